Context: an optimization exercise on an open-source flow, tuned for small area. The choices shown serve that exercise and are no tape-out recipe. Where RTL was checked, it was by simulation tests only, not by an equivalence proof against the original. Runs are listed by start time; runs that overlapped did not see each other's results, and the first one shown may already differ from the original design. The series may have gaps, and a smaller design here may also do less where the tests do not look. The RTL of run 1 was laid out without a check of its function. In runs 8 to 13 the design's own scripts or RTL, not TritonCTS, make the clock network. The clock input has no modelled driver; a real chip could not lean on it and would need a root buffer or a full tree.

<file path="flow/design.v">
module debouncer (SIGNAL_I, CLK_I, RST_I, SIGNAL_O);
    parameter integer DEBNC_CLOCKS = 1 << 16;
    parameter integer PORT_WIDTH   = 4;
    input  [PORT_WIDTH-1:0] SIGNAL_I;
    input                   CLK_I;
    input                   RST_I;   
    output [PORT_WIDTH-1:0] SIGNAL_O;
    reg [31:0] sig_cntrs_ary [0:PORT_WIDTH-1];
    reg [PORT_WIDTH-1:0] sig_out_reg;
    integer idx;
    always @(posedge CLK_I) begin
        if (RST_I)
            sig_out_reg <= {PORT_WIDTH{1'b0}};
        else
        for (idx = 0; idx < PORT_WIDTH; idx = idx + 1) begin
            if (sig_cntrs_ary[idx] == (DEBNC_CLOCKS-1))
                sig_out_reg[idx] <= ~sig_out_reg[idx];
        end
    end
    always @(posedge CLK_I) begin
        for (idx = 0; idx < PORT_WIDTH; idx = idx + 1) begin
            if (RST_I) begin
                sig_cntrs_ary[idx] <= 32'd0;
            end else if (sig_out_reg[idx] ^ SIGNAL_I[idx]) begin
                if (sig_cntrs_ary[idx] == (DEBNC_CLOCKS-1))
                    sig_cntrs_ary[idx] <= 32'd0;
                else
                    sig_cntrs_ary[idx] <= sig_cntrs_ary[idx] + 32'd1;
            end else begin
                sig_cntrs_ary[idx] <= 32'd0;
            end
        end
    end
    assign SIGNAL_O = sig_out_reg;
endmodule
module UART_TX_CTRL (SEND, DATA, CLK, RST, READY, UART_TX);
    input        SEND;
    input  [7:0] DATA;
    input        CLK;
    input        RST;    
    output       READY;
    output       UART_TX;
    parameter [6:0]  BIT_TMR_MAX    = 7'd86;      
    parameter integer BIT_INDEX_MAX = 10;
    reg [1:0]  txState;           
    reg [6:0]  bitTmr;
    wire       bitDone;
    reg [3:0]  bitIndex;
    reg [9:0]  txData;
    reg        txBit;
    parameter RDY      = 2'd0;
    parameter LOAD_BIT = 2'd1;
    parameter SEND_BIT = 2'd2;
    assign bitDone = (bitTmr == BIT_TMR_MAX);
    assign UART_TX = txBit;
    assign READY   = (txState == RDY);
    always @(posedge CLK) begin
        if (RST) txState <= RDY;
        else
        case (txState)
            RDY: begin
                if (SEND) txState <= LOAD_BIT;
                else      txState <= RDY;
            end
            LOAD_BIT: txState <= SEND_BIT;
            SEND_BIT: begin
                if (bitDone) begin
                    if (bitIndex == BIT_INDEX_MAX) txState <= RDY;
                    else                           txState <= LOAD_BIT;
                end
            end
            default: txState <= RDY;
        endcase
    end
    always @(posedge CLK) begin
        if (RST)                  bitTmr <= 7'd0;
        else if (txState == RDY)  bitTmr <= 7'd0;
        else if (bitDone)         bitTmr <= 7'd0;
        else                      bitTmr <= bitTmr + 7'd1;
    end
    always @(posedge CLK) begin
        if (RST)                  bitIndex <= 4'd0;
        else if (txState == RDY)  bitIndex <= 4'd0;
        else if (txState == LOAD_BIT) bitIndex <= bitIndex + 4'd1;
    end
    always @(posedge CLK) begin
        if (RST)       txData <= 10'b11_1111_1111;
        else if (SEND) txData <= {1'b1, DATA, 1'b0};  
    end
    always @(posedge CLK) begin
        if (RST)                  txBit <= 1'b1;
        else if (txState == RDY)  txBit <= 1'b1;             
        else if (txState == LOAD_BIT) txBit <= txData[bitIndex];
    end
endmodule
module RGB_controller (GCLK, RST, RGB_LED_1_O, RGB_LED_2_O);
    input        GCLK;
    input        RST;           
    output [2:0] RGB_LED_1_O;   
    output [2:0] RGB_LED_2_O;
    parameter [7:0]  WINDOW        = 8'hFF;
    parameter [10:0] DELTACOUNTMAX = 11'd2000;    
    parameter [8:0]  VALCOUNTMAX   = 9'b101_111_111;
    reg [7:0]  windowcount;
    reg [10:0] deltacount;
    reg [8:0]  valcount;
    wire [7:0] incVal;
    wire [7:0] decVal;
    reg [7:0] redVal,   greenVal,   blueVal;
    reg [7:0] redVal2,  greenVal2,  blueVal2;
    reg [2:0] rgbLedReg1;
    reg [2:0] rgbLedReg2;
    assign incVal = {1'b0, valcount[6:0]};
    assign decVal = {1'b0,
                     ~valcount[6], ~valcount[5], ~valcount[4],
                     ~valcount[3], ~valcount[2], ~valcount[1], ~valcount[0]};
    always @(posedge GCLK) begin
        if (RST)                  windowcount <= 8'd0;
        else if (windowcount < WINDOW) windowcount <= windowcount + 8'd1;
        else                      windowcount <= 8'd0;
    end
    always @(posedge GCLK) begin
        if (RST)                        deltacount <= 11'd0;
        else if (deltacount < DELTACOUNTMAX) deltacount <= deltacount + 11'd1;
        else                            deltacount <= 11'd0;
    end
    always @(posedge GCLK) begin
        if (RST) valcount <= 9'd0;
        else if (deltacount == 11'd0) begin
            if (valcount < VALCOUNTMAX) valcount <= valcount + 9'd1;
            else                        valcount <= 9'd0;
        end
    end
    always @(*) begin
        case (valcount[8:7])
            2'b00: begin
                redVal   = incVal; greenVal = decVal; blueVal  = 8'd0;
                redVal2  = incVal; greenVal2= decVal; blueVal2 = 8'd0;
            end
            2'b01: begin
                redVal   = decVal; greenVal = 8'd0;   blueVal  = incVal;
                redVal2  = decVal; greenVal2= 8'd0;   blueVal2 = incVal;
            end
            default: begin
                redVal   = 8'd0;   greenVal = incVal; blueVal  = decVal;
                redVal2  = 8'd0;   greenVal2= incVal; blueVal2 = decVal;
            end
        endcase
    end
    always @(posedge GCLK) begin
        if (RST) begin
            rgbLedReg1 <= 3'b000;
            rgbLedReg2 <= 3'b000;
        end else begin
        rgbLedReg1[2] <= (redVal   > windowcount);
        rgbLedReg1[1] <= (greenVal > windowcount);
        rgbLedReg1[0] <= (blueVal  > windowcount);
        rgbLedReg2[2] <= (redVal2   > windowcount);
        rgbLedReg2[1] <= (greenVal2 > windowcount);
        rgbLedReg2[0] <= (blueVal2  > windowcount);
        end
    end
    assign RGB_LED_1_O = rgbLedReg1;
    assign RGB_LED_2_O = rgbLedReg2;
endmodule
module GPIO_demo (
    SW, BTN, CLK, RST, LED, UART_TXD,
    RGB0_Red, RGB0_Green, RGB0_Blue,
    RGB1_Red, RGB1_Green, RGB1_Blue,
    RGB2_Red, RGB2_Green, RGB2_Blue,
    RGB3_Red, RGB3_Green, RGB3_Blue
);
    input  [3:0] SW;
    input  [3:0] BTN;
    input        CLK;
    input        RST;    
    output [3:0] LED;
    output       UART_TXD;
    output       RGB0_Red, RGB0_Green, RGB0_Blue;
    output       RGB1_Red, RGB1_Green, RGB1_Blue;
    output       RGB2_Red, RGB2_Green, RGB2_Blue;
    output       RGB3_Red, RGB3_Green, RGB3_Blue;
    parameter integer MAX_STR_LEN     = 31;
    parameter integer WELCOME_STR_LEN = 31;
    parameter integer BTN_STR_LEN     = 24;
    parameter integer RESET_CNTR_MAX  = 2000;    
    parameter [2:0] RST_REG     = 3'd0;
    parameter [2:0] LD_INIT_STR = 3'd1;
    parameter [2:0] SEND_CHAR   = 3'd2;
    parameter [2:0] RDY_LOW     = 3'd3;
    parameter [2:0] WAIT_RDY    = 3'd4;
    parameter [2:0] WAIT_BTN    = 3'd5;
    parameter [2:0] LD_BTN_STR  = 3'd6;
    wire [3:0] btnDeBnc;
    reg  [3:0] btnReg;
    wire       btnDetect;
    reg  [2:0] uartState;
    wire       uartRdy;
    reg        uartSend;
    reg  [7:0] uartData;
    wire       uartTX;
    reg        sel_btn_str;
    reg  [5:0] strIndex;
    reg  [5:0] strEnd;
    reg [10:0] reset_cntr;
    assign LED = SW;
    debouncer
    #(
        .DEBNC_CLOCKS (1 << 10),
        .PORT_WIDTH   (4)
    )
    Inst_btn_debounce (
        .SIGNAL_I (BTN),
        .CLK_I    (CLK),
        .RST_I    (RST),
        .SIGNAL_O (btnDeBnc)
    );
    always @(posedge CLK) begin
        if (RST) btnReg <= 4'b0000;
        else     btnReg <= btnDeBnc;
    end
    assign btnDetect =
        ((~btnReg[0] & btnDeBnc[0]) |
         (~btnReg[1] & btnDeBnc[1]) |
         (~btnReg[2] & btnDeBnc[2]) |
         (~btnReg[3] & btnDeBnc[3]));
    always @(posedge CLK) begin
        if (RST)
            reset_cntr <= 11'd0;
        else if ((reset_cntr == RESET_CNTR_MAX) || (uartState != RST_REG))
            reset_cntr <= 11'd0;
        else
            reset_cntr <= reset_cntr + 11'd1;
    end
    always @(posedge CLK) begin
        if (RST) uartState <= RST_REG;
        else
        case (uartState)
            RST_REG: begin
                if (reset_cntr == RESET_CNTR_MAX) uartState <= LD_INIT_STR;
            end
            LD_INIT_STR: uartState <= SEND_CHAR;
            SEND_CHAR  : uartState <= RDY_LOW;
            RDY_LOW    : uartState <= WAIT_RDY;
            WAIT_RDY: begin
                if (uartRdy) begin
                    if (strEnd == strIndex) uartState <= WAIT_BTN;
                    else                    uartState <= SEND_CHAR;
                end
            end
            WAIT_BTN: begin
                if (btnDetect) uartState <= LD_BTN_STR;
            end
            LD_BTN_STR: uartState <= SEND_CHAR;
            default: uartState <= RST_REG;
        endcase
    end
    always @(posedge CLK) begin
        if (RST) begin
            sel_btn_str <= 1'b0;
            strEnd      <= 6'd0;
        end else if (uartState == LD_INIT_STR) begin
            sel_btn_str <= 1'b0;                        
            strEnd      <= WELCOME_STR_LEN[5:0];
        end else if (uartState == LD_BTN_STR) begin
            sel_btn_str <= 1'b1;                        
            strEnd      <= BTN_STR_LEN[5:0];
        end
    end
    always @(posedge CLK) begin
        if (RST)
            strIndex <= 6'd0;
        else if ((uartState == LD_INIT_STR) || (uartState == LD_BTN_STR))
            strIndex <= 6'd0;
        else if (uartState == SEND_CHAR)
            strIndex <= strIndex + 6'd1;
    end
    function [7:0] welcome_byte;
        input [5:0] idx;
        begin
            case (idx)
                6'd0 : welcome_byte = 8'h0A;
                6'd1 : welcome_byte = 8'h0D;
                6'd2 : welcome_byte = 8'h41;
                6'd3 : welcome_byte = 8'h52;
                6'd4 : welcome_byte = 8'h54;
                6'd5 : welcome_byte = 8'h59;
                6'd6 : welcome_byte = 8'h20;
                6'd7 : welcome_byte = 8'h47;
                6'd8 : welcome_byte = 8'h50;
                6'd9 : welcome_byte = 8'h49;
                6'd10: welcome_byte = 8'h4F;
                6'd11: welcome_byte = 8'h2F;
                6'd12: welcome_byte = 8'h55;
                6'd13: welcome_byte = 8'h41;
                6'd14: welcome_byte = 8'h52;
                6'd15: welcome_byte = 8'h54;
                6'd16: welcome_byte = 8'h20;
                6'd17: welcome_byte = 8'h44;
                6'd18: welcome_byte = 8'h45;
                6'd19: welcome_byte = 8'h4D;
                6'd20: welcome_byte = 8'h4F;
                6'd21: welcome_byte = 8'h21;
                6'd22: welcome_byte = 8'h20;
                6'd23: welcome_byte = 8'h20;
                6'd24: welcome_byte = 8'h20;
                6'd25: welcome_byte = 8'h20;
                6'd26: welcome_byte = 8'h20;
                6'd27: welcome_byte = 8'h20;
                6'd28: welcome_byte = 8'h0A;
                6'd29: welcome_byte = 8'h0A;
                6'd30: welcome_byte = 8'h0D;
                default: welcome_byte = 8'h00;
            endcase
        end
    endfunction
    function [7:0] btn_byte;
        input [5:0] idx;
        begin
            case (idx)
                6'd0 : btn_byte = 8'h42;
                6'd1 : btn_byte = 8'h75;
                6'd2 : btn_byte = 8'h74;
                6'd3 : btn_byte = 8'h74;
                6'd4 : btn_byte = 8'h6F;
                6'd5 : btn_byte = 8'h6E;
                6'd6 : btn_byte = 8'h20;
                6'd7 : btn_byte = 8'h70;
                6'd8 : btn_byte = 8'h72;
                6'd9 : btn_byte = 8'h65;
                6'd10: btn_byte = 8'h73;
                6'd11: btn_byte = 8'h73;
                6'd12: btn_byte = 8'h20;
                6'd13: btn_byte = 8'h64;
                6'd14: btn_byte = 8'h65;
                6'd15: btn_byte = 8'h74;
                6'd16: btn_byte = 8'h65;
                6'd17: btn_byte = 8'h63;
                6'd18: btn_byte = 8'h74;
                6'd19: btn_byte = 8'h65;
                6'd20: btn_byte = 8'h64;
                6'd21: btn_byte = 8'h21;
                6'd22: btn_byte = 8'h0A;
                6'd23: btn_byte = 8'h0D;
                default: btn_byte = 8'h00;
            endcase
        end
    endfunction
    always @(posedge CLK) begin
        if (RST) begin
            uartSend <= 1'b0;
            uartData <= 8'h00;
        end else if (uartState == SEND_CHAR) begin
            uartSend <= 1'b1;
            if (sel_btn_str) uartData <= btn_byte(strIndex);
            else             uartData <= welcome_byte(strIndex);
        end else begin
            uartSend <= 1'b0;
        end
    end
    UART_TX_CTRL u_uart_tx_ctrl (
        .SEND    (uartSend),
        .DATA    (uartData),
        .CLK     (CLK),
        .RST     (RST),
        .READY   (uartRdy),
        .UART_TX (uartTX)
    );
    assign UART_TXD = uartTX;
    RGB_controller RGB_Core1 (
        .GCLK        (CLK),
        .RST         (RST),
        .RGB_LED_1_O ({RGB0_Red, RGB0_Blue, RGB0_Green}),
        .RGB_LED_2_O ({RGB2_Red, RGB2_Blue, RGB2_Green})
    );
    RGB_controller RGB_Core2 (
        .GCLK        (CLK),
        .RST         (RST),
        .RGB_LED_1_O ({RGB1_Red, RGB1_Blue, RGB1_Green}),
        .RGB_LED_2_O ({RGB3_Red, RGB3_Blue, RGB3_Green})
    );
endmodule
</file>
<file path="flow/constraint.sdc">
create_clock -name core_clock -period 10.0 [get_ports {CLK}]
set_input_delay 2.0000 -clock core_clock [delete_from_list [all_inputs] [get_ports {CLK}]]
set_output_delay 2.0000 -clock core_clock [all_outputs]
set_load 0.01 [all_outputs]
</file>
<file path="flow/run.sh">
#!/bin/bash
# synth_recipe.tcl (not shown) runs the flow's synth.tcl, then flattens the netlist and writes it again
# the make line also repeats each setting of config.mk as NAME=value (left out here)
make -C /OpenROAD-flow-scripts/flow DESIGN_CONFIG=/design/flow/config.mk WORK_HOME=/design/flow/orfs CLKGATE_MAP_FILE= SYNTH_SCRIPT=/design/flow/synth_recipe.tcl finish
</file>
<file path="flow/config.mk">
export PLATFORM = sky130hd
export DESIGN_NAME = GPIO_demo
export DESIGN_NICKNAME = GPIO_demo
export VERILOG_FILES = /design/flow/design.v
export SDC_FILE = /design/flow/constraint.sdc
export NUM_CORES = 4
export LEC_CHECK = 0
export CAP_MARGIN = 20
export CORE_MARGIN = 2
export CORE_UTILIZATION = 40
export SLEW_MARGIN = 20
</file>
==> results of run 1 <==
==> worst max-delay path, delay by kind of cell <==
kind | cells | cell delay (ns)
AOI/OAI and AO/OA | 2 | 0.47
adders and majority gates | 1 | 0.41
buffers and inverters | 3 | 0.68
and+or+nand+nor | 2 | 0.84
==> Yosys cell counts, types with 12 or more instances <==
library cell and n:
mux2_2 12, ha_1 71, and4_1 14, nand2b_1 12, clkbuf_1 55, nand3_1 84
xor2_1 98, xnor2_1 92, inv_1 48, nor2_1 287, nor4_1 26, nor3_1 36
dfxtp_1 265, nand4_1 50, o21ai_0 46, or3_1 14, a21oi_1 56, nand2_1 92
and2_1 16, nor2b_1 18, and3_1 47, mux2i_1 15
==> worst max path at each step <==
stage / cells past startpoint / to
5_1_grt: 8 / register
6_report: 8 / register
3_5_place_dp: 8 / register
3_3_place_gp: 8 / register
4_1_cts: 8 / register
2_1_floorplan: 1 / LED[0]
==> final cells by class <==
class	count	area (µm²)
Multi-Input combinational cell	1191	7560
Sequential cell	265	5310
Tap cell	448	561
Clock inverter	7	63.8
Clock buffer	47	886
Fill cell	3323	18500
Inverter	51	191
Timing Repair Buffer	19	183
==> through the flow <==
| stage | area (µm²) | std cells | worst slack [ns] |
|---|---|---|---|
| 5_1_grt | 14700 | 2028 | 5.70 |
| 3_3_place_gp | 13800 | 1974 | 5.52 |
| 3_5_place_dp | 13800 | 1974 | 5.41 |
| 2_1_floorplan | 13400 | 1588 | 5.88 |
| 4_1_cts | 14700 | 2028 | 5.99 |
| 6_report | 14700 | 2028 | 5.95 |
==> logic make-up after synthesis <==
| family | Yosys count | share of synthesized area |
|---|---|---|
| AOI/OAI and AO/OA | 178 | 0.0853 |
| adders and majority gates | 71 | 0.0662 |
| muxes | 29 | 0.0241 |
| and+or+nand+nor | 723 | 0.263 |
| DFF | 265 | 0.395 |
| xor gates and xnor gates | 190 | 0.124 |
| buffers and inverters | 132 | 0.0416 |
==> metal layers <==
metal / GRT usage / vias up
met1: 0.200 / 4687
li1: - / 5384
met5: 0 / -
met2: 0.232 / 125
met4: 0.0339 / 0
met3: 0.0235 / 37
==> results.yml, run 1 <==
timing:
  fmax_mhz: 247
  worst_pin_slew_ns: 0.847
  finalSetupTns_ns: 0
  report.final.slew_viol_count: 0
  slew_headroom: 0.435
  finalHoldViolCount: 0
  skew_ns: 0.0202
  min_period_ns: 4.05
  timing.final.crit_share: 0.405
  setup_violations: 0
  rsz0062_at_grt: "false"
  hold_slack_ns: 0.446
place:
  place_congestion: 0.860
  hpwl_mm: 17.1
  portBuffers: 18
logic_synthesis:
  synthTopCellsByArea: "dfxtp_1, nor2_1, ha_1, xor2_1, xnor2_1"
  syn_nets: 1669
  synth_cell_type_count: 75
  syn_area_per_cell_um2: 8.45
  synth.top_cell.area_share: 0.395
  yosysWarnings: 5
  ys_async_sr_fraction: 0
  ys_seq_area_frac: 0.395
  synth_top_cell_by_area: "dfxtp_1"
  synth_cells: 1588
  ys_ff_latch: 265
  netlist_area_um2: 13400
  synth_edf_count: 0
  synth_ff_type: "dfxtp_1"
setup_path:
  slowest_delay_ns: 0.78
  cp-startpoint: "RST"
  slowest_stage: "nor3_1"
  critPathLaunchType: "input pin"
  cp_data_arrival_time_ns: 4.45
  cp_cell_sequence: "buf_2 > buf_4 > nor3_1 > inv_1 > ha_1 > nor2_1 > a2111oi_1 > a31oi_1"
  crit_path_end_kind: "register"
  worstPathRequired_ns: 10.40
  timing.rr.start: "uartState[2]$_SDFFE_PP0P_"
  r2r_cells: 8
  reg2reg_slack_ns: 6.82
  critical_path_class: "in -> reg"
  worstPathMaxFanout: 73
detailed_routing:
  highest_layer: "met4"
  wl_met2_mm: 11.1
  drc: 0
  num_vias: 10200
  drt-met1-wl_mm: 12.7
  wl_met3_um: 890
  dr.first_iter.drc_count: 457
  ant_nets: 0
  firstDrtPassIters: 5
  wl_per_cell_um: 12.4
  viasPerCell: 5.05
  routed_wl_mm: 25.2
floorplan:
  initial_core_util: 0.403
  die_x_um: 187
  die_y_um: 187
  core-area_um2: 33300
  pin_count: 27
  die_area_um2: 35000
  rows: 67
layout:
  largest_register: "Inst_btn_debounce.sig_cntrs_ary"
  final_cell_mix: "nor2_1, dfxtp_1, xor2_1"
  area_growth_pct: 9.92
  largest_reg_flops: 128
  nets: 1639
  final_common_cell: "nor2_1"
  final_util: 0.443
  drive_gt1_frac: 0.0525
  num_antenna_cells: 0
clock_network:
  clock_sinks: 265
  hold_buffers: 0
  clk_latency_ns: 0.55
  cts_setup_buffers: 0
  cts_buffers: 30
  cts_tree: "built"
  cts_max_path_buffers: 3
  cts_root_buffer: "clkbuf_16"
  htree_levels: 1
  cts_resized: 0
  clkTransAtPathRegs_ns: 0.06
global_route:
  grt_max_degree: 74
  grt_use_total: 0.143
  gr-total-overflow: 0
  grt_antenna_before_repair: 0
  grt_pass1_wl_mm: 44.5
  grt_pass1_vias: 9568
hold_path:
  worstHoldPathCells: 1
  hp-start: "Inst_btn_debounce.sig_cntrs_ary[3][0]$_SDFF_PP0_"
  min_path_type: "reg -> reg"
  hold_end: "Inst_btn_debounce.sig_cntrs_ary[3][0]$_SDFF_PP0_"
status:
  status: "complete, no violations"
job:
  cap_violations: 0
Power of run 1 is not shown: the default activity estimate is doubtful for this run.
==> run 2, diff against run 1 <==
==> flow/design.v (replaced) <==
module debouncer (SIGNAL_I, CLK_I, RST_I, PRESS_O);
    input  [3:0] SIGNAL_I;
    input        CLK_I;
    input        RST_I;      
    output       PRESS_O;    
    parameter [9:0] CNT_MAX = 10'b10_0000_0000;
    reg [9:0] cnt0, cnt1, cnt2, cnt3;
    reg [3:0] sig_out_reg;
    wire [3:0] at_max;
    assign at_max[0] = (cnt0 == CNT_MAX);
    assign at_max[1] = (cnt1 == CNT_MAX);
    assign at_max[2] = (cnt2 == CNT_MAX);
    assign at_max[3] = (cnt3 == CNT_MAX);
    wire [3:0] clr = {4{RST_I}} | ~(SIGNAL_I ^ sig_out_reg) | at_max;
    function [9:0] nxt;
        input [9:0] c;
        begin
            nxt = {c[8:0], ~(c[9] ^ c[6]) ^ (&c[8:0])};
        end
    endfunction
    always @(posedge CLK_I) begin
        cnt0 <= clr[0] ? 10'd0 : nxt(cnt0);
        cnt1 <= clr[1] ? 10'd0 : nxt(cnt1);
        cnt2 <= clr[2] ? 10'd0 : nxt(cnt2);
        cnt3 <= clr[3] ? 10'd0 : nxt(cnt3);
    end
    always @(posedge CLK_I) begin
        if (RST_I) sig_out_reg <= 4'b0000;
        else       sig_out_reg <= sig_out_reg ^ at_max;
    end
    assign PRESS_O = |(at_max & ~sig_out_reg);
endmodule
module UART_TX_CTRL (CLK, RST, E_WRAP, PRESS, UART_TX);
    input  CLK;
    input  RST;       
    input  E_WRAP;    
    input  PRESS;     
    output UART_TX;
    parameter [3:0] S_RST0  = 4'd9;     
    parameter [3:0] S_RST1  = 4'd10;    
    parameter [3:0] S_WAIT  = 4'd11;    
    parameter [3:0] S_IDLE  = 4'd14;    
    parameter [3:0] S_STOP  = 4'd8;
    parameter [6:0] T_0  = 7'b0000000;
    parameter [6:0] T_82 = 7'b0010100;
    parameter [6:0] T_84 = 7'b1010010;
    parameter [6:0] T_85 = 7'b0100100;
    parameter [6:0] T_86 = 7'b1001000;
    reg [3:0] slot;
    reg [6:0] tmr;
    reg [5:0] chr;     
    wire tmr_end = (tmr == T_86);
    wire active  = (slot[3:2] != 2'b10) && (slot != S_WAIT);   
    wire last    = chr[5] ? (chr[4:0] == 5'd23) : (chr[4:0] == 5'd30);
    always @(posedge CLK) begin
        if (RST) slot <= S_RST0;
        else case (slot)
            S_RST0: if (E_WRAP) slot <= S_RST1;
            S_RST1: if (E_WRAP) slot <= S_IDLE;
            S_WAIT: if (PRESS)  slot <= S_IDLE;
            S_STOP: if (tmr_end) slot <= last ? (PRESS ? S_IDLE : S_WAIT) : S_IDLE;
            default: if (tmr_end) slot <= slot + 4'd1;
        endcase
    end
    always @(posedge CLK) begin
        if ((slot == S_RST1) && E_WRAP)          tmr <= T_85;
        else if ((slot == S_WAIT) ||
                 ((slot == S_STOP) && tmr_end && last)) tmr <= T_82;
        else if ((slot == S_STOP) && tmr_end)    tmr <= T_84;
        else if (tmr_end)                        tmr <= T_0;
        else                                     tmr <= {tmr[5:0], ~(tmr[6] ^ tmr[5])};
    end
    always @(posedge CLK) begin
        if ((slot == S_RST1) && E_WRAP)          chr <= 6'd0;
        else if ((slot == S_WAIT) ||
                 ((slot == S_STOP) && tmr_end && last)) chr <= 6'd32;
        else if ((slot == S_STOP) && tmr_end)    chr <= chr + 6'd1;
    end
    function [7:0] rom_byte;
        input [5:0] idx;
        begin
            case (idx)
                6'd0 : rom_byte = 8'h0A;
                6'd1 : rom_byte = 8'h0D;
                6'd2 : rom_byte = 8'h41;
                6'd3 : rom_byte = 8'h52;
                6'd4 : rom_byte = 8'h54;
                6'd5 : rom_byte = 8'h59;
                6'd6 : rom_byte = 8'h20;
                6'd7 : rom_byte = 8'h47;
                6'd8 : rom_byte = 8'h50;
                6'd9 : rom_byte = 8'h49;
                6'd10: rom_byte = 8'h4F;
                6'd11: rom_byte = 8'h2F;
                6'd12: rom_byte = 8'h55;
                6'd13: rom_byte = 8'h41;
                6'd14: rom_byte = 8'h52;
                6'd15: rom_byte = 8'h54;
                6'd16: rom_byte = 8'h20;
                6'd17: rom_byte = 8'h44;
                6'd18: rom_byte = 8'h45;
                6'd19: rom_byte = 8'h4D;
                6'd20: rom_byte = 8'h4F;
                6'd21: rom_byte = 8'h21;
                6'd22: rom_byte = 8'h20;
                6'd23: rom_byte = 8'h20;
                6'd24: rom_byte = 8'h20;
                6'd25: rom_byte = 8'h20;
                6'd26: rom_byte = 8'h20;
                6'd27: rom_byte = 8'h20;
                6'd28: rom_byte = 8'h0A;
                6'd29: rom_byte = 8'h0A;
                6'd30: rom_byte = 8'h0D;
                6'd32: rom_byte = 8'h42;
                6'd33: rom_byte = 8'h75;
                6'd34: rom_byte = 8'h74;
                6'd35: rom_byte = 8'h74;
                6'd36: rom_byte = 8'h6F;
                6'd37: rom_byte = 8'h6E;
                6'd38: rom_byte = 8'h20;
                6'd39: rom_byte = 8'h70;
                6'd40: rom_byte = 8'h72;
                6'd41: rom_byte = 8'h65;
                6'd42: rom_byte = 8'h73;
                6'd43: rom_byte = 8'h73;
                6'd44: rom_byte = 8'h20;
                6'd45: rom_byte = 8'h64;
                6'd46: rom_byte = 8'h65;
                6'd47: rom_byte = 8'h74;
                6'd48: rom_byte = 8'h65;
                6'd49: rom_byte = 8'h63;
                6'd50: rom_byte = 8'h74;
                6'd51: rom_byte = 8'h65;
                6'd52: rom_byte = 8'h64;
                6'd53: rom_byte = 8'h21;
                6'd54: rom_byte = 8'h0A;
                6'd55: rom_byte = 8'h0D;
                default: rom_byte = 8'h00;
            endcase
        end
    endfunction
    wire [7:0] cur_byte = rom_byte(chr);
    assign UART_TX = slot[3] ? ~(slot[2] & slot[1] & slot[0]) : cur_byte[slot[2:0]];
endmodule
module RGB_controller (GCLK, RST, E_WRAP, RED_O, GREEN_O, BLUE_O);
    input  GCLK;
    input  RST;         
    output E_WRAP;
    output RED_O, GREEN_O, BLUE_O;
    parameter [10:0] E_START = 11'b101_1101_0011;    
    parameter [10:0] E_LAST  = 11'b011_1010_0111;    
    parameter [8:0]  VALCOUNTMAX = 9'd383;
    reg [7:0]  wcnt;
    reg [10:0] ecnt;
    reg [8:0]  vcnt;
    assign E_WRAP = (ecnt == E_LAST);
    always @(posedge GCLK) begin
        if (RST) wcnt <= 8'hFF;
        else     wcnt <= wcnt + 8'd1;
    end
    always @(posedge GCLK) begin
        if (RST)         ecnt <= E_START;
        else if (E_WRAP) ecnt <= 11'd0;
        else             ecnt <= {ecnt[9:0], ~(ecnt[10] ^ ecnt[8])};
    end
    always @(posedge GCLK) begin
        if (RST) vcnt <= 9'd0;
        else if (E_WRAP) begin
            if (vcnt == VALCOUNTMAX) vcnt <= 9'd0;
            else                     vcnt <= vcnt + 9'd1;
        end
    end
    wire inc_on = ~wcnt[7] & (vcnt[6:0] > wcnt[6:0]);
    wire dec_on = ~wcnt[7] & (~vcnt[6:0] > wcnt[6:0]);
    reg red, green, blue;
    always @(*) begin
        case (vcnt[8:7])
            2'b00:   begin red = inc_on; green = dec_on; blue = 1'b0;   end
            2'b01:   begin red = dec_on; green = 1'b0;   blue = inc_on; end
            default: begin red = 1'b0;   green = inc_on; blue = dec_on; end
        endcase
    end
    assign RED_O   = red;
    assign GREEN_O = green;
    assign BLUE_O  = blue;
endmodule
module GPIO_demo (
    SW, BTN, CLK, RST, LED, UART_TXD,
    RGB0_Red, RGB0_Green, RGB0_Blue,
    RGB1_Red, RGB1_Green, RGB1_Blue,
    RGB2_Red, RGB2_Green, RGB2_Blue,
    RGB3_Red, RGB3_Green, RGB3_Blue
);
    input  [3:0] SW;
    input  [3:0] BTN;
    input        CLK;
    input        RST;    
    output [3:0] LED;
    output       UART_TXD;
    output       RGB0_Red, RGB0_Green, RGB0_Blue;
    output       RGB1_Red, RGB1_Green, RGB1_Blue;
    output       RGB2_Red, RGB2_Green, RGB2_Blue;
    output       RGB3_Red, RGB3_Green, RGB3_Blue;
    assign LED = SW;
    wire press;      
    debouncer Inst_btn_debounce (
        .SIGNAL_I (BTN),
        .CLK_I    (CLK),
        .RST_I    (RST),
        .PRESS_O  (press)
    );
    wire pwm_red, pwm_green, pwm_blue;
    wire e_wrap;     
    RGB_controller RGB_Core (
        .GCLK    (CLK),
        .RST     (RST),
        .E_WRAP  (e_wrap),
        .RED_O   (pwm_red),
        .GREEN_O (pwm_green),
        .BLUE_O  (pwm_blue)
    );
    assign RGB0_Red = pwm_red;  assign RGB0_Blue = pwm_green;  assign RGB0_Green = pwm_blue;
    assign RGB1_Red = pwm_red;  assign RGB1_Blue = pwm_green;  assign RGB1_Green = pwm_blue;
    assign RGB2_Red = pwm_red;  assign RGB2_Blue = pwm_green;  assign RGB2_Green = pwm_blue;
    assign RGB3_Red = pwm_red;  assign RGB3_Blue = pwm_green;  assign RGB3_Green = pwm_blue;
    UART_TX_CTRL u_uart_tx_ctrl (
        .CLK     (CLK),
        .RST     (RST),
        .E_WRAP  (e_wrap),
        .PRESS   (press),
        .UART_TX (UART_TXD)
    );
endmodule
==> run 2 against run 1 <==
Compared with the run above: still clean on timing, DRC and antenna; first-iteration DRC count shrank 55%; clock skew fell by 0.0094 ns; register-to-register slack gained 0.87 ns; synthesized cell count decreased by 67%; sequential cell count shrank 176; maximum frequency fell by 23%; via count shrank 65%; critical path depth stayed put; critical path type is now reg -> out.
==> results.yml, run 2 <==
detailed_routing:
  firstDrtPassIters: 5
  routed_wl_mm: 8.91
  num_vias: 3561
  drc: 0
  viasPerCell: 5.28
  wl_per_cell_um: 13.2
  ant_nets: 0
  dr.first_iter.drc_count: 204
timing:
  min_period_ns: 5.28
  fmax_mhz: 189
  slew_headroom: 0.366
  report.final.slew_viol_count: 0
  skew_ns: 0.0108
  rsz0062_at_grt: "false"
  setup_violations: 0
  finalHoldViolCount: 0
  timing.final.crit_share: 0.528
  worst_pin_slew_ns: 0.950
  finalSetupTns_ns: 0
setup_path:
  crit_path_end_kind: "primary output"
  reg2reg_slack_ns: 7.69
  slowest_stage: "dfxtp_1"
  worstReg2RegEnd: "u_uart_tx_ctrl.slot[1]$_SDFFE_PP0P_"
  critical_path_class: "reg -> out"
  cp_cell_sequence: "inv_1 > ha_1 > o21ai_0 > or3b_2 > a221oi_1 > o41ai_1 > a31oi_1 > clkdlybuf4s50_1"
  critPathLaunchType: "register"
  timing.rr.start: "Inst_btn_debounce.cnt1[7]$_SDFF_PP0_"
  worstPathRequired_ns: 8.00
  worstSetupEndpoint: "UART_TXD"
  cp_data_arrival_time_ns: 3.28
  cp-startpoint: "u_uart_tx_ctrl.chr[1]$_SDFFE_PP0P_"
  worstPathMaxFanout: 15
  slowest_delay_ns: 0.64
  r2r_cells: 8
logic_synthesis:
  ys_ff_latch: 89
  synthTopCellsByCount: "dfxtp_1, nand2_1, and2_1"
  synth_cell_type_count: 69
  yosysWarnings: 3
  synth_cells: 531
  syn_area_per_cell_um2: 8.77
  netlist_area_um2: 4660
  ys_seq_area_frac: 0.382
  synthTopCellsByArea: "dfxtp_1, ha_1, and2_1, nand2_1, xnor2_1"
  synth_top_cell_by_area: "dfxtp_1"
  yosysMostFrequentCell: "dfxtp_1"
  synth_ff_type: "dfxtp_1"
  synth_edf_count: 0
  synth.top_cell.area_share: 0.382
  ys_async_sr_fraction: 0
  syn_nets: 574
clock_network:
  htree_levels: 3
  clock_sinks: 89
  cts_buffers: 9
  hold_buffers: 0
  clk_latency_ns: 0.33
  cts_max_path_buffers: 2
  cts_resized: 0
  cts_root_buffer: "clkbuf_16"
  cts_tree: "built"
  clkTransAtPathRegs_ns: 0.07
  cts_setup_buffers: 0
floorplan:
  rows: 39
  die_area_um2: 12500
  die_y_um: 112
  core-area_um2: 11400
  initial_core_util: 0.410
  pin_count: 27
  die_x_um: 112
layout:
  final_common_cell: "dfxtp_1"
  drive_gt1_frac: 0.0695
  final_cell_mix: "dfxtp_1, nand2_1, and2_1"
  largest_reg_flops: 11
  largest_register: "RGB_Core.ecnt"
  fill_cells: 1101
  area_growth_pct: 10.5
  nets: 570
  num_antenna_cells: 0
global_route:
  grt_antenna_before_repair: 0
  gr-total-overflow: 0
  grt_use_total: 0.147
  grt_max_degree: 39
  grt_pass1_vias: 3377
  grt_pass1_wl_mm: 15.5
place:
  place_congestion: 0.918
  portBuffers: 18
  hpwl_mm: 6.35
status:
  status: "complete, no violations"
job:
  cap_violations: 0
hold_path:
  min_path_type: "reg -> reg"
[run 2: cell count changes in the layout (fill, tap and decap cells not counted), moves of 36 or more]
| cell | previous run | this run |
|---|---|---|
| nor2_1 | 287 | 33 |
| dfxtp_1 | 265 | 89 |
| xor2_1 | 98 | 11 |
| xnor2_1 | 92 | 18 |
| nand3_1 | 84 | 11 |
| nand2_1 | 92 | 45 |
| and3_1 | 47 | 4 |
| ha_1 | 71 | 33 |
| a21oi_1 | 56 | 20 |
| nand4_1 | 50 | 14 |
[run 2: layout make-up]
type | count | area, µm² | share of cell area
clock buffers | 9 | 225 | 0.0438
flip-flops and latches | 89 | 1780 | 0.346
well taps | 143 | 179 | 0.0348
clock inverters | 7 | 100 | 0.0194
inverters | 32 | 120 | 0.0233
repair buffers | 19 | 188 | 0.0365
multi-input cells | 376 | 2550 | 0.496
[run 2: worst max-delay path, delay by kind of cell, from the launching register on]
family                     cells  cell delay, ns
AOI/OAI and AO/OA              4            0.76
adders and majority gates      1            0.34
buffers and inverters          2            0.75
DFF                            1            0.64
and+or+nand+nor                1            0.46
[run 2: logic make-up after synthesis]
| group | synth area share |
|---|---|
| DFF | 0.382 |
| AOI/OAI and AO/OA | 0.126 |
| and+or+nand+nor | 0.266 |
| buffers and inverters | 0.0693 |
| adders and majority gates | 0.0886 |
| muxes | 0.0132 |
| xor gates and xnor gates | 0.0545 |
[run 2: worst min-delay path by stage]
stage / endpoint / cells past startpoint / slack (ns) / start
5_1_grt: RGB_Core.ecnt[8]$_SDFF_PP1_ / 2 / 0.46 / RGB_Core.ecnt[7]$_SDFF_PP1_
6_report: RGB_Core.ecnt[10]$_SDFF_PP1_ / 2 / 0.44 / RGB_Core.ecnt[9]$_SDFF_PP0_
3_5_place_dp: RGB_Core.wcnt[0]$_SDFF_PP1_ / 1 / 0.43 / RGB_Core.wcnt[0]$_SDFF_PP1_
3_3_place_gp: RGB_Core.wcnt[0]$_SDFF_PP1_ / 1 / 0.43 / RGB_Core.wcnt[0]$_SDFF_PP1_
2_1_floorplan: RGB_Core.wcnt[0]$_SDFF_PP1_ / 1 / 0.41 / RGB_Core.wcnt[0]$_SDFF_PP1_
4_1_cts: RGB_Core.ecnt[10]$_SDFF_PP1_ / 2 / 0.45 / RGB_Core.ecnt[9]$_SDFF_PP0_
[run 2: through the flow]
step	worst slack (ns)	std cells	instance area [µm²]	hold WS, ns	util
after CTS	4.74	675	5150	0.447	0.453
final	4.72	675	5150	0.441	0.453
after floorplan	5.70	531	4660	0.406	-
after global routing	4.45	675	5150	0.461	0.453
after global placement	5.19	659	4820	0.428	0.424
after detailed placement	5.10	659	4820	0.434	0.424
[run 2: layer usage]
layer  part of all wire  wire (µm)  vias up  global-route usage
li1                   -          -     1823                   -
met1               0.50       4430     1630               0.204
met2               0.44       3960       96               0.226
met3              0.046        410       12              0.0250
met4              0.013        114        0              0.0658
met5                  0          0        -                   0
Power of run 2 is not shown: the default activity estimate is doubtful for this run.
==> run 3, diff against run 2 <==
==> flow/design.v (replaced) <==
module debouncer (SIGNAL_I, CLK_I, RST_I, PRESS_O);
    input  [3:0] SIGNAL_I;
    input        CLK_I;
    input        RST_I;      
    output       PRESS_O;    
    parameter [9:0] CNT_POL = 10'b10_1010_1010;
    reg [9:0] cnt_q0, cnt_q1, cnt_q2, cnt_q3;    
    reg [3:0] sig_out_reg;
    wire [9:0] cnt0 = cnt_q0 ^ CNT_POL;
    wire [9:0] cnt1 = cnt_q1 ^ CNT_POL;
    wire [9:0] cnt2 = cnt_q2 ^ CNT_POL;
    wire [9:0] cnt3 = cnt_q3 ^ CNT_POL;
    wire [3:0] low_zero = {~|cnt3[8:0], ~|cnt2[8:0], ~|cnt1[8:0], ~|cnt0[8:0]};
    wire [3:0] at_max   = {cnt3[9], cnt2[9], cnt1[9], cnt0[9]} & low_zero;
    wire [3:0] clr = {4{RST_I}} | ~(SIGNAL_I ^ sig_out_reg) | at_max;
    function [9:0] nxt;
        input [9:0] c;
        input       z;
        begin
            nxt = {c[8:0], c[9] ^ c[6] ^ z};
        end
    endfunction
    always @(posedge CLK_I) begin
        cnt_q0 <= (clr[0] ? 10'd0 : nxt(cnt0, low_zero[0])) ^ CNT_POL;
        cnt_q1 <= (clr[1] ? 10'd0 : nxt(cnt1, low_zero[1])) ^ CNT_POL;
        cnt_q2 <= (clr[2] ? 10'd0 : nxt(cnt2, low_zero[2])) ^ CNT_POL;
        cnt_q3 <= (clr[3] ? 10'd0 : nxt(cnt3, low_zero[3])) ^ CNT_POL;
    end
    always @(posedge CLK_I) begin
        if (RST_I) sig_out_reg <= 4'b0000;
        else       sig_out_reg <= sig_out_reg ^ at_max;
    end
    assign PRESS_O = |(at_max & ~sig_out_reg);
endmodule
module UART_TX_CTRL (CLK, RST, E_WRAP, V_LSB, PRESS, UART_TX);
    input  CLK;
    input  RST;       
    input  E_WRAP;    
    input  V_LSB;     
    input  PRESS;     
    output UART_TX;
    parameter [3:0] S_GUARD = 4'd9;
    parameter [3:0] S_WAIT  = 4'd10;
    parameter [3:0] S_PRESS = 4'd11;
    parameter [3:0] S_SEND  = 4'd13;
    parameter [3:0] S_IDLE  = 4'd14;
    parameter [3:0] S_STOP  = 4'd8;
    parameter [6:0] T_FIRST = 7'd7;     
    parameter [6:0] T_LOAD  = 7'd5;     
    parameter [6:0] T_LAST  = 7'd10;    
    parameter [5:0] C_WELCOME = 6'd33;
    parameter [5:0] C_BUTTON  = 6'd8;
    reg [3:0] slot;
    reg [6:0] tmr;
    reg [5:0] chr;
    wire tmr_end = (tmr == T_LAST);
    wire timed   = (slot < 4'd9) || (slot > 4'd13);    
    wire last    = &chr[4:0];
    always @(posedge CLK) begin
        if (RST) slot <= S_GUARD;
        else case (slot)
            S_GUARD: if (E_WRAP && V_LSB) slot <= S_IDLE;
            S_WAIT:  if (PRESS) slot <= S_PRESS;
            S_STOP:  if (tmr_end) slot <= last ? (PRESS ? S_PRESS : S_WAIT) : S_SEND;
            4'd11, 4'd12, S_SEND: slot <= slot + 4'd1;
            default: if (tmr_end) slot <= slot + 4'd1;
        endcase
    end
    always @(posedge CLK) begin
        if (!timed)       tmr <= T_LOAD;
        else if (tmr_end) tmr <= T_FIRST;
        else              tmr <= {tmr[5:0], tmr[6] ^ tmr[5]};
    end
    always @(posedge CLK) begin
        if (slot == S_GUARD)              chr <= C_WELCOME;
        else if (slot == S_PRESS)         chr <= C_BUTTON;
        else if ((slot == S_STOP) && tmr_end) chr <= chr + 6'd1;
    end
    function [7:0] rom_byte;
        input [5:0] idx;
        begin
            case (idx)
                6'd8 : rom_byte = 8'h42;
                6'd9 : rom_byte = 8'h75;
                6'd10: rom_byte = 8'h74;
                6'd11: rom_byte = 8'h74;
                6'd12: rom_byte = 8'h6F;
                6'd13: rom_byte = 8'h6E;
                6'd14: rom_byte = 8'h20;
                6'd15: rom_byte = 8'h70;
                6'd16: rom_byte = 8'h72;
                6'd17: rom_byte = 8'h65;
                6'd18: rom_byte = 8'h73;
                6'd19: rom_byte = 8'h73;
                6'd20: rom_byte = 8'h20;
                6'd21: rom_byte = 8'h64;
                6'd22: rom_byte = 8'h65;
                6'd23: rom_byte = 8'h74;
                6'd24: rom_byte = 8'h65;
                6'd25: rom_byte = 8'h63;
                6'd26: rom_byte = 8'h74;
                6'd27: rom_byte = 8'h65;
                6'd28: rom_byte = 8'h64;
                6'd29: rom_byte = 8'h21;
                6'd30: rom_byte = 8'h0A;
                6'd31: rom_byte = 8'h0D;
                6'd33: rom_byte = 8'h0A;
                6'd34: rom_byte = 8'h0D;
                6'd35: rom_byte = 8'h41;
                6'd36: rom_byte = 8'h52;
                6'd37: rom_byte = 8'h54;
                6'd38: rom_byte = 8'h59;
                6'd39: rom_byte = 8'h20;
                6'd40: rom_byte = 8'h47;
                6'd41: rom_byte = 8'h50;
                6'd42: rom_byte = 8'h49;
                6'd43: rom_byte = 8'h4F;
                6'd44: rom_byte = 8'h2F;
                6'd45: rom_byte = 8'h55;
                6'd46: rom_byte = 8'h41;
                6'd47: rom_byte = 8'h52;
                6'd48: rom_byte = 8'h54;
                6'd49: rom_byte = 8'h20;
                6'd50: rom_byte = 8'h44;
                6'd51: rom_byte = 8'h45;
                6'd52: rom_byte = 8'h4D;
                6'd53: rom_byte = 8'h4F;
                6'd54: rom_byte = 8'h21;
                6'd55: rom_byte = 8'h20;
                6'd56: rom_byte = 8'h20;
                6'd57: rom_byte = 8'h20;
                6'd58: rom_byte = 8'h20;
                6'd59: rom_byte = 8'h20;
                6'd60: rom_byte = 8'h20;
                6'd61: rom_byte = 8'h0A;
                6'd62: rom_byte = 8'h0A;
                6'd63: rom_byte = 8'h0D;
                default: rom_byte = 8'h00;
            endcase
        end
    endfunction
    wire [7:0] cur_byte = rom_byte(chr);
    assign UART_TX = slot[3] ? ~(slot[2] & slot[1] & slot[0]) : cur_byte[slot[2:0]];
endmodule
module RGB_controller (GCLK, RST, E_WRAP, V_LSB, RED_O, GREEN_O, BLUE_O);
    input  GCLK;
    input  RST;         
    output E_WRAP;
    output V_LSB;
    output RED_O, GREEN_O, BLUE_O;
    parameter [10:0] E_FIRST = 11'd235;    
    parameter [10:0] E_START = 11'd227;    
    parameter [10:0] E_LAST  = 11'd454;    
    parameter [10:0] E_POL   = 11'b010_1010_1010;
    parameter [8:0]  VALCOUNTMAX = 9'd383;
    reg [7:0]  wcnt;
    reg [10:0] ecnt_q;
    reg [8:0]  vcnt;
    wire [10:0] ecnt = ecnt_q ^ E_POL;
    assign E_WRAP = (ecnt == E_LAST);
    assign V_LSB  = vcnt[0];
    always @(posedge GCLK) begin
        if (RST) wcnt <= 8'hFF;
        else     wcnt <= wcnt + 8'd1;
    end
    always @(posedge GCLK) begin
        if (RST)         ecnt_q <= E_START ^ E_POL;
        else if (E_WRAP) ecnt_q <= E_FIRST ^ E_POL;
        else             ecnt_q <= {ecnt[9:0], ecnt[10] ^ ecnt[8]} ^ E_POL;
    end
    always @(posedge GCLK) begin
        if (RST || (E_WRAP && (vcnt == VALCOUNTMAX))) vcnt <= 9'd0;
        else                                          vcnt <= vcnt + {8'd0, E_WRAP};
    end
    wire inc_on = ~wcnt[7] & (vcnt[6:0] > wcnt[6:0]);
    wire dec_on = ~wcnt[7] & (~vcnt[6:0] > wcnt[6:0]);
    reg red, green, blue;
    always @(*) begin
        case (vcnt[8:7])
            2'b00:   begin red = inc_on; green = dec_on; blue = 1'b0;   end
            2'b01:   begin red = dec_on; green = 1'b0;   blue = inc_on; end
            default: begin red = 1'b0;   green = inc_on; blue = dec_on; end
        endcase
    end
    assign RED_O   = red;
    assign GREEN_O = green;
    assign BLUE_O  = blue;
endmodule
module GPIO_demo (
    SW, BTN, CLK, RST, LED, UART_TXD,
    RGB0_Red, RGB0_Green, RGB0_Blue,
    RGB1_Red, RGB1_Green, RGB1_Blue,
    RGB2_Red, RGB2_Green, RGB2_Blue,
    RGB3_Red, RGB3_Green, RGB3_Blue
);
    input  [3:0] SW;
    input  [3:0] BTN;
    input        CLK;
    input        RST;    
    output [3:0] LED;
    output       UART_TXD;
    output       RGB0_Red, RGB0_Green, RGB0_Blue;
    output       RGB1_Red, RGB1_Green, RGB1_Blue;
    output       RGB2_Red, RGB2_Green, RGB2_Blue;
    output       RGB3_Red, RGB3_Green, RGB3_Blue;
    assign LED = SW;
    wire press;      
    debouncer Inst_btn_debounce (
        .SIGNAL_I (BTN),
        .CLK_I    (CLK),
        .RST_I    (RST),
        .PRESS_O  (press)
    );
    wire pwm_red, pwm_green, pwm_blue;
    wire e_wrap;     
    wire v_lsb;      
    RGB_controller RGB_Core (
        .GCLK    (CLK),
        .RST     (RST),
        .E_WRAP  (e_wrap),
        .V_LSB   (v_lsb),
        .RED_O   (pwm_red),
        .GREEN_O (pwm_green),
        .BLUE_O  (pwm_blue)
    );
    assign RGB0_Red = pwm_red;  assign RGB0_Blue = pwm_green;  assign RGB0_Green = pwm_blue;
    assign RGB1_Red = pwm_red;  assign RGB1_Blue = pwm_green;  assign RGB1_Green = pwm_blue;
    assign RGB2_Red = pwm_red;  assign RGB2_Blue = pwm_green;  assign RGB2_Green = pwm_blue;
    assign RGB3_Red = pwm_red;  assign RGB3_Blue = pwm_green;  assign RGB3_Green = pwm_blue;
    UART_TX_CTRL u_uart_tx_ctrl (
        .CLK     (CLK),
        .RST     (RST),
        .E_WRAP  (e_wrap),
        .V_LSB   (v_lsb),
        .PRESS   (press),
        .UART_TX (UART_TXD)
    );
endmodule
==> run 3 against run 2 <==
Compared with the run above: final cell count decreased by 2.5%; die area decreased by 2.0%; register-to-register slack got worse by 0.13 ns; sequential cell count unchanged; sequential share of layout area increased by 1.0 points; via count decreased by 4.6%; critical endpoint unchanged; largest cell class unchanged; highest routed layer unchanged.
==> results.yml, run 3 <==
detailed_routing:
  wl_per_cell_um: 13.0
  num_vias: 3397
  ant_nets: 0
  viasPerCell: 5.16
  drc: 0
  firstDrtPassIters: 4
  routed_wl_mm: 8.53
  dr.first_iter.drc_count: 159
layout:
  final_cell_mix: "dfxtp_1, nor2_1, nand2_1"
  multi_input_area_um2: 2430
  final_common_cell: "dfxtp_1"
  fill_cells: 1036
  largest_reg_flops: 11
  register_area_um2: 1780
  num_antenna_cells: 0
  area_growth_pct: 9.82
  drive_gt1_frac: 0.0734
  largest_register: "RGB_Core.ecnt_q"
  nets: 557
place:
  place_congestion: 0.900
  hpwl_mm: 6.19
  portBuffers: 18
logic_synthesis:
  ys_seq_area_frac: 0.391
  ys_async_sr_fraction: 0
  ys_ff_latch: 89
  synth_cell_type_count: 69
  syn_area_per_cell_um2: 8.79
  netlist_area_um2: 4560
  syn_nets: 563
  synth_top_cell_by_area: "dfxtp_1"
  yosysWarnings: 3
  synth_cells: 519
  yosysMostFrequentCell: "dfxtp_1"
  synthTopCellsByCount: "dfxtp_1, nor2_1, nand2_1"
  synth_edf_count: 0
  synthTopCellsByArea: "dfxtp_1, ha_1, nor2_1, nand2_1, xnor2_1"
  synth.top_cell.area_share: 0.391
  synth_ff_type: "dfxtp_1"
setup_path:
  cp_data_arrival_time_ns: 3.12
  critical_path_class: "reg -> out"
  worstPathRequired_ns: 8.00
  crit_buf_inv: 2
  critPathLaunchType: "register"
  cp_top_family: "simple AND/OR/NAND/NOR gates"
  worstPathMaxFanout: 11
  crit_path_end_kind: "primary output"
  slowest_stage: "dfxtp_1"
  slowest_delay_ns: 0.57
  cp_cell_sequence: "inv_1 > ha_1 > nor2b_1 > nor3_2 > a221o_1 > a21oi_1 > or3_1 > a31oi_1 > clkdlybuf4s50_1"
clock_network:
  cts_max_path_buffers: 2
  cts_buffers: 9
  cts_setup_buffers: 0
  clk_latency_ns: 0.34
  cts_resized: 0
  hold_buffers: 0
  cts_tree: "built"
  htree_levels: 3
  clock_sinks: 89
  clkTransAtPathRegs_ns: 0.07
  cts_root_buffer: "clkbuf_16"
timing:
  report.final.slew_viol_count: 0
  rsz0062_at_grt: "false"
  finalHoldViolCount: 0
  fmax_mhz: 195
  finalSetupTns_ns: 0
  timing.final.crit_share: 0.512
  setup_violations: 0
  worst_pin_slew_ns: 0.778
  min_period_ns: 5.12
  skew_ns: 0.00836
  slew_headroom: 0.481
floorplan:
  core-area_um2: 11000
  die_y_um: 111
  pin_count: 27
  initial_core_util: 0.415
  die_x_um: 111
  die_area_um2: 12300
  rows: 38
global_route:
  grt_pass1_wl_mm: 14.9
  grt_max_degree: 36
  gr-total-overflow: 0
  grt_use_total: 0.143
  grt_pass1_vias: 3239
  grt_antenna_before_repair: 0
status:
  status: "complete, no violations"
job:
  cap_violations: 0
hold_path:
  min_path_type: "reg -> reg"
[run 3: cell types whose count changed in the layout (fill, tap and decap cells not counted), sizes merged, moves of 7 or more]
cell | before | now
xnor2 | 18 | 25
nand3 | 11 | 22
nor2 | 35 | 62
nand4 | 14 | 5
and2 | 41 | 7
o21ai | 21 | 14
nand2 | 45 | 60
[run 3: through the flow]
stage               hold slack [ns]  area [µm²]  setup WS (ns)   util  cells
floorplan                     0.353        4560           5.88      -    519
global placement              0.362        4690           5.11  0.427    642
detailed placement            0.368        4690           5.04  0.427    642
CTS                           0.384        5010           4.68  0.456    658
global route                  0.394        5010           4.62  0.456    658
finish                        0.382        5010           4.88  0.456    658
[run 3: final timing paths]
path	cells after the start	from	slack, ns	endpoint
worst max-delay path	9	u_uart_tx_ctrl.chr[0]$_SDFFE_PP1P_	4.88	UART_TXD
worst min-delay path	1	Inst_btn_debounce.cnt_q1[2]$_SDFF_PP0_	0.38	Inst_btn_debounce.cnt_q1[3]$_DFF_P_
worst max register to register	10	Inst_btn_debounce.cnt_q3[2]$_SDFF_PP0_	7.56	u_uart_tx_ctrl.slot[0]$_SDFFE_PP1P_
worst min register to register	1	Inst_btn_debounce.cnt_q1[2]$_SDFF_PP0_	0.38	Inst_btn_debounce.cnt_q1[3]$_DFF_P_
[run 3: final cells by class]
class	count	share of cell area
Multi-Input combinational cell	363	0.485
Sequential cell	89	0.356
Clock buffer	9	0.0450
Timing Repair Buffer	18	0.0360
Tap cell	140	0.0350
Inverter	32	0.0245
Clock inverter	7	0.0185
[run 3: kinds of logic after synthesis]
kind of cell,after synthesis,share of synthesized area
flip-flops,89,0.391
XOR/XNOR,32,0.0614
AND/OR/NAND/NOR,211,0.230
adder cells (fa/ha/maj),34,0.0933
AO/OA/AOI/OAI,76,0.120
multiplexers,10,0.0280
buffers and inverters,67,0.0768
[run 3: worst register-to-register path, cell delays in order (launching register included)]
cell and delay, ns:
dfxtp_1 0.31, or4b_1 0.51, nor3_1 0.17, nand4_1 0.16, nor2_2 0.15, ha_1 0.16, nor4_1 0.07, nand3_1 0.10
o221a_2 0.26, o21ai_1 0.08, a221o_1 0.34
[run 3: per-layer routing]
metal  global-route usage  vias up  part of all wire
met4               0.0450        0             0.013
met3               0.0306        9             0.031
met1                0.200     1585              0.51
met2                0.222       51              0.44
met5                    0        -                 0
li1                     -     1752                 -
Power of run 3 is not shown: the default activity estimate is doubtful for this run.
==> run 4, diff against run 3 <==
==> flow/flow/run.sh (new file) <==
#!/bin/bash
# Layout flow: the standard synthesis, then a stronger ABC re-mapping of the
# combinational logic (registers are kept as they are), then the standard ORFS
# flow from floorplan to finish with smaller port buffers and a leaner clock tree.
# Each tool's full output goes to a log file in the work folder.
set -euo pipefail
WORK=$(pwd)
RES=$WORK/orfs/results/$FLOW_PLATFORM/GPIO_demo/base

bash standard.sh synth > $WORK/log_1_standard_synth.txt 2>&1

cp $RES/1_2_yosys.v $RES/1_2_yosys_standard.v
REOPT_IN=$RES/1_2_yosys_standard.v REOPT_OUT=$RES/1_2_yosys.v \
  REOPT_SCRIPT=$WORK/flow/deep.script \
  yosys -c $WORK/flow/reopt.tcl > $WORK/log_2_reopt.txt 2>&1

export BUFFER_PORTS_ARGS="-buffer_cell sky130_fd_sc_hd__buf_1"
if [[ -f $WORK/flow/cts_args.txt ]]; then
  export CTS_ARGS="$(cat $WORK/flow/cts_args.txt)"
fi
bash standard.sh finish > $WORK/log_3_standard_finish.txt 2>&1
==> flow/flow/cts_args.txt (new file) <==
-sink_clustering_enable -repair_clock_nets -dont_use_dummy_load -buf_list sky130_fd_sc_hd__clkbuf_8 -sink_clustering_size 30 -sink_clustering_max_diameter 100
==> flow/flow/deep.script (new file) <==
strash
&get -n
&deepsyn -T 60
&put
dch -f
amap
==> flow/flow/reopt.tcl (new file) <==
# Re-map the combinational logic of the standard synthesis netlist with a
# stronger ABC script. Flip-flop cells stay as they are (same names, same cells).
yosys -import
set lib $::env(FLOW_HOME)/platforms/$::env(FLOW_PLATFORM)/lib/sky130_fd_sc_hd__tt_025C_1v80.lib
set top $::env(FLOW_TOP)

read_liberty -ignore_miss_func $lib
blackbox sky130_fd_sc_hd__df* sky130_fd_sc_hd__edf* sky130_fd_sc_hd__sdf* sky130_fd_sc_hd__dl*
read_verilog $::env(REOPT_IN)
hierarchy -top $top
flatten
opt -purge
tee -o $::env(REOPT_OUT).before_stat.txt stat
abc -script $::env(REOPT_SCRIPT) -liberty $lib \
  -dont_use sky130_fd_sc_hd__lpflow_* -dont_use sky130_fd_sc_hd__probe* \
  -dont_use sky130_fd_sc_hd__clkdly* -dont_use sky130_fd_sc_hd__dlygate* \
  -dont_use sky130_fd_sc_hd__dlymetal* -dont_use sky130_fd_sc_hd__clkbuf* \
  -dont_use sky130_fd_sc_hd__clkinv*
read_liberty -lib -overwrite $lib
hierarchy -top $top
opt_clean -purge
hilomap -singleton -hicell sky130_fd_sc_hd__conb_1 HI -locell sky130_fd_sc_hd__conb_1 LO
insbuf -buf sky130_fd_sc_hd__buf_4 A X
splitnets
opt_clean -purge
check -assert -mapped
tee -o $::env(REOPT_OUT).stat.txt stat -liberty $lib
write_verilog -noattr -nohex -nodec $::env(REOPT_OUT)
==> flow/standard.sh (new file) <==
#!/bin/bash
# synth_recipe.tcl (not shown) runs the flow's synth.tcl, then flattens the netlist and writes it again
# the make line also repeats each setting of config.mk as NAME=value (left out here)
make -C /OpenROAD-flow-scripts/flow DESIGN_CONFIG=/design/flow/config.mk WORK_HOME=/design/flow/orfs CLKGATE_MAP_FILE= SYNTH_SCRIPT=/design/flow/synth_recipe.tcl "${@:-finish}"
removed: flow/run.sh
==> run 4 against run 3 <==
Compared with the run above: still clean; maximum frequency up 0.32%; non-clock buffer count increased by 1; clock skew rose by 0.017 ns; first-iteration DRC count decreased by 26%; clock-buffer cell count stayed put; highest routed layer unchanged; final cell count down 14%; critical path type unchanged; synthesized cell count down 15%; sequential cell count unchanged; via count shrank 12%; utilization shrank 1.7 points; worst setup slack better by 0.016 ns.
==> results.yml, run 4 <==
layout:
  largest_reg_flops: 11
  finish.instance_area_um2: 3810
  final_common_cell: "nor2_1"
  nets: 469
  final_cell_mix: "nor2_1, dfxtp_1, inv_1"
  area_growth_pct: 6.62
  fill_cells: 904
  drive_gt1_frac: 0.0219
  largest_register: "RGB_Core.ecnt_q"
  num_antenna_cells: 0
floorplan:
  initial_core_util: 0.412
  core-area_um2: 8680
  die_y_um: 98.5
  die_area_um2: 9710
  die_x_um: 98.5
  rows: 34
  pin_count: 27
clock_network:
  cts_buffers: 9
  cts_tree: "built"
  clk_latency_ns: 0.34
  cts_root_buffer: "clkbuf_8"
  cts_max_path_buffers: 2
  clkTransAtPathRegs_ns: 0.09
  hold_buffers: 0
  htree_levels: 3
  cts_resized: 0
  cts_setup_buffers: 0
  clock_sinks: 89
global_route:
  grt_use_total: 0.160
  grt_pass1_vias: 2979
  grt_max_degree: 24
  grt_pass1_wl_mm: 12.8
  grt_antenna_before_repair: 0
  gr-total-overflow: 0
logic_synthesis:
  synth_cells: 442
  netlist_area_um2: 3570
  yosysWarnings: 3
  syn_area_per_cell_um2: 8.09
  syn_nets: 452
setup_path:
  cp-startpoint: "u_uart_tx_ctrl.chr[0]$_SDFFE_PP1P_"
  slowest_delay_ns: 0.35
  worstSetupEndpoint: "UART_TXD"
  cp_cell_sequence: "inv_1 > nor2_1 > inv_1 > nor2_1 > a221oi_1 > nor2_1 > o21ai_0 > o311ai_0 > nor3_1 > or2_0 > a31oi_1 > nor2_1 > a311oi_1 > a31oi_1 > nor2_1 > a21oi_1 > buf_1"
  worstPathRequired_ns: 8.00
  crit_top_cell: "nor2_1"
  reg2reg_slack_ns: 7.66
  slowest_stage: "dfxtp_1"
  cp.depth: 17
  critPathLaunchType: "register"
  crit_path_end_kind: "primary output"
  critical_path_class: "reg -> out"
  timing.rr.start: "u_uart_tx_ctrl.tmr[5]$_SDFF_PP0_"
  r2r_cells: 11
  cp_data_arrival_time_ns: 3.10
  crit_buf_inv: 3
  worstReg2RegEnd: "u_uart_tx_ctrl.slot[2]$_SDFFE_PP0P_"
  worstPathMaxFanout: 10
  cp_top_family: "compound AO/OA/AOI/OAI gates"
place:
  place_congestion: 0.871
  place_ws_ns: 5.27
  hpwl_mm: 5.28
  portBuffers: 18
  placed_area_um2: 3690
status:
  status: "complete, no violations"
detailed_routing:
  wl_per_cell_um: 12.7
  routed_wl_mm: 7.16
  viasPerCell: 5.26
  dr.first_iter.drc_count: 117
  firstDrtPassIters: 4
  ant_nets: 0
  drc: 0
  num_vias: 2974
hold_path:
  min_path_type: "reg -> reg"
timing:
  finalSetupTns_ns: 0
  report.final.slew_viol_count: 0
  fin_ws_ns: 4.90
  timing.final.crit_share: 0.510
  min_period_ns: 5.10
  slew_headroom: 0.529
  setup_violations: 0
  fmax_mhz: 196
  rsz0062_at_grt: "false"
  skew_ns: 0.0253
  worst_pin_slew_ns: 0.700
  finalHoldViolCount: 0
job:
  cap_violations: 0
-- run 4: cell count changes in the layout (fill, tap and decap cells not counted), moves of 18 or more --
cell             before  now
xnor2_1              25    0
ha_1                 34    0
nor2_1               61   97
nand2_1              60   37
buf_1                 0   18
clkdlybuf4s50_1      18    0
-- run 4: area by class of cell --
type | count | area (µm²) | share of cell area
flip-flops and latches | 89 | 1780 | 0.467
multi-input cells | 298 | 1540 | 0.403
inverters | 42 | 158 | 0.0414
well taps | 108 | 135 | 0.0355
clock buffers | 9 | 124 | 0.0325
repair buffers | 19 | 75.1 | 0.0197
-- run 4: worst min-delay path by stage --
| stage | startpoint | slack, ns | cells past startpoint | end |
|---|---|---|---|---|
| floorplan | Inst_btn_debounce.cnt_q1[4]$_SDFF_PP0_ | 0.35 | 1 | Inst_btn_debounce.cnt_q1[5]$_DFF_P_ |
| global placement | Inst_btn_debounce.cnt_q2[4]$_SDFF_PP0_ | 0.36 | 1 | Inst_btn_debounce.cnt_q2[5]$_DFF_P_ |
| detailed placement | Inst_btn_debounce.cnt_q1[8]$_SDFF_PP0_ | 0.37 | 1 | Inst_btn_debounce.cnt_q1[9]$_DFF_P_ |
| CTS | Inst_btn_debounce.cnt_q0[2]$_SDFF_PP0_ | 0.38 | 1 | Inst_btn_debounce.cnt_q0[3]$_DFF_P_ |
| global route | Inst_btn_debounce.cnt_q0[2]$_SDFF_PP0_ | 0.41 | 1 | Inst_btn_debounce.cnt_q0[3]$_DFF_P_ |
| finish | Inst_btn_debounce.cnt_q0[2]$_SDFF_PP0_ | 0.38 | 1 | Inst_btn_debounce.cnt_q0[3]$_DFF_P_ |
-- run 4: metal layers --
metal  track usage  vias up  wire, µm
met1         0.194     1311      3320
met3        0.0461       30       352
li1              -     1554         -
met2         0.262       79      3220
met5             0        -         0
met4        0.0769        0       270
-- run 4: worst register-to-register path: stages, from the launching register on --
cell and delay, ns:
dfxtp_1 0.31, nor2_1 0.13, nand3_1 0.08, nor4_1 0.54, nand4_1 0.25, nor2_1 0.20, nand2_1 0.13, nand2_1 0.17
o21ai_0 0.10, o21a_1 0.14, o21a_1 0.10, nor3_1 0.12
-- run 4: per-stage QoR --
stage	hold slack, ns	utilization	cells
5_1_grt	0.406	0.439	565
3_3_place_gp	0.364	0.425	556
6_report	0.381	0.439	565
2_1_floorplan	0.353	-	442
4_1_cts	0.384	0.439	565
3_5_place_dp	0.367	0.425	556
Power of run 4 is not shown: the default activity estimate is doubtful for this run.
==> run 5, diff against run 4 <==
==> flow/flow/cts_args.txt (replaced) <==
-sink_clustering_enable -repair_clock_nets -dont_use_dummy_load -buf_list sky130_fd_sc_hd__clkbuf_8
--- a/flow/config.mk
+++ b/flow/config.mk
@@ -8,4 +8,5 @@
 export CAP_MARGIN = 20
 export CORE_MARGIN = 2
-export CORE_UTILIZATION = 40
+export CORE_UTILIZATION = 65
+export PLACE_DENSITY = 0.8
 export SLEW_MARGIN = 20
==> run 5 against run 4 <==
Compared with the run above: still clean on timing, DRC and antenna; sequential share of layout area about the same; clock-buffer cell count unchanged; first-iteration DRC count up 120%; design area about the same; synthesized cell count up 2.0%; via count up 5.6%; wire length up 6.4%; worst setup slack worse by 0.0033 ns; maximum frequency about the same; critical path depth down 3; synthesized area up 1.3%; sequential cell count unchanged; critical endpoint unchanged.
==> results.yml, run 5 <==
status:
  status: "complete, no violations"
layout:
  final_common_cell: "nor2_1"
  final_cell_mix: "nor2_1, dfxtp_1, inv_1"
  area_growth_pct: 5.29
  num_antenna_cells: 0
  nets: 478
  instances_no_fill: 538
  largest_reg_flops: 11
  largest_register: "RGB_Core.ecnt_q"
  drive_gt1_frac: 0.0215
  final_util: 0.701
place:
  place_congestion: 0.961
  hpwl_mm: 5.63
  dp_cells: 529
  portBuffers: 18
setup_path:
  cp_data_arrival_time_ns: 3.10
  worstPathRequired_ns: 8.00
  critPathLaunchType: "register"
  critical_path_class: "reg -> out"
  crit_path_end_kind: "primary output"
  worstPathMaxFanout: 8
global_route:
  grt_pass1_wl_mm: 12.5
  grt_antenna_before_repair: 0
  gr-total-overflow: 0
  grt_use_total: 0.256
  grt_pass1_vias: 2913
  grt_max_degree: 25
detailed_routing:
  wl_per_cell_um: 14.2
  dr.first_iter.drc_count: 258
  routed_wl_mm: 7.62
  firstDrtPassIters: 5
  num_vias: 3140
  ant_nets: 0
  drc: 0
  viasPerCell: 5.84
clock_network:
  clkTransAtPathRegs_ns: 0.07
  cts_resized: 0
  cts_setup_buffers: 0
  cts_tree: "built"
  cts_max_path_buffers: 2
  htree_levels: 3
  hold_buffers: 0
  clk_latency_ns: 0.36
  cts_root_buffer: "clkbuf_8"
  cts_buffers: 9
  clock_sinks: 89
floorplan:
  pin_count: 27
  core-area_um2: 5440
  initial_core_util: 0.666
  die_area_um2: 6190
  die_x_um: 78.7
  rows: 27
  die_y_um: 78.7
logic_synthesis:
  yosysWarnings: 3
  netlist_area_um2: 3620
  synth_cells: 451
  syn_area_per_cell_um2: 8.03
  syn_nets: 461
timing:
  skew_ns: 0.0251
  finalHoldViolCount: 0
  slew_headroom: 0.435
  report.final.slew_viol_count: 0
  min_period_ns: 5.10
  finalSetupTns_ns: 0
  worst_pin_slew_ns: 0.839
  fmax_mhz: 196
  timing.final.crit_share: 0.510
  setup_violations: 0
  rsz0062_at_grt: "false"
job:
  cap_violations: 0
hold_path:
  min_path_type: "reg -> reg"
-- run 5: final timing paths --
path	start	slack [ns]	to	depth (start not counted)
worst min-delay path	Inst_btn_debounce.cnt_q2[4]$_SDFF_PP0_	0.38	Inst_btn_debounce.cnt_q2[5]$_DFF_P_	1
worst min register to register	Inst_btn_debounce.cnt_q2[4]$_SDFF_PP0_	0.38	Inst_btn_debounce.cnt_q2[5]$_DFF_P_	1
worst max-delay path	u_uart_tx_ctrl.chr[3]$_SDFFE_PP0P_	4.90	UART_TXD	14
worst max register to register	RGB_Core.ecnt_q[8]$_SDFF_PP0_	7.17	RGB_Core.vcnt[8]$_SDFF_PP0_	8
-- run 5: metal layers --
layer | GRT usage | vias up | wire length, µm
met5 | 0 | - | 0
met4 | 0.104 | 0 | 167
met1 | 0.303 | 1451 | 3330
li1 | - | 1570 | -
met3 | 0.0598 | 20 | 345
met2 | 0.448 | 99 | 3780
-- run 5: layout make-up --
| class | count | area, µm² |
|---|---|---|
| flip-flops and latches | 89 | 1780 |
| fillers | 410 | 1630 |
| multi-input cells | 305 | 1580 |
| inverters | 44 | 165 |
| clock buffers | 9 | 124 |
| well taps | 72 | 90.1 |
| repair buffers | 19 | 75.1 |
-- run 5: worst max-delay path: stages, from the launching register on --
cell and delay (ns):
dfxtp_1 0.36, inv_1 0.22, nor2_1 0.13, nor2_1 0.11
nor2_1 0.04, a21oi_1 0.20, nor2_1 0.06, o311ai_0 0.56
a21oi_1 0.15, or4_1 0.41, o21a_1 0.11, o32a_1 0.15
nor2_1 0.08, a21oi_1 0.04, buf_1 0.14
-- run 5: per-stage QoR --
stage / setup slack [ns] / area [µm²] / hold slack [ns]
6_report: 4.90 / 3810 / 0.385
5_1_grt: 4.60 / 3810 / 0.398
4_1_cts: 4.92 / 3810 / 0.384
3_5_place_dp: 5.30 / 3690 / 0.377
3_3_place_gp: 5.25 / 3690 / 0.370
2_1_floorplan: 5.74 / 3620 / 0.358
Power of run 5 is not shown: the default activity estimate is doubtful for this run.
==> run 6, diff against run 5 <==
==> flow/flow/run.sh (replaced) <==
#!/bin/bash
# Layout flow: the standard synthesis, then a stronger ABC re-mapping of the
# combinational logic (registers are kept as they are: same names, same cells),
# then the standard ORFS flow from floorplan to finish, with smaller port buffers
# and clock tree settings from flow/cts_args.txt.
# Each tool's full output goes to a log file of its own in the work folder.
set -euo pipefail
WORK=$(pwd)
RES=$WORK/orfs/results/$FLOW_PLATFORM/GPIO_demo/base
SEEDS="${REOPT_SEEDS:-1 2 3 4}"
DEEP_T="${REOPT_T:-240}"

bash standard.sh synth > $WORK/log_1_standard_synth.txt 2>&1

cp $RES/1_2_yosys.v $RES/1_2_yosys_standard.v
# several ABC runs with different seeds in parallel; keep the smallest result
for s in $SEEDS; do
  sed -e "s/@T@/$DEEP_T/" -e "s/@S@/$s/" $WORK/flow/deep.script.in > $WORK/deep_$s.script
  REOPT_IN=$RES/1_2_yosys_standard.v REOPT_OUT=$WORK/reopt_$s.v \
    REOPT_SCRIPT=$WORK/deep_$s.script \
    yosys -c $WORK/flow/reopt.tcl > $WORK/log_2_reopt_seed$s.txt 2>&1 &
done
wait
best=""; best_area=""
for s in $SEEDS; do
  [[ -f $WORK/reopt_$s.v.stat.txt ]] || continue
  a=$(awk '/Chip area/ {print $NF}' $WORK/reopt_$s.v.stat.txt)
  echo "seed $s area $a" >> $WORK/log_2_reopt_choice.txt
  if [[ -z "$best" ]] || awk -v a=$a -v b=$best_area 'BEGIN {exit !(a < b)}'; then best=$s; best_area=$a; fi
done
echo "chosen seed $best area $best_area" >> $WORK/log_2_reopt_choice.txt
cp $WORK/reopt_$best.v $RES/1_2_yosys.v

export BUFFER_PORTS_ARGS="-buffer_cell sky130_fd_sc_hd__buf_1"
if [[ -f $WORK/flow/cts_args.txt ]]; then
  export CTS_ARGS="$(cat $WORK/flow/cts_args.txt)"
fi
bash standard.sh finish > $WORK/log_3_standard_finish.txt 2>&1
==> flow/flow/deep.script.in (new file) <==
strash
&get -n
&deepsyn -T @T@ -S @S@
&put
dch -f
amap
removed: flow/flow/deep.script
==> run 6 against run 5 <==
Compared with the run above: still clean on timing, DRC and antenna; via count is 4.3% lower; utilization is 1.8 points higher; sequential cell count stayed put; synthesized area is 1.9% lower; clock skew hardly changed; sequential share of layout area is 0.89 points higher; final cell count is 3.5% lower; non-clock buffer count stayed put; largest cell class unchanged.
==> results.yml, run 6 <==
timing:
  worst_pin_slew_ns: 0.876
  min_period_ns: 4.57
  report.final.slew_viol_count: 0
  skew_ns: 0.0246
  timing.final.crit_share: 0.457
  rsz0062_at_grt: "false"
  finalHoldViolCount: 0
  fmax_mhz: 219
  slew_headroom: 0.410
  setup_violations: 0
  finalSetupTns_ns: 0
layout:
  num_antenna_cells: 0
  largest_reg_flops: 11
  finish.instance_area_um2: 3740
  final_common_cell: "nor2_1"
  largest_register: "RGB_Core.ecnt_q"
  final_cell_mix: "nor2_1, dfxtp_1, inv_1"
  register_area_um2: 1780
  multi_input_area_um2: 1510
  drive_gt1_frac: 0.0223
  nets: 461
  fill_cells: 398
  area_growth_pct: 5.32
detailed_routing:
  routed_wl_mm: 7.12
  num_vias: 3006
  wl_per_cell_um: 13.7
  firstDrtPassIters: 5
  drc: 0
  dr.first_iter.drc_count: 182
  viasPerCell: 5.79
  ant_nets: 0
place:
  portBuffers: 18
  hpwl_mm: 5.14
  placed_area_um2: 3620
  place_congestion: 0.968
global_route:
  gr-total-overflow: 0
  grt_use_total: 0.248
  grt_max_degree: 23
  grt_pass1_wl_mm: 12.1
  grt_antenna_before_repair: 0
  grt_pass1_vias: 2797
floorplan:
  die_y_um: 77.9
  die_x_um: 77.9
  pin_count: 27
  core-area_um2: 5200
  initial_core_util: 0.683
  rows: 26
  die_area_um2: 6070
hold_path:
  min_path_type: "reg -> reg"
  hp-start: "Inst_btn_debounce.cnt_q0[8]$_SDFF_PP0_"
clock_network:
  clock_sinks: 89
  cts_root_buffer: "clkbuf_8"
  cts_buffers: 9
  cts_tree: "built"
  cts_setup_buffers: 0
  clk_latency_ns: 0.35
  cts_resized: 0
  cts_max_path_buffers: 2
  htree_levels: 3
  hold_buffers: 0
  clkTransAtPathRegs_ns: 0.08
setup_path:
  cp-startpoint: "u_uart_tx_ctrl.chr[1]$_SDFFE_PP0P_"
  timing.rr.start: "RGB_Core.ecnt_q[6]$_SDFF_PP1_"
  worstPathRequired_ns: 8.00
  worstPathMaxFanout: 10
  crit_path_end_kind: "primary output"
  critPathLaunchType: "register"
  critical_path_class: "reg -> out"
  cp_data_arrival_time_ns: 2.57
status:
  status: "complete, no violations"
logic_synthesis:
  syn_area_per_cell_um2: 8.19
  syn_nets: 444
  yosysWarnings: 3
  netlist_area_um2: 3550
  synth_cells: 434
job:
  cap_violations: 0
## run 6: per-layer routing
| metal | vias up | wire, µm | track usage |
|---|---|---|---|
| li1 | 1528 | - | - |
| met1 | 1393 | 3280 | 0.308 |
| met2 | 75 | 3430 | 0.418 |
| met3 | 10 | 308 | 0.0616 |
| met4 | 0 | 90 | 0.0895 |
| met5 | - | 0 | 0 |
## run 6: final timing paths
check / slack [ns] / endpoint / depth (start not counted)
worst max-delay path: 5.43 / UART_TXD / 10
worst min-delay path: 0.38 / Inst_btn_debounce.cnt_q0[9]$_DFF_P_ / 1
worst max register to register: 7.15 / RGB_Core.vcnt[8]$_SDFF_PP0_ / 8
worst min register to register: 0.38 / Inst_btn_debounce.cnt_q0[9]$_DFF_P_ / 1
## run 6: metrics by stage
stage / std cells / setup WS, ns / hold WS [ns] / util
2_1_floorplan: 434 / 5.88 / 0.358 / -
3_3_place_gp: 510 / 5.84 / 0.369 / 0.695
3_5_place_dp: 510 / 5.84 / 0.373 / 0.695
4_1_cts: 519 / 5.46 / 0.383 / 0.719
5_1_grt: 519 / 5.16 / 0.399 / 0.719
6_report: 519 / 5.43 / 0.381 / 0.719
## run 6: critical path, stage by stage, from the launching register on
cell and delay [ns]:
dfxtp_1 0.48, inv_1 0.22, a22oi_1 0.26, nand2_1 0.11, a221oi_1 0.40, o21ai_0 0.19
a31oi_1 0.20, nor2_1 0.06, nor2_1 0.09, o32ai_1 0.08, buf_1 0.15
## run 6: layout make-up
type	instances	share of cell area
Multi-Input combinational cell	288	0.403
Timing Repair Buffer	19	0.0201
Inverter	44	0.0441
Tap cell	70	0.0234
Clock buffer	9	0.0331
Sequential cell	89	0.476
Power of run 6 is not shown: the default activity estimate is doubtful for this run.
==> run 7, diff against run 6 <==
--- a/flow/design.v
+++ b/flow/design.v
@@ -13,5 +13,5 @@
     wire [3:0] low_zero = {~|cnt3[8:0], ~|cnt2[8:0], ~|cnt1[8:0], ~|cnt0[8:0]};
     wire [3:0] at_max   = {cnt3[9], cnt2[9], cnt1[9], cnt0[9]} & low_zero;
-    wire [3:0] clr = {4{RST_I}} | ~(SIGNAL_I ^ sig_out_reg) | at_max;
+    wire [3:0] clr = {4{RST_I}} | ~(SIGNAL_I ^ sig_out_reg);
     function [9:0] nxt;
         input [9:0] c;
@@ -46,9 +46,8 @@
     parameter [3:0] S_IDLE  = 4'd14;
     parameter [3:0] S_STOP  = 4'd8;
-    parameter [6:0] T_FIRST = 7'd7;     
-    parameter [6:0] T_LOAD  = 7'd5;     
-    parameter [6:0] T_LAST  = 7'd10;    
+    parameter [6:0] T_LOAD  = 7'd53;    
+    parameter [6:0] T_LAST  = 7'd107;   
     parameter [5:0] C_WELCOME = 6'd33;
-    parameter [5:0] C_BUTTON  = 6'd8;
+    parameter [5:0] C_BUTTON  = 6'd7;     
     reg [3:0] slot;
     reg [6:0] tmr;
@@ -68,12 +67,11 @@
     end
     always @(posedge CLK) begin
-        if (!timed)       tmr <= T_LOAD;
-        else if (tmr_end) tmr <= T_FIRST;
-        else              tmr <= {tmr[5:0], tmr[6] ^ tmr[5]};
+        if (!timed) tmr <= T_LOAD;
+        else        tmr <= {tmr[5:0], tmr[6] ^ tmr[5] ^ tmr_end};
     end
     always @(posedge CLK) begin
-        if (slot == S_GUARD)              chr <= C_WELCOME;
-        else if (slot == S_PRESS)         chr <= C_BUTTON;
-        else if ((slot == S_STOP) && tmr_end) chr <= chr + 6'd1;
+        if (slot == S_GUARD)      chr <= C_WELCOME;
+        else if (slot == S_PRESS) chr <= C_BUTTON;
+        else if (slot == S_SEND)  chr <= chr + 6'd1;
     end
     function [7:0] rom_byte;
@@ -149,7 +147,6 @@
     output V_LSB;
     output RED_O, GREEN_O, BLUE_O;
-    parameter [10:0] E_FIRST = 11'd235;    
-    parameter [10:0] E_START = 11'd227;    
-    parameter [10:0] E_LAST  = 11'd454;    
+    parameter [10:0] E_START = 11'd614;     
+    parameter [10:0] E_LAST  = 11'd1228;    
     parameter [10:0] E_POL   = 11'b010_1010_1010;
     parameter [8:0]  VALCOUNTMAX = 9'd383;
@@ -165,7 +162,6 @@
     end
     always @(posedge GCLK) begin
-        if (RST)         ecnt_q <= E_START ^ E_POL;
-        else if (E_WRAP) ecnt_q <= E_FIRST ^ E_POL;
-        else             ecnt_q <= {ecnt[9:0], ecnt[10] ^ ecnt[8]} ^ E_POL;
+        if (RST) ecnt_q <= E_START ^ E_POL;
+        else     ecnt_q <= {ecnt[9:0], ecnt[10] ^ ecnt[8] ^ E_WRAP} ^ E_POL;
     end
     always @(posedge GCLK) begin
==> run 7 against run 6 <==
Compared with the run above: synthesized area down 0.67%; clock-buffer cell count stayed put; global-route usage down 1.0 points; worst hold slack better by 0.011 ns; via count decreased by 4.2%; still clean on timing, DRC and antenna; first-iteration DRC count up 40%.
==> results.yml, run 7 <==
setup_path:
  worstReg2RegEnd: "RGB_Core.vcnt[1]$_SDFF_PP0_"
  worstPathMaxFanout: 10
  timing.rr.start: "RGB_Core.ecnt_q[8]$_SDFF_PP0_"
  reg2reg_slack_ns: 6.85
  critPathLaunchType: "register"
  worstPathRequired_ns: 8.00
  cp_data_arrival_time_ns: 2.97
  r2r_cells: 13
  critical_path_class: "reg -> out"
  crit_path_end_kind: "primary output"
timing:
  skew_ns: 0.0189
  slew_headroom: 0.389
  finalSetupTns_ns: 0
  finalHoldViolCount: 0
  setup_violations: 0
  report.final.slew_viol_count: 0
  worst_pin_slew_ns: 0.907
  min_period_ns: 4.97
  fmax_mhz: 201
  rsz0062_at_grt: "false"
  timing.final.crit_share: 0.497
detailed_routing:
  wl_per_cell_um: 13.3
  num_vias: 2881
  routed_wl_mm: 6.72
  firstDrtPassIters: 4
  dr.first_iter.drc_count: 254
  viasPerCell: 5.68
  drc: 0
  ant_nets: 0
hold_path:
  worstHoldPathCells: 1
  hp-start: "Inst_btn_debounce.cnt_q2[2]$_SDFF_PP0_"
  hold_end: "Inst_btn_debounce.cnt_q2[3]$_DFF_P_"
  min_path_type: "reg -> reg"
global_route:
  grt_pass1_wl_mm: 11.7
  grt_use_total: 0.238
  grt_antenna_before_repair: 0
  gr-total-overflow: 0
  grt_pass1_vias: 2691
  grt_max_degree: 19
clock_network:
  htree_levels: 3
  cts_setup_buffers: 0
  cts_root_buffer: "clkbuf_8"
  cts_resized: 0
  clk_latency_ns: 0.34
  cts_buffers: 9
  cts_tree: "built"
  hold_buffers: 0
  clkTransAtPathRegs_ns: 0.06
  cts_max_path_buffers: 2
  clock_sinks: 89
logic_synthesis:
  syn_nets: 432
  netlist_area_um2: 3530
  yosysWarnings: 3
  syn_area_per_cell_um2: 8.36
  synth_cells: 422
layout:
  largest_register: "RGB_Core.ecnt_q"
  final_cell_mix: "nor2_1, dfxtp_1, inv_1"
  nets: 449
  final_common_cell: "nor2_1"
  fill_cells: 380
  num_antenna_cells: 0
  drive_gt1_frac: 0.0229
  largest_reg_flops: 11
  area_growth_pct: 5.35
  multi_input_area_um2: 1510
  register_area_um2: 1780
floorplan:
  initial_core_util: 0.682
  die_x_um: 77.7
  die_y_um: 77.7
  rows: 26
  core-area_um2: 5170
  die_area_um2: 6040
  pin_count: 27
place:
  place_congestion: 0.958
  hpwl_mm: 4.92
  portBuffers: 18
job:
  cap_violations: 0
status:
  status: "complete, no violations"
run 7: cell count changes in the layout (fill, tap and decap cells not counted), moves of 3 or more:
cell,change
nand4_1,-6
a221oi_1,-5
or4b_1,+3
or2_0,+6
nor3b_1,+3
nand2_1,-8
nor4_1,-6
a222oi_1,+3
o21ai_0,-4
nand2b_1,+6
inv_1,-7
nor2_1,+4
run 7: final cells by class:
class | instances | area share
repair buffers | 19 | 0.0202
inverters | 37 | 0.0373
multi-input cells | 283 | 0.406
flip-flops and latches | 89 | 0.479
well taps | 70 | 0.0236
clock buffers | 9 | 0.0333
run 7: stage by stage:
step	util	cell area [µm²]	setup slack (ns)	instances	hold slack [ns]
2_1_floorplan	-	3530	5.73	422	0.362
3_3_place_gp	0.695	3590	5.45	498	0.374
3_5_place_dp	0.695	3590	5.43	498	0.377
4_1_cts	0.719	3720	5.08	507	0.396
5_1_grt	0.719	3720	4.79	507	0.403
6_report	0.719	3720	5.03	507	0.392
run 7: worst max-delay path: stages (launching register included):
cell,delay (ns)
dfxtp_1,0.41
inv_1,0.19
o221a_1,0.32
a221oi_1,0.28
nor2_1,0.08
a21oi_1,0.15
o21ai_0,0.09
o311a_1,0.12
or4_1,0.39
a222oi_1,0.22
nor2_1,0.07
a21oi_1,0.15
buf_1,0.17
run 7: how the worst max path moves through the flow:
stage                                                   from  endpoint  slack, ns
after floorplan           u_uart_tx_ctrl.chr[0]$_SDFFE_PP1P_  UART_TXD       5.73
after global placement    u_uart_tx_ctrl.chr[0]$_SDFFE_PP1P_  UART_TXD       5.45
after detailed placement  u_uart_tx_ctrl.chr[0]$_SDFFE_PP1P_  UART_TXD       5.43
after CTS                 u_uart_tx_ctrl.chr[0]$_SDFFE_PP1P_  UART_TXD       5.08
after global routing      u_uart_tx_ctrl.chr[0]$_SDFFE_PP1P_  UART_TXD       4.79
final                     u_uart_tx_ctrl.chr[0]$_SDFFE_PP1P_  UART_TXD       5.03
run 7: routing by layer:
layer	routed length [µm]	GRT usage
met3	357	0.0465
met2	3110	0.393
met5	0	0
met4	59	0.0875
met1	3200	0.308
Power of run 7 is not shown: the default activity estimate is doubtful for this run.
==> run 8, diff against run 7 <==
--- a/flow/flow/run.sh
+++ b/flow/flow/run.sh
@@ -3,11 +3,11 @@
 # combinational logic (registers are kept as they are: same names, same cells),
 # then the standard ORFS flow from floorplan to finish, with smaller port buffers
-# and clock tree settings from flow/cts_args.txt.
+# and clock tree settings from flow/cts_args.txt or flow/manual_cts.tcl.
 # Each tool's full output goes to a log file of its own in the work folder.
 set -euo pipefail
 WORK=$(pwd)
 RES=$WORK/orfs/results/$FLOW_PLATFORM/GPIO_demo/base
-SEEDS="${REOPT_SEEDS:-1 2 3 4}"
-DEEP_T="${REOPT_T:-240}"
+SEEDS="${REOPT_SEEDS:-1 2}"
+DEEP_T="${REOPT_T:-60}"
 
 bash standard.sh synth > $WORK/log_1_standard_synth.txt 2>&1
@@ -36,3 +36,9 @@
   export CTS_ARGS="$(cat $WORK/flow/cts_args.txt)"
 fi
+# flow/manual_cts.tcl, if present, replaces TritonCTS with a fixed buffer grid
+# (settings in flow/manual_cts.env)
+if [[ -f $WORK/flow/manual_cts.tcl ]]; then
+  export PRE_CTS_TCL=$WORK/flow/manual_cts.tcl
+  set -a; source $WORK/flow/manual_cts.env; set +a
+fi
 bash standard.sh finish > $WORK/log_3_standard_finish.txt 2>&1
==> flow/flow/manual_cts.env (new file) <==
MANUAL_CTS_GX=3
MANUAL_CTS_GY=3
MANUAL_CTS_CELL=sky130_fd_sc_hd__clkbuf_4
MANUAL_CTS_ROOT=sky130_fd_sc_hd__clkbuf_4
==> flow/flow/manual_cts.tcl (new file) <==
# Clock buffering in place of TritonCTS: the clock port drives a few clock
# buffers (MANUAL_CTS_CELL), each driving the clock pins of the flip-flops in
# one cell of a GX x GY grid over the flip-flops (equal counts per strip).
proc clock_tree_synthesis {args} {
  set gx [expr {[info exists ::env(MANUAL_CTS_GX)] ? $::env(MANUAL_CTS_GX) : 2}]
  set gy [expr {[info exists ::env(MANUAL_CTS_GY)] ? $::env(MANUAL_CTS_GY) : 2}]
  set cell [expr {[info exists ::env(MANUAL_CTS_CELL)] ? $::env(MANUAL_CTS_CELL) : "sky130_fd_sc_hd__clkbuf_8"}]
  set block [ord::get_db_block]
  set db [ord::get_db]
  set master [$db findMaster $cell]
  set clknet [[$block findBTerm CLK] getNet]
  set sinks {}
  foreach it [$clknet getITerms] {
    set bb [[$it getInst] getBBox]
    lappend sinks [list [expr {([$bb xMin] + [$bb xMax]) / 2}] [expr {([$bb yMin] + [$bb yMax]) / 2}] $it]
  }
  set sinks [lsort -integer -index 0 $sinks]
  set drv $clknet
  if {$gx * $gy > 4} {
    set rcell [expr {[info exists ::env(MANUAL_CTS_ROOT)] ? $::env(MANUAL_CTS_ROOT) : $cell}]
    set root [odb::dbInst_create $block [$db findMaster $rcell] "clkbuf_manual_root"]
    set drv [odb::dbNet_create $block "clknet_manual_root"]
    $drv setSigType CLOCK
    [$root findITerm A] connect $clknet
    [$root findITerm X] connect $drv
    set sx 0; set sy 0
    foreach s $sinks { set sx [expr {$sx + [lindex $s 0]}]; set sy [expr {$sy + [lindex $s 1]}] }
    $root setLocation [expr {$sx / [llength $sinks]}] [expr {$sy / [llength $sinks]}]
    $root setPlacementStatus PLACED
  }
  set n [llength $sinks]
  puts "manual CTS: $n sinks, ${gx}x${gy} x $cell"
  set g 0
  for {set i 0} {$i < $gx} {incr i} {
    set strip [lsort -integer -index 1 [lrange $sinks [expr {$i * $n / $gx}] [expr {($i + 1) * $n / $gx - 1}]]]
    set m [llength $strip]
    for {set j 0} {$j < $gy} {incr j} {
      set grp [lrange $strip [expr {$j * $m / $gy}] [expr {($j + 1) * $m / $gy - 1}]]
      set buf [odb::dbInst_create $block $master "clkbuf_manual_$g"]
      set net [odb::dbNet_create $block "clknet_manual_$g"]
      $net setSigType CLOCK
      set sx 0; set sy 0
      foreach s $grp {
        set it [lindex $s 2]
        $it disconnect
        $it connect $net
        set sx [expr {$sx + [lindex $s 0]}]; set sy [expr {$sy + [lindex $s 1]}]
      }
      [$buf findITerm A] connect $drv
      [$buf findITerm X] connect $net
      set k [llength $grp]
      $buf setLocation [expr {$sx / $k}] [expr {$sy / $k}]
      $buf setPlacementStatus PLACED
      incr g
    }
  }
  set_propagated_clock [all_clocks]
}
removed: flow/flow/cts_args.txt
==> run 8 against run 7 <==
Compared with the run above: register-to-register slack better by 0.02 ns; worst hold slack worse by 0.0031 ns; die area is 0.50% higher; global-route usage is 0.35 points higher; critical path depth is 2 higher; wire length is 8.9% higher; sequential cell count stayed put; critical path type unchanged; critical endpoint unchanged.
==> results.yml, run 8 <==
layout:
  drive_gt1_frac: 0.0223
  final_common_cell: "nor2_1"
  fill_cells: 412
  area_growth_pct: 3.74
  largest_register: "RGB_Core.ecnt_q"
  multi_input_area_um2: 1520
  largest_reg_flops: 11
  final_cell_mix: "nor2_1, dfxtp_1, nand2_1"
  register_area_um2: 1780
  num_antenna_cells: 0
  nets: 461
detailed_routing:
  ant_nets: 0
  drc: 0
  viasPerCell: 5.85
  firstDrtPassIters: 5
  wl_per_cell_um: 14.1
  num_vias: 3038
  routed_wl_mm: 7.31
  dr.first_iter.drc_count: 383
place:
  place_congestion: 0.904
  hpwl_mm: 5.46
  portBuffers: 18
logic_synthesis:
  syn_area_per_cell_um2: 8.18
  netlist_area_um2: 3550
  synth_cells: 434
  yosysWarnings: 3
  syn_nets: 444
global_route:
  grt_pass1_wl_mm: 12.3
  grt_use_total: 0.241
  grt_max_degree: 19
  grt_pass1_vias: 2776
  gr-total-overflow: 0
  grt_antenna_before_repair: 0
setup_path:
  reg2reg_slack_ns: 6.87
  cp_data_arrival_time_ns: 2.90
  crit_path_end_kind: "primary output"
  timing.rr.start: "RGB_Core.ecnt_q[8]$_SDFF_PP0_"
  worstReg2RegEnd: "RGB_Core.vcnt[1]$_SDFF_PP0_"
  critPathLaunchType: "register"
  r2r_cells: 13
  worstPathMaxFanout: 9
  critical_path_class: "reg -> out"
  cp-startpoint: "u_uart_tx_ctrl.chr[2]$_SDFFE_PP0P_"
  worstPathRequired_ns: 8.00
  worstSetupEndpoint: "UART_TXD"
floorplan:
  die_y_um: 77.9
  die_area_um2: 6070
  rows: 26
  pin_count: 27
  die_x_um: 77.9
  core-area_um2: 5170
  initial_core_util: 0.686
timing:
  worst_pin_slew_ns: 0.866
  rsz0062_at_grt: "false"
  skew_ns: 0.0141
  min_period_ns: 4.90
  fmax_mhz: 204
  setup_violations: 0
  timing.final.crit_share: 0.490
  finalHoldViolCount: 0
  slew_headroom: 0.419
  report.final.slew_viol_count: 0
  finalSetupTns_ns: 0
clock_network:
  cts_resized: 0
  cts_setup_buffers: 0
  clk_latency_ns: 0.43
  clkTransAtPathRegs_ns: 0.10
  hold_buffers: 0
status:
  status: "complete, no violations"
hold_path:
  min_path_type: "reg -> reg"
job:
  cap_violations: 0
-- run 8: critical path, stage by stage, from the launching register on --
cell and delay [ns]:
dfxtp_1 0.43, inv_1 0.18, nor2_1 0.31, inv_1 0.15, o21ai_0 0.15, a21boi_0 0.28
nand3_1 0.11, o211ai_1 0.09, a222oi_1 0.09, a31oi_1 0.15, nor2_1 0.05, nor3_1 0.14
nor2_1 0.06, a21oi_1 0.11, buf_1 0.16
-- run 8: routing by layer --
layer / global-route usage / vias to the layer above / routed length (µm)
li1: - / 1515 / -
met2: 0.432 / 110 / 3500
met5: 0 / - / 0
met4: 0.0571 / 0 / 181
met3: 0.0209 / 19 / 384
met1: 0.314 / 1394 / 3250
-- run 8: worst min-delay path by stage --
stage	start	to	slack (ns)	cells after the start
finish	Inst_btn_debounce.cnt_q2[2]$_SDFF_PP0_	Inst_btn_debounce.cnt_q2[3]$_DFF_P_	0.39	1
global route	Inst_btn_debounce.cnt_q2[2]$_SDFF_PP0_	Inst_btn_debounce.cnt_q2[3]$_DFF_P_	0.41	1
CTS	Inst_btn_debounce.cnt_q2[2]$_SDFF_PP0_	Inst_btn_debounce.cnt_q2[3]$_DFF_P_	0.39	1
detailed placement	RGB_Core.ecnt_q[1]$_SDFF_PP0_	RGB_Core.ecnt_q[2]$_SDFF_PP1_	0.37	1
global placement	Inst_btn_debounce.cnt_q2[2]$_SDFF_PP0_	Inst_btn_debounce.cnt_q2[3]$_DFF_P_	0.36	1
floorplan	Inst_btn_debounce.cnt_q1[2]$_SDFF_PP0_	Inst_btn_debounce.cnt_q1[3]$_DFF_P_	0.35	1
-- run 8: cell type report --
| class | count | share of cell area |
|---|---|---|
| Multi-Input combinational cell | 293 | 0.414 |
| Inverter | 39 | 0.0398 |
| Buffer | 10 | 0.0204 |
| Sequential cell | 89 | 0.484 |
| Tap cell | 70 | 0.0238 |
| Timing Repair Buffer | 18 | 0.0184 |
-- run 8: per-stage QoR --
step / hold WS [ns] / cells / utilization / cell area, µm² / setup WS, ns
2_1_floorplan: 0.353 / 434 / - / 3550 / 5.88
3_3_place_gp: 0.363 / 509 / 0.697 / 3610 / 5.68
3_5_place_dp: 0.372 / 509 / 0.697 / 3610 / 5.63
4_1_cts: 0.392 / 519 / 0.712 / 3680 / 5.14
5_1_grt: 0.406 / 519 / 0.712 / 3680 / 4.77
6_report: 0.389 / 519 / 0.712 / 3680 / 5.10
Power of run 8 is not shown: the default activity estimate is doubtful for this run.
==> run 9, diff against run 8 <==
--- a/flow/flow/run.sh
+++ b/flow/flow/run.sh
@@ -8,6 +8,6 @@
 WORK=$(pwd)
 RES=$WORK/orfs/results/$FLOW_PLATFORM/GPIO_demo/base
-SEEDS="${REOPT_SEEDS:-1 2}"
-DEEP_T="${REOPT_T:-60}"
+SEEDS="${REOPT_SEEDS:-1 2 3 4}"
+DEEP_T="${REOPT_T:-240}"
 
 bash standard.sh synth > $WORK/log_1_standard_synth.txt 2>&1
==> run 9 against run 8 <==
Compared with the run above: register-to-register slack lost 0.05 ns; synthesized cell count is 2.8% lower; design area down 0.31%; final cell count down 2.1%; worst hold slack improved by 0.0053 ns; synthesized area down 0.53%; via count shrank 4.0%; still clean on timing, DRC and antenna; worst setup slack worse by 0.21 ns; critical path type unchanged.
==> results.yml, run 9 <==
hold_path:
  hold_end: "RGB_Core.ecnt_q[6]$_SDFF_PP1_"
  hp-start: "RGB_Core.ecnt_q[5]$_SDFF_PP0_"
  worstHoldPathCells: 1
  min_path_type: "reg -> reg"
setup_path:
  r2r_cells: 13
  critPathLaunchType: "register"
  timing.rr.start: "RGB_Core.ecnt_q[8]$_SDFF_PP0_"
  cp-startpoint: "u_uart_tx_ctrl.chr[0]$_SDFFE_PP1P_"
  reg2reg_slack_ns: 6.82
  critical_path_class: "reg -> out"
  crit_path_end_kind: "primary output"
  worstPathRequired_ns: 8.00
  worstReg2RegEnd: "RGB_Core.vcnt[1]$_SDFF_PP0_"
  worstPathMaxFanout: 10
  cp_data_arrival_time_ns: 3.10
timing:
  finalSetupTns_ns: 0
  fmax_mhz: 196
  timing.final.crit_share: 0.510
  hold_slack_ns: 0.394
  finalHoldViolCount: 0
  worst_pin_slew_ns: 0.960
  report.final.slew_viol_count: 0
  min_period_ns: 5.10
  rsz0062_at_grt: "false"
  setup_violations: 0
  slew_headroom: 0.353
  skew_ns: 0.0212
layout:
  register_area_um2: 1780
  area_growth_pct: 3.97
  largest_reg_flops: 11
  num_antenna_cells: 0
  fill_cells: 384
  finish.instance_area_um2: 3670
  largest_register: "RGB_Core.ecnt_q"
  drive_gt1_frac: 0.0251
  final_cell_mix: "nor2_1, dfxtp_1, inv_1"
  multi_input_area_um2: 1510
  nets: 450
  final_common_cell: "nor2_1"
place:
  place_congestion: 0.958
  placed_area_um2: 3590
  hpwl_mm: 4.92
  portBuffers: 18
global_route:
  grt_max_degree: 19
  grt_pass1_wl_mm: 11.8
  grt_use_total: 0.227
  gr-total-overflow: 0
  grt_pass1_vias: 2723
  grt_antenna_before_repair: 0
job:
  cap_violations: 0
detailed_routing:
  ant_nets: 0
  firstDrtPassIters: 5
  dr.first_iter.drc_count: 239
  num_vias: 2916
  routed_wl_mm: 6.78
  wl_per_cell_um: 13.3
  drc: 0
  viasPerCell: 5.74
logic_synthesis:
  syn_area_per_cell_um2: 8.36
  yosysWarnings: 3
  netlist_area_um2: 3530
  synth_cells: 422
  syn_nets: 432
floorplan:
  die_y_um: 77.7
  core-area_um2: 5170
  die_x_um: 77.7
  die_area_um2: 6040
  initial_core_util: 0.682
  rows: 26
  pin_count: 27
status:
  status: "complete, no violations"
clock_network:
  clk_latency_ns: 0.42
  cts_resized: 0
  hold_buffers: 0
  cts_setup_buffers: 0
  clkTransAtPathRegs_ns: 0.12
## run 9: cell types whose count changed in the layout (fill, tap and decap cells not counted), moves of 3 or more
cell,before,now
a21oi_1,13,16
nand2_1,41,26
nand2b_1,7,17
nor2_1,105,96
nor3_1,14,17
o22ai_1,7,10
## run 9: worst max-delay path by stage
stage                    end
finish              UART_TXD
detailed placement  UART_TXD
global placement    UART_TXD
global route        UART_TXD
floorplan           UART_TXD
CTS                 UART_TXD
## run 9: stage by stage
stage / util / worst slack (ns) / instances
2_1_floorplan: - / 5.73 / 422
3_3_place_gp: 0.695 / 5.45 / 498
3_5_place_dp: 0.695 / 5.43 / 498
4_1_cts: 0.709 / 4.95 / 508
5_1_grt: 0.709 / 4.63 / 508
6_report: 0.709 / 4.90 / 508
## run 9: layer usage
layer / up-vias / share of wire / GRT usage
met1: 1334 / 0.47 / 0.306
met2: 83 / 0.46 / 0.400
li1: 1484 / - / -
met5: - / 0 / 0
met4: 0 / 0.018 / 0.0411
met3: 15 / 0.052 / 0.0209
## run 9: critical path: stages, from the launching register on
cell and delay [ns]:
dfxtp_1 0.44, inv_1 0.18, o221a_1 0.32, a221oi_1 0.29, nor2_1 0.08, a21oi_1 0.16, o21ai_0 0.10, o311a_1 0.12
or4_1 0.39, a222oi_1 0.22, nor2_1 0.07, a21oi_1 0.15, buf_1 0.17
## run 9: area by class of cell
| type | instances | share of cell area |
|---|---|---|
| well taps | 70 | 0.0239 |
| multi-input cells | 283 | 0.412 |
| plain buffers | 10 | 0.0205 |
| repair buffers | 19 | 0.0205 |
| inverters | 37 | 0.0378 |
| flip-flops and latches | 89 | 0.486 |
Power of run 9 is not shown: the default activity estimate is doubtful for this run.
==> run 10, diff against run 9 <==
--- a/flow/design.v
+++ b/flow/design.v
@@ -150,5 +150,4 @@
     parameter [10:0] E_LAST  = 11'd1228;    
     parameter [10:0] E_POL   = 11'b010_1010_1010;
-    parameter [8:0]  VALCOUNTMAX = 9'd383;
     reg [7:0]  wcnt;
     reg [10:0] ecnt_q;
@@ -165,7 +164,11 @@
         else     ecnt_q <= {ecnt[9:0], ecnt[10] ^ ecnt[8] ^ E_WRAP} ^ E_POL;
     end
+    wire v_carry = E_WRAP & (&vcnt[6:0]);
     always @(posedge GCLK) begin
-        if (RST || (E_WRAP && (vcnt == VALCOUNTMAX))) vcnt <= 9'd0;
-        else                                          vcnt <= vcnt + {8'd0, E_WRAP};
+        if (RST) vcnt <= 9'd0;
+        else begin
+            vcnt[6:0] <= vcnt[6:0] + {6'd0, E_WRAP};
+            if (v_carry) vcnt[8:7] <= {vcnt[7], ~vcnt[8] & ~vcnt[7]};
+        end
     end
     wire inc_on = ~wcnt[7] & (vcnt[6:0] > wcnt[6:0]);
==> flow/flow/manual_cts.env (replaced) <==
MANUAL_CTS_GX=3
MANUAL_CTS_GY=3
MANUAL_CTS_CELL=sky130_fd_sc_hd__clkbuf_4
MANUAL_CTS_ROOT=sky130_fd_sc_hd__clkbuf_8
MANUAL_CTS_SLEW_PS=105
MANUAL_CTS_UPSIZE=sky130_fd_sc_hd__clkbuf_8
--- a/flow/flow/manual_cts.tcl
+++ b/flow/flow/manual_cts.tcl
@@ -1,5 +1,6 @@
 # Clock buffering in place of TritonCTS: the clock port drives a few clock
 # buffers (MANUAL_CTS_CELL), each driving the clock pins of the flip-flops in
-# one cell of a GX x GY grid over the flip-flops (equal counts per strip).
+# one group of nearby flip-flops: GX x GY groups, first a grid with equal
+# counts per strip, then refined by k-means on the clock pin positions.
 proc clock_tree_synthesis {args} {
   set gx [expr {[info exists ::env(MANUAL_CTS_GX)] ? $::env(MANUAL_CTS_GX) : 2}]
@@ -31,28 +32,79 @@
   set n [llength $sinks]
   puts "manual CTS: $n sinks, ${gx}x${gy} x $cell"
-  set g 0
+  # initial groups: a GX x GY grid with equal counts per strip
+  set groups {}
   for {set i 0} {$i < $gx} {incr i} {
     set strip [lsort -integer -index 1 [lrange $sinks [expr {$i * $n / $gx}] [expr {($i + 1) * $n / $gx - 1}]]]
     set m [llength $strip]
     for {set j 0} {$j < $gy} {incr j} {
-      set grp [lrange $strip [expr {$j * $m / $gy}] [expr {($j + 1) * $m / $gy - 1}]]
-      set buf [odb::dbInst_create $block $master "clkbuf_manual_$g"]
-      set net [odb::dbNet_create $block "clknet_manual_$g"]
-      $net setSigType CLOCK
-      set sx 0; set sy 0
-      foreach s $grp {
-        set it [lindex $s 2]
-        $it disconnect
-        $it connect $net
-        set sx [expr {$sx + [lindex $s 0]}]; set sy [expr {$sy + [lindex $s 1]}]
-      }
-      [$buf findITerm A] connect $drv
-      [$buf findITerm X] connect $net
-      set k [llength $grp]
-      $buf setLocation [expr {$sx / $k}] [expr {$sy / $k}]
-      $buf setPlacementStatus PLACED
-      incr g
+      lappend groups [lrange $strip [expr {$j * $m / $gy}] [expr {($j + 1) * $m / $gy - 1}]]
     }
   }
+  # refine with a few rounds of k-means on the pin positions
+  set iters [expr {[info exists ::env(MANUAL_CTS_KMEANS)] ? $::env(MANUAL_CTS_KMEANS) : 10}]
+  for {set it 0} {$it < $iters} {incr it} {
+    set cents {}
+    foreach grp $groups {
+      if {[llength $grp] == 0} continue
+      set sx 0; set sy 0
+      foreach s $grp { set sx [expr {$sx + [lindex $s 0]}]; set sy [expr {$sy + [lindex $s 1]}] }
+      lappend cents [list [expr {$sx / [llength $grp]}] [expr {$sy / [llength $grp]}]]
+    }
+    set groups {}
+    foreach c $cents { lappend groups {} }
+    foreach s $sinks {
+      set best 0; set bd -1
+      for {set k 0} {$k < [llength $cents]} {incr k} {
+        set c [lindex $cents $k]
+        set d [expr {abs([lindex $s 0] - [lindex $c 0]) + abs([lindex $s 1] - [lindex $c 1])}]
+        if {$bd < 0 || $d < $bd} { set bd $d; set best $k }
+      }
+      lset groups $best [concat [lindex $groups $best] [list $s]]
+    }
+  }
+  set g 0
+  foreach grp $groups {
+    if {[llength $grp] == 0} continue
+    set buf [odb::dbInst_create $block $master "clkbuf_manual_$g"]
+    set net [odb::dbNet_create $block "clknet_manual_$g"]
+    $net setSigType CLOCK
+    set sx 0; set sy 0
+    foreach s $grp {
+      set it [lindex $s 2]
+      $it disconnect
+      $it connect $net
+      set sx [expr {$sx + [lindex $s 0]}]; set sy [expr {$sy + [lindex $s 1]}]
+    }
+    [$buf findITerm A] connect $drv
+    [$buf findITerm X] connect $net
+    set k [llength $grp]
+    $buf setLocation [expr {$sx / $k}] [expr {$sy / $k}]
+    $buf setPlacementStatus PLACED
+    incr g
+  }
   set_propagated_clock [all_clocks]
+  # leaf buffers whose estimated worst clock-pin slew is over the limit are
+  # upsized, repeatedly, along MANUAL_CTS_UPSIZE (a list of cells)
+  set limit [expr {[info exists ::env(MANUAL_CTS_SLEW_PS)] ? $::env(MANUAL_CTS_SLEW_PS) : 100}]
+  set sizes [expr {[info exists ::env(MANUAL_CTS_UPSIZE)] ? $::env(MANUAL_CTS_UPSIZE) : "sky130_fd_sc_hd__clkbuf_8 sky130_fd_sc_hd__clkbuf_16"}]
+  foreach next $sizes {
+    estimate_parasitics -placement
+    for {set i 0} {$i < $g} {incr i} {
+      set inst [$block findInst "clkbuf_manual_$i"]
+      set worst 0
+      foreach it [[[$inst findITerm X] getNet] getITerms] {
+        if {[$it isInputSignal] || [$it getIoType] eq "INPUT"} {
+          set pin [get_pins [[$it getInst] getName]/[[$it getMTerm] getName]]
+          set sl [expr {[get_property $pin slew_max] * 1000.0}]
+          if {$sl > $worst} { set worst $sl }
+        }
+      }
+      puts "manual CTS: clkbuf_manual_$i [[$inst getMaster] getName] worst clock-pin slew $worst ps (estimate)"
+      if {$worst > $limit} {
+        $inst swapMaster [$db findMaster $next]
+        puts "manual CTS: clkbuf_manual_$i -> $next"
+      }
+    }
+  }
+  estimate_parasitics -placement
 }
==> run 10 against run 9 <==
Compared with the run above: utilization increased by 0.36 points; register-to-register slack improved by 0.86 ns; via count decreased by 0.99%; largest cell class unchanged; highest routed layer unchanged.
==> results.yml, run 10 <==
layout:
  finish.instance_area_um2: 3690
  nets: 463
  fill_cells: 394
  largest_reg_flops: 11
  final_cell_mix: "dfxtp_1, nor2_1, nand2_1"
  drive_gt1_frac: 0.0244
  num_antenna_cells: 0
  final_util: 0.713
  area_growth_pct: 4.69
  largest_register: "RGB_Core.ecnt_q"
logic_synthesis:
  syn_area_per_cell_um2: 8.10
  syn_nets: 445
  yosysWarnings: 3
  netlist_area_um2: 3520
  synth_cells: 435
floorplan:
  core-area_um2: 5170
  die_x_um: 77.6
  die_y_um: 77.6
  rows: 26
  pin_count: 27
  die_area_um2: 6030
  initial_core_util: 0.681
timing:
  slew_headroom: 0.522
  timing.final.crit_share: 0.489
  fmax_mhz: 205
  finalSetupTns_ns: 0
  report.final.slew_viol_count: 0
  setup_violations: 0
  skew_ns: 0.0165
  min_period_ns: 4.89
  finalHoldViolCount: 0
  worst_pin_slew_ns: 0.713
  rsz0062_at_grt: "false"
setup_path:
  worstPathRequired_ns: 8.00
  cp_data_arrival_time_ns: 2.89
  crit_path_end_kind: "primary output"
  critical_path_class: "reg -> out"
  r2r_cells: 6
  reg2reg_slack_ns: 7.68
  worstReg2RegEnd: "RGB_Core.vcnt[7]$_SDFFE_PP0P_"
  timing.rr.start: "RGB_Core.ecnt_q[7]$_SDFF_PP1_"
  worstPathMaxFanout: 9
  critPathLaunchType: "register"
place:
  portBuffers: 18
  hpwl_mm: 5.14
  placed_area_um2: 3590
  place_congestion: 0.935
global_route:
  grt_pass1_vias: 2724
  grt_use_total: 0.232
  grt_antenna_before_repair: 0
  grt_max_degree: 26
  grt_pass1_wl_mm: 12.0
  gr-total-overflow: 0
clock_network:
  cts_setup_buffers: 0
  clk_latency_ns: 0.36
  hold_buffers: 0
  cts_resized: 0
  clkTransAtPathRegs_ns: 0.08
detailed_routing:
  drc: 0
  firstDrtPassIters: 4
  ant_nets: 0
  wl_per_cell_um: 13.3
  routed_wl_mm: 6.92
  dr.first_iter.drc_count: 114
  viasPerCell: 5.54
  num_vias: 2887
hold_path:
  hp-start: "Inst_btn_debounce.cnt_q0[2]$_SDFF_PP0_"
  worstHoldPathCells: 1
  min_path_type: "reg -> reg"
  hold_end: "Inst_btn_debounce.cnt_q0[3]$_DFF_P_"
job:
  cap_violations: 0
status:
  status: "complete, no violations"
[run 10: routing by layer]
metal / GRT usage / share of wire
met4: 0.0571 / 0.014
met1: 0.315 / 0.45
met5: 0 / 0
met3: 0.0279 / 0.047
met2: 0.394 / 0.48
[run 10: through the flow]
stage	cells	hold slack (ns)	worst slack (ns)
after floorplan	435	0.358	5.86
after global placement	511	0.363	5.48
after detailed placement	511	0.367	5.50
after CTS	521	0.388	5.12
after global routing	521	0.399	4.84
final	521	0.387	5.11
[run 10: worst max-delay path by stage]
stage	cells past startpoint	from	end	slack [ns]
after floorplan	13	u_uart_tx_ctrl.chr[1]$_SDFFE_PP0P_	UART_TXD	5.86
after global placement	14	u_uart_tx_ctrl.chr[1]$_SDFFE_PP0P_	UART_TXD	5.48
after detailed placement	14	u_uart_tx_ctrl.chr[5]$_SDFFE_PP1P_	UART_TXD	5.50
after CTS	14	u_uart_tx_ctrl.chr[5]$_SDFFE_PP1P_	UART_TXD	5.12
after global routing	14	u_uart_tx_ctrl.chr[5]$_SDFFE_PP1P_	UART_TXD	4.84
final	14	u_uart_tx_ctrl.chr[5]$_SDFFE_PP1P_	UART_TXD	5.11
[run 10: cell type report]
type / count / area [µm²] / area share
flip-flops and latches: 89 / 1780 / 0.483
multi-input cells: 289 / 1480 / 0.401
repair buffers: 19 / 75.1 / 0.0204
plain buffers: 10 / 100 / 0.0271
inverters: 44 / 165 / 0.0448
well taps: 70 / 87.6 / 0.0237
[run 10: worst max-delay path: stages, from the launching register on]
cell	delay, ns
dfxtp_1	0.50
inv_1	0.15
nor2_1	0.18
or3_1	0.15
a31oi_1	0.09
nor3_1	0.20
a21oi_1	0.12
nor3_1	0.17
o21ai_0	0.10
nor4b_1	0.16
o32a_1	0.29
nor2_1	0.10
nor3b_1	0.05
nor2_1	0.11
buf_1	0.16
Power of run 10 is not shown: the default activity estimate is doubtful for this run.
==> run 11, diff against run 10 <==
--- a/flow/design.v
+++ b/flow/design.v
@@ -73,5 +73,5 @@
         if (slot == S_GUARD)      chr <= C_WELCOME;
         else if (slot == S_PRESS) chr <= C_BUTTON;
-        else if (slot == S_SEND)  chr <= chr + 6'd1;
+        else if (slot == S_SEND)  chr[4:0] <= chr[4:0] + 5'd1;    
     end
     function [7:0] rom_byte;
--- a/flow/flow/run.sh
+++ b/flow/flow/run.sh
@@ -8,5 +8,5 @@
 WORK=$(pwd)
 RES=$WORK/orfs/results/$FLOW_PLATFORM/GPIO_demo/base
-SEEDS="${REOPT_SEEDS:-1 2 3 4}"
+SEEDS="${REOPT_SEEDS:-1 2 3 4 5 6}"
 DEEP_T="${REOPT_T:-240}"
 
==> run 11 against run 10 <==
Compared with the run above: still clean on timing, DRC and antenna; utilization fell by 0.22 points; final cell count fell by 0.58%; via count rose by 3.7%; first-iteration DRC count up 110%; register-to-register slack improved by 0.15 ns; synthesized area down 0.14%; sequential share of layout area increased by 0.15 points; wire length down 5.1%; die area is 0.14% lower; maximum frequency shrank 4.5%; clock skew rose by 0.017 ns; critical endpoint unchanged; largest cell class unchanged.
==> results.yml, run 11 <==
detailed_routing:
  wl_per_cell_um: 12.7
  dr.first_iter.drc_count: 237
  num_vias: 2993
  viasPerCell: 5.78
  ant_nets: 0
  drc: 0
  routed_wl_mm: 6.57
  firstDrtPassIters: 6
timing:
  finalHoldViolCount: 0
  worst_pin_slew_ns: 0.667
  skew_ns: 0.0335
  slew_headroom: 0.553
  min_period_ns: 5.11
  finalSetupTns_ns: 0
  setup_violations: 0
  report.final.slew_viol_count: 0
  rsz0062_at_grt: "false"
  fmax_mhz: 196
  timing.final.crit_share: 0.511
setup_path:
  slowest_stage: "dfxtp_1"
  critical_path_class: "reg -> out"
  cp-startpoint: "u_uart_tx_ctrl.chr[2]$_SDFFE_PP0P_"
  cp_top_family: "compound AO/OA/AOI/OAI gates"
  cp_cell_sequence: "inv_1 > nor2_1 > nand2_1 > o21ai_0 > nand2_1 > o221ai_1 > nor4_1 > o32ai_1 > o211ai_1 > o21bai_1 > a222oi_1 > o21bai_1 > buf_1"
  cp_data_arrival_time_ns: 3.11
  timing.rr.start: "RGB_Core.ecnt_q[0]$_SDFF_PP0_"
  r2r_cells: 6
  worstReg2RegEnd: "RGB_Core.vcnt[8]$_SDFFE_PP0P_"
  slowest_delay_ns: 0.41
  worstSetupEndpoint: "UART_TXD"
  worstPathRequired_ns: 8.00
  worstPathMaxFanout: 10
  crit_buf_inv: 2
  reg2reg_slack_ns: 7.83
  cp.depth: 13
  critPathLaunchType: "register"
  crit_path_end_kind: "primary output"
place:
  portBuffers: 18
  place_congestion: 1.09
  hpwl_mm: 4.74
logic_synthesis:
  syn_area_per_cell_um2: 8.14
  syn_nets: 442
  synth_cells: 432
  netlist_area_um2: 3520
  yosysWarnings: 3
clock_network:
  cts_setup_buffers: 0
  clk_latency_ns: 0.37
  clkTransAtPathRegs_ns: 0.11
  hold_buffers: 0
  cts_resized: 0
layout:
  final_common_cell: "nor2_1"
  largest_register: "RGB_Core.ecnt_q"
  final_cell_mix: "nor2_1, dfxtp_1, inv_1"
  area_growth_pct: 4.52
  register_area_um2: 1780
  fill_cells: 425
  nets: 460
  multi_input_area_um2: 1480
  largest_reg_flops: 11
  drive_gt1_frac: 0.0246
  num_antenna_cells: 0
hold_path:
  min_path_type: "reg -> reg"
global_route:
  gr-total-overflow: 0
  grt_pass1_wl_mm: 11.6
  grt_use_total: 0.223
  grt_pass1_vias: 2733
  grt_antenna_before_repair: 0
  grt_max_degree: 24
floorplan:
  core-area_um2: 5170
  die_x_um: 77.6
  initial_core_util: 0.680
  rows: 26
  die_y_um: 77.6
  pin_count: 27
  die_area_um2: 6020
status:
  status: "complete, no violations"
job:
  cap_violations: 0
## run 11: worst min path at each step
stage | startpoint | endpoint | slack, ns | cells past startpoint
final | Inst_btn_debounce.cnt_q2[6]$_SDFF_PP0_ | Inst_btn_debounce.cnt_q2[7]$_DFF_P_ | 0.37 | 1
after global routing | RGB_Core.ecnt_q[5]$_SDFF_PP0_ | RGB_Core.ecnt_q[6]$_SDFF_PP1_ | 0.38 | 1
after CTS | RGB_Core.ecnt_q[5]$_SDFF_PP0_ | RGB_Core.ecnt_q[6]$_SDFF_PP1_ | 0.36 | 1
after detailed placement | Inst_btn_debounce.cnt_q0[4]$_SDFF_PP0_ | Inst_btn_debounce.cnt_q0[5]$_DFF_P_ | 0.37 | 1
after global placement | Inst_btn_debounce.cnt_q0[4]$_SDFF_PP0_ | Inst_btn_debounce.cnt_q0[5]$_DFF_P_ | 0.36 | 1
after floorplan | Inst_btn_debounce.cnt_q0[2]$_SDFF_PP0_ | Inst_btn_debounce.cnt_q0[3]$_DFF_P_ | 0.35 | 1
## run 11: metrics by stage
stage | worst slack [ns] | std cells | instance area [µm²] | util | hold slack, ns
final | 4.89 | 518 | 3680 | 0.711 | 0.365
after global routing | 4.67 | 518 | 3680 | 0.711 | 0.377
after CTS | 5.00 | 518 | 3680 | 0.711 | 0.365
after detailed placement | 5.40 | 508 | 3580 | 0.693 | 0.367
after global placement | 5.58 | 508 | 3580 | 0.693 | 0.361
after floorplan | 5.85 | 432 | 3520 | - | 0.353
## run 11: cell type report
class                      instances  area share
multi-input combinational        287       0.402
timing repair buffer              19      0.0204
tap                               70      0.0238
inverter                          43      0.0439
sequential                        89       0.485
buffer                            10      0.0255
## run 11: per-layer routing
layer / track usage / vias up / share of wire / wire length [µm]
li1: - / 1513 / - / -
met1: 0.299 / 1345 / 0.46 / 3000
met2: 0.385 / 100 / 0.46 / 3000
met3: 0.0198 / 35 / 0.053 / 350
met4: 0.0607 / 0 / 0.035 / 229
met5: 0 / - / 0 / 0
Power of run 11 is not shown: the default activity estimate is doubtful for this run.
==> run 12, diff against run 11 <==
--- a/flow/flow/run.sh
+++ b/flow/flow/run.sh
@@ -8,6 +8,6 @@
 WORK=$(pwd)
 RES=$WORK/orfs/results/$FLOW_PLATFORM/GPIO_demo/base
-SEEDS="${REOPT_SEEDS:-1 2 3 4 5 6}"
-DEEP_T="${REOPT_T:-240}"
+SEEDS="${REOPT_SEEDS:-1 2 3 4 5 6 7 8}"
+DEEP_T="${REOPT_T:-150}"
 
 bash standard.sh synth > $WORK/log_1_standard_synth.txt 2>&1
==> flow/flow/manual_cts.env (replaced) <==
MANUAL_CTS_GRIDS="3x3 4x2 2x4 3x4 4x3"
MANUAL_CTS_CELL=sky130_fd_sc_hd__clkbuf_4
MANUAL_CTS_ROOT=sky130_fd_sc_hd__clkbuf_4
MANUAL_CTS_SLEW_PS=100
MANUAL_CTS_UPSIZE="sky130_fd_sc_hd__clkbuf_8 sky130_fd_sc_hd__clkbuf_16"
==> flow/flow/manual_cts.tcl (replaced) <==

proc mcts_env {name default} {
  if {[info exists ::env($name)] && $::env($name) ne ""} { return $::env($name) }
  return $default
}

proc mcts_area {cell} {
  return [get_property [lindex [get_lib_cells */$cell] 0] area]
}

# build one tree; returns {area insts nets}
proc mcts_build {gx gy} {
  set cell [mcts_env MANUAL_CTS_CELL sky130_fd_sc_hd__clkbuf_4]
  set rcell [mcts_env MANUAL_CTS_ROOT $cell]
  set limit [mcts_env MANUAL_CTS_SLEW_PS 100]
  set sizes [mcts_env MANUAL_CTS_UPSIZE "sky130_fd_sc_hd__clkbuf_8 sky130_fd_sc_hd__clkbuf_16"]
  set iters [mcts_env MANUAL_CTS_KMEANS 10]
  set block [ord::get_db_block]
  set db [ord::get_db]
  set master [$db findMaster $cell]
  set clknet [[$block findBTerm CLK] getNet]
  set insts {}; set nets {}
  set sinks {}
  foreach it [$clknet getITerms] {
    set bb [[$it getInst] getBBox]
    lappend sinks [list [expr {([$bb xMin] + [$bb xMax]) / 2}] [expr {([$bb yMin] + [$bb yMax]) / 2}] $it]
  }
  set sinks [lsort -integer -index 0 $sinks]
  set n [llength $sinks]
  set drv $clknet
  if {$gx * $gy > 4} {
    set root [odb::dbInst_create $block [$db findMaster $rcell] "clkbuf_manual_root"]
    set drv [odb::dbNet_create $block "clknet_manual_root"]
    $drv setSigType CLOCK
    lappend insts $root; lappend nets $drv
    [$root findITerm A] connect $clknet
    [$root findITerm X] connect $drv
    set sx 0; set sy 0
    foreach s $sinks { set sx [expr {$sx + [lindex $s 0]}]; set sy [expr {$sy + [lindex $s 1]}] }
    $root setLocation [expr {$sx / $n}] [expr {$sy / $n}]
    $root setPlacementStatus PLACED
  }
  set groups {}
  for {set i 0} {$i < $gx} {incr i} {
    set strip [lsort -integer -index 1 [lrange $sinks [expr {$i * $n / $gx}] [expr {($i + 1) * $n / $gx - 1}]]]
    set m [llength $strip]
    for {set j 0} {$j < $gy} {incr j} {
      lappend groups [lrange $strip [expr {$j * $m / $gy}] [expr {($j + 1) * $m / $gy - 1}]]
    }
  }
  for {set it 0} {$it < $iters} {incr it} {
    set cents {}
    foreach grp $groups {
      if {[llength $grp] == 0} continue
      set sx 0; set sy 0
      foreach s $grp { set sx [expr {$sx + [lindex $s 0]}]; set sy [expr {$sy + [lindex $s 1]}] }
      lappend cents [list [expr {$sx / [llength $grp]}] [expr {$sy / [llength $grp]}]]
    }
    set groups {}
    foreach c $cents { lappend groups {} }
    foreach s $sinks {
      set best 0; set bd -1
      for {set k 0} {$k < [llength $cents]} {incr k} {
        set c [lindex $cents $k]
        set d [expr {abs([lindex $s 0] - [lindex $c 0]) + abs([lindex $s 1] - [lindex $c 1])}]
        if {$bd < 0 || $d < $bd} { set bd $d; set best $k }
      }
      lset groups $best [concat [lindex $groups $best] [list $s]]
    }
  }
  set leaves {}
  set g 0
  foreach grp $groups {
    if {[llength $grp] == 0} continue
    set buf [odb::dbInst_create $block $master "clkbuf_manual_$g"]
    set net [odb::dbNet_create $block "clknet_manual_$g"]
    $net setSigType CLOCK
    lappend insts $buf; lappend nets $net; lappend leaves $buf
    set sx 0; set sy 0
    foreach s $grp {
      set it [lindex $s 2]
      $it disconnect
      $it connect $net
      set sx [expr {$sx + [lindex $s 0]}]; set sy [expr {$sy + [lindex $s 1]}]
    }
    [$buf findITerm A] connect $drv
    [$buf findITerm X] connect $net
    set k [llength $grp]
    $buf setLocation [expr {$sx / $k}] [expr {$sy / $k}]
    $buf setPlacementStatus PLACED
    incr g
  }
  set_propagated_clock [all_clocks]
  set worst_all 0
  foreach next [concat $sizes {{}}] {
    estimate_parasitics -placement
    set worst_all 0
    foreach inst $leaves {
      set worst 0
      foreach it [[[$inst findITerm X] getNet] getITerms] {
        if {[$it getIoType] eq "INPUT"} {
          set pin [get_pins [[$it getInst] getName]/[[$it getMTerm] getName]]
          set sl [expr {[get_property $pin slew_max] * 1000.0}]
          if {$sl > $worst} { set worst $sl }
        }
      }
      if {$worst > $worst_all} { set worst_all $worst }
      if {$worst > $limit && $next ne ""} {
        $inst swapMaster [$db findMaster $next]
      }
    }
  }
  set area 0
  foreach inst $insts { set area [expr {$area + [mcts_area [[$inst getMaster] getName]]}] }
  # a tree still over the limit after all upsizing counts as unusable
  if {$worst_all > $limit} { set area [expr {$area + 1e6}] }
  puts "manual CTS: grid ${gx}x${gy}: [llength $leaves] leaves, buffer area $area um2, worst clock-pin slew $worst_all ps (estimate)"
  return [list $area $insts $nets]
}

proc mcts_undo {insts nets} {
  set block [ord::get_db_block]
  set clknet [[$block findBTerm CLK] getNet]
  foreach net $nets {
    foreach it [$net getITerms] {
      set inst [$it getInst]
      if {[lsearch -exact $insts $inst] >= 0} continue
      $it disconnect
      $it connect $clknet
    }
  }
  foreach inst $insts { odb::dbInst_destroy $inst }
  foreach net $nets { odb::dbNet_destroy $net }
}

proc clock_tree_synthesis {args} {
  set grids [mcts_env MANUAL_CTS_GRIDS "3x3"]
  set best ""; set best_area 0
  foreach gr $grids {
    lassign [split $gr x] gx gy
    lassign [mcts_build $gx $gy] area insts nets
    if {$best eq "" || $area < $best_area} { set best $gr; set best_area $area }
    mcts_undo $insts $nets
  }
  puts "manual CTS: chosen grid $best"
  lassign [split $best x] gx gy
  mcts_build $gx $gy
  estimate_parasitics -placement
}
==> run 12 against run 11 <==
Compared with the run above: register-to-register slack worse by 0.03 ns; global-route usage rose by 0.33 points; design area is 0.10% higher; sequential cell count did not move; critical path depth unchanged; critical endpoint unchanged; final cell count grew 0.58%; wire length rose by 1.5%; via count rose by 0.40%; worst hold slack better by 0.014 ns; synthesized cell count unchanged.
==> results.yml, run 12 <==
timing:
  timing.final.crit_share: 0.526
  fin_ws_ns: 4.74
  report.final.slew_viol_count: 0
  rsz0062_at_grt: "false"
  slew_headroom: 0.555
  finalHoldViolCount: 0
  worst_pin_slew_ns: 0.664
  min_period_ns: 5.26
  fmax_mhz: 190
  setup_violations: 0
  skew_ns: 0.0364
  finalSetupTns_ns: 0
status:
  status: "complete, no violations"
setup_path:
  worstPathMaxFanout: 10
  worstReg2RegEnd: "RGB_Core.vcnt[8]$_SDFFE_PP0P_"
  timing.rr.start: "RGB_Core.ecnt_q[0]$_SDFF_PP0_"
  crit_path_end_kind: "primary output"
  cp_cell_sequence: "inv_1 > nor2_1 > nand2_1 > o21ai_0 > nand2_1 > o221ai_1 > nor4_1 > o32ai_1 > o211ai_1 > o21bai_1 > a222oi_1 > o21bai_1 > buf_1"
  worstPathRequired_ns: 8.00
  r2r_cells: 6
  crit_buf_inv: 2
  cp_data_arrival_time_ns: 3.26
  reg2reg_slack_ns: 7.80
  critical_path_class: "reg -> out"
  critPathLaunchType: "register"
  slowest_delay_ns: 0.40
  slowest_stage: "dfxtp_1"
  cp_top_family: "compound AO/OA/AOI/OAI gates"
logic_synthesis:
  synth_cells: 432
  netlist_area_um2: 3520
  syn_nets: 442
  syn_area_per_cell_um2: 8.14
  yosysWarnings: 3
detailed_routing:
  drc: 0
  drt-met1-wl_mm: 3.00
  ant_nets: 0
  num_vias: 3005
  firstDrtPassIters: 6
  wl_met3_um: 427
  dr.first_iter.drc_count: 261
  wl_per_cell_um: 12.8
  viasPerCell: 5.77
  routed_wl_mm: 6.67
  highest_layer: "met4"
  wl_met2_mm: 3.05
floorplan:
  pin_count: 27
  die_x_um: 77.6
  initial_core_util: 0.680
  die_area_um2: 6020
  rows: 26
  core-area_um2: 5170
  die_y_um: 77.6
layout:
  instances_no_fill: 521
  nets: 463
  final_util: 0.712
  largest_reg_flops: 11
  final_cell_mix: "nor2_1, dfxtp_1, inv_1"
  area_growth_pct: 4.62
  final_common_cell: "nor2_1"
  drive_gt1_frac: 0.0310
  largest_register: "RGB_Core.ecnt_q"
  num_antenna_cells: 0
  fill_cells: 425
place:
  place_ws_ns: 5.40
  hpwl_mm: 4.74
  place_congestion: 1.09
  portBuffers: 18
  dp_cells: 508
global_route:
  grt_pass1_vias: 2748
  gr-total-overflow: 0
  grt_antenna_before_repair: 0
  grt_max_degree: 24
  grt_use_total: 0.226
  grt_pass1_wl_mm: 11.8
hold_path:
  min_path_type: "reg -> reg"
  hold_end: "Inst_btn_debounce.cnt_q1[9]$_DFF_P_"
  hp-start: "Inst_btn_debounce.cnt_q1[8]$_SDFF_PP0_"
  worstHoldPathCells: 1
clock_network:
  clkTransAtPathRegs_ns: 0.08
  clk_latency_ns: 0.46
  hold_buffers: 0
  cts_setup_buffers: 0
  cts_resized: 0
job:
  cap_violations: 0
## run 12: worst max path at each step
stage | from | to | slack, ns | cells past startpoint
detailed placement | u_uart_tx_ctrl.chr[2]$_SDFFE_PP0P_ | UART_TXD | 5.40 | 13
CTS | u_uart_tx_ctrl.chr[2]$_SDFFE_PP0P_ | UART_TXD | 4.90 | 13
global placement | u_uart_tx_ctrl.chr[3]$_SDFFE_PP0P_ | UART_TXD | 5.58 | 13
finish | u_uart_tx_ctrl.chr[2]$_SDFFE_PP0P_ | UART_TXD | 4.74 | 13
floorplan | u_uart_tx_ctrl.chr[3]$_SDFFE_PP0P_ | UART_TXD | 5.85 | 12
global route | u_uart_tx_ctrl.chr[3]$_SDFFE_PP0P_ | UART_TXD | 4.58 | 13
## run 12: area by class of cell
| class | instances | area [µm²] | area share |
|---|---|---|---|
| Timing Repair Buffer | 19 | 75.1 | 0.0204 |
| Inverter | 43 | 161 | 0.0438 |
| Multi-Input combinational cell | 287 | 1480 | 0.401 |
| Buffer | 13 | 97.6 | 0.0265 |
| Sequential cell | 89 | 1780 | 0.484 |
| Tap cell | 70 | 87.6 | 0.0238 |
## run 12: stage by stage
step                      hold slack (ns)  cell area [µm²]
after floorplan                     0.353             3520
after global routing                0.392             3680
final                               0.379             3680
after global placement              0.361             3580
after CTS                           0.381             3680
after detailed placement            0.367             3580
## run 12: routing by layer
metal | GRT usage | vias to the layer above
li1 | - | 1517
met1 | 0.306 | 1346
met2 | 0.386 | 112
met3 | 0.0198 | 30
met4 | 0.0679 | 0
met5 | 0 | -
Power of run 12 is not shown: the default activity estimate is doubtful for this run.
==> run 13, diff against run 12 <==
--- a/flow/design.v
+++ b/flow/design.v
@@ -75,69 +75,842 @@
         else if (slot == S_SEND)  chr[4:0] <= chr[4:0] + 5'd1;    
     end
-    function [7:0] rom_byte;
-        input [5:0] idx;
-        begin
-            case (idx)
-                6'd8 : rom_byte = 8'h42;
-                6'd9 : rom_byte = 8'h75;
-                6'd10: rom_byte = 8'h74;
-                6'd11: rom_byte = 8'h74;
-                6'd12: rom_byte = 8'h6F;
-                6'd13: rom_byte = 8'h6E;
-                6'd14: rom_byte = 8'h20;
-                6'd15: rom_byte = 8'h70;
-                6'd16: rom_byte = 8'h72;
-                6'd17: rom_byte = 8'h65;
-                6'd18: rom_byte = 8'h73;
-                6'd19: rom_byte = 8'h73;
-                6'd20: rom_byte = 8'h20;
-                6'd21: rom_byte = 8'h64;
-                6'd22: rom_byte = 8'h65;
-                6'd23: rom_byte = 8'h74;
-                6'd24: rom_byte = 8'h65;
-                6'd25: rom_byte = 8'h63;
-                6'd26: rom_byte = 8'h74;
-                6'd27: rom_byte = 8'h65;
-                6'd28: rom_byte = 8'h64;
-                6'd29: rom_byte = 8'h21;
-                6'd30: rom_byte = 8'h0A;
-                6'd31: rom_byte = 8'h0D;
-                6'd33: rom_byte = 8'h0A;
-                6'd34: rom_byte = 8'h0D;
-                6'd35: rom_byte = 8'h41;
-                6'd36: rom_byte = 8'h52;
-                6'd37: rom_byte = 8'h54;
-                6'd38: rom_byte = 8'h59;
-                6'd39: rom_byte = 8'h20;
-                6'd40: rom_byte = 8'h47;
-                6'd41: rom_byte = 8'h50;
-                6'd42: rom_byte = 8'h49;
-                6'd43: rom_byte = 8'h4F;
-                6'd44: rom_byte = 8'h2F;
-                6'd45: rom_byte = 8'h55;
-                6'd46: rom_byte = 8'h41;
-                6'd47: rom_byte = 8'h52;
-                6'd48: rom_byte = 8'h54;
-                6'd49: rom_byte = 8'h20;
-                6'd50: rom_byte = 8'h44;
-                6'd51: rom_byte = 8'h45;
-                6'd52: rom_byte = 8'h4D;
-                6'd53: rom_byte = 8'h4F;
-                6'd54: rom_byte = 8'h21;
-                6'd55: rom_byte = 8'h20;
-                6'd56: rom_byte = 8'h20;
-                6'd57: rom_byte = 8'h20;
-                6'd58: rom_byte = 8'h20;
-                6'd59: rom_byte = 8'h20;
-                6'd60: rom_byte = 8'h20;
-                6'd61: rom_byte = 8'h0A;
-                6'd62: rom_byte = 8'h0A;
-                6'd63: rom_byte = 8'h0D;
-                default: rom_byte = 8'h00;
-            endcase
-        end
-    endfunction
-    wire [7:0] cur_byte = rom_byte(chr);
-    assign UART_TX = slot[3] ? ~(slot[2] & slot[1] & slot[0]) : cur_byte[slot[2:0]];
+    wire rom_bit;
+    uart_rom u_rom (.chr(chr), .b(slot[2:0]), .o(rom_bit));
+    assign UART_TX = slot[3] ? ~(slot[2] & slot[1] & slot[0]) : rom_bit;
+endmodule
+module uart_rom(chr, b, o);
+  input [5:0] chr;
+  wire [5:0] chr;
+  input [2:0] b;
+  wire [2:0] b;
+  output o;
+  wire o;
+  wire _000_;
+  wire _001_;
+  wire _002_;
+  wire _003_;
+  wire _004_;
+  wire _005_;
+  wire _006_;
+  wire _007_;
+  wire _008_;
+  wire _009_;
+  wire _010_;
+  wire _011_;
+  wire _012_;
+  wire _013_;
+  wire _014_;
+  wire _015_;
+  wire _016_;
+  wire _017_;
+  wire _018_;
+  wire _019_;
+  wire _020_;
+  wire _021_;
+  wire _022_;
+  wire _023_;
+  wire _024_;
+  wire _025_;
+  wire _026_;
+  wire _027_;
+  wire _028_;
+  wire _029_;
+  wire _030_;
+  wire _031_;
+  wire _032_;
+  wire _033_;
+  wire _034_;
+  wire _035_;
+  wire _036_;
+  wire _037_;
+  wire _038_;
+  wire _039_;
+  wire _040_;
+  wire _041_;
+  wire _042_;
+  wire _043_;
+  wire _044_;
+  wire _045_;
+  wire _046_;
+  wire _047_;
+  wire _048_;
+  wire _049_;
+  wire _050_;
+  wire _051_;
+  wire _052_;
+  wire _053_;
+  wire _054_;
+  wire _055_;
+  wire _056_;
+  wire _057_;
+  wire _058_;
+  wire _059_;
+  wire _060_;
+  wire _061_;
+  wire _062_;
+  wire _063_;
+  wire _064_;
+  wire _065_;
+  wire _066_;
+  wire _067_;
+  wire _068_;
+  wire _069_;
+  wire _070_;
+  wire _071_;
+  wire _072_;
+  wire _073_;
+  wire _074_;
+  wire _075_;
+  wire _076_;
+  wire _077_;
+  wire _078_;
+  wire _079_;
+  wire _080_;
+  wire _081_;
+  wire _082_;
+  wire _083_;
+  wire _084_;
+  wire _085_;
+  wire _086_;
+  wire _087_;
+  wire _088_;
+  wire _089_;
+  wire _090_;
+  wire _091_;
+  wire _092_;
+  wire _093_;
+  wire _094_;
+  wire _095_;
+  wire _096_;
+  wire _097_;
+  wire _098_;
+  wire _099_;
+  wire _100_;
+  wire _101_;
+  wire _102_;
+  wire _103_;
+  wire _104_;
+  wire _105_;
+  wire _106_;
+  wire _107_;
+  wire _108_;
+  wire _109_;
+  wire _110_;
+  wire _111_;
+  wire _112_;
+  wire _113_;
+  wire _114_;
+  wire _115_;
+  wire _116_;
+  wire _117_;
+  wire _118_;
+  wire _119_;
+  wire _120_;
+  wire _121_;
+  wire _122_;
+  wire _123_;
+  wire _124_;
+  wire _125_;
+  wire _126_;
+  wire _127_;
+  wire _128_;
+  wire _129_;
+  wire _130_;
+  wire _131_;
+  wire _132_;
+  wire _133_;
+  wire _134_;
+  wire _135_;
+  wire _136_;
+  wire _137_;
+  wire _138_;
+  wire _139_;
+  wire _140_;
+  wire _141_;
+  wire _142_;
+  wire _143_;
+  wire _144_;
+  wire _145_;
+  wire _146_;
+  wire _147_;
+  wire _148_;
+  wire _149_;
+  wire _150_;
+  wire _151_;
+  wire _152_;
+  wire _153_;
+  wire _154_;
+  wire _155_;
+  wire _156_;
+  wire _157_;
+  wire _158_;
+  wire _159_;
+  wire _160_;
+  wire _161_;
+  wire _162_;
+  wire _163_;
+  wire _164_;
+  wire _165_;
+  wire _166_;
+  wire _167_;
+  wire _168_;
+  wire _169_;
+  wire _170_;
+  wire _171_;
+  wire _172_;
+  wire _173_;
+  wire _174_;
+  wire _175_;
+  wire _176_;
+  wire _177_;
+  wire _178_;
+  wire _179_;
+  wire _180_;
+  wire _181_;
+  wire _182_;
+  wire _183_;
+  wire _184_;
+  wire _185_;
+  wire _186_;
+  wire _187_;
+  wire _188_;
+  wire _189_;
+  wire _190_;
+  wire _191_;
+  wire _192_;
+  wire _193_;
+  wire _194_;
+  wire _195_;
+  wire _196_;
+  wire _197_;
+  wire _198_;
+  wire _199_;
+  wire _200_;
+  wire _201_;
+  wire _202_;
+  wire _203_;
+  wire _204_;
+  wire _205_;
+  wire _206_;
+  wire _207_;
+  wire _208_;
+  wire _209_;
+  wire _210_;
+  wire _211_;
+  wire _212_;
+  wire _213_;
+  wire _214_;
+  wire _215_;
+  wire _216_;
+  wire _217_;
+  wire _218_;
+  wire _219_;
+  wire _220_;
+  wire _221_;
+  wire _222_;
+  wire _223_;
+  wire _224_;
+  wire _225_;
+  wire _226_;
+  wire _227_;
+  wire _228_;
+  wire _229_;
+  wire _230_;
+  wire _231_;
+  wire _232_;
+  wire _233_;
+  wire _234_;
+  wire _235_;
+  wire _236_;
+  wire _237_;
+  wire _238_;
+  wire _239_;
+  wire _240_;
+  wire _241_;
+  wire _242_;
+  wire _243_;
+  wire _244_;
+  wire _245_;
+  wire _246_;
+  wire _247_;
+  wire _248_;
+  wire _249_;
+  wire _250_;
+  wire _251_;
+  wire _252_;
+  wire _253_;
+  wire _254_;
+  wire _255_;
+  wire _256_;
+  wire _257_;
+  wire _258_;
+  wire _259_;
+  wire _260_;
+  wire _261_;
+  wire _262_;
+  wire _263_;
+  wire _264_;
+  wire _265_;
+  wire _266_;
+  wire _267_;
+  wire _268_;
+  wire _269_;
+  wire _270_;
+  wire _271_;
+  wire _272_;
+  wire _273_;
+  wire _274_;
+  wire _275_;
+  wire _276_;
+  wire _277_;
+  wire _278_;
+  wire _279_;
+  wire _280_;
+  wire _281_;
+  wire _282_;
+  wire _283_;
+  wire _284_;
+  wire _285_;
+  wire _286_;
+  wire _287_;
+  wire _288_;
+  wire _289_;
+  wire _290_;
+  wire _291_;
+  wire _292_;
+  wire _293_;
+  wire _294_;
+  wire _295_;
+  wire _296_;
+  wire _297_;
+  wire _298_;
+  wire _299_;
+  wire _300_;
+  wire _301_;
+  wire _302_;
+  wire _303_;
+  wire _304_;
+  wire _305_;
+  wire _306_;
+  wire _307_;
+  wire _308_;
+  wire _309_;
+  wire _310_;
+  wire _311_;
+  wire _312_;
+  wire _313_;
+  wire _314_;
+  wire _315_;
+  wire _316_;
+  wire _317_;
+  wire _318_;
+  wire _319_;
+  wire _320_;
+  wire _321_;
+  wire _322_;
+  wire _323_;
+  wire _324_;
+  wire _325_;
+  wire _326_;
+  wire _327_;
+  wire _328_;
+  wire _329_;
+  wire _330_;
+  wire _331_;
+  wire _332_;
+  wire _333_;
+  wire _334_;
+  wire _335_;
+  wire _336_;
+  wire _337_;
+  wire _338_;
+  wire _339_;
+  wire _340_;
+  wire _341_;
+  wire _342_;
+  wire _343_;
+  wire _344_;
+  wire _345_;
+  wire _346_;
+  wire \_073_.B ;
+  wire \_074_.B ;
+  wire \_075_.A ;
+  wire \_076_.A ;
+  wire \_077_.A1 ;
+  wire \_077_.A2 ;
+  wire \_077_.B2 ;
+  wire \_078_.B ;
+  wire \_079_.A ;
+  wire \_080_.B ;
+  wire \_081_.A ;
+  wire \_084_.A1 ;
+  wire \_084_.A2 ;
+  wire \_084_.B1 ;
+  wire \_086_.A ;
+  wire \_088_.B ;
+  wire \_089_.A2 ;
+  wire \_089_.B1 ;
+  wire \_089_.B2 ;
+  wire \_089_.C1 ;
+  wire \_090_.B1 ;
+  wire \_092_.A ;
+  wire \_093_.B ;
+  wire \_094_.A1 ;
+  wire \_094_.A2 ;
+  wire \_095_.A2 ;
+  wire \_095_.B1 ;
+  wire \_097_.A ;
+  wire \_098_.B1 ;
+  wire \_099_.A1 ;
+  wire \_099_.A2 ;
+  wire \_102_.A1 ;
+  wire \_102_.A2 ;
+  wire \_102_.B1 ;
+  wire \_107_.A2 ;
+  wire \_107_.C1 ;
+  wire \_107_.C2 ;
+  wire \_108_.A ;
+  wire \_108_.B ;
+  wire \_109_.A ;
+  wire \_109_.B ;
+  wire \_112_.B1 ;
+  wire \_112_.B2 ;
+  wire \_113_.A2 ;
+  wire \_114_.C1 ;
+  wire \_114_.C2 ;
+  wire \_117_.D1 ;
+  wire \_118_.A1 ;
+  wire \_118_.A2 ;
+  wire \_118_.B1 ;
+  wire \_120_.C1 ;
+  wire \_122_.C1 ;
+  wire \_123_.A2 ;
+  wire \_123_.C1 ;
+  wire \_123_.D1 ;
+  wire \_125_.A2 ;
+  wire \_126_.B2 ;
+  wire \_128_.B ;
+  wire \_129_.B ;
+  wire \_130_.B1 ;
+  wire \_130_.B2 ;
+  wire \_131_.A ;
+  wire \_131_.B ;
+  wire \_132_.A1 ;
+  wire \_132_.A2 ;
+  wire \_132_.B1 ;
+  assign \_081_.A  = ~chr[2];
+  assign \_076_.A  = ~chr[1];
+  assign \_078_.B  = ~chr[0];
+  assign \_073_.B  = ~chr[3];
+  assign \_090_.B1  = ~chr[4];
+  assign \_098_.B1  = ~chr[5];
+  assign \_074_.B  = ~b[1];
+  assign \_077_.A1  = _000_ & _001_;
+  assign _000_ = ~chr[1];
+  assign _001_ = ~\_073_.B ;
+  assign \_075_.A  = _002_ & _003_;
+  assign _002_ = ~chr[2];
+  assign _003_ = ~\_074_.B ;
+  assign \_077_.A2  = ~\_075_.A ;
+  assign \_077_.B2  = _004_ & _005_;
+  assign _004_ = ~\_076_.A ;
+  assign _005_ = ~chr[3];
+  assign _014_ = _006_ & _007_;
+  assign _015_ = _008_ & _009_;
+  assign _016_ = _010_ & _011_;
+  assign _017_ = _012_ & _013_;
+  assign _018_ = _014_ | _015_;
+  assign _019_ = _018_ | _016_;
+  assign \_089_.A2  = _019_ | _017_;
+  assign _006_ = ~\_077_.A1 ;
+  assign _007_ = ~b[1];
+  assign _008_ = ~\_077_.A1 ;
+  assign _009_ = ~\_077_.B2 ;
+  assign _010_ = ~\_077_.A2 ;
+  assign _011_ = ~b[1];
+  assign _012_ = ~\_077_.A2 ;
+  assign _013_ = ~\_077_.B2 ;
+  assign \_079_.A  = _020_ & _021_;
+  assign _020_ = ~chr[1];
+  assign _021_ = ~\_078_.B ;
+  assign \_080_.B  = ~\_079_.A ;
+  assign _025_ = _022_ & _023_;
+  assign \_084_.B1  = _025_ & _024_;
+  assign _022_ = ~chr[2];
+  assign _023_ = ~\_080_.B ;
+  assign _024_ = ~chr[3];
+  assign \_084_.A1  = _026_ & _027_;
+  assign _026_ = ~\_081_.A ;
+  assign _027_ = ~chr[1];
+  assign \_113_.A2  = _028_ & _029_;
+  assign _028_ = ~chr[0];
+  assign _029_ = ~b[1];
+  assign _033_ = _030_ & _031_;
+  assign \_084_.A2  = _033_ | _032_;
+  assign _030_ = ~chr[0];
+  assign _031_ = ~b[1];
+  assign _032_ = ~chr[5];
+  assign _038_ = _034_ & _035_;
+  assign _039_ = _036_ & _037_;
+  assign \_089_.C1  = _038_ | _039_;
+  assign _034_ = ~\_084_.A1 ;
+  assign _035_ = ~\_084_.B1 ;
+  assign _036_ = ~\_084_.A2 ;
+  assign _037_ = ~\_084_.B1 ;
+  assign \_086_.A  = _040_ & _041_;
+  assign _040_ = ~\_076_.A ;
+  assign _041_ = ~\_073_.B ;
+  assign \_089_.B1  = ~\_086_.A ;
+  assign \_088_.B  = _042_ & _043_;
+  assign _042_ = ~\_078_.B ;
+  assign _043_ = ~b[1];
+  assign \_089_.B2  = _044_ & _045_;
+  assign _044_ = ~\_075_.A ;
+  assign _045_ = ~\_088_.B ;
+  assign _051_ = _046_ & _047_;
+  assign _052_ = _048_ & _049_;
+  assign _053_ = _051_ | _052_;
+  assign \_094_.A1  = _053_ | _050_;
+  assign _046_ = ~\_089_.B1 ;
+  assign _047_ = ~\_089_.B2 ;
+  assign _048_ = ~chr[0];
+  assign _049_ = ~\_089_.A2 ;
+  assign _050_ = ~\_089_.C1 ;
+  assign _057_ = _054_ & _055_;
+  assign \_094_.A2  = _057_ | _056_;
+  assign _054_ = ~chr[5];
+  assign _055_ = ~\_077_.A1 ;
+  assign _056_ = ~\_090_.B1 ;
+  assign \_092_.A  = _058_ & _059_;
+  assign _058_ = ~\_081_.A ;
+  assign _059_ = ~\_090_.B1 ;
+  assign \_093_.B  = ~\_092_.A ;
+  assign \_095_.A2  = _060_ & _061_;
+  assign _060_ = ~\_077_.B2 ;
+  assign _061_ = ~\_093_.B ;
+  assign _066_ = _062_ & _063_;
+  assign _067_ = _064_ & _065_;
+  assign \_095_.B1  = _066_ | _067_;
+  assign _062_ = ~\_094_.A1 ;
+  assign _063_ = ~b[2];
+  assign _064_ = ~\_094_.A2 ;
+  assign _065_ = ~b[2];
+  assign _071_ = _068_ & _069_;
+  assign \_132_.A1  = _071_ | _070_;
+  assign _068_ = ~\_094_.A1 ;
+  assign _069_ = ~\_095_.A2 ;
+  assign _070_ = ~\_095_.B1 ;
+  assign \_097_.A  = _072_ & _073_;
+  assign _072_ = ~chr[3];
+  assign _073_ = ~chr[4];
+  assign \_099_.A1  = ~\_097_.A ;
+  assign _078_ = _074_ & _075_;
+  assign _079_ = _076_ & _077_;
+  assign \_099_.A2  = _078_ | _079_;
+  assign _074_ = ~\_081_.A ;
+  assign _075_ = ~\_098_.B1 ;
+  assign _076_ = ~\_078_.B ;
+  assign _077_ = ~\_098_.B1 ;
+  assign _080_ = \_099_.A1  & b[2];
+  assign _081_ = \_099_.A2  & b[2];
+  assign \_102_.B1  = _080_ | _081_;
+  assign \_102_.A1  = _082_ & _083_;
+  assign _082_ = ~chr[2];
+  assign _083_ = ~\_090_.B1 ;
+  assign _089_ = _084_ & _085_;
+  assign _090_ = _089_ & _086_;
+  assign _091_ = _087_ & _088_;
+  assign \_102_.A2  = _090_ | _091_;
+  assign _084_ = ~\_073_.B ;
+  assign _085_ = ~chr[5];
+  assign _086_ = ~\_080_.B ;
+  assign _087_ = ~chr[3];
+  assign _088_ = ~\_079_.A ;
+  assign _092_ = \_102_.A1  & \_102_.A2 ;
+  assign \_109_.A  = _092_ | \_102_.B1 ;
+  assign _096_ = _093_ | _094_;
+  assign \_108_.A  = _096_ | _095_;
+  assign _093_ = ~chr[3];
+  assign _094_ = ~\_093_.B ;
+  assign _095_ = ~\_094_.A2 ;
+  assign _100_ = _097_ & _098_;
+  assign \_107_.C1  = _100_ | _099_;
+  assign _097_ = ~\_081_.A ;
+  assign _098_ = ~\_076_.A ;
+  assign _099_ = ~chr[5];
+  assign _105_ = _101_ & _102_;
+  assign _106_ = _103_ & _104_;
+  assign \_107_.C2  = _105_ | _106_;
+  assign _101_ = ~\_078_.B ;
+  assign _102_ = ~\_086_.A ;
+  assign _103_ = ~\_090_.B1 ;
+  assign _104_ = ~\_086_.A ;
+  assign \_107_.A2  = _107_ & _108_;
+  assign _107_ = ~chr[0];
+  assign _108_ = ~\_073_.B ;
+  assign _133_ = _109_ & _110_;
+  assign _134_ = _133_ & _111_;
+  assign _135_ = _112_ & _113_;
+  assign _136_ = _135_ & _114_;
+  assign _137_ = _115_ & _116_;
+  assign _138_ = _137_ & _117_;
+  assign _139_ = _118_ & _119_;
+  assign _140_ = _139_ & _120_;
+  assign _141_ = _121_ & _122_;
+  assign _142_ = _141_ & _123_;
+  assign _143_ = _124_ & _125_;
+  assign _144_ = _143_ & _126_;
+  assign _145_ = _127_ & _128_;
+  assign _146_ = _145_ & _129_;
+  assign _147_ = _130_ & _131_;
+  assign _148_ = _147_ & _132_;
+  assign _149_ = _134_ | _136_;
+  assign _150_ = _149_ | _138_;
+  assign _151_ = _150_ | _140_;
+  assign _152_ = _151_ | _142_;
+  assign _153_ = _152_ | _144_;
+  assign _154_ = _153_ | _146_;
+  assign \_108_.B  = _154_ | _148_;
+  assign _109_ = ~\_084_.A1 ;
+  assign _110_ = ~\_079_.A ;
+  assign _111_ = ~\_107_.C1 ;
+  assign _112_ = ~\_084_.A1 ;
+  assign _113_ = ~\_079_.A ;
+  assign _114_ = ~\_107_.C2 ;
+  assign _115_ = ~\_084_.A1 ;
+  assign _116_ = ~\_102_.A1 ;
+  assign _117_ = ~\_107_.C1 ;
+  assign _118_ = ~\_107_.A2 ;
+  assign _119_ = ~\_079_.A ;
+  assign _120_ = ~\_107_.C1 ;
+  assign _121_ = ~\_084_.A1 ;
+  assign _122_ = ~\_102_.A1 ;
+  assign _123_ = ~\_107_.C2 ;
+  assign _124_ = ~\_107_.A2 ;
+  assign _125_ = ~\_079_.A ;
+  assign _126_ = ~\_107_.C2 ;
+  assign _127_ = ~\_107_.A2 ;
+  assign _128_ = ~\_102_.A1 ;
+  assign _129_ = ~\_107_.C1 ;
+  assign _130_ = ~\_107_.A2 ;
+  assign _131_ = ~\_102_.A1 ;
+  assign _132_ = ~\_107_.C2 ;
+  assign \_109_.B  = _155_ | _156_;
+  assign _155_ = ~\_108_.A ;
+  assign _156_ = ~\_108_.B ;
+  assign _160_ = _157_ | _158_;
+  assign \_132_.A2  = _160_ | _159_;
+  assign _157_ = ~\_109_.A ;
+  assign _158_ = ~\_109_.B ;
+  assign _159_ = ~\_074_.B ;
+  assign \_112_.B1  = _161_ & _162_;
+  assign _161_ = ~\_073_.B ;
+  assign _162_ = ~\_090_.B1 ;
+  assign \_112_.B2  = _163_ & _164_;
+  assign _163_ = ~\_076_.A ;
+  assign _164_ = ~\_107_.C1 ;
+  assign _169_ = _165_ & _166_;
+  assign _170_ = _167_ & _168_;
+  assign \_114_.C1  = _169_ | _170_;
+  assign _165_ = ~\_112_.B1 ;
+  assign _166_ = ~\_112_.B2 ;
+  assign _167_ = ~chr[0];
+  assign _168_ = ~\_073_.B ;
+  assign _174_ = _171_ & _172_;
+  assign \_114_.C2  = _174_ | _173_;
+  assign _171_ = ~\_076_.A ;
+  assign _172_ = ~\_113_.A2 ;
+  assign _173_ = ~chr[5];
+  assign _199_ = _175_ & _176_;
+  assign _200_ = _199_ & _177_;
+  assign _201_ = _178_ & _179_;
+  assign _202_ = _201_ & _180_;
+  assign _203_ = _181_ & _182_;
+  assign _204_ = _203_ & _183_;
+  assign _205_ = _184_ & _185_;
+  assign _206_ = _205_ & _186_;
+  assign _207_ = _187_ & _188_;
+  assign _208_ = _207_ & _189_;
+  assign _209_ = _190_ & _191_;
+  assign _210_ = _209_ & _192_;
+  assign _211_ = _193_ & _194_;
+  assign _212_ = _211_ & _195_;
+  assign _213_ = _196_ & _197_;
+  assign _214_ = _213_ & _198_;
+  assign _215_ = _200_ | _202_;
+  assign _216_ = _215_ | _204_;
+  assign _217_ = _216_ | _206_;
+  assign _218_ = _217_ | _208_;
+  assign _219_ = _218_ | _210_;
+  assign _220_ = _219_ | _212_;
+  assign \_118_.B1  = _220_ | _214_;
+  assign _175_ = ~\_081_.A ;
+  assign _176_ = ~\_113_.A2 ;
+  assign _177_ = ~\_114_.C1 ;
+  assign _178_ = ~\_081_.A ;
+  assign _179_ = ~\_113_.A2 ;
+  assign _180_ = ~\_114_.C2 ;
+  assign _181_ = ~\_081_.A ;
+  assign _182_ = ~\_102_.A1 ;
+  assign _183_ = ~\_114_.C1 ;
+  assign _184_ = ~\_079_.A ;
+  assign _185_ = ~\_113_.A2 ;
+  assign _186_ = ~\_114_.C1 ;
+  assign _187_ = ~\_081_.A ;
+  assign _188_ = ~\_102_.A1 ;
+  assign _189_ = ~\_114_.C2 ;
+  assign _190_ = ~\_079_.A ;
+  assign _191_ = ~\_113_.A2 ;
+  assign _192_ = ~\_114_.C2 ;
+  assign _193_ = ~\_079_.A ;
+  assign _194_ = ~\_102_.A1 ;
+  assign _195_ = ~\_114_.C1 ;
+  assign _196_ = ~\_079_.A ;
+  assign _197_ = ~\_102_.A1 ;
+  assign _198_ = ~\_114_.C2 ;
+  assign _227_ = _221_ & _222_;
+  assign _228_ = _227_ & _223_;
+  assign _229_ = _224_ & _225_;
+  assign _230_ = _229_ & _226_;
+  assign \_117_.D1  = _228_ | _230_;
+  assign _221_ = ~chr[1];
+  assign _222_ = ~chr[3];
+  assign _223_ = ~\_079_.A ;
+  assign _224_ = ~\_077_.A2 ;
+  assign _225_ = ~chr[3];
+  assign _226_ = ~\_079_.A ;
+  assign \_118_.A1  = _231_ | _232_;
+  assign _231_ = ~\_077_.A2 ;
+  assign _232_ = ~\_086_.A ;
+  assign _241_ = _233_ & _234_;
+  assign _242_ = _241_ & _235_;
+  assign _243_ = _242_ & _236_;
+  assign _244_ = _237_ & _238_;
+  assign _245_ = _244_ & _239_;
+  assign _246_ = _245_ & _240_;
+  assign \_118_.A2  = _243_ | _246_;
+  assign _233_ = ~chr[2];
+  assign _234_ = ~chr[5];
+  assign _235_ = ~\_097_.A ;
+  assign _236_ = ~\_117_.D1 ;
+  assign _237_ = ~\_088_.B ;
+  assign _238_ = ~chr[5];
+  assign _239_ = ~\_097_.A ;
+  assign _240_ = ~\_117_.D1 ;
+  assign _253_ = _247_ & _248_;
+  assign _254_ = _249_ & _250_;
+  assign _255_ = _251_ & _252_;
+  assign _256_ = _253_ | _254_;
+  assign \_123_.D1  = _256_ | _255_;
+  assign _247_ = ~\_118_.A1 ;
+  assign _248_ = ~\_118_.B1 ;
+  assign _249_ = ~\_118_.A2 ;
+  assign _250_ = ~\_118_.B1 ;
+  assign _251_ = ~\_109_.B ;
+  assign _252_ = ~\_118_.B1 ;
+  assign \_120_.C1  = _257_ | _258_;
+  assign _257_ = ~chr[2];
+  assign _258_ = ~\_113_.A2 ;
+  assign _263_ = _259_ & _260_;
+  assign _264_ = _263_ | _261_;
+  assign \_123_.A2  = _264_ | _262_;
+  assign _259_ = ~\_074_.B ;
+  assign _260_ = ~\_080_.B ;
+  assign _261_ = ~\_107_.C1 ;
+  assign _262_ = ~\_120_.C1 ;
+  assign _269_ = _265_ & _266_;
+  assign _270_ = _267_ & _268_;
+  assign \_122_.C1  = _269_ | _270_;
+  assign _265_ = ~chr[0];
+  assign _266_ = ~\_076_.A ;
+  assign _267_ = ~b[1];
+  assign _268_ = ~\_076_.A ;
+  assign _277_ = _271_ & _272_;
+  assign _278_ = _277_ & _273_;
+  assign _279_ = _274_ & _275_;
+  assign _280_ = _279_ & _276_;
+  assign \_123_.C1  = _278_ | _280_;
+  assign _271_ = ~b[1];
+  assign _272_ = ~\_099_.A1 ;
+  assign _273_ = ~\_122_.C1 ;
+  assign _274_ = ~\_079_.A ;
+  assign _275_ = ~\_099_.A1 ;
+  assign _276_ = ~\_122_.C1 ;
+  assign _289_ = _281_ & _282_;
+  assign _290_ = _289_ & _283_;
+  assign _291_ = _290_ & _284_;
+  assign _292_ = _285_ & _286_;
+  assign _293_ = _292_ & _287_;
+  assign _294_ = _293_ & _288_;
+  assign \_131_.A  = _291_ | _294_;
+  assign _281_ = ~\_112_.B1 ;
+  assign _282_ = ~b[2];
+  assign _283_ = ~\_123_.C1 ;
+  assign _284_ = ~\_123_.D1 ;
+  assign _285_ = ~\_123_.A2 ;
+  assign _286_ = ~b[2];
+  assign _287_ = ~\_123_.C1 ;
+  assign _288_ = ~\_123_.D1 ;
+  assign \_125_.A2  = _295_ & _296_;
+  assign _295_ = ~\_077_.A1 ;
+  assign _296_ = ~\_077_.B2 ;
+  assign _301_ = _297_ & _298_;
+  assign _302_ = _299_ & _300_;
+  assign \_126_.B2  = _301_ | _302_;
+  assign _297_ = ~chr[2];
+  assign _298_ = ~\_077_.A1 ;
+  assign _299_ = ~\_074_.B ;
+  assign _300_ = ~\_125_.A2 ;
+  assign _303_ = b[1] & chr[0];
+  assign _304_ = _303_ & \_098_.B1 ;
+  assign _305_ = \_089_.C1  & chr[0];
+  assign _306_ = _305_ & \_098_.B1 ;
+  assign _307_ = b[1] & \_126_.B2 ;
+  assign _308_ = _307_ & \_098_.B1 ;
+  assign _309_ = \_089_.C1  & \_126_.B2 ;
+  assign _310_ = _309_ & \_098_.B1 ;
+  assign _311_ = _304_ | _306_;
+  assign _312_ = _311_ | _308_;
+  assign \_130_.B1  = _312_ | _310_;
+  assign \_128_.B  = _313_ & _314_;
+  assign _313_ = ~\_092_.A ;
+  assign _314_ = ~\_107_.A2 ;
+  assign \_129_.B  = _315_ & _316_;
+  assign _315_ = ~b[1];
+  assign _316_ = ~\_128_.B ;
+  assign _321_ = _317_ & _318_;
+  assign _322_ = _321_ & _319_;
+  assign \_130_.B2  = _322_ & _320_;
+  assign _317_ = ~\_112_.B1 ;
+  assign _318_ = ~\_129_.B ;
+  assign _319_ = ~\_109_.B ;
+  assign _320_ = ~\_084_.B1 ;
+  assign _323_ = \_075_.A  & \_130_.B1 ;
+  assign _324_ = _323_ & \_102_.B1 ;
+  assign _325_ = \_114_.C1  & \_130_.B1 ;
+  assign _326_ = _325_ & \_102_.B1 ;
+  assign _327_ = \_075_.A  & \_130_.B2 ;
+  assign _328_ = _327_ & \_102_.B1 ;
+  assign _329_ = \_114_.C1  & \_130_.B2 ;
+  assign _330_ = _329_ & \_102_.B1 ;
+  assign _331_ = _324_ | _326_;
+  assign _332_ = _331_ | _328_;
+  assign \_131_.B  = _332_ | _330_;
+  assign _336_ = _333_ & _334_;
+  assign \_132_.B1  = _336_ & _335_;
+  assign _333_ = ~\_131_.A ;
+  assign _334_ = ~\_131_.B ;
+  assign _335_ = ~b[0];
+  assign _343_ = _337_ & _338_;
+  assign _344_ = _339_ & _340_;
+  assign _345_ = _341_ & _342_;
+  assign _346_ = _343_ | _344_;
+  assign o = _346_ | _345_;
+  assign _337_ = ~\_132_.A1 ;
+  assign _338_ = ~\_132_.B1 ;
+  assign _339_ = ~\_132_.A2 ;
+  assign _340_ = ~\_132_.B1 ;
+  assign _341_ = ~b[0];
+  assign _342_ = ~\_132_.B1 ;
 endmodule
 module RGB_controller (GCLK, RST, E_WRAP, V_LSB, RED_O, GREEN_O, BLUE_O);
==> run 13 against run 12 <==
Compared with the run above: worst hold slack is essentially flat; sequential cell count is the same; design area decreased by 1.2%; synthesized cell count fell by 2.3%; critical path type unchanged; utilization shrank 0.43 points; highest routed layer unchanged; via count fell by 2.6%.
==> results.yml, run 13 <==
setup_path:
  slowest_delay_ns: 0.85
  worstPathMaxFanout: 7
  critPathLaunchType: "register"
  cp_cell_sequence: "inv_1 > nor2_1 > nor2_1 > a2111oi_0 > o211ai_1 > a21oi_1 > o21ai_0 > a32oi_1 > buf_1"
  crit_path_end_kind: "primary output"
  worstReg2RegEnd: "RGB_Core.vcnt[8]$_SDFFE_PP0P_"
  r2r_cells: 10
  timing.rr.start: "RGB_Core.ecnt_q[4]$_SDFF_PP0_"
  worstPathRequired_ns: 8.00
  reg2reg_slack_ns: 7.20
  cp_data_arrival_time_ns: 3.02
  crit_top_cell: "nor2_1"
  critical_path_class: "reg -> out"
  cp-startpoint: "u_uart_tx_ctrl.chr[3]$_SDFFE_PP0P_"
  worstSetupEndpoint: "UART_TXD"
  slowest_stage: "a2111oi_0"
layout:
  final_util: 0.707
  final_common_cell: "dfxtp_1"
  nets: 450
  num_antenna_cells: 0
  final_cell_mix: "dfxtp_1, nor2_1, nand2_1"
  largest_register: "RGB_Core.ecnt_q"
  area_growth_pct: 4.76
  finish.instance_area_um2: 3640
  largest_reg_flops: 11
  drive_gt1_frac: 0.0251
floorplan:
  die_y_um: 77.1
  pin_count: 27
  die_area_um2: 5940
  die_x_um: 77.1
  rows: 26
  core-area_um2: 5140
  initial_core_util: 0.675
timing:
  rsz0062_at_grt: "false"
  worst_pin_slew_ns: 0.925
  report.final.slew_viol_count: 0
  setup_violations: 0
  min_period_ns: 5.02
  slew_headroom: 0.367
  timing.final.crit_share: 0.502
  finalSetupTns_ns: 0
  fmax_mhz: 199
  finalHoldViolCount: 0
  skew_ns: 0.0303
global_route:
  met2_usage: 0.411
  grt_pass1_vias: 2731
  grt_use_met3: 0.0212
  gr-total-overflow: 0
  grt_pass1_wl_mm: 11.9
  grt_antenna_before_repair: 0
  grt_use_total: 0.233
  grt_max_degree: 25
  busiest_layer: "met2"
  use_met1: 0.310
logic_synthesis:
  netlist_area_um2: 3470
  yosysWarnings: 3
  syn_area_per_cell_um2: 8.22
  synth_cells: 422
  syn_nets: 432
detailed_routing:
  drc: 0
  ant_nets: 0
  firstDrtPassIters: 6
  routed_wl_mm: 6.75
  viasPerCell: 5.76
  num_vias: 2928
  wl_per_cell_um: 13.3
  dr.first_iter.drc_count: 272
clock_network:
  clkTransAtPathRegs_ns: 0.07
  clk_latency_ns: 0.45
  hold_buffers: 0
  cts_setup_buffers: 0
  cts_resized: 0
place:
  portBuffers: 18
  place_congestion: 0.954
  placed_area_um2: 3540
  hpwl_mm: 4.88
status:
  status: "complete, no violations"
hold_path:
  min_path_type: "reg -> reg"
job:
  cap_violations: 0
[run 13: layout make-up]
| class | instances | area, µm² |
|---|---|---|
| multi-input cells | 284 | 1460 |
| inverters | 36 | 135 |
| repair buffers | 19 | 75.1 |
| flip-flops and latches | 89 | 1780 |
| well taps | 70 | 87.6 |
| plain buffers | 10 | 100 |
| fillers | 410 | 1500 |
[run 13: metrics by stage]
stage          setup slack (ns)  hold WS, ns  std cells
3_5_place_dp               5.57        0.364        498
2_1_floorplan              5.88        0.353        422
5_1_grt                    4.85        0.381        508
6_report                   4.98        0.379        508
3_3_place_gp               5.50        0.358        498
4_1_cts                    5.07        0.380        508
[run 13: critical path: cells and delay by family (launching register included)]
kind / cells / cell delay, ns
flip-flops: 1 / 0.46
buffers and inverters: 2 / 0.35
AND/OR/NAND/NOR: 2 / 0.29
AO/OA/AOI/OAI: 5 / 1.50
[run 13: metal layers]
layer / part of all wire / up-vias
met2: 0.47 / 89
met1: 0.45 / 1331
li1: - / 1480
met5: 0 / -
met4: 0.027 / 0
met3: 0.049 / 28
[run 13: worst min path at each step]
stage	start	end	slack, ns	cells past startpoint
2_1_floorplan	Inst_btn_debounce.cnt_q3[2]$_SDFF_PP0_	Inst_btn_debounce.cnt_q3[3]$_DFF_P_	0.35	1
3_3_place_gp	Inst_btn_debounce.cnt_q3[4]$_SDFF_PP0_	Inst_btn_debounce.cnt_q3[5]$_DFF_P_	0.36	1
3_5_place_dp	Inst_btn_debounce.cnt_q3[8]$_SDFF_PP0_	Inst_btn_debounce.cnt_q3[9]$_DFF_P_	0.36	1
4_1_cts	RGB_Core.ecnt_q[5]$_SDFF_PP0_	RGB_Core.ecnt_q[6]$_SDFF_PP1_	0.38	1
5_1_grt	RGB_Core.ecnt_q[5]$_SDFF_PP0_	RGB_Core.ecnt_q[6]$_SDFF_PP1_	0.38	1
6_report	Inst_btn_debounce.cnt_q3[0]$_SDFF_PP0_	Inst_btn_debounce.cnt_q3[1]$_DFF_P_	0.38	1
Power of run 13 is not shown: the default activity estimate is doubtful for this run.

what the ideal ports hide:
The flow's constraints put no driver on any port. The routed layouts listed below were extracted and timed again, unchanged, in two steps.
Step 1 sets driving cells, clkbuf_16 on the clock port and buf_2 on the other inputs (assumed; they add their load-dependent delay and slew).
Step 2, shift: input delay + t, output delay - t, t = (earliest + latest rising clock arrival at the registers) / 2. This alone moves slack from input paths to output paths.
Three values: ideal ports, drivers, drivers and shift; two values: the first two.
run | t (ns) | setup slack, ns | worst data-port slew with drivers (ns)
run 1 | 0.589 | 5.951 / 5.959 / 5.390 | 0.06
run 2 | 0.363 | 4.723 / 4.686 / 5.049 | 0.07
run 3 | 0.367 | 4.882 / 4.846 / 5.213 | 0.06
run 4 | 0.368 | 4.898 / 4.867 / 5.235 | 0.07
run 5 | 0.371 | 4.895 / 4.864 / 5.235 | 0.07
run 6 | 0.368 | 5.434 / 5.405 / 5.773 | 0.06
run 7 | 0.354 | 5.034 / 5.008 / 5.362 | 0.07
run 8 | 0.444 | 5.102 / 5.078 / 5.522 | 0.07
run 9 | 0.438 | 4.896 / 4.869 / 5.306 | 0.07
run 10 | 0.376 | 5.115 / 5.087 / 5.463 | 0.07
run 11 | 0.377 | 4.885 / 4.859 / 5.236 | 0.06
run 12 | 0.462 | 4.745 / 4.720 / 5.182 | 0.06
run 13 | 0.455 | 4.984 / 4.961 / 5.416 | 0.06
After both steps setup and hold are still met in every run listed. For run 1, which loses most, drivers alone change the setup slack by +0.008 ns; drivers and shift together by -0.561 ns.
